From an optimization exercise on the open Yosys and OpenROAD flow, aimed at small area; shortcuts taken in it are not production practice.
Where RTL was checked, it was by simulation tests only, not by an equivalence proof against the original.
The runs stand in the order in which they began. Some may have run side by side, so a run need not build on the results above it, and the first need not be the original design.
Not every run is shown, and edits may drop behaviour that the tests do not exercise.
Only the layout flow was run in run 2; the RTL was not checked for function there.
Power figures rest on the tool's default switching activity, not on a simulated workload.

==> design/flow/design.v <==
module ahb(
input clk,
input rst,
output [33:0]haddr,
output hwrite,
output [2:0]hsize,
output [2:0]hburst,
output [3:0]hprot,
output [1:0]htrans,
output hmastlock,
output [31:0]hwdata,
input wire hready,
input wire hresp,
input wire hreset_n,
input wire [31:0]hrdata,
input r32,
input r16,
input r8,
input w32,
input w16,
input w8,
output ahb_acc_fault,
output [31:0]data_out,
output [31:0]data_q,
output rdy_ahb,
input [33:0]addr_in,
input [31:0]data_in
);
reg statu_ahb; 
reg [31:0]data_ahb;
always@(posedge clk)begin
	if(rst)begin
		statu_ahb <= 1'b0;
	end
	else if(statu_ahb==1'b0)begin
		statu_ahb <= (r32|r16|r8|w32|w16|w8)?1'b1 : statu_ahb;
	end
	else if(statu_ahb==1'b1)begin
		statu_ahb <= (hready|hresp)?1'b0:statu_ahb;
	end
end
assign haddr= addr_in;
assign hwrite= (w32|w16|w8)&(!statu_ahb);
assign hsize=
(
	{2{w32|r32}}&2'b10|
	{2{w16|r16}}&2'b01|
	2'b00
);
assign hburst= 3'b000;
assign hprot = 4'b0011;
assign htrans= ((!statu_ahb)&(w32|w16|w8|r32|r16|r8))?2'b10:2'b00;  
assign hmastlock= 1'b0;
assign hwdata = statu_ahb?data_in : 32'b0;
assign ahb_acc_fault = statu_ahb&hresp;
assign rdy_ahb = statu_ahb&hready;
assign data_q = data_ahb;
assign data_out = ({32{statu_ahb&hready}}&hrdata)|data_ahb;
always@(posedge clk)begin
	data_ahb <= (rst)?32'b0:(statu_ahb&hready)?hrdata : data_ahb;
end
endmodule
module alu(
input clk,
input rst,
input wire [3:0]statu_cpu,
input wire [2:0]opc_biu,
input wire rdy_biu,
input wire addi ,
input wire sltiu,
input wire andi,
input wire ori,
input wire slli,
input wire srli,
input wire srai,
input wire lui,
input wire addp,
input wire subp,
input wire sltup,
input wire andp,
input wire orp,
input wire sllp,
input wire srlp,
input wire srap,
input wire jal,
input wire jalr,
input wire beq,
input wire bne,
input wire blt,
input wire bltu,
input wire bge,
input wire bgeu,
input wire csr_op,
input wire sc_w,
input wire amoswap,
input wire amoadd,
input wire amoxor,
input wire amoand,
input wire amo,
input wire amomax_any,
input wire amomin_any,
input wire [31:0]csr,
input wire [31:0]rs1,
input wire [31:0]rport,
input wire [19:0]imm20,
input wire [11:0]imm12,
input wire [4:0] shamt,
input wire [31:0]data_biu,
input wire [31:0]pc,
input wire [31:0]pc4,
output reg [31:0]data_rd,
output reg [31:0]data_tobiu,
output wire [31:0]sum,
output wire pc_jmp,
output wire rdy_alu
);
parameter if0 = 4'b0000;
parameter ex0 = 4'b0001;
parameter ex1 = 4'b1001;
reg [4:0]shift_counter;
wire [31:0]rs2 = data_tobiu;
wire [31:0]imm32 = {{20{imm12[11]}},imm12};
wire [31:0]ds1 = amo ? data_biu : rs1;
wire branch = beq | bne | blt | bltu | bge | bgeu;
wire [31:0]sub_b = sltiu ? imm32 : rs2;
wire [31:0]diff;
wire nborrow;
cla32 u_sub(.a(ds1), .b(~sub_b), .ci(1'b1), .s(diff), .co(nborrow));
wire lt = !nborrow;
wire eq = (diff == 32'b0);
wire gt = nborrow & !eq;
wire [31:0]add_a = (jal | branch) ? pc : ds1;
wire [31:0]add_b = (addp | amoadd) ? rs2 :
                   (addi | (opc_biu != 3'b000)) ? imm32 :
                   (jalr | branch) ? {imm32[30:0],1'b0} :
                   jal ? {{11{imm20[19]}},imm20,1'b0} : pc;
wire add_co;
cla32 u_add(.a(add_a), .b(add_b), .ci(1'b0), .s(sum), .co(add_co));
wire cmp_out = lt | (ds1[31] & !sub_b[31]);
wire [31:0]amo_cmp_out = ((amomax_any & lt) | (amomin_any & gt)) ? rs2 : data_biu;
wire [31:0]data_out_rd = (lui?{imm20,12'b0}:32'b0)|((jal|jalr)?pc4:32'b0)|
							((addi|addp)?sum:32'b0) | (subp?diff:32'b0)|
							(andi?(rs1&imm32):32'b0) | (andp?(rs1&rs2):32'b0) |
							(ori?(rs1|imm32):32'b0) | (orp?(rs1|rs2):32'b0) |
							(sltiu?{31'b0,cmp_out}:32'b0)|
							(csr_op?csr:32'b0)|
							(amo?data_biu:32'b0);
always@(posedge clk)begin
	if(rst)begin
		data_rd <= 32'b0;
		data_tobiu <= 32'b0;
		shift_counter <= 5'b0;
	end
	else begin
		if((statu_cpu==if0)&rdy_biu)begin
			data_tobiu <= rport;
		end
		if(shift_counter==5'b0)begin
			if(statu_cpu==ex0)begin
				data_rd <= data_out_rd;
				shift_counter <= (slli|srli|srai)?shamt : (sllp|srlp|srap)?rs2[4:0]:5'b0;
			end
			else if(statu_cpu==ex1)begin
				data_tobiu <= (amoswap?rs2:32'b0)|((amoadd|amoand)? sum:32'b0)|(amoxor?(data_biu^rs2):32'b0)|
							  ((amomax_any|amomin_any)?amo_cmp_out:32'b0);
			end
		end
		else begin
			if(slli | sllp)begin
				data_rd <= (data_rd<<1);
				shift_counter <= shift_counter - 5'd1;
			end
			else if(srli|srlp|srai|srap)begin
				data_rd <= (data_rd>>1);
				shift_counter <= shift_counter - 5'd1;
			end
		end
	end
end
assign pc_jmp = beq & eq | bne & !eq | blt & ((rs1[31]&!rs2[31]) | (rs1[31]==rs2[31])&lt) |
	bltu & lt | bge & ((!rs1[31]&rs2[31]) | (rs1[31]==rs2[31])&lt) | bgeu & gt | jal | jalr;
assign rdy_alu = (((slli|srli|srai)&((shamt==5'b0)|(shift_counter==5'd1))) | ((sllp|srlp|srap)&((rs2[4:0]==5'b0)|(shift_counter==5'd1)))|
						!(slli|srli|srai|sllp|srlp|srap))&((statu_cpu==ex0)|(statu_cpu==ex1));
endmodule
module cla32(
input wire [31:0]a,
input wire [31:0]b,
input wire ci,
output wire [31:0]s,
output wire co
);
wire [32:0]c;
wire [31:0]p = a ^ b;
wire [31:0]g = a & b;
assign c[0] = ci;
genvar i;
generate for(i=0;i<32;i=i+1) begin:blk
	if(i%4==3) begin:la
		wire pp = &p[i:i-3];
		wire gg = g[i] | p[i]&g[i-1] | p[i]&p[i-1]&g[i-2] | p[i]&p[i-1]&p[i-2]&g[i-3];
		assign c[i+1] = gg | pp & c[i-3];
	end
	else begin:rc
		assign c[i+1] = g[i] | (c[i]&p[i]);
	end
end endgenerate
assign s = p ^ c[31:0];
assign co = c[32];
endmodule
module inc_r #(parameter W=32)(
input wire [W-1:0]a,
input wire ci,
output wire [W-1:0]s
);
wire [W:0]c;
assign c[0] = ci;
genvar i;
generate for(i=0;i<W;i=i+1) begin:r
	assign c[i+1] = c[i] & a[i];
end endgenerate
assign s = a ^ c[W-1:0];
endmodule
module au(
input wire clk,
input wire rst,
input wire [3:0]statu_cpu,
input wire [2:0]opc_biu,
input wire rdy_alu,
input wire csrrw,
input wire csrrs,
input wire csrrc,
input wire csrrwi,
input wire csrrsi,
input wire csrrci,
input wire amo_lrsc,
input wire pc_jmp,
input wire [4:0]rs1_index,
input wire [31:0]rs1,
input wire [31:0]csr,
input wire [31:0]sum,
input wire [31:0]pc4,
output reg [31:0]addr_csr,
output reg [31:0]pc_next
);
parameter ex0 = 4'b0001;
always@(posedge clk)begin
	if(rst)begin
		pc_next <= 32'b0;
		addr_csr <= 32'b0;
	end
	else if((statu_cpu==ex0)&rdy_alu)begin
		pc_next <= pc_jmp ? sum : pc4;
		addr_csr <= amo_lrsc ? rs1 :
		(opc_biu!=3'b000) ? sum :
		csrrw ?  rs1 : csrrs ? (csr | rs1) : csrrc ? (csr | {31'b0,(rs1==32'b0)}):csrrwi? {27'b0,rs1_index} :csrrsi? (csr | {27'b0,rs1_index}):
		csrrci? (csr | {31'b0,(rs1_index==5'b0)}):32'b0;
	end
end
endmodule
module mmu(
input clk,
input rst,
input wire [6:0]statu_biu,
input wire [31:0]data_in,
input wire [31:0]addr,
input wire [31:0]satp,
output wire [33:0]addr_mmu,
output wire [31:0]pte_new,
input wire mxr,
input wire sum,
input wire [1:0]msu,
output wire ld_page_fault,
output wire st_page_fault,
output wire page_not_value
);
parameter stb		=7'b0000000;
parameter rdy		=7'b0000001;
parameter err		=7'b0000010;
parameter ifnp		=7'b0001000;
parameter ifwp0	=7'b0010000;
parameter ifwp1	=7'b0010001;
parameter ifwp2	=7'b0010010;
parameter ifwp3	=7'b0010011;
parameter ifwp4	=7'b0010100;
parameter r32np	=7'b0011000;
parameter r32wp0	=7'b0100000;
parameter r32wp1	=7'b0100001;
parameter r32wp2	=7'b0100010;
parameter r32wp3	=7'b0100011;
parameter r32wp4	=7'b0100100;
parameter r16np	=7'b0101000;
parameter r16wp0	=7'b0110000;
parameter r16wp1	=7'b0110001;
parameter r16wp2	=7'b0110010;
parameter r16wp3	=7'b0110011;
parameter r16wp4	=7'b0110100;
parameter r8np		=7'b0111000;
parameter r8wp0	=7'b1000000;
parameter r8wp1	=7'b1000001;
parameter r8wp2	=7'b1000010;
parameter r8wp3	=7'b1000011;
parameter r8wp4	=7'b1000100;
parameter w32np	=7'b1001000;
parameter w32wp0	=7'b1010000;
parameter w32wp1	=7'b1010001;
parameter w32wp2	=7'b1010010;
parameter w32wp3	=7'b1010011;
parameter w32wp4	=7'b1010100;
parameter w16np	=7'b1011000;
parameter w16wp0	=7'b1100000;
parameter w16wp1	=7'b1100001;
parameter w16wp2	=7'b1100010;
parameter w16wp3	=7'b1100011;
parameter w16wp4	=7'b1100100;
parameter w8np		=7'b1101000;
parameter w8wp0	=7'b1110000;
parameter w8wp1	=7'b1110001;
parameter w8wp2	=7'b1110010;
parameter w8wp3	=7'b1110011;
parameter w8wp4	=7'b1110100;
reg  [21:0]reg_ppn;
always@(posedge clk)begin
	if((statu_biu[2:0]==3'b001)|(statu_biu[2:0]==3'b011))
		reg_ppn <= data_in[31:10];
end
assign ld_page_fault = 
							  (((statu_biu==ifwp1)|(statu_biu==ifwp3)|(statu_biu==r32wp1)|(statu_biu==r16wp1)|(statu_biu==r8wp1)|(statu_biu==r32wp3)|(statu_biu==r16wp3)|(statu_biu==r8wp3))&(data_in[0]==1'b0))|
							  (((statu_biu==r16wp3)|(statu_biu==r8wp3))&(data_in[0]==1'b0))|
							  (((statu_biu==r32wp1)|(statu_biu==r32wp3)|(statu_biu==r16wp1)|(statu_biu==r16wp3)|(statu_biu==r8wp1)|(statu_biu==r8wp3))&((mxr==1'b0)&(data_in[1]==1'b1)))|
							  (((statu_biu==ifwp1)|(statu_biu==ifwp3))&(data_in[3]==1'b0))|
							  (((statu_biu==ifwp1)|(statu_biu==ifwp3)|(statu_biu==r32wp1)|(statu_biu==r32wp3)|(statu_biu==r16wp1)|(statu_biu==r16wp3)|(statu_biu==r8wp1)|(statu_biu==r8wp3))&(msu!=2'b01)&(data_in[4]==1'b1))|	 
							  (((statu_biu==ifwp1)|(statu_biu==ifwp3)|(statu_biu==r32wp1)|(statu_biu==r32wp3)|(statu_biu==r16wp1)|(statu_biu==r16wp3)|(statu_biu==r8wp1)|(statu_biu==r8wp3))&(sum==1'b0)&(msu==2'b01)&(data_in[4]==1'b1))|  
							  (((statu_biu==ifwp1)|(statu_biu==ifwp3)|(statu_biu==r32wp1)|(statu_biu==r32wp3)|(statu_biu==r16wp1)|(statu_biu==r16wp3)|(statu_biu==r8wp1)|(statu_biu==r8wp3))&(data_in[7:6]==2'b00));    
assign st_page_fault = (((statu_biu[2:0]==3'b001)&(statu_biu[6:3]!=4'b0000))&data_in[0]==1'b0) | 
							  (((statu_biu[2:0]==3'b011)&(statu_biu[6:0]!=4'b0000))&data_in[0]==1'b0) |
							  (((statu_biu[2:0]==3'b011)&(statu_biu[6:0]!=4'b0000))&(data_in[2]==1'b0)&((statu_biu[6:3]==4'b1010)|(statu_biu[6:3]==4'b1100)|(statu_biu[6:3]==4'b0110)|(statu_biu[6:3]==4'b1110))) |  
							  (((statu_biu[2:0]==3'b011)&(statu_biu[6:0]!=4'b0000))&(data_in[4]==1'b1)&(data_in[7:6]==2'b00));	  
assign page_not_value =(((statu_biu==ifwp1)|(statu_biu==ifwp3)|(statu_biu==r32wp1)|(statu_biu==r16wp1)|(statu_biu==r8wp1)|(statu_biu==r32wp3)|(statu_biu==r16wp3)|(statu_biu==r8wp3)	 
								 |(statu_biu==w32wp1)|(statu_biu==w32wp3)|(statu_biu==w16wp1)|(statu_biu==w16wp3)|(statu_biu==w8wp1)|(statu_biu==w8wp3))&(data_in[0]==1'b0)); 							  
assign addr_mmu =  ((statu_biu[2:1]==2'b00)?{satp[21:0],addr[31:22],2'b0} : 34'b0) |
						 ((statu_biu[2:1]==2'b01)?{reg_ppn,addr[21:12],2'b0} : 34'b0) |
						 ((statu_biu[2:1]==2'b10)?{reg_ppn,addr[11:0]} : 34'b0) ;
assign pte_new  =  (((statu_biu[6:3]==4'b0001)|(statu_biu[6:3]==4'b0010)|(statu_biu[6:3]==4'b0100)|(statu_biu[6:3]==4'b0110)|(statu_biu[6:3]==4'b1000)|(statu_biu[6:3]==4'b1010)|(statu_biu[6:3]==4'b1100)|(statu_biu[6:3]==4'b1110))?{data_in[31:8],2'b11,data_in[5:0]}:32'b0) | 
					    (((statu_biu[6:3]==4'b1010)|(statu_biu[6:3]==4'b1100)|(statu_biu[6:3]==4'b1110))?{data_in[31:8],2'b11,data_in[5:0]}:32'b0); 
endmodule
module exce_chk(
input [6:0]statu_biu,
input [3:0]statu_cpu,
input [2:0]opc,
input rdy_ahb,
input pmp_chk_fault,
input ahb_acc_fault,
input addr_mis,
input page_not_value,
input mmu_ld_page_fault,
input mmu_st_page_fault,
output wire ins_addr_mis,
output wire ins_acc_fault,
output wire load_addr_mis,
output wire load_acc_fault,
output wire st_addr_mis,
output wire st_acc_fault,
output wire ins_page_fault,
output wire ld_page_fault,
output wire st_page_fault
);
parameter stb		=7'b0000000;
parameter rdy		=7'b0000001;
parameter err		=7'b0000010;
parameter ifnp		=7'b0001000;
parameter ifwp0	=7'b0010000;
parameter ifwp1	=7'b0010001;
parameter ifwp2	=7'b0010010;
parameter ifwp3	=7'b0010011;
parameter ifwp4	=7'b0010100;
parameter r32np	=7'b0011000;
parameter r32wp0	=7'b0100000;
parameter r32wp1	=7'b0100001;
parameter r32wp2	=7'b0100010;
parameter r32wp3	=7'b0100011;
parameter r32wp4	=7'b0100100;
parameter r16np	=7'b0101000;
parameter r16wp0	=7'b0110000;
parameter r16wp1	=7'b0110001;
parameter r16wp2	=7'b0110010;
parameter r16wp3	=7'b0110011;
parameter r16wp4	=7'b0110100;
parameter r8np		=7'b0111000;
parameter r8wp0	=7'b1000000;
parameter r8wp1	=7'b1000001;
parameter r8wp2	=7'b1000010;
parameter r8wp3	=7'b1000011;
parameter r8wp4	=7'b1000100;
parameter w32np	=7'b1001000;
parameter w32wp0	=7'b1010000;
parameter w32wp1	=7'b1010001;
parameter w32wp2	=7'b1010010;
parameter w32wp3	=7'b1010011;
parameter w32wp4	=7'b1010100;
parameter w16np	=7'b1011000;
parameter w16wp0	=7'b1100000;
parameter w16wp1	=7'b1100001;
parameter w16wp2	=7'b1100010;
parameter w16wp3	=7'b1100011;
parameter w16wp4	=7'b1100100;
parameter w8np		=7'b1101000;
parameter w8wp0	=7'b1110000;
parameter w8wp1	=7'b1110001;
parameter w8wp2	=7'b1110010;
parameter w8wp3	=7'b1110011;
parameter w8wp4	=7'b1110100;
assign ins_addr_mis = (statu_cpu==4'b0000)&(addr_mis);
assign ins_acc_fault= (statu_cpu==4'b0000)&((ahb_acc_fault)|(pmp_chk_fault));
assign load_addr_mis= (statu_cpu[2:0]==3'b010)&(opc[2])&(addr_mis);
assign load_acc_fault= (statu_cpu[2:0]==3'b010)&((statu_biu==r32np)|(statu_biu==r32wp4)|(statu_biu==r16np)|
							  (statu_biu==r16wp4)|(statu_biu==r8np)|(statu_biu==r8wp4))&(ahb_acc_fault|pmp_chk_fault);
assign st_addr_mis  = (statu_cpu[2:0]==3'b010)&(!opc[2])&(addr_mis);
assign st_acc_fault = (statu_cpu[2:0]==3'b010)&((statu_biu==w32np)|(statu_biu==w32wp4)|(statu_biu==w16np)|
							  (statu_biu==w16wp4)|(statu_biu==w8np)|(statu_biu==w8wp4))&(ahb_acc_fault|pmp_chk_fault);
assign ins_page_fault=rdy_ahb&((statu_biu==ifwp1)|(statu_biu==ifwp3))&(mmu_ld_page_fault)|(((statu_biu==ifwp1)|(statu_biu==ifwp3))&page_not_value);
assign ld_page_fault =rdy_ahb&((statu_biu==r32wp1)|(statu_biu==r32wp3)|(statu_biu==r16wp1)|(statu_biu==r16wp3)|
							 (statu_biu==r8wp1)|(statu_biu==r8wp3))&((mmu_ld_page_fault))|(((statu_biu==r32wp1)|
							 (statu_biu==r32wp3)|(statu_biu==r16wp1)|(statu_biu==r16wp3)|(statu_biu==r8wp1)|(statu_biu==r8wp3))&page_not_value);
assign st_page_fault =rdy_ahb&((statu_biu==w32wp1)|(statu_biu==w32wp3)|(statu_biu==w16wp1)|(statu_biu==w16wp3)|
							 (statu_biu==w8wp1)|(statu_biu==w8wp3))&((mmu_st_page_fault))|(((statu_biu==w32wp1)|
							 (statu_biu==w32wp3)|(statu_biu==w16wp1)|(statu_biu==w16wp3)|(statu_biu==w8wp1)|(statu_biu==w8wp3))&page_not_value);
endmodule
module biu(
input clk,
input rst,
output [33:0]haddr,
output hwrite,
output [1:0]hsize,
output [2:0]hburst,
output [3:0]hprot,
output [1:0]htrans,
output hmastlock,
output [31:0]hwdata,
input wire hready,
input wire hresp,
input wire hreset_n,
input wire [31:0]hrdata,
input wire[2:0]opc,
input wire[3:0]statu_cpu,
output wire [33:0]addr_out,
input wire pmp_chk_fault,
input wire [31:0]satp,
input wire [31:0]addr,
input wire [31:0]pc,
input wire [31:0]biu_data_in,
output reg [31:0]biu_data_out,
input wire [1:0]msu,
output reg [31:0]ins,
output wire [31:0]fetch_data,
output wire rdy_biu,
input wire mxr,
input wire sum,
output wire ins_addr_mis,
output wire ins_acc_fault,
output wire load_addr_mis,
output wire load_acc_fault,
output wire st_addr_mis,
output wire st_acc_fault,
output wire ins_page_fault,
output wire ld_page_fault,
output wire st_page_fault
);
parameter stb		=7'b0000000;
parameter rdy		=7'b0000001;
parameter err		=7'b0000010;
parameter ifnp		=7'b0001000;
parameter ifwp0	=7'b0010000;
parameter ifwp1	=7'b0010001;
parameter ifwp2	=7'b0010010;
parameter ifwp3	=7'b0010011;
parameter ifwp4	=7'b0010100;
parameter r32np	=7'b0011000;
parameter r32wp0	=7'b0100000;
parameter r32wp1	=7'b0100001;
parameter r32wp2	=7'b0100010;
parameter r32wp3	=7'b0100011;
parameter r32wp4	=7'b0100100;
parameter r16np	=7'b0101000;
parameter r16wp0	=7'b0110000;
parameter r16wp1	=7'b0110001;
parameter r16wp2	=7'b0110010;
parameter r16wp3	=7'b0110011;
parameter r16wp4	=7'b0110100;
parameter r8np		=7'b0111000;
parameter r8wp0	=7'b1000000;
parameter r8wp1	=7'b1000001;
parameter r8wp2	=7'b1000010;
parameter r8wp3	=7'b1000011;
parameter r8wp4	=7'b1000100;
parameter w32np	=7'b1001000;
parameter w32wp0	=7'b1010000;
parameter w32wp1	=7'b1010001;
parameter w32wp2	=7'b1010010;
parameter w32wp3	=7'b1010011;
parameter w32wp4	=7'b1010100;
parameter w16np	=7'b1011000;
parameter w16wp0	=7'b1100000;
parameter w16wp1	=7'b1100001;
parameter w16wp2	=7'b1100010;
parameter w16wp3	=7'b1100011;
parameter w16wp4	=7'b1100100;
parameter w8np		=7'b1101000;
parameter w8wp0	=7'b1110000;
parameter w8wp1	=7'b1110001;
parameter w8wp2	=7'b1110010;
parameter w8wp3	=7'b1110011;
parameter w8wp4	=7'b1110100;
parameter opw8 = 3'b001;
parameter opw16= 3'b010;
parameter opw32= 3'b011;
parameter opr8 = 3'b101;
parameter opr16= 3'b110;
parameter opr32= 3'b111;
reg [6:0]statu_biu;
wire [33:0]addr_ahb;
wire [31:0]data_ahb;
wire [31:0]data_ahb_out;
wire rdy_ahb;
wire [31:0]data_dcv;
wire [31:0]data_dcv_out;
wire [33:0]addr_mmu;
wire [31:0]addr_mmu_in;
wire [31:0]data_mmu;
wire [31:0]pte;
wire w32;
wire w16;
wire w8;
wire r32;
wire r16;
wire r8;
wire ahb_acc_fault;	 
wire mmu_ld_page_fault; 
wire mmu_st_page_fault; 
wire page_not_value; 
wire pmp_chk_err;		   
wire addr_mis;			  
always@(posedge clk)begin
		if(rst)begin
			statu_biu <= stb;
		end
		else if(statu_biu==stb)begin
			if((statu_cpu==4'b0000)&(!addr_mis))begin
				statu_biu <= satp[31]?ifwp0:ifnp;
			end
			else if((statu_cpu[2:0]==3'b010)&(opc==3'b001)&(!addr_mis))begin
				statu_biu <= satp[31]?w8wp0 : w8np;
			end
			else if((statu_cpu[2:0]==3'b010)&(opc==3'b010)&(!addr_mis))begin
				statu_biu <= satp[31]?w16wp0 : w16np;
			end
			else if((statu_cpu[2:0]==3'b010)&(opc==3'b011)&(!addr_mis))begin
				statu_biu <= satp[31]?w32wp0 : w32np;
			end
			else if((statu_cpu[2:0]==3'b010)&(opc==3'b101)&(!addr_mis))begin
				statu_biu <= satp[31]?r8wp0 : r8np;
			end
			else if((statu_cpu[2:0]==3'b010)&(opc==3'b110)&(!addr_mis))begin
				statu_biu <= satp[31]?r16wp0 : r16np;
			end
			else if((statu_cpu[2:0]==3'b010)&(opc==3'b111)&(!addr_mis))begin
				statu_biu <= satp[31]?r32wp0 : r32np;
			end
			else begin
				statu_biu <= statu_biu;
			end
		end
		else if(statu_biu==ifnp)begin
				statu_biu <= (ahb_acc_fault|pmp_chk_err|addr_mis) ? stb : rdy_ahb ? rdy : statu_biu;
		end
		else if(statu_biu==ifwp0)begin
				statu_biu <= (ahb_acc_fault|pmp_chk_err|addr_mis) ? stb : rdy_ahb ? ifwp1 : statu_biu;
		end
		else if(statu_biu==ifwp1)begin
				statu_biu <= (ahb_acc_fault|pmp_chk_err|addr_mis|page_not_value) ? stb : (rdy_ahb&(mmu_ld_page_fault|mmu_st_page_fault))?stb : rdy_ahb ? ifwp2 : statu_biu;
		end
		else if(statu_biu==ifwp2)begin
				statu_biu <= (ahb_acc_fault|pmp_chk_err|addr_mis) ? stb : rdy_ahb ? ifwp3 : statu_biu;
		end
		else if(statu_biu==ifwp3)begin
				statu_biu <= (ahb_acc_fault|pmp_chk_err|addr_mis|page_not_value) ? stb : (rdy_ahb&(mmu_ld_page_fault|mmu_st_page_fault))?stb : rdy_ahb ? ifwp4 : statu_biu;
		end
		else if(statu_biu==ifwp4)begin
				statu_biu <= (ahb_acc_fault|pmp_chk_err|addr_mis) ? stb : rdy_ahb ? rdy : statu_biu;
		end
		else if(statu_biu==rdy)begin
				statu_biu <= stb;
		end
		else if(statu_biu==w32np)begin
				statu_biu <= (ahb_acc_fault|pmp_chk_err|addr_mis) ? stb : rdy_ahb ? rdy : statu_biu;
		end
		else if(statu_biu==w32wp0)begin
				statu_biu <= (ahb_acc_fault|pmp_chk_err|addr_mis) ? stb : rdy_ahb ? w32wp1 : statu_biu;
		end
		else if(statu_biu==w32wp1)begin
				statu_biu <= (ahb_acc_fault|pmp_chk_err|addr_mis|page_not_value) ? stb : (rdy_ahb&(mmu_ld_page_fault|mmu_st_page_fault))?stb : rdy_ahb ? w32wp2 : statu_biu;
		end
		else if(statu_biu==w32wp2)begin
				statu_biu <= (ahb_acc_fault|pmp_chk_err|addr_mis) ? stb : rdy_ahb ? w32wp3 : statu_biu;
		end
		else if(statu_biu==w32wp3)begin
				statu_biu <= (ahb_acc_fault|pmp_chk_err|addr_mis|page_not_value) ? stb : (rdy_ahb&(mmu_ld_page_fault|mmu_st_page_fault))?stb : rdy_ahb ? w32wp4 : statu_biu;
		end
		else if(statu_biu==w32wp4)begin
				statu_biu <= (ahb_acc_fault|pmp_chk_err|addr_mis) ? stb : rdy_ahb ? rdy : statu_biu;
		end
		else if(statu_biu==w16np)begin
				statu_biu <= (ahb_acc_fault|pmp_chk_err|addr_mis) ? stb : rdy_ahb ? rdy : statu_biu;
		end
		else if(statu_biu==w16wp0)begin
				statu_biu <= (ahb_acc_fault|pmp_chk_err|addr_mis) ? stb : rdy_ahb ? w16wp1 : statu_biu;
		end
		else if(statu_biu==w16wp1)begin
				statu_biu <= (ahb_acc_fault|pmp_chk_err|addr_mis|page_not_value) ? stb : (rdy_ahb&(mmu_ld_page_fault|mmu_st_page_fault))?stb : rdy_ahb ? w16wp2 : statu_biu;
		end
		else if(statu_biu==w16wp2)begin
				statu_biu <= (ahb_acc_fault|pmp_chk_err|addr_mis) ? stb : rdy_ahb ? w16wp3 : statu_biu;
		end
		else if(statu_biu==w16wp3)begin
				statu_biu <= (ahb_acc_fault|pmp_chk_err|addr_mis|page_not_value) ? stb : (rdy_ahb&(mmu_ld_page_fault|mmu_st_page_fault))?stb : rdy_ahb ? w16wp4 : statu_biu;
		end
		else if(statu_biu==w16wp4)begin
				statu_biu <= (ahb_acc_fault|pmp_chk_err|addr_mis) ? stb : rdy_ahb ? rdy : statu_biu;
		end
		else if(statu_biu==w8np)begin
				statu_biu <= (ahb_acc_fault|pmp_chk_err|addr_mis) ? stb : rdy_ahb ? rdy : statu_biu;
		end
		else if(statu_biu==w8wp0)begin
				statu_biu <= (ahb_acc_fault|pmp_chk_err|addr_mis) ? stb : rdy_ahb ? w8wp1 : statu_biu;
		end
		else if(statu_biu==w8wp1)begin
				statu_biu <= (ahb_acc_fault|pmp_chk_err|addr_mis|page_not_value) ? stb : (rdy_ahb&(mmu_ld_page_fault|mmu_st_page_fault))?stb : rdy_ahb ? w8wp2 : statu_biu;
		end
		else if(statu_biu==w8wp2)begin
				statu_biu <= (ahb_acc_fault|pmp_chk_err|addr_mis) ? stb : rdy_ahb ? w8wp3 : statu_biu;
		end
		else if(statu_biu==w8wp3)begin
				statu_biu <= (ahb_acc_fault|pmp_chk_err|addr_mis|page_not_value) ? stb : (rdy_ahb&(mmu_ld_page_fault|mmu_st_page_fault))?stb : rdy_ahb ? w8wp4 : statu_biu;
		end
		else if(statu_biu==w8wp4)begin
				statu_biu <= (ahb_acc_fault|pmp_chk_err|addr_mis) ? stb : rdy_ahb ? rdy : statu_biu;
		end
		else if(statu_biu==r32np)begin
				statu_biu <= (ahb_acc_fault|pmp_chk_err|addr_mis) ? stb : rdy_ahb ? rdy : statu_biu;
		end
		else if(statu_biu==r32wp0)begin
				statu_biu <= (ahb_acc_fault|pmp_chk_err|addr_mis) ? stb : rdy_ahb ? r32wp1 : statu_biu;
		end
		else if(statu_biu==r32wp1)begin
				statu_biu <= (ahb_acc_fault|pmp_chk_err|addr_mis|page_not_value) ? stb : (rdy_ahb&(mmu_ld_page_fault|mmu_st_page_fault))?stb : rdy_ahb ? r32wp2 : statu_biu;
		end
		else if(statu_biu==r32wp2)begin
				statu_biu <= (ahb_acc_fault|pmp_chk_err|addr_mis) ? stb : rdy_ahb ? r32wp3 : statu_biu;
		end
		else if(statu_biu==r32wp3)begin
				statu_biu <= (ahb_acc_fault|pmp_chk_err|addr_mis|page_not_value) ? stb : (rdy_ahb&(mmu_ld_page_fault|mmu_st_page_fault))?stb : rdy_ahb ? r32wp4 : statu_biu;
		end
		else if(statu_biu==r32wp4)begin
				statu_biu <= (ahb_acc_fault|pmp_chk_err|addr_mis) ? stb : rdy_ahb ? rdy : statu_biu;
		end
		else if(statu_biu==r16np)begin
				statu_biu <= (ahb_acc_fault|pmp_chk_err|addr_mis) ? stb : rdy_ahb ? rdy : statu_biu;
		end
		else if(statu_biu==r16wp0)begin
				statu_biu <= (ahb_acc_fault|pmp_chk_err|addr_mis) ? stb : rdy_ahb ? r16wp1 : statu_biu;
		end
		else if(statu_biu==r16wp1)begin
				statu_biu <= (ahb_acc_fault|pmp_chk_err|addr_mis|page_not_value) ? stb : (rdy_ahb&(mmu_ld_page_fault|mmu_st_page_fault))?stb : rdy_ahb ? r16wp2 : statu_biu;
		end
		else if(statu_biu==r16wp2)begin
				statu_biu <= (ahb_acc_fault|pmp_chk_err|addr_mis) ? stb : rdy_ahb ? r16wp3 : statu_biu;
		end
		else if(statu_biu==r16wp3)begin
				statu_biu <= (ahb_acc_fault|pmp_chk_err|addr_mis|page_not_value) ? stb : (rdy_ahb&(mmu_ld_page_fault|mmu_st_page_fault))?stb : rdy_ahb ? r16wp4 : statu_biu;
		end
		else if(statu_biu==r16wp4)begin
				statu_biu <= (ahb_acc_fault|pmp_chk_err|addr_mis) ? stb : rdy_ahb ? rdy : statu_biu;
		end
		else if(statu_biu==r8np)begin
				statu_biu <= (ahb_acc_fault|pmp_chk_err|addr_mis) ? stb : rdy_ahb ? rdy : statu_biu;
		end
		else if(statu_biu==r8wp0)begin
				statu_biu <= (ahb_acc_fault|pmp_chk_err|addr_mis) ? stb : rdy_ahb ? r8wp1 : statu_biu;
		end
		else if(statu_biu==r8wp1)begin
				statu_biu <= (ahb_acc_fault|pmp_chk_err|addr_mis|page_not_value) ? stb : (rdy_ahb&(mmu_ld_page_fault|mmu_st_page_fault))?stb : rdy_ahb ? r8wp2 : statu_biu;
		end
		else if(statu_biu==r8wp2)begin
				statu_biu <= (ahb_acc_fault|pmp_chk_err|addr_mis) ? stb : rdy_ahb ? r8wp3 : statu_biu;
		end
		else if(statu_biu==r8wp3)begin
				statu_biu <= (ahb_acc_fault|pmp_chk_err|addr_mis|page_not_value) ? stb : (rdy_ahb&(mmu_ld_page_fault|mmu_st_page_fault))?stb : rdy_ahb ? r8wp4 : statu_biu;
		end
		else if(statu_biu==r8wp4)begin
				statu_biu <= (ahb_acc_fault|pmp_chk_err|addr_mis) ? stb : rdy_ahb ? rdy : statu_biu;
		end	
end
assign pmp_chk_err = pmp_chk_fault;
assign addr_mmu_in = ((statu_biu==ifnp)|(statu_biu==ifwp0)|(statu_biu==ifwp1)|(statu_biu==ifwp1)|(statu_biu==ifwp2)|(statu_biu==ifwp3)|(statu_biu==ifwp4))?pc:addr;
assign addr_ahb = (statu_biu==ifnp)?{2'b0,pc}:((statu_biu==w32np)|(statu_biu==w16np)|(statu_biu==w8np)|(statu_biu==r32np)|(statu_biu==r16np)|(statu_biu==r8np)|(statu_biu==rdy))?{2'b0,addr}:addr_mmu;
assign data_ahb = ((statu_biu==ifwp1)|(statu_biu==ifwp3)|(statu_biu==w32wp1)|(statu_biu==w32wp3)|
						(statu_biu==w16wp1)|(statu_biu==w16wp3)|(statu_biu==w8wp1) |(statu_biu==w8wp3)|
						(statu_biu==r32wp1)|(statu_biu==r32wp3)|(statu_biu==r16wp1)|(statu_biu==r16wp3)|
						(statu_biu==r16wp1)|(statu_biu==r8wp3)| 
						(statu_biu==w32np)|(statu_biu==w32wp4)| 
						(((statu_biu==w16np)|(statu_biu==w16wp4)|(statu_biu==w8np)|(statu_biu==w8wp4))&(addr_ahb[1:0]==2'b00))) ? data_dcv: 
						(((statu_biu==w16np)|(statu_biu==w16wp4)|(statu_biu==w8np)|(statu_biu==w8wp4))&(addr_ahb[1:0]==2'b01))?{8'b0,data_dcv[15:0],8'b0}:
						(((statu_biu==w16np)|(statu_biu==w16wp4)|(statu_biu==w8np)|(statu_biu==w8wp4))&(addr_ahb[1:0]==2'b10))?{data_dcv[15:0],16'b0}:
						(((statu_biu==w8np)|(statu_biu==w8wp4))&(addr_ahb[1:0]==2'b11))?{data_dcv[7:0],24'b0}:data_dcv;
assign data_dcv = ((statu_biu==ifwp1)|(statu_biu==ifwp3)|(statu_biu==w32wp1)|(statu_biu==w32wp3)|
						 (statu_biu==w16wp1)|(statu_biu==w16wp3)|(statu_biu==w8wp1)|
						 (statu_biu==w8wp3)|(statu_biu==r32wp1)|(statu_biu==r32wp3)|
						 (statu_biu==r16wp1)|(statu_biu==r16wp3)|(statu_biu==r8wp1)|(statu_biu==r8wp3))?pte:biu_data_in;
assign addr_mis =  ((statu_cpu[2:0]==3'b010)&(((opc[1:0]==2'b11)&(addr[1:0]!=2'b00))|((opc[1:0]==2'b10)&(addr[1:0]==2'b11))))|	
						 (statu_cpu==4'b0000)&(pc[1:0]!=2'b00);
assign data_mmu=data_ahb_out;
assign data_dcv_out = (((opc==opr16)|(opc==opr8))&(addr_ahb[1:0]==2'b00)) ? data_ahb_out: 
						(((opc==opr16))&(addr_ahb[1:0]==2'b01))?{16'b0,data_ahb_out[23:8]}:
						(((opc==opr16))&(addr_ahb[1:0]==2'b10))?{16'b0,data_ahb_out[31:16]}:
						((opc==opr8)&(addr_ahb[1:0]==2'b01))?{24'b0,data_ahb_out[15:8]}:
						((opc==opr8)&(addr_ahb[1:0]==2'b10))?{24'b0,data_ahb_out[23:16]}:
						(((opc==opr8))&(addr_ahb[1:0]==2'b11))?{24'b0,data_ahb_out[31:24]}:data_ahb_out;
assign addr_out = addr_ahb;
assign w32 = (!pmp_chk_fault&!page_not_value&!addr_mis)&((statu_biu==ifwp1)|(statu_biu==ifwp3)|(statu_biu==w32np)|(statu_biu==w32wp1)|(statu_biu==w32wp3)|(statu_biu==w32wp4)|
				 (statu_biu==w16wp1)|(statu_biu==w16wp3)|(statu_biu==w8wp1)|(statu_biu==w8wp3)|(statu_biu==r32wp1)|
				 (statu_biu==r32wp3)|(statu_biu==r16wp1)|(statu_biu==r16wp3)|(statu_biu==r8wp1)|(statu_biu==r8wp3));
assign w16 = (!pmp_chk_fault&!page_not_value&!addr_mis)&((statu_biu==w16np)|(statu_biu==w16wp4));
assign w8  = (!pmp_chk_fault&!page_not_value&!addr_mis)&((statu_biu==w8np)|(statu_biu==w8wp4));
assign r32 = (!pmp_chk_fault&!page_not_value&!addr_mis)&((statu_biu==ifnp)|(statu_biu==ifwp0)|(statu_biu==ifwp2)|(statu_biu==ifwp4)|(statu_biu==w32wp0)|(statu_biu==w32wp2)|(statu_biu==w16wp0)|(statu_biu==w16wp2)|
	     (statu_biu==w8wp0)|(statu_biu==w8wp2)|(statu_biu==r8wp0)|(statu_biu==r8wp2)|(statu_biu==r16wp0)|(statu_biu==r16wp2)|(statu_biu==r32wp0)|(statu_biu==r32wp2)|
		(statu_biu==r32np)|(statu_biu==r32wp4));
assign r16 = (!pmp_chk_fault&!page_not_value&!addr_mis)&((statu_biu==r16np)|(statu_biu==r16wp4));
assign r8  = (!pmp_chk_fault&!page_not_value&!addr_mis)&((statu_biu==r8np)|(statu_biu==r8wp4));
assign rdy_biu=(statu_biu==rdy);
always@(posedge clk)begin
		biu_data_out <= rst?32'b0:((statu_cpu[1:0]==2'b10)&(statu_biu==rdy))?data_dcv_out:biu_data_out;
		ins			 <= rst?32'b0:((statu_cpu==4'b0000)&(statu_biu==rdy))?data_ahb_out:ins;
end
mmu mmu(
.clk (clk),
.rst (rst),
.statu_biu (statu_biu),
.data_in (data_mmu),
.addr (addr_mmu_in),
.satp (satp),
.addr_mmu (addr_mmu),
.pte_new (pte),
.mxr(mxr),
.sum(sum),
.msu(msu),
.ld_page_fault(mmu_ld_page_fault),
.st_page_fault(mmu_st_page_fault),
.page_not_value(page_not_value)
);
ahb ahb(
.clk(clk),
.rst(rst),
.haddr(haddr),
.hwrite(hwrite),
.hsize(hsize),
.hburst(hburst),
.hprot(hprot),
.htrans(htrans),
.hmastlock(hmastlock),
.hwdata(hwdata),
.hready(hready),
.hresp(hresp),
.hreset_n(hreset_n),
.hrdata(hrdata),
.r32(r32),
.r16(r16),
.r8(r8),
.w32(w32),
.w16(w16),
.w8(w8),
.ahb_acc_fault(ahb_acc_fault),
.data_out(data_ahb_out),
.data_q(fetch_data),
.rdy_ahb(rdy_ahb),
.addr_in(addr_ahb),
.data_in(data_ahb)
);
exce_chk exce_chk(
.statu_biu(statu_biu),
.statu_cpu(statu_cpu),
.opc(opc),
.rdy_ahb(rdy_ahb),
.pmp_chk_fault(pmp_chk_fault),
.ahb_acc_fault(ahb_acc_fault),
.addr_mis(addr_mis),
.page_not_value(page_not_value),
.mmu_ld_page_fault(mmu_ld_page_fault),
.mmu_st_page_fault(mmu_st_page_fault),
.ins_addr_mis(ins_addr_mis),
.ins_acc_fault(ins_acc_fault),
.load_addr_mis(load_addr_mis),
.load_acc_fault(load_acc_fault),
.st_addr_mis(st_addr_mis),
.st_acc_fault(st_acc_fault),
.ins_page_fault(ins_page_fault),
.ld_page_fault(ld_page_fault),
.st_page_fault(st_page_fault)
);
endmodule
module csr(
input wire clk,
input wire rst,  
input wire [3:0]statu_cpu,
output reg [31:0]pc,
output reg [1:0]msu,		
input [33:0]pmp_addr,
output wire pmp_chk_fault,
output wire [31:0]csr_out,
output wire [31:0]pc4,
output reg mxr,
output reg sum,
output wire mie_out,
output wire sie_out,
output wire [31:0]medeleg_out,
output wire [31:0]mideleg_out,
output wire meie_out,
output wire seie_out,
output wire mtie_out,
output wire stie_out,
output wire msie_out,
output wire ssie_out,
output wire ssip_out,
output wire msip_out,
output wire stip_out,
output wire mtip_out,
output wire seip_out,
output wire meip_out,
input wire [1:0]priv_d,		 
input wire [31:0]cause,		
input wire [31:0]tval,		
output wire tsr_out,
output wire tvm_out,
output wire [31:0]satp_out,
input wire [31:0]csr_in,
input wire [11:0]csr_index, 
input wire [31:0]pc_next,
input wire csr_wr,				 
input wire mtip_in,
input wire mtip_wr,
input wire meip_in,
input wire meip_wr,
input wire msip_in,
input wire msip_wr,
input wire stip_in,
input wire stip_wr,
input wire seip_in,
input wire seip_wr,
input wire ssip_in,
input wire ssip_wr,
input wire ret						
);
parameter if0 = 4'b0000;
parameter ex0 = 4'b0001;
parameter mem0= 4'b0010;
parameter mem1=4'b1010;
parameter ex1 = 4'b1001;
parameter wb = 4'b0011;
parameter exc = 4'b1111;
parameter m = 2'b11;
parameter h = 2'b10; 
parameter s = 2'b01;
parameter u = 2'b00;
parameter mcycle_index   = 12'hb00;		
parameter minstret_index = 12'hb02;		
parameter mstatus_index  = 12'h300;
parameter medeleg_index  = 12'h302;
parameter mideleg_index  = 12'h303;
parameter mie_index      = 12'h304;
parameter mtvec_index    = 12'h305;
parameter mscratch_index = 12'h340;
parameter mepc_index     = 12'h341;
parameter mcause_index   = 12'h342;
parameter mtval_index    = 12'h343;
parameter mip_index 		 = 12'h344;
parameter pmpcfg0_index  = 12'h3a0;
parameter pmpcfg1_index  = 12'h3a1;
parameter pmpcfg2_index  = 12'h3a2;
parameter pmpcfg3_index  = 12'h3a3;
parameter pmpaddr0_index = 12'h3b0;
parameter pmpaddr1_index = 12'h3b1;
parameter pmpaddr2_index = 12'h3b2;
parameter pmpaddr3_index = 12'h3b3;
parameter sstatus_index  = 12'h100;
parameter sie_index 		 = 12'h104;
parameter stvec_index	 = 12'h105;
parameter sscratch_index = 12'h140;
parameter sepc_index  	 = 12'h141;
parameter scause_index	 = 12'h142;
parameter stval_index 	 = 12'h143;
parameter sip_index		 = 12'h144;
parameter satp_index		 = 12'h180;
parameter usint =32'h8000000; 
parameter ssint =32'h8000001;
parameter msint =32'h8000003; 
parameter utint =32'h8000004; 
parameter stint =32'h8000005; 
parameter mtint =32'h8000007; 
parameter ueint =32'h8000008;
parameter seint =32'h8000009; 
parameter meint =32'h800000b; 
parameter iam	 =32'h0000000;
parameter iaf   =32'h0000001;
parameter ii    =32'h0000002;
parameter bk    =32'h0000003;
parameter lam	 =32'h0000004;
parameter laf	 =32'h0000005;
parameter sam	 =32'h0000006;
parameter saf	 =32'h0000007;
parameter ecu	 =32'h0000008;
parameter ecs	 =32'h0000009;
parameter ecm	 =32'h000000b;
parameter ipf	 =32'h000000c;
parameter lpf	 =32'h000000d;
parameter spf	 =32'h000000f;
parameter pc_rst=32'h00000000;
reg [31:0]mcycle;
reg [31:0]minstret;
reg tsr;
reg tvm;
reg mprv;
reg [1:0]mpp;
reg spp;
reg mpie;
reg spie;
reg mie;
reg sie;
reg [31:0]mtvec;
reg [31:0]mepc;
reg [31:0]mcause;
reg [31:0]mtval;
reg [31:0]mideleg;
reg [31:0]medeleg;
reg meip;	
reg seip;	 
reg mtip;	
reg stip;	 
reg msip;	
reg ssip;	
reg meie;
reg seie;
reg mtie;
reg stie;
reg msie;
reg ssie;
reg [31:0]mscratch;
reg [7:0]pmp0cfg;
reg [7:0]pmp1cfg;
reg [7:0]pmp2cfg;
reg [7:0]pmp3cfg;
reg [7:0]pmp4cfg;
reg [7:0]pmp5cfg;
reg [7:0]pmp6cfg;
reg [7:0]pmp7cfg;
reg [31:0]pmpaddr0;
reg [31:0]pmpaddr1;
reg [31:0]pmpaddr2;
reg [31:0]pmpaddr3;
reg [31:0]stvec;
reg [31:0]stval;
reg [31:0]sepc;
reg [31:0]scause;
reg [31:0]sscratch;
reg [31:0]satp;
wire [31:0]mcycle_inc;
wire [31:0]minstret_inc;
inc_r #(30) u_pc4(.a(pc[31:2]), .ci(1'b1), .s(pc4[31:2]));
assign pc4[1:0] = pc[1:0];
inc_r #(32) u_mcyc(.a(mcycle), .ci(1'b1), .s(mcycle_inc));
inc_r #(32) u_mins(.a(minstret), .ci(1'b1), .s(minstret_inc));
wire [8:0]mvec_lo = {1'b0,mtvec[9:2]} + {1'b0,cause[7:0]};
wire [21:0]mvec_hi;
inc_r #(22) u_mvh(.a(mtvec[31:10]), .ci(mvec_lo[8]), .s(mvec_hi));
wire [8:0]svec_lo = {1'b0,stvec[9:2]} + {1'b0,cause[7:0]};
wire [21:0]svec_hi;
inc_r #(22) u_svh(.a(stvec[31:10]), .ci(svec_lo[8]), .s(svec_hi));
assign meie_out=meie;
assign seie_out=seie;
assign mtie_out=mtie;
assign stie_out=stie;
assign msie_out=msie;
assign ssie_out=ssie;
always@(posedge clk)begin
	if(rst)begin
		msu<= m;
		tsr <= 1'b0;
		tvm <= 1'b0;
		mxr <= 1'b0;
		sum <= 1'b0;
		mprv<= 1'b0;
		mpp <= 2'b0;
		spp <= 1'b0;
		mpie<= 1'b0;
		spie<= 1'b0;
		mie <= 1'b0;
		sie <= 1'b0;
		mtvec <= 32'b0;
		mepc  <= 32'b0;
		mcause <=32'b0;
		mideleg<=32'b0;
		medeleg<=32'b0;
		meie <= 1'b0;
		seie <= 1'b0;
		mtie <= 1'b0;
		stie <= 1'b0;
		msie <= 1'b0;
		ssie <= 1'b0;
		mscratch <= 32'b0;
		pmp0cfg <= 8'b0;
		pmp1cfg <= 8'b0;
		pmp2cfg <= 8'b0;
		pmp3cfg <= 8'b0;
		pmp4cfg <= 8'b0;
		pmp5cfg <= 8'b0;
		pmp6cfg <= 8'b0;
		pmp7cfg <= 8'b0;
		pmpaddr0 <= 32'b0;
		pmpaddr1 <= 32'b0;
		pmpaddr2 <= 32'b0;
		pmpaddr3 <= 32'b0;
		stvec <= 32'b0;
		sscratch <= 32'b0;
		pc <= pc_rst;
		satp <= 32'b0;
	end
	else if((statu_cpu==wb)&csr_wr)begin
		if(csr_index==mstatus_index)begin
			tsr <= csr_in[22];
			tvm <= csr_in[20];
			mxr <= csr_in[19];
			sum <= csr_in[18];
			mprv<= csr_in[17];
			mpp <= csr_in[12:11];
			spp <= csr_in[8];
			mpie<= csr_in[7];
			spie<= csr_in[5];
			mie <= csr_in[3];
			sie <= csr_in[1];
			pc	 <= pc_next;
		end
		else if(csr_index==medeleg_index)begin
			medeleg <= csr_in;
			pc	 <= pc_next;
		end
		else if(csr_index==mideleg_index)begin
			mideleg <= csr_in;
			pc	 <= pc_next;
		end
		else if(csr_index==mie_index)begin
			meie <= csr_in[11];
			seie <= csr_in[9];
			mtie <= csr_in[7];
			stie <= csr_in[5];
			msie <= csr_in[3];
			ssie <= csr_in[1];
			pc	 <= pc_next;
		end
		else if(csr_index==mtvec_index)begin
			mtvec <= csr_in;
			pc	 <= pc_next;
		end
		else if(csr_index==mscratch_index)begin
			mscratch <= csr_in;
			pc	 <= pc_next;
		end
		else if(csr_index==mepc_index)begin
			mepc		<= csr_in;
			pc	 <= pc_next;
		end
		else if(csr_index==mcause_index)begin
			mcause <= csr_in;
			pc	 <= pc_next;
		end
		else if(csr_index==mtval_index)begin
			mtval <= csr_in;
			pc	 <= pc_next;
		end
		else if(csr_index==pmpcfg0_index)begin
			pmp0cfg <= csr_in[7:0];
			pmp1cfg <= csr_in[15:8];
			pmp2cfg <= csr_in[23:16];
			pmp3cfg <= csr_in[31:24];
			pc	 <= pc_next;
		end
		else if(csr_index==pmpcfg1_index)begin
			pmp4cfg <= csr_in[7:0];
			pmp5cfg <= csr_in[15:8];
			pmp6cfg <= csr_in[23:16];
			pmp7cfg <= csr_in[31:24];
			pc	 <= pc_next;
		end
		else if(csr_index==pmpaddr0_index)begin
			pmpaddr0 <= csr_in;
			pc	 <= pc_next;
		end
		else if(csr_index==pmpaddr1_index)begin
			pmpaddr1 <= csr_in;
			pc	 <= pc_next;
		end
		else if(csr_index==pmpaddr2_index)begin
			pmpaddr2 <= csr_in;
			pc	 <= pc_next;
		end
		else if(csr_index==pmpaddr3_index)begin
			pmpaddr3 <= csr_in;
			pc	 <= pc_next;
		end
		else if(csr_index==sstatus_index)begin
			mxr <= csr_in[19];
			sum <= csr_in[18];
			spp <= csr_in[8];
			sie <= csr_in[1]; 
			pc	 <= pc_next;
		end
		else if(csr_index==sie_index)begin
			seie <= csr_in[9];
			stie <= csr_in[5];
			ssie <= csr_in[1];
			pc	 <= pc_next;
		end
		else if(csr_index==stvec_index)begin
			stvec <= csr_in;
			pc	 <= pc_next;
		end
		else if(csr_index==sscratch_index)begin
			sscratch <= csr_in;
			pc	 <= pc_next;
		end
		else if(csr_index==sepc_index)begin
			sepc <= csr_in;
			pc	 <= pc_next;
		end
		else if(csr_index==scause_index)begin
			scause <= csr_in;
			pc	 <= pc_next;
		end
		else if(csr_index==stval_index)begin
			stval <= csr_in;
			pc	 <= pc_next;
		end
		else if(csr_index==satp_index)begin
			satp <= csr_in;
			pc	 <= pc_next;
		end
	end
	else if((statu_cpu==wb)&(ret))begin
		if(msu==m)begin
			msu <= mpp;
			mie <= mpie;
			pc	 <= mepc;
		end
		else if(msu==s)begin
			msu <= spp ? s : u;
			sie <= spie;
			pc  <= sepc;
		end
	end
	else if((statu_cpu==wb)&(!ret)&(!csr_wr))begin
		pc <= pc_next;
	end
	else if(statu_cpu==exc)begin
		if(priv_d==m)begin
			mepc <= ((cause==ecu)|(cause==ecs)|(cause==ecm)|(cause==bk))? pc4 : pc;	 
			mtval<= tval;
			mcause <= cause;
			mpie <= mie;
			mie  <= 1'b0;
			mpp  <= msu;
			msu  <= m;
			pc   <= (mtvec[1:0]==2'b00) ? {mtvec[31:2],2'b00} : (!mcause[31])? {mtvec[31:3],2'b00} : 
						{mvec_hi,mvec_lo[7:0],2'b00};
		end
		else if(priv_d==s)begin
			sepc <= ((cause==ecu)|(cause==ecs)|(cause==ecm)|(cause==bk))? pc4 : pc;
			stval<= tval;
			scause <= cause;
			spie <= mie;
			sie  <= 1'b0;
			spp  <= (msu==u)?1'b0:1'b1;
			msu  <= s;
			pc   <= (stvec[1:0]==2'b00) ? {stvec[31:2],2'b00} : (!scause[31])? {stvec[31:3],2'b00} : 
						{svec_hi,svec_lo[7:0],2'b00};
		end
	end
end
always@(posedge clk)begin
	if(rst)begin			 
		meip <= 1'b0;	
		seip <= 1'b0;	 
		mtip <= 1'b0;	
		stip <= 1'b0;	 
		msip <= 1'b0;	
		ssip <= 1'b0;	
	end
	else begin
		meip <= meip_wr?meip_in:meip;
		seip <= seip_wr?seip_in:seip;
		mtip <= mtip_wr?mtip_in:mtip;
		stip <= stip_wr?stip_in:stip;
		msip <= msip_wr?msip_in:msip;
	   ssip <= ssip_wr?ssip_in:ssip;
	end
end
always@(posedge clk)begin
	if(rst)begin
		mcycle <= 32'b0;
		minstret <= 32'b0;
	end
	else if(statu_cpu==wb)begin	 
		if(csr_index==mcycle)begin
			mcycle <= csr_in;
		end
		else if(csr_index==minstret)begin
			minstret <= csr_in;
		end
		else begin	
			minstret <= minstret_inc;
		end
	end
	else begin
		mcycle <= mcycle_inc;	 
	end	
end
assign csr_out = ((csr_index==mcycle_index)?mcycle:32'b0)|
					  ((csr_index==minstret_index)?minstret:32'b0)|
					  ((csr_index==mstatus_index)?{9'b0,tsr,1'b0,tvm,mxr,sum,mprv,4'b0,mpp,2'b0,spp,mpie,1'b0,spie,1'b0,mie,1'b0,sie,1'b0}:32'b0)|
					  ((csr_index==medeleg_index)?medeleg :32'b0)|
					  ((csr_index==medeleg_index)?mideleg :32'b0)|
					  ((csr_index==mie_index)?{20'b0,meie,1'b0,seie,1'b0,mtie,1'b0,stie,1'b0,msie,1'b0,ssie,1'b0}:32'b0)|
					  ((csr_index==mtvec_index)?mtvec:32'b0)|
					  ((csr_index==mscratch_index)?mscratch:32'b0)|
					  ((csr_index==mepc_index)?mepc:32'b0)|
					  ((csr_index==mcause_index)?mcause:32'b0)|
					  ((csr_index==mtval_index)?mtval:32'b0)|
					  ((csr_index==mip_index)?{20'b0,meip,1'b0,seip,1'b0,mtip,1'b0,stip,1'b0,msip,1'b0,ssip,1'b0}:32'b0)|
					  ((csr_index==pmpcfg0_index)?{pmp3cfg,pmp2cfg,pmp1cfg,pmp0cfg}:32'b0)|
					  ((csr_index==pmpcfg1_index)?{pmp7cfg,pmp6cfg,pmp5cfg,pmp4cfg}:32'b0)|
					  ((csr_index==pmpaddr0_index)?pmpaddr0:32'b0)|
					  ((csr_index==pmpaddr1_index)?pmpaddr1:32'b0)|
					  ((csr_index==pmpaddr2_index)?pmpaddr2:32'b0)|
					  ((csr_index==pmpaddr3_index)?pmpaddr3:32'b0)|
					  ((csr_index==sstatus_index)?{12'b0,mxr,sum,1'b0,4'b0,4'b0,spp,2'b0,spie,1'b0,2'b0,sie,1'b0}:32'b0)|
					  ((csr_index==sie_index)?{22'b0,seie,1'b0,2'b0,stie,1'b0,2'b0,ssie,1'b0}:32'b0)|
					  ((csr_index==stvec_index)?stvec:32'b0)|
					  ((csr_index==sscratch_index)?sscratch:32'b0)|
					  ((csr_index==sepc_index)?sepc:32'b0)|
					  ((csr_index==scause_index)?scause:32'b0)|
					  ((csr_index==stval_index)?stval:32'b0)|
					  ((csr_index==sip_index)?{22'b0,seip,1'b0,2'b0,stip,1'b0,2'b0,ssip,1'b0}:32'b0)|
					  ((csr_index==satp_index)?satp:32'h00000000);
assign satp_out = satp;
assign pmp_chk_fault = 1'b0;
assign tsr_out = tsr;
assign tvm_out = tvm;
assign meie_out = meie;
assign seie_out = seie;
assign mtie_out = mtie;
assign stie_out = stie;
assign msie_out = msie;
assign ssie_out = ssie;
assign ssip_out = ssip;
assign msip_out = msip;
assign stip_out = stip;
assign mtip_out = mtip;
assign seip_out = seip;
assign meip_out = meip;
assign mie_out = mie;
assign sie_out = sie;
assign mideleg_out = mideleg;
assign medeleg_out = medeleg;
endmodule
module int_ctrl(
input clk,
input rst,
input wire [3:0]statu_cpu,
input wire [1:0]msu,
input wire [31:0]pc,
input wire timer_int_in,
input wire soft_int_in,
input wire ext_int_in,
input wire [31:0]mideleg,
input wire [31:0]medeleg,
input wire [31:0]csr_in,
input wire [11:0]csr_index,
input wire csr_wr,
input wire sie,
input wire mie,
input wire mtie,
input wire msie,
input wire meie,
input wire stie,
input wire ssie,
input wire seie,
input wire stip_in,
input wire ssip_in,
input wire seip_in,
input wire ecall,
input wire ebreak,
input wire ill_ins,
input wire [31:0]ins,
output wire int_acc,
input wire ins_addr_mis,
input wire ins_acc_fault,
input wire load_addr_mis,
input wire load_acc_fault,
input wire st_addr_mis,
input wire st_acc_fault,
input wire ins_page_fault,
input wire ld_page_fault,
input wire st_page_fault,
input wire [31:0]addr_biu,
output wire mtip,
output wire mtip_wr,
output wire meip,
output wire meip_wr,
output wire msip,
output wire msip_wr,
output wire stip,
output wire stip_wr,
output wire seip,
output wire seip_wr,
output wire ssip,
output wire ssip_wr,
output wire [1:0]priv_d, 
output wire [31:0]cause,  
output wire [31:0]tval	  
);
parameter if0 = 4'b0000;
parameter ex0 = 4'b0001;
parameter mem0= 4'b0010;
parameter mem1=4'b1010;
parameter ex1 = 4'b1001;
parameter wb = 4'b0011;
parameter exc = 4'b1111;
parameter m = 2'b11;
parameter h = 2'b10; 
parameter s = 2'b01;
parameter u = 2'b00;
parameter usint =32'h8000000; 
parameter ssint =32'h8000001;
parameter msint =32'h8000003; 
parameter utint =32'h8000004; 
parameter stint =32'h8000005; 
parameter mtint =32'h8000007; 
parameter ueint =32'h8000008;
parameter seint =32'h8000009; 
parameter meint =32'h800000b; 
parameter iam	 =32'h0000000;
parameter iaf   =32'h0000001;
parameter ii    =32'h0000002;
parameter bk    =32'h0000003;
parameter lam	 =32'h0000004;
parameter laf	 =32'h0000005;
parameter sam	 =32'h0000006;
parameter saf	 =32'h0000007;
parameter ecu	 =32'h0000008;
parameter ecs	 =32'h0000009;
parameter ecm	 =32'h000000b;
parameter ipf	 =32'h000000c;
parameter lpf	 =32'h000000d;
parameter spf	 =32'h000000f;
parameter mstatus_index  = 12'h300;
parameter medeleg_index  = 12'h302;
parameter mideleg_index  = 12'h303;
parameter mie_index      = 12'h304;
parameter mtvec_index    = 12'h305;
parameter mscratch_index = 12'h340;
parameter mepc_index     = 12'h341;
parameter mcause_index   = 12'h342;
parameter mtval_index    = 12'h343;
parameter mip_index 		 = 12'h344;
parameter pmpcfg0_index  = 12'h3a0;
parameter pmpcfg1_index  = 12'h3a1;
parameter pmpcfg2_index  = 12'h3a2;
parameter pmpcfg3_index  = 12'h3a3;
parameter pmpaddr0_index = 12'h3b0;
parameter pmpaddr1_index = 12'h3b1;
parameter pmpaddr2_index = 12'h3b2;
parameter pmpaddr3_index = 12'h3b3;
parameter sstatus_index  = 12'h100;
parameter sie_index 		 = 12'h104;
parameter stvec_index	 = 12'h105;
parameter sscratch_index = 12'h140;
parameter sepc_index  	 = 12'h141;
parameter scause_index	 = 12'h142;
parameter stval_index 	 = 12'h143;
parameter sip_index		 = 12'h144;
parameter satp_index		 = 12'h180;
reg timer_int;
reg soft_int;
reg ext_int;
wire mti;
wire msi;
wire mei;
wire sti;
wire ssi;
wire sei;
wire stip_wr_en;
wire ssip_wr_en;
wire seip_wr_en;
assign mti = ((msu==m)&timer_int&mtie&mie)|((msu==s)&timer_int&(!mideleg[5]))|((msu==u)&timer_int&(!mideleg[4]));
assign sti = ((msu==s)&sie&stie&(timer_int|stip_in)&mideleg[5]) | ((msu==u)&timer_int&mideleg[4]);
assign msi = ((msu==m)&soft_int&msie&mie)|((msu==s)&soft_int&(!mideleg[1]))|((msu==u)&soft_int&(!mideleg[0]));
assign ssi = ((msu==s)&sie&ssie&(soft_int|ssip_in)&mideleg[1]) | ((msu==u)&soft_int&mideleg[0]);
assign mei = ((msu==m)&ext_int&meie&mie)|((msu==s)&ext_int&(!mideleg[9]))|((msu==u)&ext_int&(!mideleg[8]));
assign sei = ((msu==s)&sie&seie&(ext_int|seip_in)&mideleg[9]) | ((msu==u)&ext_int&mideleg[8]);
assign priv_d = (((msu==m)&(ins_acc_fault|ins_addr_mis|ill_ins|load_acc_fault|load_addr_mis|st_addr_mis|st_acc_fault 
									|ins_page_fault|ld_page_fault|st_page_fault|ecall|ebreak))|
					 ((msu==s)&((ins_acc_fault&!medeleg[1])|(ins_addr_mis&!medeleg[0])|(ill_ins&!medeleg[2])|        
									(load_acc_fault&!medeleg[5])|(load_addr_mis&!medeleg[4])|(st_addr_mis&!medeleg[6])|
									(st_acc_fault&!medeleg[7])|(ins_page_fault&!medeleg[12])|(ld_page_fault&!medeleg[13])|
									(st_page_fault&!medeleg[15])|(ecall&!medeleg[9])|(ebreak&!medeleg[3]))) |
					 ((msu==u)&((ins_acc_fault&!medeleg[1])|(ins_addr_mis&!medeleg[0])|(ill_ins&!medeleg[2])|        
									(load_acc_fault&!medeleg[5])|(load_addr_mis&!medeleg[4])|(st_addr_mis&!medeleg[6])|
									(st_acc_fault&!medeleg[7])|(ins_page_fault&!medeleg[12])|(ld_page_fault&!medeleg[13])|
									(st_page_fault&!medeleg[15])|(ecall&!medeleg[8])|(ebreak&!medeleg[3]))))? m : 
					 (((msu==s)&((ins_acc_fault&medeleg[1])|(ins_addr_mis&medeleg[0])|(ill_ins&medeleg[2])|        
									(load_acc_fault&medeleg[5])|(load_addr_mis&medeleg[4])|(st_addr_mis&medeleg[6])|
									(st_acc_fault&medeleg[7])|(ins_page_fault&medeleg[12])|(ld_page_fault&medeleg[13])|
									(st_page_fault&medeleg[15])|(ecall&medeleg[9])|(ebreak&medeleg[3]))) |
					 ((msu==u)&((ins_acc_fault&medeleg[1])|(ins_addr_mis&medeleg[0])|(ill_ins&medeleg[2])|        
									(load_acc_fault&medeleg[5])|(load_addr_mis&medeleg[4])|(st_addr_mis&medeleg[6])|
									(st_acc_fault&medeleg[7])|(ins_page_fault&medeleg[12])|(ld_page_fault&medeleg[13])|
									(st_page_fault&medeleg[15])|(ecall&medeleg[8])|(ebreak&medeleg[3]))))? s :
					  (mti|msi|mei)?m : (sti|ssi|sei)? s : h;
assign cause =ins_addr_mis ? iam : ins_acc_fault ? iaf : ill_ins ? ii : ebreak ? bk : load_addr_mis ? lam : load_acc_fault ? laf :
				  st_addr_mis ? sam : st_acc_fault ? saf : (ecall&(msu==m))? ecm : (ecall&(msu==s))? ecs : (ecall&(msu==u))? ecu : 
				  ins_page_fault ? ipf : ld_page_fault ? lpf : st_page_fault ? spf : mti ? mtint : msi ? msint : mei ? meint : sti ?
				  stint : ssi ? ssint : sei ? seint : 32'hffffffff;
assign tval = (ins_addr_mis | ins_acc_fault | ins_page_fault)? pc : (load_addr_mis|load_acc_fault|ld_page_fault|st_addr_mis|st_acc_fault|st_page_fault)? addr_biu : ill_ins ? ins : 32'b0;
assign mtip 	= mti;
assign mtip_wr = (statu_cpu==wb);
assign meip	   = mei;
assign meip_wr	= (statu_cpu==wb);
assign msip		= msi;
assign msip_wr	= (statu_cpu==wb);
assign stip_wr_en = (msu==m)&(csr_index==sip_index)&csr_wr;
assign ssip_wr_en = (msu==m)&(csr_index==sip_index)&csr_wr;
assign seip_wr_en = (msu==m)&(csr_index==sip_index)&csr_wr;
assign stip		=  !((!stip_in&!sti&!stip_wr_en&!csr_in[5]) | (!stip_in&!sti&!stip_wr_en&csr_in[5]) |
						(!stip_in&!sti&stip_wr_en&!csr_in[5]) | (stip_in&!sti&stip_wr_en&!csr_in[5]));
assign stip_wr	= (statu_cpu==wb);
assign seip		=  !((!seip_in&!sei&!seip_wr_en&!csr_in[9]) | (!seip_in&!sei&!seip_wr_en&csr_in[9]) |
						(!seip_in&!sei&seip_wr_en&!csr_in[9]) | (seip_in&!sei&seip_wr_en&!csr_in[9]));
assign seip_wr = (statu_cpu==wb);
assign ssip		= !((!ssip_in&!ssi&!ssip_wr_en&!csr_in[1]) | (!ssip_in&!ssi&!ssip_wr_en&csr_in[1]) |
						(!ssip_in&!ssi&ssip_wr_en&!csr_in[1]) | (ssip_in&!ssi&ssip_wr_en&!csr_in[1]));
assign ssip_wr	= (statu_cpu==wb);
assign int_acc = mti | sti | msi | ssi | mei | sei;									
always@(posedge clk)begin
	if(rst)begin
		timer_int <= 1'b0;
		soft_int  <= 1'b0;
		ext_int   <= 1'b0;
	end
	else if((statu_cpu==mem1)|(statu_cpu==mem0))begin
		timer_int<=timer_int_in;
		soft_int <= soft_int_in;
		ext_int  <= ext_int_in;
	end
	else begin
		timer_int <= timer_int;
		soft_int  <= soft_int;
		ext_int   <= ext_int;
	end
end
endmodule
module ins_dec(
input wire [31:0]ins,
input wire [3:0]statu_cpu,
input wire [1:0]msu,					
input wire tsr,
input wire tvm,
output wire [2:0]opc_biu,
output wire addi ,
output wire slti,
output wire sltiu,
output wire andi,
output wire ori,
output wire xori,
output wire slli,
output wire srli,
output wire srai,
output wire lui,
output wire auipc,
output wire addp,
output wire subp,
output wire sltp,
output wire sltup,
output wire andp,
output wire orp,
output wire xorp,
output wire sllp,
output wire srlp,
output wire srap,
output wire jal,
output wire jalr,
output wire beq,
output wire bne,
output wire blt,
output wire bltu,
output wire bge,
output wire bgeu,
output wire lb,
output wire lh,
output wire csrrw,
output wire csrrs,
output wire csrrc,
output wire csrrwi,
output wire csrrsi,
output wire csrrci,
output wire lr_w,
output wire sc_w,
output wire amoswap,
output wire amoadd,
output wire amoxor,
output wire amoand,
output wire amoor,
output wire amomin,
output wire amomax,
output wire amominu,
output wire amomaxu,
output wire csr_wr,
output wire gpr_wr,
output wire ebreak,
output wire ecall,
output wire ret,
output wire fence,
output wire [4:0]rs1_index,
output wire [4:0]rs2_index,
output wire [4:0]rd_index,
output wire [11:0]csr_index,
output wire [19:0]imm20,
output wire [11:0]imm12,
output wire [4:0] shamt,
output wire [3:0]ins_flow,				
output wire ill_ins					   
);
parameter if0 = 4'b0000;
parameter ex0 = 4'b0001;
parameter mem0= 4'b0010;
parameter mem1=4'b1010;
parameter ex1 = 4'b1001;
parameter wb = 4'b0011;
parameter exc = 4'b1111;
parameter if_ex_mem_wb=4'b0001;
parameter if_ex_wb	 =4'b0010;
parameter if_ex_mem_ex_mem_wb=4'b0011;
parameter w8 = 3'b001;
parameter w16= 3'b010;
parameter w32= 3'b011;
parameter r8 = 3'b101;
parameter r16= 3'b110;
parameter r32= 3'b111;
assign addi = ((ins[6:0]==7'b0010011)&(ins[14:12]==3'b000))? 1'b1 : 1'b0;
assign slti = ((ins[6:0]==7'b0010011)&(ins[14:12]==3'b010))? 1'b1 : 1'b0;
assign sltiu= ((ins[6:0]==7'b0010011)&(ins[14:12]==3'b011))? 1'b1 : 1'b0;
assign xori = ((ins[6:0]==7'b0010011)&(ins[14:12]==3'b100))? 1'b1 : 1'b0;
assign ori  = ((ins[6:0]==7'b0010011)&(ins[14:12]==3'b110))? 1'b1 : 1'b0;
assign andi = ((ins[6:0]==7'b0010011)&(ins[14:12]==3'b111))? 1'b1 : 1'b0;
assign slli = ((ins[6:0]==7'b0010011)&(ins[14:12]==3'b001))? 1'b1 : 1'b0;
assign srli = ((ins[6:0]==7'b0010011)&(ins[14:12]==3'b101)&(ins[31:25]==7'b0000000))? 1'b1 : 1'b0;
assign srai = ((ins[6:0]==7'b0010011)&(ins[14:12]==3'b101)&(ins[31:25]==7'b0100000))? 1'b1 : 1'b0;
assign lui = ((ins[6:0])==7'b0110111)?1'b1 : 1'b0;
assign auipc = (ins[6:0]==7'b0010111) ? 1'b1 : 1'b0;
assign addp = ((ins[6:0]==7'b0110011)&(ins[14:12]==3'b000)&(ins[31:25]==7'b0000000))? 1'b1 : 1'b0;
assign subp = ((ins[6:0]==7'b0110011)&(ins[14:12]==3'b000)&(ins[31:25]==7'b0100000))? 1'b1 : 1'b0;
assign sllp = ((ins[6:0]==7'b0110011)&(ins[14:12]==3'b001))? 1'b1 : 1'b0;
assign sltp = ((ins[6:0]==7'b0110011)&(ins[14:12]==3'b010))? 1'b1 : 1'b0;
assign sltup= ((ins[6:0]==7'b0110011)&(ins[14:12]==3'b011))? 1'b1 : 1'b0;
assign xorp = ((ins[6:0]==7'b0110011)&(ins[14:12]==3'b100))? 1'b1 : 1'b0;
assign srlp = ((ins[6:0]==7'b0110011)&(ins[14:12]==3'b101)&(ins[31:25]==7'b0000000))? 1'b1 : 1'b0;
assign srap = ((ins[6:0]==7'b0110011)&(ins[14:12]==3'b101)&(ins[31:25]==7'b0100000))? 1'b1 : 1'b0;
assign orp  = ((ins[6:0]==7'b0110011)&(ins[14:12]==3'b110))? 1'b1 : 1'b0;
assign andp = ((ins[6:0]==7'b0110011)&(ins[14:12]==3'b111))? 1'b1 : 1'b0;
assign jal  = (ins[6:0]==7'b1101111)? 1'b1 : 1'b0;
assign jalr = (ins[6:0]==7'b1100111)? 1'b1 : 1'b0;
assign beq  = ((ins[6:0]==7'b1100011)&(ins[14:12]==3'b000))?1'b1:1'b0;
assign bne  = ((ins[6:0]==7'b1100011)&(ins[14:12]==3'b001))?1'b1:1'b0; 
assign blt  = ((ins[6:0]==7'b1100011)&(ins[14:12]==3'b100))?1'b1:1'b0;
assign bge  = ((ins[6:0]==7'b1100011)&(ins[14:12]==3'b101))?1'b1:1'b0;
assign bltu = ((ins[6:0]==7'b1100011)&(ins[14:12]==3'b110))?1'b1:1'b0;
assign bgeu = ((ins[6:0]==7'b1100011)&(ins[14:12]==3'b111))?1'b1:1'b0;
assign csrrw= ((ins[6:0]==7'b1110011)&(ins[14:12]==3'b001))?1'b1:1'b0;
assign csrrs= ((ins[6:0]==7'b1110011)&(ins[14:12]==3'b010))?1'b1:1'b0;
assign csrrc= ((ins[6:0]==7'b1110011)&(ins[14:12]==3'b011))?1'b1:1'b0;
assign csrrwi=((ins[6:0]==7'b1110011)&(ins[14:12]==3'b101))?1'b1:1'b0;
assign csrrsi=((ins[6:0]==7'b1110011)&(ins[14:12]==3'b110))?1'b1:1'b0;
assign csrrci=((ins[6:0]==7'b1110011)&(ins[14:12]==3'b111))?1'b1:1'b0;
assign lr_w		=(ins[6:0] == 7'b0101111)&(ins[31:27]==5'b00010);
assign sc_w		=(ins[6:0] == 7'b0101111)&(ins[31:27]==5'b00011);
assign amoswap	=(ins[6:0] == 7'b0101111)&(ins[31:27]==5'b00001);
assign amoadd	=(ins[6:0] == 7'b0101111)&(ins[31:27]==5'b00000);
assign amoxor	=(ins[6:0] == 7'b0101111)&(ins[31:27]==5'b00100);
assign amoand	=(ins[6:0] == 7'b0101111)&(ins[31:27]==5'b01100);
assign amoor	=(ins[6:0] == 7'b0101111)&(ins[31:27]==5'b01000);
assign amomin	=(ins[6:0] == 7'b0101111)&(ins[31:27]==5'b10000);
assign amomax	=(ins[6:0] == 7'b0101111)&(ins[31:27]==5'b10100);
assign amominu	=(ins[6:0] == 7'b0101111)&(ins[31:27]==5'b11000);
assign amomaxu	=(ins[6:0] == 7'b0101111)&(ins[31:27]==5'b11100);
assign ebreak=((ins[6:0]==7'b1110011)&(ins[14:12]==3'b000)&(ins[31:20]==12'b0000_0000_0001))?1'b1:1'b0;
assign ecall =((ins[6:0]==7'b1110011)&(ins[14:12]==3'b000)&(ins[31:20]==12'b0000_0000_0000))?1'b1:1'b0;
assign ret   =(ins[6:0]==7'b1110011)&(ins[14:12]==3'b000)&((ins[31:20]==12'b001100000010)|(ins[31:20]==12'b000100000010)|(ins[31:20]==12'b000000000010))?1'b1:1'b0;
assign opc_biu=((ins[6:0]==7'b0100011)&(ins[14:12]==3'b000))?w8:((ins[6:0]==7'b0100011)&(ins[14:12]==3'b001))?w16:
((ins[6:0]==7'b0100011)&(ins[14:12]==3'b010))?w32:((ins[6:0]==7'b0000011)&((ins[14:12]==3'b000)|(ins[14:12]==3'b100)))?r8:
((ins[6:0]==7'b0000011)&((ins[14:12]==3'b001)|(ins[14:12]==3'b101)))?r16:((ins[6:0]==7'b0000011)&(ins[14:12]==3'b010))?r32:  
(amoswap|amoadd|amoxor|amoand|amoor|amomin|amomax|amominu|amomaxu)&(statu_cpu==mem1)?r32:(amoswap|amoadd|amoxor|amoand|amoor|amomin|amomax|amominu|amomaxu)&(statu_cpu==mem0)?w32:lr_w?r32:sc_w?w32:3'b000;
assign fence=(ins[6:0]==7'b0001111);
assign rs1_index=ins[19:15];       
assign rs2_index=ins[24:20];
assign rd_index =ins[11:7];
assign csr_index=ins[31:20];
assign imm20    =ins[31:12];
assign imm12    =((ins[6:0]==7'b1100011) | (ins[6:0]==7'b0100011)) ? {ins[31:25],ins[11:7]} : ins[31:20];
assign shamt    =ins[24:20];
assign ill_ins=  !((ins[6:0] == 7'b0110111) |
                   (ins[6:0] == 7'b0010111) |
                   (ins[6:0] == 7'b1101111) |
                   (ins[6:0] == 7'b1100111) & (ins[14:12] == 3'b000) |
                   (ins[6:0] == 7'b1100011) & (ins[14:12] != 3'b010)  |
                   (ins[6:0] == 7'b0000011) & ((ins[14:12] != 3'b011) | (ins[14:12] != 3'b110) | (ins[14:12] != 3'b111)) |
                   (ins[6:0] == 7'b0100011) & ((ins[14:12] == 3'b000) | (ins[14:12] != 3'b001) | (ins[14:12] != 3'b010)) |
                   (ins[6:0] == 7'b0010011) |
                   (ins[6:0] == 7'b0110011) |
                   (ins[6:0] == 7'b0001111) & (ins[14:12] == 3'b000) |
                   (ins[6:0] == 7'b1110011) |
						 (ins[6:0] == 7'b0101111));					 
assign ins_flow = (lui|auipc|jal|jalr|beq|bne|blt|bge|bltu|bgeu|addi|slti|sltiu|xori|
						ori|andi|slli|srli|srai|addp|subp|sllp|sltp|sltup|xorp|srlp|srap|orp|
						andp|csrrw|csrrs|csrrc|csrrwi|csrrsi|csrrci|fence|ret)? if_ex_wb :
						((ins[6:0]==7'b0000011)|(ins[6:0]==7'b0100011)|lr_w|sc_w)? if_ex_mem_wb :  
						(amoswap|amoadd|amoxor|amoand|amoor|amomin|amomax|
						amominu|amomaxu)? if_ex_mem_ex_mem_wb : 4'b1111;
assign lb = ((ins[6:0]==7'b0000011)&(ins[14:12]==3'b000));
assign lh = ((ins[6:0]==7'b0000011)&(ins[14:12]==3'b001));
assign csr_wr = csrrw | csrrs | csrrc| csrrwi|csrrsi|csrrci;
assign gpr_wr = (statu_cpu==wb)&(!beq)&(!bne)&(!blt)&(!bge)&(!bltu)&(!bgeu)&
				(opc_biu!=w32)&(opc_biu!=w16)&(opc_biu!=w8)&(!ecall)&(!ebreak)&(!fence);
endmodule
module csr_gpr_iu(
input wire clk,
input wire rst,
input wire timer_int,
input wire soft_int,
input wire ext_int,
input wire rdy_exu,
input wire rdy_biu,
output wire sum,
output wire mxr,
output wire [31:0]satp,
input wire [33:0]pmp_addr,
output wire pmp_chk_fault,
input wire ins_addr_mis_in,
input wire ins_acc_fault_in,
input wire load_addr_mis_in,
input wire load_acc_fault_in,
input wire st_addr_mis_in,
input wire st_acc_fault_in,
input wire ins_page_fault_in,
input wire ld_page_fault_in,
input wire st_page_fault_in,
input wire [31:0]ins,
input wire [31:0]addr_biu,
output reg [3:0] statu_cpu,
output wire [1:0]msu,
output wire [31:0]pc,
output wire addi ,
output wire slti,
output wire sltiu,
output wire andi,
output wire ori,
output wire xori,
output wire slli,
output wire srli,
output wire srai,
output wire lui,
output wire auipc,
output wire addp,
output wire subp,
output wire sltp,
output wire sltup,
output wire andp,
output wire orp,
output wire xorp,
output wire sllp,
output wire srlp,
output wire srap,
output wire jal,
output wire jalr,
output wire beq,
output wire bne,
output wire blt,
output wire bltu,
output wire bge,
output wire bgeu,
output wire lb,
output wire lh,
output wire csrrw,
output wire csrrs,
output wire csrrc,
output wire csrrwi,
output wire csrrsi,
output wire csrrci,
output wire lr_w,
output wire sc_w,
output wire amoswap,
output wire amoadd,
output wire amoxor,
output wire amoand,
output wire amoor,
output wire amomin,
output wire amomax,
output wire amominu,
output wire amomaxu,
output wire [4:0]rs1_index,
output wire [31:0]rs1,
input wire [31:0]fetch_data,
output wire [31:0]pc4,
output wire [31:0]csr_out,
output wire [19:0]imm20,
output wire [11:0]imm12,
output wire [4:0] shamt,
input wire [31:0]csr_in,
input wire [31:0]data_gpr,
input wire [31:0]pc_next,
output wire [2:0]opc_biu
);
parameter if0 = 4'b0000;
parameter ex0 = 4'b0001;
parameter mem0= 4'b0010;
parameter mem1=4'b1010;
parameter ex1 = 4'b1001;
parameter wb = 4'b0011;
parameter exc = 4'b1111;
parameter m = 2'b11;
parameter h = 2'b10; 
parameter s = 2'b01;
parameter u = 2'b00;
parameter if_ex_mem_wb=4'b0001;
parameter if_ex_wb	 =4'b0010;
parameter if_ex_mem_ex_mem_wb=4'b0011;
wire [3:0]ins_flow;
wire ill_ins;
wire ecall;
wire ebreak;
wire fence;
wire csr_wr;
wire gpr_wr;
wire int_acc;
wire ret;
wire stip;
wire ssip;
wire seip;
wire sie;
wire mie;
wire mtie;
wire msie;
wire meie;
wire stie;
wire ssie;
wire seie;
wire [31:0]mideleg;
wire [31:0]medeleg;
wire msip;
wire mtip;
wire meip;
wire mtip_tocsr;
wire mtip_wr;
wire meip_tocsr;
wire meip_wr;
wire msip_tocsr;
wire msip_wr;
wire stip_tocsr;
wire stip_wr;
wire seip_tocsr;
wire seip_wr;
wire ssip_tocsr;
wire ssip_wr;
wire [1:0]priv_d; 
wire [31:0]cause;  
wire [31:0]tval;	  
wire [11:0]csr_index;
wire [4:0]rs2_index;
wire [4:0]rd_index;
wire tvm;
wire tsr;
wire ins_addr_mis;
wire ins_acc_fault;
wire load_addr_mis;
wire load_acc_fault;
wire st_addr_mis;
wire st_acc_fault;
wire ins_page_fault;
wire ld_page_fault;
wire st_page_fault;
reg [31:0] gpr [31:1];
reg ins_addr_mis_reg;
reg ins_acc_fault_reg;
reg load_addr_mis_reg;
reg load_acc_fault_reg;
reg st_addr_mis_reg;
reg st_acc_fault_reg;
reg ins_page_fault_reg;
reg ld_page_fault_reg;
reg st_page_fault_reg;
always@(posedge clk)begin
	if(rst)begin
		ins_addr_mis_reg 	<= 1'b0;
		ins_acc_fault_reg	<= 1'b0;
		load_addr_mis_reg <= 1'b0;
		load_acc_fault_reg<= 1'b0;
		st_addr_mis_reg	<= 1'b0;
		st_acc_fault_reg	<= 1'b0;
		ins_page_fault_reg<= 1'b0;
		ld_page_fault_reg	<= 1'b0;
		st_page_fault_reg	<= 1'b0;
	end
	else begin
		ins_addr_mis_reg 	<= ins_addr_mis_in;
		ins_acc_fault_reg	<= ins_acc_fault_in;
		load_addr_mis_reg <= load_addr_mis_in;
		load_acc_fault_reg<= load_acc_fault_in;
		st_addr_mis_reg	<= st_addr_mis_in;
		st_acc_fault_reg	<= st_acc_fault_in;
		ins_page_fault_reg<= ins_page_fault_in;
		ld_page_fault_reg	<= ld_page_fault_in;
		st_page_fault_reg	<= st_page_fault_in;	
	end
end
assign ins_addr_mis	=ins_addr_mis_reg  | ins_addr_mis_in;
assign ins_acc_fault =ins_acc_fault_reg | ins_acc_fault_in;
assign load_addr_mis =load_addr_mis_reg | load_addr_mis_in;
assign load_acc_fault=load_acc_fault_reg| load_acc_fault_in;
assign st_addr_mis   =st_addr_mis_reg	 | st_addr_mis_in;
assign st_acc_fault	=st_acc_fault_reg	 | st_acc_fault_in;
assign ins_page_fault=ins_page_fault_reg| ins_page_fault_in;
assign ld_page_fault =ld_page_fault_reg | ld_page_fault_in;
assign st_page_fault =st_page_fault_reg | st_page_fault_in;
always@(posedge clk)begin
	if(rst)begin
		statu_cpu <= if0;
	end
	else if(statu_cpu==if0)begin
		statu_cpu <=  (ins_addr_mis | ins_acc_fault | load_addr_mis | load_acc_fault|st_addr_mis |
		st_acc_fault | ins_page_fault | ld_page_fault | st_page_fault )?exc : rdy_biu?ex0 : statu_cpu;
	end
	else if(statu_cpu==ex0)begin
		statu_cpu <= (ill_ins|ecall|ebreak)?exc:(rdy_exu&(ins_flow==if_ex_mem_wb))?mem0:(rdy_exu&(ins_flow==if_ex_wb))?wb:
							(rdy_exu&(ins_flow==if_ex_mem_ex_mem_wb))?mem1:statu_cpu;
	end
	else if(statu_cpu==mem0)begin
		statu_cpu <= (ins_addr_mis | ins_acc_fault | load_addr_mis | load_acc_fault|st_addr_mis |
		st_acc_fault | ins_page_fault | ld_page_fault | st_page_fault )?exc : rdy_biu?wb : statu_cpu;
	end
	else if(statu_cpu==mem1)begin
		statu_cpu <= (ins_addr_mis | ins_acc_fault | load_addr_mis | load_acc_fault|st_addr_mis |
		st_acc_fault | ins_page_fault | ld_page_fault | st_page_fault )?exc : rdy_biu?ex1 : statu_cpu;
	end
	else if(statu_cpu==ex1)begin
		statu_cpu <= rdy_exu ? mem0 : statu_cpu;
	end
	else if(statu_cpu==wb)begin
		statu_cpu <= int_acc? exc : if0;
	end
	else if(statu_cpu==exc)begin
		statu_cpu <= if0;
	end
end
always@(posedge clk)begin
	if((statu_cpu==wb)&gpr_wr)begin
		if(rd_index==5'b0)begin
		end
		else begin
		gpr[rd_index] <= data_gpr;
		end
	end
	else begin
	end
end
ins_dec ins_dec(
.ins(ins),
.statu_cpu(statu_cpu),
.msu(msu),					
.tsr(tsr),
.tvm(tvm),
.opc_biu(opc_biu),
.addi(addi) ,
.slti(slti),
.sltiu(sltiu),
.andi(andi),
.ori(ori),
.xori(xori),
.slli(slli),
.srli(srli),
.srai(srai),
.lui(lui),
.auipc(auipc),
.addp(addp),
.subp(subp),
.sltp(sltp),
.sltup(sltup),
.andp(andp),
.orp(orp),
.xorp(xorp),
.sllp(sllp),
.srlp(srlp),
.srap(srap),
.jal(jal),
.jalr(jalr),
.beq(beq),
.bne(bne),
.blt(blt),
.bltu(bltu),
.bge(bge),
.bgeu(bgeu),
.lb(lb),
.lh(lh),
.csrrw(csrrw),
.csrrs(csrrs),
.csrrc(csrrc),
.csrrwi(csrrwi),
.csrrsi(csrrsi),
.csrrci(csrrci),
.lr_w(lr_w),
.sc_w(sc_w),
.amoswap(amoswap),
.amoadd(amoadd),
.amoxor(amoxor),
.amoand(amoand),
.amoor(amoor),
.amomin(amomin),
.amomax(amomax),
.amominu(amominu),
.amomaxu(amomaxu),
.csr_wr(csr_wr),
.gpr_wr(gpr_wr),
.ebreak(ebreak),
.ecall(ecall),
.fence(fence),
.ret(ret),
.rs1_index(rs1_index),
.rs2_index(rs2_index),
.rd_index(rd_index),
.csr_index(csr_index),
.imm20(imm20),
.imm12(imm12),
.shamt(shamt),
.ins_flow(ins_flow),				
.ill_ins(ill_ins)					   
);
int_ctrl int_ctrl(
.clk(clk),
.rst(rst),
.statu_cpu(statu_cpu),
.msu(msu),
.pc(pc),
.timer_int_in(timer_int),
.soft_int_in(soft_int),
.ext_int_in(ext_int),
.mideleg(mideleg),
.medeleg(medeleg),
.csr_in(csr_in),
.csr_index(csr_index),
.csr_wr(csr_wr),
.sie(sie),
.mie(mie),
.mtie(mtie),
.msie(msie),
.meie(meie),
.stie(stie),
.ssie(ssie),
.seie(seie),
.stip_in(stip),
.ssip_in(ssip),
.seip_in(seip),
.ecall(ecall),
.ebreak(ebreak),
.ill_ins(ill_ins),
.ins(ins),
.int_acc(int_acc),
.ins_addr_mis(ins_addr_mis),
.ins_acc_fault(ins_acc_fault),
.load_addr_mis(load_addr_mis),
.load_acc_fault(load_acc_fault),
.st_addr_mis(st_addr_mis),
.st_acc_fault(st_acc_fault),
.ins_page_fault(ins_page_fault),
.ld_page_fault(ld_page_fault),
.st_page_fault(st_page_fault),
.addr_biu(addr_biu),
.mtip(mtip_tocsr),
.mtip_wr(mtip_wr),
.meip(meip_tocsr),
.meip_wr(meip_wr),
.msip(msip_tocsr),
.msip_wr(msip_wr),
.stip(stip_tocsr),
.stip_wr(stip_wr),
.seip(seip_tocsr),
.seip_wr(seip_wr),
.ssip(ssip_tocsr),
.ssip_wr(ssip_wr),
.priv_d(priv_d), 
.cause(cause),  
.tval(tval)	  
);
csr csr(
.clk(clk),
.rst(rst),
.statu_cpu(statu_cpu),
.pc(pc),
.msu(msu),		
.pmp_addr(pmp_addr),
.pmp_chk_fault(pmp_chk_fault),
.csr_out(csr_out),
.pc4(pc4),
.mxr(mxr),
.sum(sum),
.mie_out(mie),
.sie_out(sie),
.mideleg_out(mideleg),
.medeleg_out(medeleg),
.meie_out(meie),
.seie_out(seie),
.mtie_out(mtie),
.stie_out(stie),
.msie_out(msie),
.ssie_out(ssie),
.ssip_out(ssip),
.msip_out(msip),
.stip_out(stip),
.mtip_out(mtip),
.seip_out(seip),
.meip_out(meip),
.priv_d(priv_d),		
.cause(cause),		
.tval(tval),		
.tsr_out(tsr),
.tvm_out(tvm),
.satp_out(satp),
.csr_in(csr_in),
.csr_index(csr_index), 
.pc_next(pc_next),
.csr_wr(csr_wr),				 
.mtip_in(mtip_tocsr),
.mtip_wr(mtip_wr),
.meip_in(meip_tocsr),
.meip_wr(meip_wr),
.msip_in(msip_tocsr),
.msip_wr(msip_wr),
.stip_in(stip_tocsr),
.stip_wr(stip_wr),
.seip_in(seip_tocsr),
.seip_wr(seip_wr),
.ssip_in(ssip_tocsr),
.ssip_wr(ssip_wr),
.ret(ret)						
);
wire [4:0]rport_index = rdy_biu ? fetch_data[24:20] : rs1_index;
assign rs1 = (rport_index==5'b0)?32'b0 : gpr[rport_index];
endmodule
module exu(
input wire clk,
input wire rst,
input wire [3:0]statu_cpu,
input wire [2:0]opc_biu,
input wire rdy_biu,
input wire addi ,
input wire slti,
input wire sltiu,
input wire andi,
input wire ori,
input wire xori,
input wire slli,
input wire srli,
input wire srai,
input wire lui,
input wire auipc,
input wire addp,
input wire subp,
input wire sltp,
input wire sltup,
input wire andp,
input wire orp,
input wire xorp,
input wire sllp,
input wire srlp,
input wire srap,
input wire jal,
input wire jalr,
input wire beq,
input wire bne,
input wire blt,
input wire bltu,
input wire bge,
input wire bgeu,
input wire csrrw,
input wire csrrs,
input wire csrrc,
input wire csrrwi,
input wire csrrsi,
input wire csrrci,
input wire lr_w,
input wire sc_w,
input wire amoswap,
input wire amoadd,
input wire amoxor,
input wire amoand,
input wire amoor,
input wire amomin,
input wire amomax,
input wire amominu,
input wire amomaxu,
input wire [4:0]rs1_index,
input wire [31:0]rs1,
input wire [31:0]csr,
input wire [19:0]imm20,
input wire [11:0]imm12,
input wire [4:0] shamt,
input wire [31:0]data_biu,
input wire [31:0]pc,
input wire [31:0]pc4,
output wire [31:0]pc_next,
output wire [31:0]addr_csr,
output wire [31:0]data_tobiu,
output wire [31:0]data_rd,
output wire rdy_exu
);
wire amo = amoswap|amoadd|amoxor|amoand|amoor|amomin|amomax|amominu|amomaxu;
wire csr_op = csrrw|csrrs|csrrc|csrrwi|csrrsi|csrrci;
wire [31:0]sum;
wire pc_jmp;
alu alu(
.clk(clk),
.rst(rst),
.statu_cpu(statu_cpu),
.opc_biu(opc_biu),
.rdy_biu(rdy_biu),
.addi(addi),
.sltiu(sltiu),
.andi(andi),
.ori(ori),
.slli(slli),
.srli(srli),
.srai(srai),
.lui(lui),
.addp(addp),
.subp(subp),
.sltup(sltup),
.andp(andp),
.orp(orp),
.sllp(sllp),
.srlp(srlp),
.srap(srap),
.jal(jal),
.jalr(jalr),
.beq(beq),
.bne(bne),
.blt(blt),
.bltu(bltu),
.bge(bge),
.bgeu(bgeu),
.csr_op(csr_op),
.sc_w(sc_w),
.amoswap(amoswap),
.amoadd(amoadd),
.amoxor(amoxor),
.amoand(amoand),
.amo(amo),
.amomax_any(amomax|amomaxu),
.amomin_any(amomin|amominu),
.csr(csr),
.rs1(rs1),
.rport(rs1),
.imm20(imm20),
.imm12(imm12),
.shamt(shamt),
.data_biu(data_biu),
.pc(pc),
.pc4(pc4),
.data_rd(data_rd),
.data_tobiu(data_tobiu),
.sum(sum),
.pc_jmp(pc_jmp),
.rdy_alu(rdy_exu)
);
au au(
.clk(clk),
.rst(rst),
.statu_cpu(statu_cpu),
.opc_biu(opc_biu),
.rdy_alu(rdy_exu),
.csrrw(csrrw),
.csrrs(csrrs),
.csrrc(csrrc),
.csrrwi(csrrwi),
.csrrsi(csrrsi),
.csrrci(csrrci),
.amo_lrsc(amo|lr_w|sc_w),
.pc_jmp(pc_jmp),
.rs1_index(rs1_index),
.rs1(rs1),
.csr(csr),
.sum(sum),
.pc4(pc4),
.addr_csr(addr_csr),
.pc_next(pc_next)
);
endmodule
module prv332sv0(
input wire clk,
input wire rst,
input wire timer_int,
input wire soft_int,
input wire ext_int,
output wire [33:0]haddr,
output wire hwrite,
output wire [1:0]hsize,
output wire [2:0]hburst,
output wire [3:0]hprot,
output wire [1:0]htrans,
output wire hmastlock,
output wire [31:0]hwdata,
input wire hready,
input wire hresp,
input wire hreset_n,
input wire [31:0]hrdata
);
parameter w8 = 3'b001;
parameter w16= 3'b010;
parameter w32= 3'b011;
parameter r8 = 3'b101;
parameter r16= 3'b110;
parameter r32= 3'b111;
wire[3:0]statu_cpu;
wire [33:0]addr_out;
wire pmp_chk_fault;
wire [31:0]satp;
wire [31:0]pc;
wire [31:0]biu_data_out;
wire [1:0]msu;
wire [31:0]ins;
wire rdy_biu;
wire mxr;
wire sum;
wire ins_addr_mis;
wire ins_acc_fault;
wire load_addr_mis;
wire load_acc_fault;
wire st_addr_mis;
wire st_acc_fault;
wire ins_page_fault;
wire ld_page_fault;
wire st_page_fault;
wire rdy_exu;
wire addi;
wire slti;
wire sltiu;
wire andi;
wire ori;
wire xori;
wire slli;
wire srli;
wire srai;
wire lui;
wire auipc;
wire addp;
wire subp;
wire sltp;
wire sltup;
wire andp;
wire orp;
wire xorp;
wire sllp;
wire srlp;
wire srap;
wire jal;
wire jalr;
wire beq;
wire bne;
wire blt;
wire bltu;
wire bge;
wire bgeu;
wire lb;
wire lh;
wire csrrw;
wire csrrs;
wire csrrc;
wire csrrwi;
wire csrrsi;
wire csrrci;
wire lr_w;
wire sc_w;
wire amoswap;
wire amoadd;
wire amoxor;
wire amoand;
wire amoor;
wire amomin;
wire amomax;
wire amominu;
wire amomaxu;
wire [4:0]rs1_index;
wire [31:0]rs1;
wire [31:0]fetch_data;
wire [31:0]pc4;
wire [31:0]csr;
wire [19:0]imm20;
wire [11:0]imm12;
wire [4:0] shamt;
wire [2:0]opc_biu;
wire [31:0]pc_next;	
wire [31:0]addr_csr;	 
wire [31:0]data_tobiu;
wire [31:0]data_rd;
wire [31:0]data_togpr;
assign data_togpr = ((opc_biu==r16)&lh)?{{16{biu_data_out[15]}},biu_data_out[15:0]}:
	((opc_biu==r16)&!lh)?{16'b0,biu_data_out[15:0]}:((opc_biu==r8)&lb)?{{24{biu_data_out[7]}},biu_data_out[7:0]}:
	((opc_biu==r16)&!lb)?{24'b0,biu_data_out[7:0]}:(opc_biu==r32)?biu_data_out : data_rd;
biu biu(
.clk(clk),
.rst(rst),
.haddr(haddr),
.hwrite(hwrite),
.hsize(hsize),
.hburst(hburst),
.hprot(hprot),
.htrans(htrans),
.hmastlock(hmastlock),
.hwdata(hwdata),
.hready(hready),
.hresp(hresp),
.hreset_n(hreset_n),
.hrdata(hrdata),
.opc(opc_biu),
.statu_cpu(statu_cpu),
.addr_out(addr_out),
.pmp_chk_fault(pmp_chk_fault),
.satp(satp),
.addr(addr_csr),
.pc(pc),
.biu_data_in(data_tobiu),
.biu_data_out(biu_data_out),
.msu(msu),
.ins(ins),
.fetch_data(fetch_data),
.rdy_biu(rdy_biu),
.mxr(mxr),
.sum(sum),
.ins_addr_mis(ins_addr_mis),
.ins_acc_fault(ins_acc_fault),
.load_addr_mis(load_addr_mis),
.load_acc_fault(load_acc_fault),
.st_addr_mis(st_addr_mis),
.st_acc_fault(st_acc_fault),
.ins_page_fault(ins_page_fault),
.ld_page_fault(ld_page_fault),
.st_page_fault(st_page_fault)
);
csr_gpr_iu csr_gpr_iu(
.clk(clk),
.rst(rst),
.timer_int(timer_int),
.soft_int(soft_int),
.ext_int(ext_int),
.rdy_exu(rdy_exu),
.rdy_biu(rdy_biu),
.satp(satp),
.pmp_addr(addr_out),
.pmp_chk_fault(pmp_chk_fault),
.ins_addr_mis_in(ins_addr_mis),
.ins_acc_fault_in(ins_acc_fault),
.load_addr_mis_in(load_addr_mis),
.load_acc_fault_in(load_acc_fault),
.st_addr_mis_in(st_addr_mis),
.st_acc_fault_in(st_acc_fault),
.ins_page_fault_in(ins_page_fault),
.ld_page_fault_in(ld_page_fault),
.st_page_fault_in(st_page_fault),
.ins(ins),
.addr_biu(addr_csr),
.statu_cpu(statu_cpu),
.msu(msu),
.pc(pc),
.addi(addi) ,
.slti(slti),
.sltiu(sltiu),
.andi(andi),
.ori(ori),
.xori(xori),
.slli(slli),
.srli(srli),
.srai(srai),
.lui(lui),
.auipc(auipc),
.addp(addp),
.subp(subp),
.sltp(sltp),
.sltup(sltup),
.andp(andp),
.orp(orp),
.xorp(xorp),
.sllp(sllp),
.srlp(srlp),
.srap(srap),
.jal(jal),
.jalr(jalr),
.beq(beq),
.bne(bne),
.blt(blt),
.bltu(bltu),
.bge(bge),
.bgeu(bgeu),
.lb(lb),
.lh(lh),
.csrrw(csrrw),
.csrrs(csrrs),
.csrrc(csrrc),
.csrrwi(csrrwi),
.csrrsi(csrrsi),
.csrrci(csrrci),
.lr_w(lr_w),
.sc_w(sc_w),
.amoswap(amoswap),
.amoadd(amoadd),
.amoxor(amoxor),
.amoand(amoand),
.amoor(amoor),
.amomin(amomin),
.amomax(amomax),
.amominu(amominu),
.amomaxu(amomaxu),
.rs1_index(rs1_index),
.rs1(rs1),
.fetch_data(fetch_data),
.pc4(pc4),
.csr_out(csr),
.imm20(imm20),
.imm12(imm12),
.shamt(shamt),
.csr_in(addr_csr),
.data_gpr(data_togpr),
.pc_next(pc_next),
.mxr(mxr),
.sum(sum),
.opc_biu(opc_biu)
);
exu exu(
.clk(clk),
.rst(rst),
.statu_cpu(statu_cpu),
.opc_biu(opc_biu),
.rdy_biu(rdy_biu),
.addi(addi) ,
.slti(slti),
.sltiu(sltiu),
.andi(andi),
.ori(ori),
.xori(xori),
.slli(slli),
.srli(srli),
.srai(srai),
.lui(lui),
.auipc(auipc),
.addp(addp),
.subp(subp),
.sltp(sltp),
.sltup(sltup),
.andp(andp),
.orp(orp),
.xorp(xorp),
.sllp(sllp),
.srlp(srlp),
.srap(srap),
.jal(jal),
.jalr(jalr),
.beq(beq),
.bne(bne),
.blt(blt),
.bltu(bltu),
.bge(bge),
.bgeu(bgeu),
.csrrw(csrrw),
.csrrs(csrrs),
.csrrc(csrrc),
.csrrwi(csrrwi),
.csrrsi(csrrsi),
.csrrci(csrrci),
.lr_w(lr_w),
.sc_w(sc_w),
.amoswap(amoswap),
.amoadd(amoadd),
.amoxor(amoxor),
.amoand(amoand),
.amoor(amoor),
.amomin(amomin),
.amomax(amomax),
.amominu(amominu),
.amomaxu(amomaxu),
.rs1_index(rs1_index),
.rs1(rs1),
.imm20(imm20),
.imm12(imm12),
.csr(csr),
.shamt(shamt),
.data_biu(biu_data_out),
.pc(pc),
.pc4(pc4),
.pc_next(pc_next),	
.addr_csr(addr_csr),	 
.data_tobiu(data_tobiu),
.data_rd(data_rd),
. rdy_exu(rdy_exu)
);
endmodule
==> design/flow/run.sh <==
#!/bin/bash
# synth_recipe.tcl (not shown) runs the flow's synth.tcl, then flattens the netlist and writes it again
# the make line also repeats each setting of config.mk as NAME=value (left out here)
make -C /OpenROAD-flow-scripts/flow DESIGN_CONFIG=/design/flow/config.mk WORK_HOME=/design/flow/orfs CLKGATE_MAP_FILE= SYNTH_SCRIPT=/design/flow/synth_recipe.tcl finish
==> design/flow/config.mk <==
export PLATFORM = sky130hd
export DESIGN_NAME = prv332sv0
export DESIGN_NICKNAME = prv332sv0
export VERILOG_FILES = /design/flow/design.v
export SDC_FILE = /design/flow/constraint.sdc
export NUM_CORES = 4
export LEC_CHECK = 0
export CAP_MARGIN = 25
export CORE_MARGIN = 2
export CORE_UTILIZATION = 40
export SLEW_MARGIN = 40
==> design/flow/constraint.sdc <==
create_clock -name core_clock -period 12.0 [get_ports {clk}]
set_input_delay 2.4000 -clock core_clock [delete_from_list [all_inputs] [get_ports {clk}]]
set_output_delay 2.4000 -clock core_clock [all_outputs]
set_load 0.01 [all_outputs]
==> out/results.ini, run 1 <==
[status]
outcome=no timing/DRC/antenna violations

[pwr]
ir_worst_vdd_mv=0.362
power_frac_seq_pct=33.3
p_sw_mw=9.43
power_leakage_nw=38.9
switching_share_pct=40.7
power_mw=23.2
p_comb_share_pct=37.1
cellInternalPower_mw=13.7
clkPwrFrac_pct=29.6
p_per_area_nw_per_um2=200

[yosys]
async_flop_share_pct=0
yosysWarnings=9
muxShareOfSynthArea_pct=5.43
synth_edf_count=1142
synth_compound_area_share_pct=20.4
synthFlopType=edfxtp_1
syn_inst=10700
ys_seq_area_share_pct=50.4
synth_top_family_by_area=compound AO/OA/AOI/OAI gates
synthXorXnorAreaFrac_pct=0.464
ys_ff_latch=1997
avgSynthCellArea_sq_um=9.52
synthSimpleGateAreaFrac_pct=15.4
syn_area_sq_um=102000
synth_fa_ha_area_share_pct=3.58
yosysUniqueCellTypes=113

[finish]
final_nets=10900
final_design_area_no_fill_sq_um=116000
regMostFlops=csr_gpr_iu.gpr
layout_commonest_cell=nand2_1
syn2layout_area_growth_pct=13.4
largest_reg_flops=992
most-common-layout-cells=nand2_1 (2005), edfxtp_1 (1142), a21oi_1 (994)
drive_above_1_share_pct=10.9
fillCellCount=23900

[route]
finalWirelength_mm=490
vias=93700
drcViolationCount=0
via_per_inst=6.63
antenna_left=0
wire_per_inst_um=34.6
first_iter_violations=14600
drtPass1Iterations=8

[sta]
fmax_mhz=88.3
hold_viol_final=0
tightestPinTransition_ps=989
post-route-min-period_ps=11320
final-setup-viol-count=0
relSlewSlack_pct=32.2
slew_violations=0
worst_slack_ps=680
skew_ps=77.3
period_share_pct=94.3
rsz0062_at_grt=no

[global_routing]
grt_pass1_vias=87200
grt_max_degree=149
grt_use_total_pct=36.6
gr-total-overflow=0
grt_pass1_wl_mm=678
antenna_found_initial=27

[floorplanning]
rows=185
start_util_pct=40.2
fp.dieH_um=509
core_sq_um=254000
die_area_sq_um=259000
die_w_um=509
ioPinCount=119

[worst_setup_path]
end_kind=register
r2r_cells=32
arrival_ps=12150
max_stage_delay_ps=580
crit_slowest_cell=clkdlybuf4s50_1
required_ps=12830
cp_common_cell=ha_1
start_kind=primary input
crit_path_max_fanout=5
crit_type=primary input to register

[clock_network]
clock_sinks=1997
root_buffer=clkbuf_16
cts_buffers=215
cts_resized=0
postCtsSetupBuffers=0
hold_buffers=0
cts_buffer_depth=3
clock_latency_ps=930
h-tree-depth=4
clk_pin_slew_ps=60
cts_tree=done

[min_path]
hp-class=register to register
min_delay_path_depth=2

[placement]
port_buffers=108
gp_congestion=1.03
placed_area_sq_um=108000
dp_hpwl_mm=335
place_ws_ps=-56.8

[flow_run]
maxCapViolCount=0

[power groups by stage]
| stage | logic (mW) | registers, mW | clock network [mW] |
|---|---|---|---|
| final | 8.60 | 7.71 | 6.86 |
| after global routing | 8.76 | 7.70 | 7.14 |
| after CTS | 8.24 | 7.69 | 6.87 |
| after detailed placement | 8.21 | 7.84 | 0 |
| after global placement | 8.14 | 7.83 | 0 |
| after floorplan | 4.44 | 7.59 | 0 |
[worst max-delay path: cells and delay by family]
family / cells / cell delay [ps]
fa+ha+maj: 22 / 4520
compound gates: 13 / 2900
simple gates: 6 / 1090
buf+inv: 3 / 930
mux: 2 / 310
[per-layer routing]
layer	GRT usage [%]	wire length, um	vias up
met4	25.6	41200	4
li1	-	-	39500
met3	8.44	53000	1545
met5	0	33	-
met1	46.1	183000	46200
met2	55.5	212000	6512
[Yosys cell counts (87+ instances only)]
cell type / count / area, sq um
edfxtp_1: 1142 / 34300
a31oi_1: 116 / 726
clkbuf_1: 776 / 2910
nand2_1: 2030 / 7620
o211ai_1: 95 / 713
o21ai_0: 605 / 3030
a21oi_1: 1016 / 5080
nor3_1: 111 / 556
nor2_1: 644 / 2420
a22o_1: 96 / 841
inv_1: 123 / 462
a211oi_1: 181 / 1360
a221oi_1: 117 / 1020
a22oi_1: 183 / 1370
buf_2: 87 / 435
and3_1: 130 / 813
a311oi_1: 97 / 850
mux2i_1: 426 / 4260
ha_1: 214 / 2680
dfxtp_1: 855 / 17100
nand3_1: 306 / 1530
[through the flow]
step	hold slack (ps)	util [%]	TNS, ps	cells
2_1_floorplan	428	-	0	10700
3_3_place_gp	435	42.5	-685	13700
3_5_place_dp	444	42.7	-56.8	13700
4_1_cts	452	45.5	0	14100
5_1_grt	465	45.6	0	14100
6_report	451	45.6	0	14100
[final timing paths]
check | slack, ps | startpoint | end
hold reg to reg | 450 | csr_gpr_iu.csr.pmpaddr2[25]$_SDFFE_PP0P_ | csr_gpr_iu.csr.pmpaddr2[25]$_SDFFE_PP0P_
setup / recovery | 680 | hready | csr_gpr_iu.csr.pc[30]$_SDFFE_PP0P_
hold / removal | 450 | csr_gpr_iu.csr.pmpaddr2[25]$_SDFFE_PP0P_ | csr_gpr_iu.csr.pmpaddr2[25]$_SDFFE_PP0P_
setup reg to reg | 1410 | biu.statu_biu[6]$_SDFFE_PP0P_ | exu.au.pc_next[28]$_SDFFE_PP0P_
[cells by family (layout without fill, tap and decap cells)]
logic type / Yosys count / after routing
and+or+nand+nor: 3615 / 3615
DFF: 1997 / 1997
xor gates and xnor gates: 54 / 54
buffers and inverters: 1076 / 1116
muxes: 514 / 514
other: 2 / 21
adders and majority gates: 263 / 263
AOI/OAI and AO/OA: 3188 / 3188
[cell type report]
| cell class | count | area, sq um | share of cell area (%) |
|---|---|---|---|
| multi-input combinational | 7643 | 47400 | 41.0 |
| inverter | 127 | 477 | 0.412 |
| tap | 3366 | 4210 | 3.64 |
| clock buffer | 288 | 6000 | 5.19 |
| timing repair buffer | 585 | 4860 | 4.20 |
| antenna | 12 | 30.0 | 0.0260 |
| sequential | 1997 | 51400 | 44.5 |
| clock inverter | 116 | 1240 | 1.07 |
==> inputs of run 2 (changes only) <==
--- a/design/flow/design.v
+++ b/design/flow/design.v
@@ -57,7 +57,7 @@
 assign data_q = data_ahb;
 assign data_out = ({32{statu_ahb&hready}}&hrdata)|data_ahb;
 always@(posedge clk)begin
-	data_ahb <= (rst)?32'b0:(statu_ahb&hready)?hrdata : data_ahb;
+	if(rst|(statu_ahb&hready)) data_ahb <= hrdata & {32{!rst}};
 end
 endmodule
 module alu(
@@ -146,35 +146,34 @@
 							(csr_op?csr:32'b0)|
 							(amo?data_biu:32'b0);
 always@(posedge clk)begin
-	if(rst)begin
-		data_rd <= 32'b0;
-		data_tobiu <= 32'b0;
+	if(rst)
 		shift_counter <= 5'b0;
+	else if(shift_counter==5'b0)begin
+		if(statu_cpu==ex0)
+			shift_counter <= (slli|srli|srai)?shamt : (sllp|srlp|srap)?rs2[4:0]:5'b0;
 	end
-	else begin
-		if((statu_cpu==if0)&rdy_biu)begin
-			data_tobiu <= rport;
-		end
+	else if(slli|sllp|srli|srlp|srai|srap)
+		shift_counter <= shift_counter - 5'd1;
+end
+always@(posedge clk)begin
+	if(!rst)begin
 		if(shift_counter==5'b0)begin
-			if(statu_cpu==ex0)begin
+			if(statu_cpu==ex0)
 				data_rd <= data_out_rd;
-				shift_counter <= (slli|srli|srai)?shamt : (sllp|srlp|srap)?rs2[4:0]:5'b0;
-			end
-			else if(statu_cpu==ex1)begin
-				data_tobiu <= (amoswap?rs2:32'b0)|((amoadd|amoand)? sum:32'b0)|(amoxor?(data_biu^rs2):32'b0)|
-							  ((amomax_any|amomin_any)?amo_cmp_out:32'b0);
-			end
-		end
-		else begin
-			if(slli | sllp)begin
-				data_rd <= (data_rd<<1);
-				shift_counter <= shift_counter - 5'd1;
-			end
-			else if(srli|srlp|srai|srap)begin
-				data_rd <= (data_rd>>1);
-				shift_counter <= shift_counter - 5'd1;
-			end
 		end
+		else if(slli | sllp)
+			data_rd <= (data_rd<<1);
+		else if(srli|srlp|srai|srap)
+			data_rd <= (data_rd>>1);
+	end
+end
+always@(posedge clk)begin
+	if(!rst)begin
+		if((statu_cpu==if0)&rdy_biu)
+			data_tobiu <= rport;
+		else if((shift_counter==5'b0)&(statu_cpu==ex1))
+			data_tobiu <= (amoswap?rs2:32'b0)|((amoadd|amoand)? sum:32'b0)|(amoxor?(data_biu^rs2):32'b0)|
+						  ((amomax_any|amomin_any)?amo_cmp_out:32'b0);
 	end
 end
 assign pc_jmp = beq & eq | bne & !eq | blt & ((rs1[31]&!rs2[31]) | (rs1[31]==rs2[31])&lt) |
@@ -240,22 +239,18 @@
 input wire [31:0]sum,
 input wire [31:0]pc4,
 output reg [31:0]addr_csr,
-output reg [31:0]pc_next
+output wire [31:0]pc_next
 );
 parameter ex0 = 4'b0001;
 always@(posedge clk)begin
-	if(rst)begin
-		pc_next <= 32'b0;
-		addr_csr <= 32'b0;
-	end
-	else if((statu_cpu==ex0)&rdy_alu)begin
-		pc_next <= pc_jmp ? sum : pc4;
+	if((!rst)&(statu_cpu==ex0)&rdy_alu)begin
 		addr_csr <= amo_lrsc ? rs1 :
 		(opc_biu!=3'b000) ? sum :
 		csrrw ?  rs1 : csrrs ? (csr | rs1) : csrrc ? (csr | {31'b0,(rs1==32'b0)}):csrrwi? {27'b0,rs1_index} :csrrsi? (csr | {27'b0,rs1_index}):
 		csrrci? (csr | {31'b0,(rs1_index==5'b0)}):32'b0;
 	end
 end
+assign pc_next = pc_jmp ? sum : pc4;
 endmodule
 module mmu(
 input clk,
@@ -737,8 +732,8 @@
 assign r8  = (!pmp_chk_fault&!page_not_value&!addr_mis)&((statu_biu==r8np)|(statu_biu==r8wp4));
 assign rdy_biu=(statu_biu==rdy);
 always@(posedge clk)begin
-		biu_data_out <= rst?32'b0:((statu_cpu[1:0]==2'b10)&(statu_biu==rdy))?data_dcv_out:biu_data_out;
-		ins			 <= rst?32'b0:((statu_cpu==4'b0000)&(statu_biu==rdy))?data_ahb_out:ins;
+		if(rst|((statu_cpu[1:0]==2'b10)&(statu_biu==rdy))) biu_data_out <= data_dcv_out & {32{!rst}};
+		if(rst|((statu_cpu==4'b0000)&(statu_biu==rdy))) ins <= data_ahb_out & {32{!rst}};
 end
 mmu mmu(
 .clk (clk),
@@ -2065,7 +2060,14 @@
 .ret(ret)						
 );
 wire [4:0]rport_index = rdy_biu ? fetch_data[24:20] : rs1_index;
-assign rs1 = (rport_index==5'b0)?32'b0 : gpr[rport_index];
+reg [31:0]rport_val;
+integer ri;
+always@(*)begin
+	rport_val = 32'b0;
+	for(ri=1;ri<32;ri=ri+1)
+		rport_val = rport_val | ({32{rport_index==ri}} & gpr[ri]);
+end
+assign rs1 = rport_val;
 endmodule
 module exu(
 input wire clk,
--- a/design/flow/config.mk
+++ b/design/flow/config.mk
@@ -7,5 +7,7 @@
 export LEC_CHECK = 0
 export CAP_MARGIN = 25
 export CORE_MARGIN = 2
-export CORE_UTILIZATION = 40
+export CORE_UTILIZATION = 65
+export CTS_BUF_LIST = sky130_fd_sc_hd__clkbuf_4 sky130_fd_sc_hd__clkbuf_8
+export CTS_CLUSTER_SIZE = 20
 export SLEW_MARGIN = 40
==> run 2 against run 1 <==
Compared with the run above: the flow now stops in 5_1_grt; area after synthesis fell by 3.7%; synthesized cell count fell by 8.9%.
==> out/results.ini, run 2 <==
[yosys]
synthXorXnorAreaFrac_pct=0.480
synthSimpleGateAreaFrac_pct=14.7
synthFlopType=edfxtp_1
yosysWarnings=9
synth.most_common_cell=nand2_1
synth_compound_area_share_pct=20.3
synth_top_area_share_pct=40.8
ys_ff_latch=1965
avgSynthCellArea_sq_um=10.1
synth_top_family_by_area=compound AO/OA/AOI/OAI gates
netlist_top_cells_count=nand2_1 (1483), edfxtp_1 (1334), nor2_1 (908)
syn_area_sq_um=98200
muxShareOfSynthArea_pct=3.25
syn_inst=9760
yosys.area.top_type=edfxtp_1
netlist_top_cells_area=edfxtp_1 (41%), dfxtp_1 (13%), nand2_1 (5.7%)
synth_fa_ha_area_share_pct=3.72
synth_edf_count=1334
ys_seq_area_share_pct=53.7
yosysUniqueCellTypes=107
async_flop_share_pct=0

[clock_network]
h-tree-depth=5
hold_buffers=0
cts_buffer_depth=4
cts_buffers=326
root_buffer=clkbuf_8
postCtsSetupBuffers=0
clock_sinks=1965
cts_resized=0

[global_routing]
antenna_found_initial=86
grt_use_total_pct=77.5
gr-total-overflow=96
grt_max_degree=205

[placement]
dp_hpwl_mm=326
gp_congestion=1.12
port_buffers=108
place_ws_ps=-28.4

[floorplanning]
die_w_um=393
fp.dieH_um=393
ioPinCount=119
rows=142
start_util_pct=65.5

[status]
lastStage=5_1_grt
outcome=stopped before the end
tool.error=[ERROR GRT-0232] Routing congestion too high. Check the congestion heatmap in the GUI.

[sta]
worst-ep-kind=sequential cell input
crit_endpoint=csr_gpr_iu.csr.pc[9]$_SDFFE_PP0P_/D

## run 2: changes by cell type after synthesis, moves of 92 or more
cell and delta:
a21oi_1 -171, a221oi_1 +99, a22o_1 +113, a22oi_1 +159, and3_1 -92, dfxtp_1 -224, edfxtp_1 +192, mux2i_1 -181
nand2_1 -547, nand3_1 -174, nor2_1 +264, o21ai_0 -167
## run 2: metrics by stage
step	std cells	setup TNS, ps	area (sq um)
2_1_floorplan	9767	0	98200
3_3_place_gp	11500	-33.1	103000
3_5_place_dp	11500	-28.4	103000
4_1_cts	12100	0	110000
## run 2: power groups by stage
stage	Sequential, mW	Clock (mW)	Combinational [mW]
after CTS	7.61	6.15	4.20
after floorplan	7.64	0	2.23
after global placement	7.75	0	4.06
after detailed placement	7.76	0	4.15
## run 2: how the worst max path moves through the flow
stage,end,slack (ps)
floorplan,csr_gpr_iu.csr.pc[31]$_SDFFE_PP0P_,1480
global placement,csr_gpr_iu.csr.pc[31]$_SDFFE_PP0P_,-30
detailed placement,csr_gpr_iu.csr.pc[31]$_SDFFE_PP0P_,-30
CTS,csr_gpr_iu.csr.pc[31]$_SDFFE_PP0P_,940
## run 2: per-layer routing
| layer | GRT overflow | GRT usage [%] |
|---|---|---|
| met5 | 1 | 42.7 |
| met4 | 39 | 74.1 |
| met3 | 9 | 65.2 |
| met2 | 46 | 89.8 |
| met1 | 1 | 79.5 |
## run 2: cells by family after synthesis
family,after synthesis
AOI/OAI and AO/OA,2929
xor gates and xnor gates,53
adders and majority gates,263
buffers and inverters,972
DFF,1965
muxes,307
other,2
and+or+nand+nor,3269
==> inputs of run 3 (changes only) <==
--- a/design/flow/design.v
+++ b/design/flow/design.v
@@ -122,20 +122,20 @@
 wire [31:0]imm32 = {{20{imm12[11]}},imm12};
 wire [31:0]ds1 = amo ? data_biu : rs1;
 wire branch = beq | bne | blt | bltu | bge | bgeu;
-wire [31:0]sub_b = sltiu ? imm32 : rs2;
-wire [31:0]diff;
-wire nborrow;
-cla32 u_sub(.a(ds1), .b(~sub_b), .ci(1'b1), .s(diff), .co(nborrow));
-wire lt = !nborrow;
-wire eq = (diff == 32'b0);
-wire gt = nborrow & !eq;
-wire [31:0]add_a = (jal | branch) ? pc : ds1;
-wire [31:0]add_b = (addp | amoadd) ? rs2 :
-                   (addi | (opc_biu != 3'b000)) ? imm32 :
-                   (jalr | branch) ? {imm32[30:0],1'b0} :
-                   jal ? {{11{imm20[19]}},imm20,1'b0} : pc;
-wire add_co;
-cla32 u_add(.a(add_a), .b(add_b), .ci(1'b0), .s(sum), .co(add_co));
+wire st_ex0 = (statu_cpu==ex0);
+wire sb = subp | sltiu | (branch & st_ex0) | amomax_any | amomin_any;
+wire [31:0]u_a = (jal | (branch & !st_ex0)) ? pc : ds1;
+wire [31:0]u_b = (addp | amoadd | subp | (branch & st_ex0) | amomax_any | amomin_any) ? rs2 :
+                 (addi | sltiu | (opc_biu != 3'b000)) ? imm32 :
+                 (jalr | branch) ? {imm32[30:0],1'b0} :
+                 jal ? {{11{imm20[19]}},imm20,1'b0} : pc;
+wire u_co;
+cla32 u_addsub(.a(u_a), .b(u_b ^ {32{sb}}), .ci(sb), .s(sum), .co(u_co));
+wire [31:0]diff = sum;
+wire lt = !u_co;
+wire eq = (sum == 32'b0);
+wire gt = u_co & !eq;
+wire [31:0]sub_b = u_b;
 wire cmp_out = lt | (ds1[31] & !sub_b[31]);
 wire [31:0]amo_cmp_out = ((amomax_any & lt) | (amomin_any & gt)) ? rs2 : data_biu;
 wire [31:0]data_out_rd = (lui?{imm20,12'b0}:32'b0)|((jal|jalr)?pc4:32'b0)|
@@ -176,8 +176,13 @@
 						  ((amomax_any|amomin_any)?amo_cmp_out:32'b0);
 	end
 end
-assign pc_jmp = beq & eq | bne & !eq | blt & ((rs1[31]&!rs2[31]) | (rs1[31]==rs2[31])&lt) |
-	bltu & lt | bge & ((!rs1[31]&rs2[31]) | (rs1[31]==rs2[31])&lt) | bgeu & gt | jal | jalr;
+reg br_q;
+always@(posedge clk)begin
+	if(st_ex0)
+		br_q <= beq & eq | bne & !eq | blt & ((rs1[31]&!rs2[31]) | (rs1[31]==rs2[31])&lt) |
+			bltu & lt | bge & ((!rs1[31]&rs2[31]) | (rs1[31]==rs2[31])&lt) | bgeu & gt;
+end
+assign pc_jmp = br_q | jal | jalr;
 assign rdy_alu = (((slli|srli|srai)&((shamt==5'b0)|(shift_counter==5'd1))) | ((sllp|srlp|srap)&((rs2[4:0]==5'b0)|(shift_counter==5'd1)))|
 						!(slli|srli|srai|sllp|srlp|srap))&((statu_cpu==ex0)|(statu_cpu==ex1));
 endmodule
@@ -534,203 +539,69 @@
 wire page_not_value; 
 wire pmp_chk_err;		   
 wire addr_mis;			  
+wire [3:0]kind = statu_biu[6:3];
+wire [2:0]step = statu_biu[2:0];
+wire s_stb = (statu_biu==stb);
+wire s_rdy = (statu_biu==rdy);
+wire s_np  = kind[0] & (kind!=4'b1111) & (step==3'b000);	 
+wire s_wp  = (kind!=4'b0000) & !kind[0] & (step[2]==1'b0 | step==3'b100);	 
+wire s_if  = (kind==4'b0001) | (kind==4'b0010);
+wire k_w32 = (kind==4'b1001) | (kind==4'b1010);
+wire k_w16 = (kind==4'b1011) | (kind==4'b1100);
+wire k_w8  = (kind==4'b1101) | (kind==4'b1110);
+wire k_r32 = (kind==4'b0011) | (kind==4'b0100);
+wire k_r16 = (kind==4'b0101) | (kind==4'b0110);
+wire k_r8  = (kind==4'b0111) | (kind==4'b1000);
+wire wp_rd = s_wp & !step[0] & !step[2];	 
+wire wp_wr = s_wp & step[0];			 
+wire last  = s_np | (s_wp & step[2]);		 
+wire ferr  = ahb_acc_fault | pmp_chk_err | addr_mis;
 always@(posedge clk)begin
-		if(rst)begin
-			statu_biu <= stb;
-		end
-		else if(statu_biu==stb)begin
-			if((statu_cpu==4'b0000)&(!addr_mis))begin
-				statu_biu <= satp[31]?ifwp0:ifnp;
-			end
-			else if((statu_cpu[2:0]==3'b010)&(opc==3'b001)&(!addr_mis))begin
-				statu_biu <= satp[31]?w8wp0 : w8np;
-			end
-			else if((statu_cpu[2:0]==3'b010)&(opc==3'b010)&(!addr_mis))begin
-				statu_biu <= satp[31]?w16wp0 : w16np;
-			end
-			else if((statu_cpu[2:0]==3'b010)&(opc==3'b011)&(!addr_mis))begin
-				statu_biu <= satp[31]?w32wp0 : w32np;
-			end
-			else if((statu_cpu[2:0]==3'b010)&(opc==3'b101)&(!addr_mis))begin
-				statu_biu <= satp[31]?r8wp0 : r8np;
-			end
-			else if((statu_cpu[2:0]==3'b010)&(opc==3'b110)&(!addr_mis))begin
-				statu_biu <= satp[31]?r16wp0 : r16np;
-			end
-			else if((statu_cpu[2:0]==3'b010)&(opc==3'b111)&(!addr_mis))begin
-				statu_biu <= satp[31]?r32wp0 : r32np;
-			end
-			else begin
-				statu_biu <= statu_biu;
-			end
-		end
-		else if(statu_biu==ifnp)begin
-				statu_biu <= (ahb_acc_fault|pmp_chk_err|addr_mis) ? stb : rdy_ahb ? rdy : statu_biu;
-		end
-		else if(statu_biu==ifwp0)begin
-				statu_biu <= (ahb_acc_fault|pmp_chk_err|addr_mis) ? stb : rdy_ahb ? ifwp1 : statu_biu;
-		end
-		else if(statu_biu==ifwp1)begin
-				statu_biu <= (ahb_acc_fault|pmp_chk_err|addr_mis|page_not_value) ? stb : (rdy_ahb&(mmu_ld_page_fault|mmu_st_page_fault))?stb : rdy_ahb ? ifwp2 : statu_biu;
-		end
-		else if(statu_biu==ifwp2)begin
-				statu_biu <= (ahb_acc_fault|pmp_chk_err|addr_mis) ? stb : rdy_ahb ? ifwp3 : statu_biu;
-		end
-		else if(statu_biu==ifwp3)begin
-				statu_biu <= (ahb_acc_fault|pmp_chk_err|addr_mis|page_not_value) ? stb : (rdy_ahb&(mmu_ld_page_fault|mmu_st_page_fault))?stb : rdy_ahb ? ifwp4 : statu_biu;
-		end
-		else if(statu_biu==ifwp4)begin
-				statu_biu <= (ahb_acc_fault|pmp_chk_err|addr_mis) ? stb : rdy_ahb ? rdy : statu_biu;
-		end
-		else if(statu_biu==rdy)begin
-				statu_biu <= stb;
-		end
-		else if(statu_biu==w32np)begin
-				statu_biu <= (ahb_acc_fault|pmp_chk_err|addr_mis) ? stb : rdy_ahb ? rdy : statu_biu;
-		end
-		else if(statu_biu==w32wp0)begin
-				statu_biu <= (ahb_acc_fault|pmp_chk_err|addr_mis) ? stb : rdy_ahb ? w32wp1 : statu_biu;
-		end
-		else if(statu_biu==w32wp1)begin
-				statu_biu <= (ahb_acc_fault|pmp_chk_err|addr_mis|page_not_value) ? stb : (rdy_ahb&(mmu_ld_page_fault|mmu_st_page_fault))?stb : rdy_ahb ? w32wp2 : statu_biu;
-		end
-		else if(statu_biu==w32wp2)begin
-				statu_biu <= (ahb_acc_fault|pmp_chk_err|addr_mis) ? stb : rdy_ahb ? w32wp3 : statu_biu;
-		end
-		else if(statu_biu==w32wp3)begin
-				statu_biu <= (ahb_acc_fault|pmp_chk_err|addr_mis|page_not_value) ? stb : (rdy_ahb&(mmu_ld_page_fault|mmu_st_page_fault))?stb : rdy_ahb ? w32wp4 : statu_biu;
-		end
-		else if(statu_biu==w32wp4)begin
-				statu_biu <= (ahb_acc_fault|pmp_chk_err|addr_mis) ? stb : rdy_ahb ? rdy : statu_biu;
-		end
-		else if(statu_biu==w16np)begin
-				statu_biu <= (ahb_acc_fault|pmp_chk_err|addr_mis) ? stb : rdy_ahb ? rdy : statu_biu;
-		end
-		else if(statu_biu==w16wp0)begin
-				statu_biu <= (ahb_acc_fault|pmp_chk_err|addr_mis) ? stb : rdy_ahb ? w16wp1 : statu_biu;
-		end
-		else if(statu_biu==w16wp1)begin
-				statu_biu <= (ahb_acc_fault|pmp_chk_err|addr_mis|page_not_value) ? stb : (rdy_ahb&(mmu_ld_page_fault|mmu_st_page_fault))?stb : rdy_ahb ? w16wp2 : statu_biu;
-		end
-		else if(statu_biu==w16wp2)begin
-				statu_biu <= (ahb_acc_fault|pmp_chk_err|addr_mis) ? stb : rdy_ahb ? w16wp3 : statu_biu;
-		end
-		else if(statu_biu==w16wp3)begin
-				statu_biu <= (ahb_acc_fault|pmp_chk_err|addr_mis|page_not_value) ? stb : (rdy_ahb&(mmu_ld_page_fault|mmu_st_page_fault))?stb : rdy_ahb ? w16wp4 : statu_biu;
-		end
-		else if(statu_biu==w16wp4)begin
-				statu_biu <= (ahb_acc_fault|pmp_chk_err|addr_mis) ? stb : rdy_ahb ? rdy : statu_biu;
-		end
-		else if(statu_biu==w8np)begin
-				statu_biu <= (ahb_acc_fault|pmp_chk_err|addr_mis) ? stb : rdy_ahb ? rdy : statu_biu;
-		end
-		else if(statu_biu==w8wp0)begin
-				statu_biu <= (ahb_acc_fault|pmp_chk_err|addr_mis) ? stb : rdy_ahb ? w8wp1 : statu_biu;
-		end
-		else if(statu_biu==w8wp1)begin
-				statu_biu <= (ahb_acc_fault|pmp_chk_err|addr_mis|page_not_value) ? stb : (rdy_ahb&(mmu_ld_page_fault|mmu_st_page_fault))?stb : rdy_ahb ? w8wp2 : statu_biu;
-		end
-		else if(statu_biu==w8wp2)begin
-				statu_biu <= (ahb_acc_fault|pmp_chk_err|addr_mis) ? stb : rdy_ahb ? w8wp3 : statu_biu;
-		end
-		else if(statu_biu==w8wp3)begin
-				statu_biu <= (ahb_acc_fault|pmp_chk_err|addr_mis|page_not_value) ? stb : (rdy_ahb&(mmu_ld_page_fault|mmu_st_page_fault))?stb : rdy_ahb ? w8wp4 : statu_biu;
-		end
-		else if(statu_biu==w8wp4)begin
-				statu_biu <= (ahb_acc_fault|pmp_chk_err|addr_mis) ? stb : rdy_ahb ? rdy : statu_biu;
-		end
-		else if(statu_biu==r32np)begin
-				statu_biu <= (ahb_acc_fault|pmp_chk_err|addr_mis) ? stb : rdy_ahb ? rdy : statu_biu;
-		end
-		else if(statu_biu==r32wp0)begin
-				statu_biu <= (ahb_acc_fault|pmp_chk_err|addr_mis) ? stb : rdy_ahb ? r32wp1 : statu_biu;
-		end
-		else if(statu_biu==r32wp1)begin
-				statu_biu <= (ahb_acc_fault|pmp_chk_err|addr_mis|page_not_value) ? stb : (rdy_ahb&(mmu_ld_page_fault|mmu_st_page_fault))?stb : rdy_ahb ? r32wp2 : statu_biu;
-		end
-		else if(statu_biu==r32wp2)begin
-				statu_biu <= (ahb_acc_fault|pmp_chk_err|addr_mis) ? stb : rdy_ahb ? r32wp3 : statu_biu;
-		end
-		else if(statu_biu==r32wp3)begin
-				statu_biu <= (ahb_acc_fault|pmp_chk_err|addr_mis|page_not_value) ? stb : (rdy_ahb&(mmu_ld_page_fault|mmu_st_page_fault))?stb : rdy_ahb ? r32wp4 : statu_biu;
-		end
-		else if(statu_biu==r32wp4)begin
-				statu_biu <= (ahb_acc_fault|pmp_chk_err|addr_mis) ? stb : rdy_ahb ? rdy : statu_biu;
-		end
-		else if(statu_biu==r16np)begin
-				statu_biu <= (ahb_acc_fault|pmp_chk_err|addr_mis) ? stb : rdy_ahb ? rdy : statu_biu;
-		end
-		else if(statu_biu==r16wp0)begin
-				statu_biu <= (ahb_acc_fault|pmp_chk_err|addr_mis) ? stb : rdy_ahb ? r16wp1 : statu_biu;
-		end
-		else if(statu_biu==r16wp1)begin
-				statu_biu <= (ahb_acc_fault|pmp_chk_err|addr_mis|page_not_value) ? stb : (rdy_ahb&(mmu_ld_page_fault|mmu_st_page_fault))?stb : rdy_ahb ? r16wp2 : statu_biu;
-		end
-		else if(statu_biu==r16wp2)begin
-				statu_biu <= (ahb_acc_fault|pmp_chk_err|addr_mis) ? stb : rdy_ahb ? r16wp3 : statu_biu;
-		end
-		else if(statu_biu==r16wp3)begin
-				statu_biu <= (ahb_acc_fault|pmp_chk_err|addr_mis|page_not_value) ? stb : (rdy_ahb&(mmu_ld_page_fault|mmu_st_page_fault))?stb : rdy_ahb ? r16wp4 : statu_biu;
-		end
-		else if(statu_biu==r16wp4)begin
-				statu_biu <= (ahb_acc_fault|pmp_chk_err|addr_mis) ? stb : rdy_ahb ? rdy : statu_biu;
-		end
-		else if(statu_biu==r8np)begin
-				statu_biu <= (ahb_acc_fault|pmp_chk_err|addr_mis) ? stb : rdy_ahb ? rdy : statu_biu;
-		end
-		else if(statu_biu==r8wp0)begin
-				statu_biu <= (ahb_acc_fault|pmp_chk_err|addr_mis) ? stb : rdy_ahb ? r8wp1 : statu_biu;
-		end
-		else if(statu_biu==r8wp1)begin
-				statu_biu <= (ahb_acc_fault|pmp_chk_err|addr_mis|page_not_value) ? stb : (rdy_ahb&(mmu_ld_page_fault|mmu_st_page_fault))?stb : rdy_ahb ? r8wp2 : statu_biu;
-		end
-		else if(statu_biu==r8wp2)begin
-				statu_biu <= (ahb_acc_fault|pmp_chk_err|addr_mis) ? stb : rdy_ahb ? r8wp3 : statu_biu;
-		end
-		else if(statu_biu==r8wp3)begin
-				statu_biu <= (ahb_acc_fault|pmp_chk_err|addr_mis|page_not_value) ? stb : (rdy_ahb&(mmu_ld_page_fault|mmu_st_page_fault))?stb : rdy_ahb ? r8wp4 : statu_biu;
-		end
-		else if(statu_biu==r8wp4)begin
-				statu_biu <= (ahb_acc_fault|pmp_chk_err|addr_mis) ? stb : rdy_ahb ? rdy : statu_biu;
-		end	
+	if(rst)
+		statu_biu <= stb;
+	else if(s_stb)begin
+		if((statu_cpu==4'b0000)&(!addr_mis))
+			statu_biu <= satp[31]?ifwp0:ifnp;
+		else if((statu_cpu[2:0]==3'b010)&(opc[1:0]!=2'b00)&(!addr_mis))
+			statu_biu <= {(opc[2] ? 3'd4 : 3'd7) - {1'b0,opc[1:0]}, !satp[31], 3'b000}
+			             + (satp[31] ? 7'b0010000 : 7'b0000000);
+	end
+	else if(s_rdy)
+		statu_biu <= stb;
+	else if(last)
+		statu_biu <= ferr ? stb : rdy_ahb ? rdy : statu_biu;
+	else if(wp_rd)
+		statu_biu <= ferr ? stb : rdy_ahb ? statu_biu + 7'd1 : statu_biu;
+	else if(wp_wr)
+		statu_biu <= (ferr|page_not_value|(rdy_ahb&(mmu_ld_page_fault|mmu_st_page_fault))) ? stb :
+		             rdy_ahb ? statu_biu + 7'd1 : statu_biu;
 end
 assign pmp_chk_err = pmp_chk_fault;
-assign addr_mmu_in = ((statu_biu==ifnp)|(statu_biu==ifwp0)|(statu_biu==ifwp1)|(statu_biu==ifwp1)|(statu_biu==ifwp2)|(statu_biu==ifwp3)|(statu_biu==ifwp4))?pc:addr;
-assign addr_ahb = (statu_biu==ifnp)?{2'b0,pc}:((statu_biu==w32np)|(statu_biu==w16np)|(statu_biu==w8np)|(statu_biu==r32np)|(statu_biu==r16np)|(statu_biu==r8np)|(statu_biu==rdy))?{2'b0,addr}:addr_mmu;
-assign data_ahb = ((statu_biu==ifwp1)|(statu_biu==ifwp3)|(statu_biu==w32wp1)|(statu_biu==w32wp3)|
-						(statu_biu==w16wp1)|(statu_biu==w16wp3)|(statu_biu==w8wp1) |(statu_biu==w8wp3)|
-						(statu_biu==r32wp1)|(statu_biu==r32wp3)|(statu_biu==r16wp1)|(statu_biu==r16wp3)|
-						(statu_biu==r16wp1)|(statu_biu==r8wp3)| 
-						(statu_biu==w32np)|(statu_biu==w32wp4)| 
-						(((statu_biu==w16np)|(statu_biu==w16wp4)|(statu_biu==w8np)|(statu_biu==w8wp4))&(addr_ahb[1:0]==2'b00))) ? data_dcv: 
-						(((statu_biu==w16np)|(statu_biu==w16wp4)|(statu_biu==w8np)|(statu_biu==w8wp4))&(addr_ahb[1:0]==2'b01))?{8'b0,data_dcv[15:0],8'b0}:
-						(((statu_biu==w16np)|(statu_biu==w16wp4)|(statu_biu==w8np)|(statu_biu==w8wp4))&(addr_ahb[1:0]==2'b10))?{data_dcv[15:0],16'b0}:
-						(((statu_biu==w8np)|(statu_biu==w8wp4))&(addr_ahb[1:0]==2'b11))?{data_dcv[7:0],24'b0}:data_dcv;
-assign data_dcv = ((statu_biu==ifwp1)|(statu_biu==ifwp3)|(statu_biu==w32wp1)|(statu_biu==w32wp3)|
-						 (statu_biu==w16wp1)|(statu_biu==w16wp3)|(statu_biu==w8wp1)|
-						 (statu_biu==w8wp3)|(statu_biu==r32wp1)|(statu_biu==r32wp3)|
-						 (statu_biu==r16wp1)|(statu_biu==r16wp3)|(statu_biu==r8wp1)|(statu_biu==r8wp3))?pte:biu_data_in;
-assign addr_mis =  ((statu_cpu[2:0]==3'b010)&(((opc[1:0]==2'b11)&(addr[1:0]!=2'b00))|((opc[1:0]==2'b10)&(addr[1:0]==2'b11))))|	
+assign addr_mmu_in = s_if ? pc : addr;
+assign addr_ahb = s_np ? {2'b0,addr_mmu_in} : s_rdy ? {2'b0,addr} : addr_mmu;
+assign data_dcv = biu_data_in;
+assign data_ahb = wp_wr ? pte :
+				(addr[1:0]==2'b01) ? {8'b0,data_dcv[15:0],8'b0} :
+				(addr[1:0]==2'b10) ? {data_dcv[15:0],16'b0} :
+				(addr[1:0]==2'b11) ? {data_dcv[7:0],24'b0} : data_dcv;
+assign addr_mis =  ((statu_cpu[2:0]==3'b010)&(((opc[1:0]==2'b11)&(addr[1:0]!=2'b00))|((opc[1:0]==2'b10)&(addr[1:0]==2'b11))))|
 						 (statu_cpu==4'b0000)&(pc[1:0]!=2'b00);
 assign data_mmu=data_ahb_out;
-assign data_dcv_out = (((opc==opr16)|(opc==opr8))&(addr_ahb[1:0]==2'b00)) ? data_ahb_out: 
-						(((opc==opr16))&(addr_ahb[1:0]==2'b01))?{16'b0,data_ahb_out[23:8]}:
-						(((opc==opr16))&(addr_ahb[1:0]==2'b10))?{16'b0,data_ahb_out[31:16]}:
-						((opc==opr8)&(addr_ahb[1:0]==2'b01))?{24'b0,data_ahb_out[15:8]}:
-						((opc==opr8)&(addr_ahb[1:0]==2'b10))?{24'b0,data_ahb_out[23:16]}:
-						(((opc==opr8))&(addr_ahb[1:0]==2'b11))?{24'b0,data_ahb_out[31:24]}:data_ahb_out;
+assign data_dcv_out = (((opc==opr16)|(opc==opr8))&(addr[1:0]==2'b00)) ? data_ahb_out:
+						(((opc==opr16))&(addr[1:0]==2'b01))?{16'b0,data_ahb_out[23:8]}:
+						(((opc==opr16))&(addr[1:0]==2'b10))?{16'b0,data_ahb_out[31:16]}:
+						((opc==opr8)&(addr[1:0]==2'b01))?{24'b0,data_ahb_out[15:8]}:
+						((opc==opr8)&(addr[1:0]==2'b10))?{24'b0,data_ahb_out[23:16]}:
+						(((opc==opr8))&(addr[1:0]==2'b11))?{24'b0,data_ahb_out[31:24]}:data_ahb_out;
 assign addr_out = addr_ahb;
-assign w32 = (!pmp_chk_fault&!page_not_value&!addr_mis)&((statu_biu==ifwp1)|(statu_biu==ifwp3)|(statu_biu==w32np)|(statu_biu==w32wp1)|(statu_biu==w32wp3)|(statu_biu==w32wp4)|
-				 (statu_biu==w16wp1)|(statu_biu==w16wp3)|(statu_biu==w8wp1)|(statu_biu==w8wp3)|(statu_biu==r32wp1)|
-				 (statu_biu==r32wp3)|(statu_biu==r16wp1)|(statu_biu==r16wp3)|(statu_biu==r8wp1)|(statu_biu==r8wp3));
-assign w16 = (!pmp_chk_fault&!page_not_value&!addr_mis)&((statu_biu==w16np)|(statu_biu==w16wp4));
-assign w8  = (!pmp_chk_fault&!page_not_value&!addr_mis)&((statu_biu==w8np)|(statu_biu==w8wp4));
-assign r32 = (!pmp_chk_fault&!page_not_value&!addr_mis)&((statu_biu==ifnp)|(statu_biu==ifwp0)|(statu_biu==ifwp2)|(statu_biu==ifwp4)|(statu_biu==w32wp0)|(statu_biu==w32wp2)|(statu_biu==w16wp0)|(statu_biu==w16wp2)|
-	     (statu_biu==w8wp0)|(statu_biu==w8wp2)|(statu_biu==r8wp0)|(statu_biu==r8wp2)|(statu_biu==r16wp0)|(statu_biu==r16wp2)|(statu_biu==r32wp0)|(statu_biu==r32wp2)|
-		(statu_biu==r32np)|(statu_biu==r32wp4));
-assign r16 = (!pmp_chk_fault&!page_not_value&!addr_mis)&((statu_biu==r16np)|(statu_biu==r16wp4));
-assign r8  = (!pmp_chk_fault&!page_not_value&!addr_mis)&((statu_biu==r8np)|(statu_biu==r8wp4));
-assign rdy_biu=(statu_biu==rdy);
+wire bus_ok = !pmp_chk_fault & !page_not_value & !addr_mis;
+assign w32 = bus_ok & (wp_wr | (last & k_w32));
+assign w16 = bus_ok & last & k_w16;
+assign w8  = bus_ok & last & k_w8;
+assign r32 = bus_ok & (wp_rd | (last & (s_if | k_r32)));
+assign r16 = bus_ok & last & k_r16;
+assign r8  = bus_ok & last & k_r8;
+assign rdy_biu = s_rdy;
 always@(posedge clk)begin
 		if(rst|((statu_cpu[1:0]==2'b10)&(statu_biu==rdy))) biu_data_out <= data_dcv_out & {32{!rst}};
 		if(rst|((statu_cpu==4'b0000)&(statu_biu==rdy))) ins <= data_ahb_out & {32{!rst}};
@@ -971,12 +842,14 @@
 assign pc4[1:0] = pc[1:0];
 inc_r #(32) u_mcyc(.a(mcycle), .ci(1'b1), .s(mcycle_inc));
 inc_r #(32) u_mins(.a(minstret), .ci(1'b1), .s(minstret_inc));
-wire [8:0]mvec_lo = {1'b0,mtvec[9:2]} + {1'b0,cause[7:0]};
-wire [21:0]mvec_hi;
-inc_r #(22) u_mvh(.a(mtvec[31:10]), .ci(mvec_lo[8]), .s(mvec_hi));
-wire [8:0]svec_lo = {1'b0,stvec[9:2]} + {1'b0,cause[7:0]};
-wire [21:0]svec_hi;
-inc_r #(22) u_svh(.a(stvec[31:10]), .ci(svec_lo[8]), .s(svec_hi));
+wire [31:0]tvec = (priv_d==m) ? mtvec : stvec;
+wire tcause31 = (priv_d==m) ? mcause[31] : scause[31];
+wire [8:0]tvec_lo = {1'b0,tvec[9:2]} + {1'b0,cause[7:0]};
+wire [21:0]tvec_hi1;
+inc_r #(22) u_tvh(.a(tvec[31:10]), .ci(1'b1), .s(tvec_hi1));
+wire [21:0]tvec_hi = tvec_lo[8] ? tvec_hi1 : tvec[31:10];
+wire [31:0]trap_pc = (tvec[1:0]==2'b00) ? {tvec[31:2],2'b00} : (!tcause31)? {1'b0,tvec[31:3],2'b00} :
+						{tvec_hi,tvec_lo[7:0],2'b00};
 assign meie_out=meie;
 assign seie_out=seie;
 assign mtie_out=mtie;
@@ -1170,8 +1043,7 @@
 			mie  <= 1'b0;
 			mpp  <= msu;
 			msu  <= m;
-			pc   <= (mtvec[1:0]==2'b00) ? {mtvec[31:2],2'b00} : (!mcause[31])? {mtvec[31:3],2'b00} : 
-						{mvec_hi,mvec_lo[7:0],2'b00};
+			pc   <= trap_pc;
 		end
 		else if(priv_d==s)begin
 			sepc <= ((cause==ecu)|(cause==ecs)|(cause==ecm)|(cause==bk))? pc4 : pc;
@@ -1181,8 +1053,7 @@
 			sie  <= 1'b0;
 			spp  <= (msu==u)?1'b0:1'b1;
 			msu  <= s;
-			pc   <= (stvec[1:0]==2'b00) ? {stvec[31:2],2'b00} : (!scause[31])? {stvec[31:3],2'b00} : 
-						{svec_hi,svec_lo[7:0],2'b00};
+			pc   <= trap_pc;
 		end
 	end
 end
==> design/flow/flow/run.sh (new file) <==
#!/bin/bash
set -euo pipefail
echo 'export CTS_ARGS = -sink_clustering_enable -repair_clock_nets -dont_use_dummy_load -sink_clustering_size 12 -sink_clustering_max_diameter 60 -buf_list {sky130_fd_sc_hd__clkbuf_8}' >> config.mk
bash standard.sh finish > flow_make.log 2>&1
==> design/flow/standard.sh (new file) <==
#!/bin/bash
# synth_recipe.tcl (not shown) runs the flow's synth.tcl, then flattens the netlist and writes it again
# the make line also repeats each setting of config.mk as NAME=value (left out here)
make -C /OpenROAD-flow-scripts/flow DESIGN_CONFIG=/design/flow/config.mk WORK_HOME=/design/flow/orfs CLKGATE_MAP_FILE= SYNTH_SCRIPT=/design/flow/synth_recipe.tcl "${@:-finish}"
==> design/flow/config.mk (replaced) <==
export PLATFORM = sky130hd
export DESIGN_NAME = prv332sv0
export DESIGN_NICKNAME = prv332sv0
export VERILOG_FILES = /design/flow/design.v
export SDC_FILE = /design/flow/constraint.sdc
export NUM_CORES = 4
export LEC_CHECK = 0
export CAP_MARGIN = 20
export CORE_MARGIN = 2
export CORE_UTILIZATION = 45
export SLEW_MARGIN = 20
export CTS_ARGS = -sink_clustering_enable -repair_clock_nets -dont_use_dummy_load -sink_clustering_size 12 -sink_clustering_max_diameter 60 -buf_list {sky130_fd_sc_hd__clkbuf_8}
removed: design/flow/run.sh
==> run 3 against run 2 <==
Compared with the run above: the run now finishes clean; area after synthesis shrank 2.9%; synthesized cell count shrank 4.4%.
==> out/results.ini, run 3 <==
[status]
outcome=no timing/DRC/antenna violations

[finish]
most-common-layout-cells=nand2_1 (1591), edfxtp_1 (1335), a21oi_1 (802)
regMostFlops=csr_gpr_iu.gpr
layout_commonest_cell=nand2_1
final_design_area_no_fill_sq_um=103000
drive_above_1_share_pct=9.68
largest_reg_flops=992
final_nets=9463
fillCellCount=19200
syn2layout_area_growth_pct=8.41

[pwr]
cellInternalPower_mw=10.3
power_frac_seq_pct=48.8
clkPwrFrac_pct=23.7
switching_share_pct=36.4
p_sw_mw=5.89
power_leakage_nw=34.8
ir_worst_vdd_mv=0.139
power_mw=16.2
p_per_area_nw_per_um2=156
p_comb_share_pct=27.5

[sta]
tightestPinTransition_ps=1360
period_share_pct=95.2
slew_violations=0
post-route-min-period_ps=11420
final-setup-viol-count=0
skew_ps=157
fmax_mhz=87.6
relSlewSlack_pct=9.05
setup_tns_ps=0
hold_viol_final=0
rsz0062_at_grt=no

[worst_setup_path]
timing.rr.end=exu.alu.data_tobiu[24]$_DFFE_PP_
required_ps=12670
endpoint=exu.alu.data_tobiu[24]$_DFFE_PP_
reg2reg_slack_ps=580
cp_common_cell=buf_4
r2r_start=biu.statu_biu[1]$_SDFFE_PP0P_
end_kind=register
arrival_ps=12090
max_stage_delay_ps=900
start_kind=register
r2r_cells=35
crit_path_max_fanout=25
crit_start=biu.statu_biu[1]$_SDFFE_PP0P_
crit_type=register to register
crit_slowest_cell=a31o_2

[clock_network]
hold_buffers=0
cts_tree=done
root_buffer=clkbuf_8
clock_sinks=1966
h-tree-depth=4
clock_latency_ps=1050
cts_resized=0
postCtsSetupBuffers=0
clk_pin_slew_ps=80
cts_buffer_depth=3
cts_buffers=204

[yosys]
netlist_top_cells_count=nand2_1 (1606), edfxtp_1 (1335), a21oi_1 (814)
yosysUniqueCellTypes=113
async_flop_share_pct=0
synth.most_common_cell=nand2_1
synthFlopType=edfxtp_1
synth_edf_count=1335
avgSynthCellArea_sq_um=10.2
yosysWarnings=9
netlist_top_cells_area=edfxtp_1 (42%), dfxtp_1 (13%), nand2_1 (6.3%)
yosys.area.top_type=edfxtp_1
synth_top_area_share_pct=42.0
ys_ff_latch=1966
ys_seq_area_share_pct=55.3
syn_inst=9326
syn_area_sq_um=95300

[global_routing]
grt_use_total_pct=42.8
gr-total-overflow=0
antenna_found_initial=40
grt_max_degree=96
grt_pass1_wl_mm=647
grt_pass1_vias=77800

[route]
antenna_left=0
drtPass1Iterations=10
via_per_inst=7.15
finalWirelength_mm=476
first_iter_violations=16800
drcViolationCount=0
wire_per_inst_um=39.5
vias=86200

[floorplanning]
rows=168
die_area_sq_um=216000
die_w_um=464
start_util_pct=45.4
core_sq_um=210000
fp.dieH_um=464
ioPinCount=119

[min_path]
hp-class=register to register

[flow_run]
maxCapViolCount=0

[placement]
dp_hpwl_mm=319
gp_congestion=1.06
port_buffers=108
placed_area_sq_um=100000

==> run 3: cells by family (layout without fill, tap and decap cells) <==
| family | after synthesis | after routing | synth area share [%] |
|---|---|---|---|
| other | 2 | 33 | 0.00788 |
| buffers and inverters | 963 | 865 | 4.10 |
| muxes | 310 | 310 | 3.32 |
| xor gates and xnor gates | 75 | 75 | 0.689 |
| adders and majority gates | 186 | 186 | 2.64 |
| DFF | 1966 | 1966 | 55.3 |
| and+or+nand+nor | 3013 | 3013 | 13.8 |
| AOI/OAI and AO/OA | 2811 | 2811 | 20.1 |
==> run 3: critical path, delay by kind of cell, from the launching register on <==
kind,cells,cell delay (ps)
AOI/OAI and AO/OA,12,3850
and+or+nand+nor,8,2710
buffers and inverters,7,1600
adders and majority gates,5,1510
muxes,2,560
xor gates and xnor gates,1,560
DFF,1,300
==> run 3: worst min path at each step <==
stage                                        startpoint  slack, ps  depth (start not counted)                                        to
2_1_floorplan   csr_gpr_iu.csr.mideleg[13]$_SDFFE_PP0P_        430                          2   csr_gpr_iu.csr.mideleg[13]$_SDFFE_PP0P_
3_3_place_gp    csr_gpr_iu.csr.mideleg[31]$_SDFFE_PP0P_        430                          2   csr_gpr_iu.csr.mideleg[31]$_SDFFE_PP0P_
3_5_place_dp   csr_gpr_iu.csr.pmpaddr0[24]$_SDFFE_PP0P_        440                          2  csr_gpr_iu.csr.pmpaddr0[24]$_SDFFE_PP0P_
4_1_cts        csr_gpr_iu.csr.pmpaddr0[14]$_SDFFE_PP0P_        450                          2  csr_gpr_iu.csr.pmpaddr0[14]$_SDFFE_PP0P_
5_1_grt        csr_gpr_iu.csr.pmpaddr0[24]$_SDFFE_PP0P_        470                          2  csr_gpr_iu.csr.pmpaddr0[24]$_SDFFE_PP0P_
6_report        csr_gpr_iu.csr.pmpaddr0[9]$_SDFFE_PP0P_        450                          2   csr_gpr_iu.csr.pmpaddr0[9]$_SDFFE_PP0P_
==> run 3: cell type report <==
type	count	area, sq um	share of cell area [%]
Tap cell	2805	3510	3.40
Multi-Input combinational cell	6404	39500	38.2
Inverter	142	533	0.516
Clock buffer	204	2810	2.72
Timing Repair Buffer	519	4220	4.08
Sequential cell	1966	52700	51.0
Antenna cell	24	60.1	0.0581
==> run 3: layer usage <==
metal	vias up	share of wire (%)	track usage, %	routed length (um)
li1	34800	-	-	-
met1	42800	38	57.3	179000
met2	7327	41	59.8	193000
met3	1376	15	16.5	73500
met4	36	6.3	22.0	30300
met5	-	0.049	0	232
==> run 3: metrics by stage <==
step                      util (%)  hold WS [ps]  std cells  worst slack, ps
final                         49.2           452      12100              580
after global routing          49.2           467      12000              508
after CTS                     49.2           453      12000             1090
after detailed placement      47.8           443      11800              851
after global placement        47.8           435      11800              841
after floorplan                  -           427       9333             2320
==> run 3: power groups by stage <==
stage	registers (mW)	clock network (mW)	logic, mW
finish	7.89	3.83	4.43
CTS	7.87	3.83	4.15
global placement	8.02	0	4.10
global route	7.89	4.05	4.47
detailed placement	8.02	0	4.13
floorplan	7.84	0	2.19
==> inputs of run 4 (changes only) <==
--- a/design/flow/design.v
+++ b/design/flow/design.v
@@ -51,7 +51,7 @@
 assign hprot = 4'b0011;
 assign htrans= ((!statu_ahb)&(w32|w16|w8|r32|r16|r8))?2'b10:2'b00;  
 assign hmastlock= 1'b0;
-assign hwdata = statu_ahb?data_in : 32'b0;
+assign hwdata = data_in;
 assign ahb_acc_fault = statu_ahb&hresp;
 assign rdy_ahb = statu_ahb&hready;
 assign data_q = data_ahb;
@@ -709,7 +709,7 @@
 input wire [31:0]csr_in,
 input wire [11:0]csr_index, 
 input wire [31:0]pc_next,
-input wire csr_wr,				 
+input wire csr_wr,				
 input wire mtip_in,
 input wire mtip_wr,
 input wire meip_in,
@@ -840,8 +840,10 @@
 wire [31:0]minstret_inc;
 inc_r #(30) u_pc4(.a(pc[31:2]), .ci(1'b1), .s(pc4[31:2]));
 assign pc4[1:0] = pc[1:0];
-inc_r #(32) u_mcyc(.a(mcycle), .ci(1'b1), .s(mcycle_inc));
-inc_r #(32) u_mins(.a(minstret), .ci(1'b1), .s(minstret_inc));
+wire [31:0]cnt_inc;
+inc_r #(32) u_cnt(.a((statu_cpu==wb) ? minstret : mcycle), .ci(1'b1), .s(cnt_inc));
+assign mcycle_inc = cnt_inc;
+assign minstret_inc = cnt_inc;
 wire [31:0]tvec = (priv_d==m) ? mtvec : stvec;
 wire tcause31 = (priv_d==m) ? mcause[31] : scause[31];
 wire [8:0]tvec_lo = {1'b0,tvec[9:2]} + {1'b0,cause[7:0]};
@@ -870,34 +872,15 @@
 		spie<= 1'b0;
 		mie <= 1'b0;
 		sie <= 1'b0;
-		mtvec <= 32'b0;
 		mepc  <= 32'b0;
 		mcause <=32'b0;
-		mideleg<=32'b0;
-		medeleg<=32'b0;
 		meie <= 1'b0;
 		seie <= 1'b0;
 		mtie <= 1'b0;
 		stie <= 1'b0;
 		msie <= 1'b0;
 		ssie <= 1'b0;
-		mscratch <= 32'b0;
-		pmp0cfg <= 8'b0;
-		pmp1cfg <= 8'b0;
-		pmp2cfg <= 8'b0;
-		pmp3cfg <= 8'b0;
-		pmp4cfg <= 8'b0;
-		pmp5cfg <= 8'b0;
-		pmp6cfg <= 8'b0;
-		pmp7cfg <= 8'b0;
-		pmpaddr0 <= 32'b0;
-		pmpaddr1 <= 32'b0;
-		pmpaddr2 <= 32'b0;
-		pmpaddr3 <= 32'b0;
-		stvec <= 32'b0;
-		sscratch <= 32'b0;
 		pc <= pc_rst;
-		satp <= 32'b0;
 	end
 	else if((statu_cpu==wb)&csr_wr)begin
 		if(csr_index==mstatus_index)begin
@@ -915,11 +898,9 @@
 			pc	 <= pc_next;
 		end
 		else if(csr_index==medeleg_index)begin
-			medeleg <= csr_in;
 			pc	 <= pc_next;
 		end
 		else if(csr_index==mideleg_index)begin
-			mideleg <= csr_in;
 			pc	 <= pc_next;
 		end
 		else if(csr_index==mie_index)begin
@@ -932,11 +913,9 @@
 			pc	 <= pc_next;
 		end
 		else if(csr_index==mtvec_index)begin
-			mtvec <= csr_in;
 			pc	 <= pc_next;
 		end
 		else if(csr_index==mscratch_index)begin
-			mscratch <= csr_in;
 			pc	 <= pc_next;
 		end
 		else if(csr_index==mepc_index)begin
@@ -952,33 +931,21 @@
 			pc	 <= pc_next;
 		end
 		else if(csr_index==pmpcfg0_index)begin
-			pmp0cfg <= csr_in[7:0];
-			pmp1cfg <= csr_in[15:8];
-			pmp2cfg <= csr_in[23:16];
-			pmp3cfg <= csr_in[31:24];
 			pc	 <= pc_next;
 		end
 		else if(csr_index==pmpcfg1_index)begin
-			pmp4cfg <= csr_in[7:0];
-			pmp5cfg <= csr_in[15:8];
-			pmp6cfg <= csr_in[23:16];
-			pmp7cfg <= csr_in[31:24];
 			pc	 <= pc_next;
 		end
 		else if(csr_index==pmpaddr0_index)begin
-			pmpaddr0 <= csr_in;
 			pc	 <= pc_next;
 		end
 		else if(csr_index==pmpaddr1_index)begin
-			pmpaddr1 <= csr_in;
 			pc	 <= pc_next;
 		end
 		else if(csr_index==pmpaddr2_index)begin
-			pmpaddr2 <= csr_in;
 			pc	 <= pc_next;
 		end
 		else if(csr_index==pmpaddr3_index)begin
-			pmpaddr3 <= csr_in;
 			pc	 <= pc_next;
 		end
 		else if(csr_index==sstatus_index)begin
@@ -995,11 +962,9 @@
 			pc	 <= pc_next;
 		end
 		else if(csr_index==stvec_index)begin
-			stvec <= csr_in;
 			pc	 <= pc_next;
 		end
 		else if(csr_index==sscratch_index)begin
-			sscratch <= csr_in;
 			pc	 <= pc_next;
 		end
 		else if(csr_index==sepc_index)begin
@@ -1015,7 +980,6 @@
 			pc	 <= pc_next;
 		end
 		else if(csr_index==satp_index)begin
-			satp <= csr_in;
 			pc	 <= pc_next;
 		end
 	end
@@ -1057,6 +1021,23 @@
 		end
 	end
 end
+wire [31:0]ci_nr = csr_in & {32{!rst}};
+wire wr_csr = (statu_cpu==wb) & csr_wr;
+always@(posedge clk)begin
+	if(rst | wr_csr&(csr_index==mtvec_index)) mtvec <= ci_nr;
+	if(rst | wr_csr&(csr_index==mscratch_index)) mscratch <= ci_nr;
+	if(rst | wr_csr&(csr_index==medeleg_index)) medeleg <= ci_nr;
+	if(rst | wr_csr&(csr_index==mideleg_index)) mideleg <= ci_nr;
+	if(rst | wr_csr&(csr_index==pmpcfg0_index)) {pmp3cfg,pmp2cfg,pmp1cfg,pmp0cfg} <= ci_nr;
+	if(rst | wr_csr&(csr_index==pmpcfg1_index)) {pmp7cfg,pmp6cfg,pmp5cfg,pmp4cfg} <= ci_nr;
+	if(rst | wr_csr&(csr_index==pmpaddr0_index)) pmpaddr0 <= ci_nr;
+	if(rst | wr_csr&(csr_index==pmpaddr1_index)) pmpaddr1 <= ci_nr;
+	if(rst | wr_csr&(csr_index==pmpaddr2_index)) pmpaddr2 <= ci_nr;
+	if(rst | wr_csr&(csr_index==pmpaddr3_index)) pmpaddr3 <= ci_nr;
+	if(rst | wr_csr&(csr_index==stvec_index)) stvec <= ci_nr;
+	if(rst | wr_csr&(csr_index==sscratch_index)) sscratch <= ci_nr;
+	if(rst | wr_csr&(csr_index==satp_index)) satp <= ci_nr;
+end
 always@(posedge clk)begin
 	if(rst)begin			 
 		meip <= 1'b0;	
==> run 4 against run 3 <==
Compared with the run above: critical endpoint is now exu.alu.data_tobiu[31]$_DFFE_PP_; clock power grew 1%; sequential power grew 4.4%; total power grew 2.4%; critical path depth is the same.
==> out/results.ini, run 4 <==
[floorplanning]
fp.dieH_um=460
start_util_pct=45.2
core_sq_um=207000
die_w_um=460
ioPinCount=119
rows=167
die_area_sq_um=211000

[placement]
gp_congestion=1.07
place_ws_ps=1190
port_buffers=108
dp_hpwl_mm=327
place_inst=10600

[finish]
final_nets=8301
fin_cells=10800
largest_reg_flops=992
fillCellCount=18300
drive_above_1_share_pct=12.3
layout_commonest_cell=edfxtp_1
syn2layout_area_growth_pct=10.1
regMostFlops=csr_gpr_iu.gpr
most-common-layout-cells=edfxtp_1 (1751), nand2_1 (825), nor2_1 (582)

[yosys]
synthFlopType=edfxtp_1
async_flop_share_pct=0
synth_top_area_share_pct=56.2
netlist_top_cells_area=edfxtp_1 (56%), dfxtp_1 (4.6%), a22oi_1 (3.6%)
yosysWarnings=9
yosys.area.top_type=edfxtp_1
syn_area_sq_um=93500
synth.most_common_cell=edfxtp_1
avgSynthCellArea_sq_um=11.8
netlist_top_cells_count=edfxtp_1 (1751), nand2_1 (847), nor2_1 (638)
ys_seq_area_share_pct=60.8
syn_inst=7952
synth_edf_count=1751
ys_ff_latch=1966
yosysUniqueCellTypes=117

[global_routing]
grt_max_degree=130
grt_use_total_pct=43.8
grt_pass1_vias=72100
antenna_found_initial=49
grt_pass1_wl_mm=631
gr-total-overflow=0

[worst_setup_path]
max_stage_delay_ps=800
end_kind=register
cp_common_cell=buf_4
arrival_ps=11900
start_kind=register
required_ps=12620
crit_path_max_fanout=37
crit_slowest_cell=mux2i_4
crit_type=register to register

[clock_network]
cts_buffer_depth=3
clock_sinks=1966
cts_buffers=208
cts_tree=done
h-tree-depth=4
cts_resized=0
root_buffer=clkbuf_8
postCtsSetupBuffers=0
clock_latency_ps=1140
hold_buffers=0
clk_pin_slew_ps=80

[sta]
fmax_mhz=88.6
rsz0062_at_grt=no
period_share_pct=94.0
worst_slack_ps=718
setup_tns_ps=0
relSlewSlack_pct=8.31
post-route-min-period_ps=11280
slew_violations=0
tightestPinTransition_ps=1360
hold_viol_final=0
skew_ps=240
final-setup-viol-count=0

[pwr]
power_leakage_nw=34.8
ir_worst_vdd_mv=0.123
p_per_area_nw_per_um2=161
power_mw=16.5

[status]
outcome=no timing/DRC/antenna violations

[route]
antenna_left=0
drcViolationCount=0
finalWirelength_mm=476
drtPass1Iterations=14
first_iter_violations=15200
wire_per_inst_um=43.9
vias=79800
via_per_inst=7.36

[min_path]
hp-class=register to register

[flow_run]
maxCapViolCount=0

==> run 4: report_power, final <==
part	internal, mW	leakage, nW	switching (mW)
sequential	7.85	18.2	0.395
combinational	1.21	15.2	3.22
clock	1.52	1.50	2.34
==> run 4: logic make-up (layout without fill, tap and decap cells) <==
kind of cell,count (synthesis),in the layout,share of synthesized area (%)
AO/OA/AOI/OAI,2497,2497,18.7
adder cells (fa/ha/maj),156,156,2.29
XOR/XNOR,79,79,0.740
AND/OR/NAND/NOR,2256,2256,11.1
other,2,46,0.00803
multiplexers,271,271,3.13
buffers and inverters,725,869,3.19
flip-flops,1966,1966,60.8
==> run 4: final timing paths <==
check	startpoint	endpoint	slack, ps	depth (start not counted)
min reg2reg	csr_gpr_iu.csr.mprv$_SDFFE_PP0P_	csr_gpr_iu.csr.mprv$_SDFFE_PP0P_	460	2
max reg2reg	biu.statu_biu[6]$_SDFFE_PP0P_	exu.alu.data_tobiu[31]$_DFFE_PP_	720	35
max	biu.statu_biu[6]$_SDFFE_PP0P_	exu.alu.data_tobiu[31]$_DFFE_PP_	720	35
min	csr_gpr_iu.csr.mprv$_SDFFE_PP0P_	csr_gpr_iu.csr.mprv$_SDFFE_PP0P_	460	2
==> run 4: metrics by stage <==
| step | hold WS, ps | utilization (%) | cell area, sq um |
|---|---|---|---|
| after detailed placement | 451 | 48.3 | 100000 |
| after global placement | 442 | 48.3 | 100000 |
| final | 460 | 49.8 | 103000 |
| after CTS | 460 | 49.7 | 103000 |
| after floorplan | 432 | - | 93600 |
| after global routing | 482 | 49.8 | 103000 |
==> run 4: layout make-up <==
cell class	count	area (sq um)	share of cell area, %
inverter	122	458	0.445
timing repair buffer	539	4360	4.23
multi-input combinational	5268	35000	33.9
antenna	37	92.6	0.0899
sequential	1966	56900	55.2
tap	2704	3380	3.28
clock buffer	208	2860	2.78
==> run 4: critical path, delay by kind of cell (launching register included) <==
kind                     cells  cell delay [ps]
AO/OA/AOI/OAI                9             2620
XOR/XNOR                     1              560
adder cells (fa/ha/maj)      4             1460
buffers and inverters        7             1530
flip-flops                   1              600
multiplexers                 2             1110
AND/OR/NAND/NOR             12             2920
==> run 4: metal layers <==
metal | vias up | routed length [um] | track usage, % | share of wire [%]
met5 | - | 514 | 0 | 0.11
met4 | 44 | 31100 | 24.3 | 6.5
met3 | 1446 | 75100 | 18.1 | 16
met2 | 7067 | 191000 | 60.1 | 40
met1 | 40000 | 177000 | 58.5 | 37
li1 | 31300 | - | - | -
==> inputs of run 5 (changes only) <==
==> design/flow/flow/run.sh (replaced) <==
#!/bin/bash
set -euo pipefail
echo 'export CTS_ARGS = -sink_clustering_enable -repair_clock_nets -dont_use_dummy_load -sink_clustering_size 13 -sink_clustering_max_diameter 64 -buf_list {sky130_fd_sc_hd__clkbuf_8}' >> config.mk
bash standard.sh finish > flow_make.log 2>&1
==> design/flow/config.mk (replaced) <==
export PLATFORM = sky130hd
export DESIGN_NAME = prv332sv0
export DESIGN_NICKNAME = prv332sv0
export VERILOG_FILES = /design/flow/design.v
export SDC_FILE = /design/flow/constraint.sdc
export NUM_CORES = 4
export LEC_CHECK = 0
export CAP_MARGIN = 10
export CORE_MARGIN = 2
export CORE_UTILIZATION = 45
export SLEW_MARGIN = 10
export CTS_ARGS = -sink_clustering_enable -repair_clock_nets -dont_use_dummy_load -sink_clustering_size 13 -sink_clustering_max_diameter 64 -buf_list {sky130_fd_sc_hd__clkbuf_8}
==> run 5 against run 4 <==
Compared with the run above: still clean; count of clock-buffer cells in the layout shrank 15; synthesized cell count unchanged; worst setup slack improved by 82 ps; critical path type unchanged; critical endpoint is now exu.alu.data_tobiu[23]$_DFFE_PP_.
==> out/results.ini, run 5 <==
[finish]
fin_util_pct=49.7
syn2layout_area_growth_pct=9.87
regMostFlops=csr_gpr_iu.gpr
layout_commonest_cell=edfxtp_1
final_design_area_no_fill_sq_um=103000
final_nets=8285
most-common-layout-cells=edfxtp_1 (1751), nand2_1 (832), nor2_1 (585)
largest_reg_flops=992
drive_above_1_share_pct=11.9
fin_cells=10800

[worst_setup_path]
start_kind=register
crit_path_max_fanout=37
reg2reg_slack_ps=800
crit_slowest_cell=mux2i_4
arrival_ps=11900
crit_type=register to register
required_ps=12700
end_kind=register
cp_common_cell=buf_4
max_stage_delay_ps=740

[clock_network]
cts_buffer_depth=3
cts_buffers=193
hold_buffers=0
cts_resized=0
postCtsSetupBuffers=0
clock_latency_ps=1050
root_buffer=clkbuf_8
clk_pin_slew_ps=90
clock_sinks=1966
h-tree-depth=4
cts_tree=done

[route]
drtPass1Iterations=10
antenna_left=0
drcViolationCount=0
vias=79800
wire_per_inst_um=44.0
first_iter_violations=15000
finalWirelength_mm=476
via_per_inst=7.36

[yosys]
avgSynthCellArea_sq_um=11.8
netlist_top_cells_count=edfxtp_1 (1751), nand2_1 (847), nor2_1 (638)
ys_ff_latch=1966
synthSimpleGateAreaFrac_pct=11.1
muxShareOfSynthArea_pct=3.13
syn_inst=7952
netlist_top_cells_area=edfxtp_1 (56%), dfxtp_1 (4.6%), a22oi_1 (3.6%)
yosys.area.top_type=edfxtp_1
yosysWarnings=9
synthFlopType=edfxtp_1
ys_seq_area_share_pct=60.8
synth_fa_ha_area_share_pct=2.29
syn_area_sq_um=93500
synthXorXnorAreaFrac_pct=0.740
yosysUniqueCellTypes=117
synth.most_common_cell=edfxtp_1
synth_top_family_by_area=compound AO/OA/AOI/OAI gates
synth_top_area_share_pct=56.2
synth_compound_area_share_pct=18.7
async_flop_share_pct=0
synth_edf_count=1751

[global_routing]
grt_max_degree=130
grt_pass1_vias=71700
grt_use_total_pct=43.8
grt_pass1_wl_mm=630
antenna_found_initial=57
gr-total-overflow=0

[placement]
port_buffers=108
place_inst=10600
placed_area_sq_um=100000
dp_hpwl_mm=327
place_ws_ps=1180
gp_congestion=1.07

[floorplanning]
start_util_pct=45.2
fp.dieH_um=460
core_sq_um=207000
die_w_um=460
ioPinCount=119
rows=167
die_area_sq_um=211000

[status]
outcome=no timing/DRC/antenna violations

[sta]
relSlewSlack_pct=8.70
hold_viol_final=0
slew_violations=0
fmax_mhz=89.3
final-setup-viol-count=0
worst_slack_ps=800
skew_ps=120
holdWs_ps=459
tightestPinTransition_ps=1360
post-route-min-period_ps=11200
rsz0062_at_grt=no
setup_tns_ps=0
period_share_pct=93.3

[pwr]
power_frac_seq_pct=50.2
p_comb_share_pct=27.0
p_per_area_nw_per_um2=160
p_sw_mw=5.94
clkPwrFrac_pct=22.7
switching_share_pct=36.2
cellInternalPower_mw=10.5
ir_worst_vdd_mv=0.134
power_leakage_nw=34.7
power_mw=16.4

[min_path]
hp-class=register to register

[flow_run]
maxCapViolCount=0

==> run 5: cell counts after synthesis <==
No cell type changed its count.
==> run 5: critical path: cells and delay by family (launching register included) <==
kind / cells / cell delay (ps)
AO/OA/AOI/OAI: 9 / 2660
XOR/XNOR: 1 / 620
adder cells (fa/ha/maj): 4 / 1450
buffers and inverters: 7 / 1540
flip-flops: 1 / 610
multiplexers: 2 / 1030
AND/OR/NAND/NOR: 12 / 2890
==> run 5: routing by layer <==
metal  wire [um]  vias to the layer above  track usage [%]
li1            -                    31200                -
met1      179000                    40100             59.0
met2      193000                     7050             60.6
met3       74200                     1362             17.0
met4       30400                       34             23.3
met5         351                        -            0.505
==> run 5: path summary, 6_finish.rpt <==
kind                                                          to                             start  cells after the start
worst max-delay path            exu.alu.data_tobiu[23]$_DFFE_PP_     biu.statu_biu[6]$_SDFFE_PP0P_                     35
worst max register to register  exu.alu.data_tobiu[23]$_DFFE_PP_     biu.statu_biu[6]$_SDFFE_PP0P_                     35
worst min-delay path            csr_gpr_iu.csr.mprv$_SDFFE_PP0P_  csr_gpr_iu.csr.mprv$_SDFFE_PP0P_                      2
worst min register to register  csr_gpr_iu.csr.mprv$_SDFFE_PP0P_  csr_gpr_iu.csr.mprv$_SDFFE_PP0P_                      2
==> run 5: cell families (layout without fill, tap and decap cells) <==
logic type	Yosys count	count (layout)
compound gates	2497	2497
simple gates	2256	2256
flops	1966	1966
buf+inv	725	853
mux	271	271
fa+ha+maj	156	156
xor+xnor	79	79
other cells	2	52
==> run 5: final cells by class <==
cell class,count,area [sq um]
clock buffer,193,2660
sequential,1966,56900
multi-input combinational,5268,34900
antenna,43,108
timing repair buffer,538,4360
inverter,122,458
tap,2704,3380
fill,18300,104000
==> run 5: power groups by stage <==
stage	Combinational (mW)	Sequential (mW)	Clock, mW
floorplan	2.03	8.11	0
global placement	4.13	8.35	0
detailed placement	4.15	8.36	0
CTS	4.16	8.21	3.73
global route	4.44	8.24	3.94
finish	4.44	8.25	3.73

[port drivers added, routing unchanged]
The flow's constraints put no driver on any port. The routed layouts listed below were extracted and timed again, unchanged, in two steps. Step 1: set_driving_cell puts a clkbuf_16 on clk and a buf_2 on each other input, an assumption about the parent block. Step 2 moves the port delays by t, midway between the first and last clock arrival at a register: inputs arrive t later, outputs are due t later. That takes back most of the time a late clock gives input paths. a / b / c = ideal ports / drivers / drivers and shift; a / b = the first two.
run | t, ns | setup WS [ns] | clock arrival spread, ns | worst slew at a driven data input, ns
run 1 | 0.987 | 0.680 / 0.743 / -0.245 | 0.083 / 0.083 | 0.06
run 3 | 1.069 | 0.580 / 0.580 / 0.580 | 0.157 / 0.157 | 0.11
run 4 | 1.115 | 0.718 / 0.718 / 0.718 | 0.241 / 0.241 | 0.13
run 5 | 1.090 | 0.800 / 0.800 / 0.800 | 0.123 / 0.123 | 0.14
With both steps, setup timing fails in run 1, where it was met with ideal ports. For run 1, which loses most, drivers alone change the setup slack by +0.063 ns; drivers and shift together by -0.925 ns.
